From an optimization exercise on the open Yosys and OpenROAD flow, aimed at small area and a short achievable clock period; shortcuts taken in it are not production practice.
RTL that was checked went through simulation tests only; none was proved equivalent to the original.
Runs are listed by start time; runs that overlapped did not see each other's results, and the first one shown may already differ from the original design.
Some runs may be left out. An edit can pass the tests and still lose a function that they never use.
The RTL of runs 2 to 4, 9, 10 and 22 was laid out without a check of its function.
No activity file was given, so power comes from the tool's default toggle rates.

File: flow/run.sh
#!/bin/bash
# synth_recipe.tcl (not shown) runs the flow's synth.tcl, then flattens the netlist and writes it again
# the make line also repeats each setting of config.mk as NAME=value (left out here)
make -C /OpenROAD-flow-scripts/flow DESIGN_CONFIG=/design/flow/config.mk WORK_HOME=/design/flow/orfs CLKGATE_MAP_FILE= SYNTH_SCRIPT=/design/flow/synth_recipe.tcl finish
File: flow/config.mk
export PLATFORM = sky130hd
export DESIGN_NAME = Microprocessor
export DESIGN_NICKNAME = Microprocessor
export VERILOG_FILES = /design/flow/design.v
export SDC_FILE = /design/flow/constraint.sdc
export NUM_CORES = 4
export LEC_CHECK = 0
export CAP_MARGIN = 20
export CORE_MARGIN = 2
export CORE_UTILIZATION = 40
export SETUP_SLACK_MARGIN = 3.0
export SLEW_MARGIN = 20
File: flow/constraint.sdc
create_clock -name core_clock -period 9.0 [get_ports {clk_in}]
set_input_delay 1.8000 -clock core_clock [delete_from_list [all_inputs] [get_ports {clk_in}]]
set_output_delay 1.8000 -clock core_clock [all_outputs]
set_load 0.01 [all_outputs]
File: flow/design.v
`timescale 1ns / 1ps
module Control(
    input [1:0] instruction,
	 output RegDst,
    output RegWrite,
    output ALUSrc,
    output Branch,
    output MemRead,
    output MemWrite,
    output MemtoReg,
    output ALUOP
    );
	wire op1 = instruction[1];
	wire op0 = instruction[0];
	assign RegDst = ~op1 & ~op0;
	assign RegWrite = ~op1;
	assign ALUSrc = (~op1 & op0)|(op1 & ~op0);
	assign Branch = op1 & op0;
	assign MemRead = ~op1 & op0;
	assign MemWrite =op1 & ~op0;
	assign MemtoReg = op0;
	assign ALUOP = ~op1 & ~op0;
endmodule
`timescale 1ns / 1ps
module ALU(
    input [7:0] Readdata1,
    input [7:0] Readdata2,
	 input ALUOP,
    output [7:0] output_data
    );
	 assign output_data = Readdata1 + Readdata2;
endmodule
`timescale 1ns / 1ps
module PC(
    input branch,
    input [7:0] add,
    input clk,
	 input clr,
	 output reg [7:0] counter 
    );
    always@(posedge clk or posedge clr)
    begin
			if (clr == 1)
				begin
						counter = 8'b00000000;  
				end
				else begin
						if (branch == 1) begin
							counter = counter + add + 8'b00000001;  
						end
						else begin
							counter = counter + 8'b00000001;  
						end
			end
		end
endmodule
`timescale 1ns / 1ps
module registers(
	input clr,
	input clk,
	input RegWrite,
	input [1:0] rs,
	input [1:0] rt,
	input [1:0] writeRegister,
	input [7:0] writeData,
	output [7:0] output_data1,
	output [7:0] output_data2
	);
	reg[7:0] data1;
	reg[7:0] data2;
	reg[7:0] data3;
	reg[7:0] data4;
	assign output_data1 = (rs == 2'b00) ? data1:
				(rs == 2'b01) ? data2:
				(rs == 2'b10) ? data3:
				data4;
	assign output_data2 = (rt == 2'b00) ? data1:
				(rt == 2'b01) ? data2:
				(rt == 2'b10)? data3:
				data4;
	always @(posedge clk or posedge clr) 
		begin
			if (clr)
				begin
					data1 = 8'b00000000;
					data2 = 8'b00000000;
					data3 = 8'b00000000;
					data4 = 8'b00000000;
				end
			else if (RegWrite) begin
				case (writeRegister)
					2'b00: data1 = writeData;
					2'b01: data2 = writeData;
					2'b10: data3 = writeData;
					2'b11: data4 = writeData;
				endcase
			end
		end
	endmodule
`timescale 1ns / 1ps
module data_memory(
    input clk,
    input clr,
    input MemWrite,
    input MemRead,
    input [7:0] Address,
    input [7:0] WriteData,
    output [7:0] ReadData
    );
	 integer i;
	reg [7:0] mem [31:0]; 
	assign ReadData = (MemRead && Address < 32) ? mem[Address[4:0]] : 0;
	always @(posedge clk or posedge clr) begin
		 if (clr) begin
				for(i = 0; i < 16; i= i+ 1)
					begin
						mem[i] = i;
						mem[i + 16] = -i;
					end
		 end
		 else begin
			  if (MemWrite && Address < 32) begin
						mem[Address[4:0]] = WriteData;
					end
			  end
		 end
endmodule
`timescale 1ns / 1ps
module Signextend(
    input [1:0] instruction,
    output [7:0] extended
    );
	assign extended = (instruction == 2'b00) ? 8'b00000000:
							(instruction == 2'b01) ? 8'b00000001:
							(instruction == 2'b10) ? 8'b11111110:
							  8'b11111111;
endmodule
`timescale 1ns / 1ps
module bcd_to_7(
    input [3:0] bcd,
    output reg[6:0] seg
    );
	always@(bcd) begin
		case(bcd)
			4'd0: seg <= 7'b0111111;
			4'd1: seg <= 7'b0000110;
			4'd2: seg <= 7'b1011011;
			4'd3: seg <= 7'b1001111;
			4'd4: seg <= 7'b1100110;
			4'd5: seg <= 7'b1101101;
			4'd6: seg <= 7'b1111101;
			4'd7: seg <= 7'b0000111;
			4'd8: seg <= 7'b1111111;
			4'd9: seg <= 7'b1101111;
			4'd10: seg <= 7'b1110111;
			4'd11: seg <= 7'b1111100;
			4'd12: seg <= 7'b0111001;
			4'd13: seg <= 7'b1011110;
			4'd14: seg <= 7'b1111001;
			4'd15: seg <= 7'b1110001;
		endcase
	end
endmodule
`timescale 1ns / 1ps
module Microprocessor(
    input clk_in,
	 input clr,
	 input [7:0] instruction,
	 output [7:0] counter2,
	 output [6:0] seg1,
	 output [6:0] seg2,
	 output [6:0] seg3,
	 output [6:0] seg4,
	 output [6:0] seg5,
	 output [6:0] seg6
    );
	 wire [7:0] counter;
	 assign counter2 = counter - 1;
	 wire RegDst;
    wire RegWrite;
    wire ALUSrc;
    wire Branch;
    wire MemRead;
    wire MemWrite;
    wire MemtoReg;
    wire ALUOP;
	 wire [1:0] WriteRegister;
	 wire [7:0] writeData;
	 wire clk;
	 wire [7:0] read_data1;
	 wire [7:0] read_data2;
	 wire [7:0] alu_res;
	 wire [7:0] data_out;
	 wire [7:0] value;
	 wire [7:0] display;
	 assign value = MemtoReg ? data_out : alu_res;
	 assign display = MemWrite ? read_data2 : value;
	 wire [7:0] extended;
	 assign clk = clk_in;
	 PC T1(.branch(Branch),.add(extended), .clk(clk), .clr(clr), .counter(counter));
	 Control T3(.instruction(instruction[7:6]), .RegDst(RegDst), .RegWrite(RegWrite), .ALUSrc(ALUSrc), .Branch(Branch),.MemRead(MemRead), .MemWrite(MemWrite), .MemtoReg(MemtoReg), .ALUOP(ALUOP));
	 registers T4(.clr(clr), .clk(clk), .RegWrite(RegWrite), .rs(instruction[5:4]), .rt(instruction[3:2]), .writeRegister(RegDst?instruction[1:0]:instruction[3:2]), .writeData(value), .output_data1(read_data1), .output_data2(read_data2)); 
	 bcd_to_7 T6(.bcd(display[7:4]), .seg(seg1));
	 bcd_to_7 T7(.bcd(display[3:0]), .seg(seg2));
	 bcd_to_7 T00(.bcd(counter[7:4]), .seg(seg3));
	 bcd_to_7 T01(.bcd(counter[3:0]), .seg(seg4));
	 bcd_to_7 T02(.bcd(alu_res[7:4]), .seg(seg5));
	 bcd_to_7 T03(.bcd(alu_res[3:0]), .seg(seg6));
	 Signextend T8(.instruction(instruction[1:0]), .extended(extended));
	 ALU T10(.Readdata1(read_data1), .Readdata2(ALUSrc?extended:read_data2), .ALUOP(ALUOP), .output_data(alu_res));
	 data_memory T11(.clk(clk), .clr(clr), .MemWrite(MemWrite), .MemRead(MemRead), .Address(alu_res), .WriteData(read_data2), .ReadData(data_out));
	 endmodule
==> flow_summary.ini, run 1 <==
[outcome]
outcome = complete, no violations

[critical_path]
start_kind = input port
rr_worst_depth = 21
reg2reg_to = T11.mem[12][4]$_DFFE_PP0P_
worstPathRequired_ns = 7.20
path_buf_inv = 9
cp_top_family = multiplexers
crit_type = in -> out
crit_path_max_fanout = 6
r2r_slack_ns = 3.97
crit_chain = buf_8 > mux4_2 > mux2_4 > ha_4 > inv_4 > fa_2 > ha_4 > buf_12 > buf_4 > and2_4 > buf_8 > buf_6 > nand3_1 > o211ai_1 > a221oi_4 > a31oi_4 > o31ai_4 > buf_4 > ha_4 > mux4_2 > inv_2 > buf_6
reg2reg_from = T4.data4[0]$_DFFE_PP0P_
crit_top_cell = ha_4
arrival_ns = 6.44
critPathCaptureType = output port
cp_slowest_cell = fa_2
max_stage_delay_ns = 0.51

[timing]
skew_ns = 0.0260
setup_violations = 0
fmax_ghz = 0.121
setup_slack_ns = 0.763
worst_slew_pin_slew_ns = 0.883
max_slew_margin = 0.411
slew_violations = 0
fin_crit_ns = 8.24
grt_setup_unrepaired = true
hold_viol = 0
fin_crit_sh = 0.915

[global_route]
grt_overflow = 0
antenna_found_initial = 1
grt_pass1_vias = 15300
grt_max_degree = 158
grt.total_usage = 0.279
grt_pass1_wl_mm = 94.2

[final_layout]
nFillCells = 3508
diodes = 0
layout-drive-gt1-share = 0.510
nets = 2056
syn2layout_area_growth_pct = 37.7
register_area_sq_um = 7560
multi_input_area_sq_um = 10000

[logic_synthesis]
synth-edff-count = 0
async_flop_share = 1.00
yosys_most_used_dff = dfrtp_1
synthSimpleGateAreaFrac = 0.109
synth_top_area_share = 0.251
synth.distinct_cells = 90
syn_area_sq_um = 17100
synth_compound_area_frac = 0.161
synthAdderAreaFrac = 0.0440
synth.area.top_cells = dfrtp_1 25%, dfstp_2 19%, mux2_2 14%
muxShareOfSynthArea = 0.185
synth-xor-area-share = 0.0132
syn_inst = 1660
ys_ff_latch = 296
synth_area_per_cell_sq_um = 10.3
synth_seq_area_share = 0.442
syn-num-nets = 1729
ys_warn_count = 5
synth_top_family_by_area = multiplexers
yosys.area.top_type = dfrtp_1

[drt]
vias = 15000
vias_per_cell = 5.86
routed_wl_mm = 61.9
firstDrtPassIters = 6
antenna_left = 0
wl_per_cell_microns = 24.2
drtIter0Drc = 1397
drc = 0

[die]
die_w_microns = 211
initial_utilization = 0.406
dieHeight_microns = 211
core_sq_um = 42100
io_pins = 60
row_count = 75
dieArea_sq_um = 44500

[placement]
hpwl_mm = 42.1
routabilityCongestion = 0.986
io_buffers = 59
place_ws_ns = -0.622

[hold_path]
min_from = T11.mem[4][6]$_DFFE_PP0P_
min_path_type = reg -> reg
hold_path_end = T11.mem[4][6]$_DFFE_PP0P_
holdPathStages = 2

[clocking]
cts.clk_slew.worst_paths_ns = 0.06
cts_tree = done
htreeDepth = 2
cts_root_buffer = clkbuf_16
ctsLongestPathBuffers = 3
clk_latency_ns = 0.53
hold_buffers = 0
cts_made_buffers = 35
cts_sinks = 296

[flow_run]
drv_cap = 0
## sequential cells by signal, summed over array words and instances (netlist names)
register,count
T4.data3,8
T4.data4,8
T4.data1,8
T4.data2,8
T11.mem,256
T1.counter,8
## cell families after synthesis
family	Yosys count
flops	296
fa+ha+maj	59
buf+inv	185
xor+xnor	22
simple gates	416
mux	266
compound gates	416
## metal layers
layer  part of all wire  vias up  global-route usage
met3              0.072      151              0.0452
met5                  0        -                   0
met1               0.43     7536               0.378
met2               0.47      645               0.451
met4              0.035        0              0.0998
li1                   -     6637                   -
## cell usage in the layout, fill, tap and decap left out, types with 10 or more instances in the layout
cell and instances:
a21oi_1 80, a21oi_2 14, a221oi_2 10, a22oi_1 22
a22oi_2 11, a31oi_1 13, buf_12 25, buf_2 28
buf_4 274, buf_6 62, buf_8 11, clkbuf_16 37
clkdlybuf4s50_1 23, dfrtp_1 172, dfstp_2 124, ha_1 31
ha_4 22, inv_1 27, inv_2 14, mux2_2 210
mux2i_1 29, mux4_2 18, nand2_1 170, nand3_1 45
nor2_1 101, nor3_1 16, o21a_1 11, o21a_2 10
o21ai_0 106, xnor2_1 13
## cell usage after synthesis, drive strengths merged, types with 5 or more instances
master	instances
o22ai	10
a22oi	33
clkbuf	88
nand3	47
a22o	8
a31oi	20
dfstp	124
nor3	23
nor2b	7
o31ai	5
nand2	174
a222oi	6
a311oi	5
nor2	115
a21oi	98
buf	50
xnor2	17
mux2i	36
mux2	212
or3	8
inv	46
ha	57
a221oi	21
a211oi	11
o211ai	5
o21ai	124
mux4	18
dfrtp	172
xor2	5
nand2b	5
o21a	21
and2	7
nor4	6
## worst min-delay path, stage by stage (launching register included)
cell and delay, ns:
dfrtp_1 0.34, nand2_1 0.04, o21ai_0 0.06
## stage by stage
step	std cells	utilization	setup TNS, ns	hold WS [ns]	area (sq um)
finish	2553	0.559	0	0.478	23600
global placement	2363	0.478	-5.16	0.457	20100
global route	2553	0.559	0	0.490	23600
CTS	2520	0.540	0	0.478	22700
detailed placement	2363	0.478	-6.12	0.469	20100
floorplan	1660	-	0	0.444	17700
## repair_timing
action                                  4_1_cts  5_1_grt
endpoints found under the setup margin      240      101
pin swaps                                    61       51
setup buffers                                92       32
gates resized for setup                     298      128
cloned                                        1        1
## worst max-delay path by stage
| stage | slack [ns] | endpoint | startpoint | depth (start not counted) |
|---|---|---|---|---|
| 2_1_floorplan | 0.56 | seg1[3] | instruction[3] | 22 |
| 3_3_place_gp | -0.57 | seg1[3] | instruction[6] | 25 |
| 3_5_place_dp | -0.62 | seg2[3] | instruction[3] | 22 |
| 4_1_cts | 0.86 | seg1[3] | instruction[3] | 23 |
| 5_1_grt | 0.60 | seg2[0] | instruction[3] | 23 |
| 6_report | 0.76 | seg1[3] | instruction[3] | 22 |
## cell type report
type                    count  share of cell area
inverters                  47             0.00813
clock buffers              46              0.0424
flip-flops and latches    296               0.321
clock inverters            18             0.00940
well taps                 539              0.0286
repair buffers            428               0.164
multi-input cells        1179               0.426
Power of run 1 is not shown: default switching activity piles up to over one toggle a cycle in this logic, so the estimate is an artifact.
==> run 2, diff against run 1 <==
==> flow/design.v (replaced) <==
module bcd_to_7(
    input  [3:0] bcd,
    output reg [6:0] seg
    );
  always @(*) begin
    case (bcd)
      4'd0:  seg = 7'b0111111;
      4'd1:  seg = 7'b0000110;
      4'd2:  seg = 7'b1011011;
      4'd3:  seg = 7'b1001111;
      4'd4:  seg = 7'b1100110;
      4'd5:  seg = 7'b1101101;
      4'd6:  seg = 7'b1111101;
      4'd7:  seg = 7'b0000111;
      4'd8:  seg = 7'b1111111;
      4'd9:  seg = 7'b1101111;
      4'd10: seg = 7'b1110111;
      4'd11: seg = 7'b1111100;
      4'd12: seg = 7'b0111001;
      4'd13: seg = 7'b1011110;
      4'd14: seg = 7'b1111001;
      default: seg = 7'b1110001;
    endcase
  end
endmodule
module Microprocessor(
    input        clk_in,
    input        clr,
    input  [7:0] instruction,
    output [7:0] counter2,
    output [6:0] seg1,
    output [6:0] seg2,
    output [6:0] seg3,
    output [6:0] seg4,
    output [6:0] seg5,
    output [6:0] seg6
    );
  wire [1:0] op = instruction[7:6];
  wire [1:0] rs = instruction[5:4];
  wire [1:0] rt = instruction[3:2];
  wire [1:0] fi = instruction[1:0];
  wire [7:0] imm = {{6{fi[1]}}, fi};
  wire op_add  = (op == 2'b00);
  wire op_load = (op == 2'b01);
  wire op_st   = (op == 2'b10);
  wire op_br   = (op == 2'b11);
  reg [7:0] pc;
  reg [7:0] r0, r1, r2, r3;
  reg [255:0] mem;
  reg [7:0] ra, rb;
  always @(*) begin
    case (rs)
      2'd0: ra = r0;
      2'd1: ra = r1;
      2'd2: ra = r2;
      default: ra = r3;
    endcase
    case (rt)
      2'd0: rb = r0;
      2'd1: rb = r1;
      2'd2: rb = r2;
      default: rb = r3;
    endcase
  end
  wire [7:0] alu = ra + ((op_load | op_st) ? imm : rb);
  wire inrange = (alu[7:5] == 3'b000);
  reg [7:0] mrd;
  integer k;
  always @(*) begin
    mrd = 8'd0;
    for (k = 0; k < 32; k = k + 1)
      if (alu[4:0] == k) mrd = mem[k*8 +: 8];
  end
  wire [7:0] ld = (op_load & inrange) ? mrd : 8'd0;
  wire [7:0] value = op[0] ? ld : alu;
  wire [7:0] disp = op_st ? rb : value;
  wire [1:0] wreg = op_add ? fi : rt;
  wire       rwe  = ~op[1];
  always @(posedge clk_in or posedge clr) begin
    if (clr) begin
      pc <= 8'd0;
      r0 <= 8'd0;
      r1 <= 8'd0;
      r2 <= 8'd0;
      r3 <= 8'd0;
    end else begin
      pc <= pc + (op_br ? imm : 8'd0) + 8'd1;
      if (rwe && wreg == 2'd0) r0 <= value;
      if (rwe && wreg == 2'd1) r1 <= value;
      if (rwe && wreg == 2'd2) r2 <= value;
      if (rwe && wreg == 2'd3) r3 <= value;
    end
  end
  genvar gi;
  generate
    for (gi = 0; gi < 32; gi = gi + 1) begin : g_mem
      localparam [7:0] RV = (gi < 16) ? gi : (8'd0 - (gi - 16));
      always @(posedge clk_in or posedge clr) begin
        if (clr)
          mem[gi*8 +: 8] <= RV;
        else if (op_st && inrange && alu[4:0] == gi)
          mem[gi*8 +: 8] <= rb;
      end
    end
  endgenerate
  assign counter2 = pc - 8'd1;
  bcd_to_7 u_seg1(.bcd(disp[7:4]), .seg(seg1));
  bcd_to_7 u_seg2(.bcd(disp[3:0]), .seg(seg2));
  bcd_to_7 u_seg3(.bcd(pc[7:4]),   .seg(seg3));
  bcd_to_7 u_seg4(.bcd(pc[3:0]),   .seg(seg4));
  bcd_to_7 u_seg5(.bcd(alu[7:4]),  .seg(seg5));
  bcd_to_7 u_seg6(.bcd(alu[3:0]),  .seg(seg6));
endmodule
--- a/flow/config.mk
+++ b/flow/config.mk
@@ -10,3 +10,3 @@
 export CORE_UTILIZATION = 40
-export SETUP_SLACK_MARGIN = 3.0
+export SETUP_SLACK_MARGIN = 0
 export SLEW_MARGIN = 20
==> run 2 against run 1 <==
  * Design area fell by 4.2%
  * Worst setup slack got worse by 0.66 ns
  * Global-route usage fell by 0.059 points
  * Highest routed layer unchanged
  * Register-to-register slack got worse by 0.28 ns
  * Die area rose by 2.8%
  * Maximum frequency fell by 7.4%
  * Worst hold slack improved by 0.021 ns
  * First-iteration DRC count fell by 1.0%
  * Wire length rose by 0.96%
  * Synthesized cell count barely moved
  * Final cell count rose by 0.16%
==> flow_summary.ini, run 2 <==
[clocking]
ctsLongestPathBuffers = 3
cts_made_buffers = 36
htreeDepth = 2
cts_root_buffer = clkbuf_16
cts.clk_slew.worst_paths_ns = 0.06
hold_buffers = 0
cts_tree = done
cts_sinks = 296
clk_latency_ns = 0.58

[logic_synthesis]
synth_common_cells = 262 x mux2_2, 172 x dfrtp_1, 124 x dfstp_2
synth.distinct_cells = 88
syn-num-nets = 1730
synthSimpleGateAreaFrac = 0.112
muxShareOfSynthArea = 0.197
ys_ff_latch = 296
yosys.cell_count.top_type = mux2_2
synth_area_per_cell_sq_um = 10.6
synth.area.top_cells = dfrtp_1 24%, dfstp_2 19%, mux2_2 17%
async_flop_share = 1.00
synth_compound_area_frac = 0.167
yosys.area.top_type = dfrtp_1
syn_area_sq_um = 17600
synthAdderAreaFrac = 0.0428
synth_seq_area_share = 0.430
yosys_most_used_dff = dfrtp_1
synth_top_family_by_area = multiplexers
synth_top_area_share = 0.244
synth-xor-area-share = 0.00988
syn_inst = 1661
ys_warn_count = 2
synth-edff-count = 0

[global_route]
grt_max_degree = 188
antenna_found_initial = 0
grt_pass1_wl_mm = 95.3
grt_overflow = 0
grt.total_usage = 0.278
grt_pass1_vias = 15400

[timing]
slew_violations = 0
max_slew_margin = 0.493
setup_violations = 0
skew_ns = 0.0332
worst_slew_pin_slew_ns = 0.761
hold_viol = 0
fmax_ghz = 0.112
fin_crit_sh = 0.989
fin_crit_ns = 8.90

[final_layout]
layout_common_cells = 289 x buf_4, 259 x mux2_2, 172 x dfrtp_1
largest_reg_flops = 256
layout-drive-gt1-share = 0.458
syn2layout_area_growth_pct = 28.2
mostFrequentLayoutCell = buf_4
final_cell_count_no_fill = 2557
nets = 2013
diodes = 0

[die]
dieHeight_microns = 214
die_w_microns = 214
row_count = 76
io_pins = 60
core_sq_um = 43300
dieArea_sq_um = 45700
initial_utilization = 0.407

[critical_path]
worstPathRequired_ns = 7.20
start_kind = input port
arrival_ns = 7.10
crit_type = in -> out
critPathCaptureType = output port
crit_path_max_fanout = 15

[drt]
vias_per_cell = 5.92
antenna_left = 0
vias = 15100
drtIter0Drc = 1383
drc = 0
routed_wl_mm = 62.5
wl_per_cell_microns = 24.4
firstDrtPassIters = 5

[placement]
hpwl_mm = 44.2
dp.cells = 2477
io_buffers = 59
routabilityCongestion = 0.999

[outcome]
outcome = complete, no violations

[flow_run]
drv_cap = 0

[hold_path]
min_path_type = reg -> reg
==> run 2: cell count changes after synthesis, moves of 12 or more <==
cell | previous run | this run
a21oi_1 | 97 | 118
a22oi_1 | 33 | 12
clkbuf_1 | 88 | 73
mux2_2 | 212 | 262
mux2i_1 | 35 | 14
nand2_1 | 172 | 118
nand3_1 | 46 | 20
nor2_1 | 112 | 79
nor2_2 | 1 | 27
nor2b_1 | 7 | 22
o211ai_1 | 5 | 28
o21a_1 | 21 | 9
o21ai_0 | 119 | 75
==> run 2: worst paths after layout <==
| path | slack, ns | startpoint | to | cells past startpoint |
|---|---|---|---|---|
| max | 0.10 | instruction[6] | seg1[2] | 22 |
| min | 0.50 | mem[203]$_DFFE_PP0P_ | mem[203]$_DFFE_PP0P_ | 1 |
| max reg2reg | 3.69 | r3[0]$_DFFE_PP0P_ | r0[7]$_DFFE_PP0P_ | 19 |
| min reg2reg | 0.50 | mem[203]$_DFFE_PP0P_ | mem[203]$_DFFE_PP0P_ | 1 |
| max in group asynchronous | 5.62 | clr | mem[170]$_DFFE_PP0P_ | 5 |
| min in group asynchronous | 1.80 | clr | pc[7]$_DFF_PP0_ | 3 |
==> run 2: metrics by stage <==
step	utilization	hold WS [ns]	area, sq um	worst slack [ns]	setup TNS (ns)
after floorplan	-	0.470	17600	0.163	0
after global placement	0.481	0.483	20800	-0.787	-8.69
after detailed placement	0.481	0.487	20800	-0.863	-9.73
after CTS	0.518	0.501	22400	0.00219	0
after global routing	0.522	0.514	22600	-0.0206	-0.0533
final	0.522	0.499	22600	0.103	0
==> run 2: logic make-up after synthesis <==
| family | count (synthesis) |
|---|---|
| multiplexers | 293 |
| buffers and inverters | 178 |
| XOR/XNOR | 19 |
| AND/OR/NAND/NOR | 384 |
| adder cells (fa/ha/maj) | 59 |
| AO/OA/AOI/OAI | 432 |
| flip-flops | 296 |
==> run 2: routing by layer <==
metal	vias to the layer above	GRT usage	wire length, microns
li1	6716	-	-
met1	7648	0.371	26600
met2	636	0.447	28700
met3	149	0.0543	4580
met4	0	0.105	2600
met5	-	0	0
==> run 2: timing repair <==
action                                  in CTS  in global routing
pin swaps                                   16                 17
endpoints found under the setup margin      14                 14
buffers inserted                            12                  1
resized for setup                           82                 51
==> run 2: final cells by class <==
cell class / instances / area [sq um]
clock buffers: 48 / 996
clock inverters: 18 / 223
fillers: 3850 / 20700
inverters: 57 / 231
multi-input cells: 1187 / 9790
flip-flops and latches: 296 / 7560
well taps: 585 / 732
repair buffers: 366 / 3050
==> run 2: worst max-delay path: stages <==
cell and delay (ns):
clkdlybuf4s50_1 0.50, clkinv_2 0.10, ha_4 0.28, mux2_2 0.33, ha_2 0.20, fa_2 0.61, inv_4 0.07, ha_4 0.21
buf_12 0.16, buf_4 0.14, nand3b_1 0.14, mux2i_1 0.23, o31ai_2 0.16, a41oi_2 0.22, nor3_1 0.09, o211a_1 0.32
o32a_1 0.40, mux2_4 0.33, ha_1 0.25, nor3_2 0.18, a21oi_1 0.06, dlygate4sd2_1 0.29
Power of run 2 is not shown: the default activity estimate is doubtful for this run.
==> run 3, diff against run 2 <==
--- a/flow/config.mk
+++ b/flow/config.mk
@@ -7,6 +7,8 @@
 export LEC_CHECK = 0
-export CAP_MARGIN = 20
+export CAP_MARGIN = 0
 export CORE_MARGIN = 2
-export CORE_UTILIZATION = 40
-export SETUP_SLACK_MARGIN = 0
-export SLEW_MARGIN = 20
+export CORE_UTILIZATION = 60
+export CTS_BUF_LIST = sky130_fd_sc_hd__clkbuf_4 sky130_fd_sc_hd__clkbuf_8
+export GPL_TIMING_DRIVEN = 0
+export SETUP_SLACK_MARGIN = 0.2
+export SLEW_MARGIN = 0
==> run 3 against run 2 <==
  * Now fails the layout checks on setup timing
  * Register-to-register slack lost 0.24 ns
  * Final cell count is 12% lower
  * Worst hold slack gained 0.0015 ns
  * Clock skew grew 0.0088 ns
  * Wire length is 13% higher
  * Utilization up 23 points
  * Synthesized cell count did not move
  * Sequential share of layout area increased by 1.5 points
  * Worst setup slack worse by 0.42 ns
  * Die area shrank 33%
  * Critical path depth grew 2
  * Critical endpoint is now seg1[4]
==> flow_summary.ini, run 3 <==
[placement]
place_ws_ns = -3.82
hpwl_mm = 47.0
io_buffers = 57
routabilityCongestion = 1.03

[timing]
grt_setup_unrepaired = true
setup_slack_ns = -0.314
worst_slew_pin_slew_ns = 1.15
skew_ns = 0.0420
fin_crit_sh = 1.03
max_slew_margin = 0.234
fmax_ghz = 0.107
fin_setup_tns_ns = -1.32
fin_crit_ns = 9.31
slew_violations = 0
hold_viol = 0
setup_violations = 8

[logic_synthesis]
ys_warn_count = 2
synth_compound_area_frac = 0.167
synth.area.top_cells = dfrtp_1 24%, dfstp_2 19%, mux2_2 17%
yosys_most_used_dff = dfrtp_1
synth_top_area_share = 0.244
synthSimpleGateAreaFrac = 0.112
synth-edff-count = 0
syn_inst = 1661
synth_top_family_by_area = multiplexers
syn-num-nets = 1730
ys_ff_latch = 296
yosys.cell_count.top_type = mux2_2
synthAdderAreaFrac = 0.0428
async_flop_share = 1.00
muxShareOfSynthArea = 0.197
synth_common_cells = 262 x mux2_2, 172 x dfrtp_1, 124 x dfstp_2
synth_area_per_cell_sq_um = 10.6
synth_seq_area_share = 0.430
syn_area_sq_um = 17600
yosys.area.top_type = dfrtp_1
synth-xor-area-share = 0.00988
synth.distinct_cells = 88

[drt]
firstDrtPassIters = 6
antenna_left = 0
drtIter0Drc = 2117
wl_per_cell_microns = 31.1
routed_wl_mm = 70.3
drc = 0
vias_per_cell = 7.08
vias = 16000

[critical_path]
arrival_ns = 7.51
crit_type = in -> out
worstPathRequired_ns = 7.20
critPathCaptureType = output port
crit_path_max_fanout = 9
start_kind = input port

[final_layout]
nets = 1903
largest_reg_flops = 256
diodes = 0
syn2layout_area_growth_pct = 22.9
layout-drive-gt1-share = 0.437
mostFrequentLayoutCell = mux2_2
layout_common_cells = 256 x mux2_2, 172 x dfrtp_1, 124 x dfstp_2

[global_route]
grt_pass1_wl_mm = 102
grt_pass1_vias = 15700
grt.total_usage = 0.454
antenna_found_initial = 3
grt_max_degree = 46
grt_overflow = 0

[clocking]
ctsLongestPathBuffers = 3
clk_latency_ns = 0.62
cts_made_buffers = 50
cts.clk_slew.worst_paths_ns = 0.06
htreeDepth = 2
cts_root_buffer = clkbuf_8
hold_buffers = 0
cts_tree = done
cts_sinks = 296

[outcome]
check.faults = setup timing
outcome = finished with violations

[die]
core_sq_um = 28800
io_pins = 60
row_count = 62
initial_utilization = 0.612
dieHeight_microns = 175
die_w_microns = 175
dieArea_sq_um = 30700

[flow_run]
drv_cap = 0

[hold_path]
min_path_type = reg -> reg
## run 3: timing repair
action / CTS / global route
endpoints found under the hold margin: 0 / 0
setup buffers: 34 / 23
gates resized for setup: 321 / 99
setup endpoints to repair: 36 / 14
pin swaps: 31 / 16
## run 3: area by class of cell
type / instances / area [sq um]
multi-input combinational: 1187 / 9990
sequential: 296 / 7560
fill: 1960 / 7140
timing repair buffer: 122 / 1140
buffer: 120 / 1070
clock buffer: 82 / 1010
tap: 384 / 480
inverter: 57 / 239
clock inverter: 11 / 148
## run 3: kinds of logic (layout without fill, tap and decap cells)
group                    Yosys count  after routing
AO/OA/AOI/OAI                    432            432
XOR/XNOR                          19             19
adder cells (fa/ha/maj)           59             59
buffers and inverters            178            392
flip-flops                       296            296
multiplexers                     293            293
AND/OR/NAND/NOR                  384            384
## run 3: path summary, 6_finish.rpt
kind	slack, ns	end	cells after the start	from
hold reg to reg	0.50	mem[55]$_DFFE_PP0P_	1	mem[55]$_DFFE_PP0P_
setup / recovery	-0.31	seg1[4]	24	instruction[3]
min in group asynchronous	1.58	mem[2]$_DFFE_PP0P_	2	clr
setup reg to reg	3.45	r1[7]$_DFFE_PP0P_	18	r3[0]$_DFFE_PP0P_
hold / removal	0.50	mem[55]$_DFFE_PP0P_	1	mem[55]$_DFFE_PP0P_
max in group asynchronous	6.00	mem[232]$_DFFE_PP1P_	6	clr
## run 3: stage by stage
step / cells / util / area (sq um) / hold WS [ns]
3_3_place_gp: 2102 / 0.649 / 18700 / 0.482
5_1_grt: 2259 / 0.752 / 21600 / 0.518
4_1_cts: 2236 / 0.733 / 21100 / 0.501
6_report: 2259 / 0.752 / 21600 / 0.501
3_5_place_dp: 2110 / 0.654 / 18800 / 0.487
2_1_floorplan: 1661 / - / 17600 / 0.470
## run 3: per-layer routing
metal	wire length, microns	GRT usage	part of all wire	up-vias
met5	30	0	0.00043	-
met1	25500	0.573	0.36	7867
met3	9030	0.160	0.13	370
met4	5720	0.296	0.081	4
met2	30000	0.663	0.43	1235
li1	-	-	-	6509
## run 3: critical path, cell delays in order
cell and delay (ns):
buf_8 0.08, buf_6 0.09, mux4_2 0.54, buf_8 0.15, mux2_4 0.27, ha_4 0.17, fa_2 0.53, inv_4 0.13
ha_1 0.23, buf_8 0.17, nor2b_1 0.17, buf_2 0.41, o2111a_1 0.26, a2111oi_1 0.06, nor4_2 0.35, nor3_1 0.12
o211a_1 0.29, o32a_1 0.36, mux2_4 0.35, inv_1 0.19, ha_1 0.18, inv_1 0.04, a221oi_1 0.34, buf_2 0.20
Power of run 3 is not shown: the default activity estimate is doubtful for this run.
==> run 4, diff against run 3 <==
--- a/flow/config.mk
+++ b/flow/config.mk
@@ -11,3 +11,2 @@
 export CTS_BUF_LIST = sky130_fd_sc_hd__clkbuf_4 sky130_fd_sc_hd__clkbuf_8
-export GPL_TIMING_DRIVEN = 0
 export SETUP_SLACK_MARGIN = 0.2
==> run 4 against run 3 <==
  * Flip-flop and latch count stayed put
  * Non-clock buffer count is 106 higher
  * Largest cell class unchanged
  * The run now finishes clean
  * Clock-buffer cell count stayed put
  * Critical endpoint is now seg2[3]
  * Critical path depth is 2 lower
  * Maximum frequency is 7.0% higher
  * Register-to-register slack better by 0.36 ns
  * Worst hold slack worse by 0.00099 ns
  * Critical path type unchanged
  * Die area stayed put
==> flow_summary.ini, run 4 <==
[timing]
worst_slew_pin_slew_ns = 1.23
grt_setup_unrepaired = false
skew_ns = 0.0368
max_slew_margin = 0.181
setup_slack_ns = 0.294
fin_crit_ns = 8.71
fin_crit_sh = 0.967
fmax_ghz = 0.115
setup_violations = 0
slew_violations = 0
hold_viol = 0

[placement]
io_buffers = 59
place_ws_ns = -0.705
dp.cells = 2257
hpwl_mm = 42.3
routabilityCongestion = 1.01

[global_route]
grt_pass1_vias = 15600
grt_overflow = 0
grt_max_degree = 165
grt.total_usage = 0.394
antenna_found_initial = 0
grt_pass1_wl_mm = 92.5

[flow_run]
drv_cap = 0

[clocking]
cts_sinks = 296
cts_tree = done
cts_made_buffers = 49
clk_latency_ns = 0.60
htreeDepth = 2
hold_buffers = 0
cts_root_buffer = clkbuf_8
cts.clk_slew.worst_paths_ns = 0.06
ctsLongestPathBuffers = 3

[logic_synthesis]
synth-edff-count = 0
synth_seq_area_share = 0.430
synth.distinct_cells = 88
synth_common_cells = 262 x mux2_2, 172 x dfrtp_1, 124 x dfstp_2
syn_area_sq_um = 17600
ys_warn_count = 2
syn-num-nets = 1730
synth_area_per_cell_sq_um = 10.6
ys_ff_latch = 296
async_flop_share = 1.00
yosys_most_used_dff = dfrtp_1
yosys.cell_count.top_type = mux2_2
synth.area.top_cells = dfrtp_1 24%, dfstp_2 19%, mux2_2 17%
syn_inst = 1661
yosys.area.top_type = dfrtp_1
synth_top_area_share = 0.244

[drt]
vias = 15600
vias_per_cell = 6.61
drtIter0Drc = 1562
routed_wl_mm = 60.3
firstDrtPassIters = 5
drc = 0
wl_per_cell_microns = 25.5
antenna_left = 0

[hold_path]
min_from = mem[30]$_DFFE_PP0P_
hold_path_end = mem[30]$_DFFE_PP0P_
min_path_type = reg -> reg
holdPathStages = 1

[critical_path]
reg2reg_from = r3[0]$_DFFE_PP0P_
worstPathRequired_ns = 7.20
start_kind = input port
crit_type = in -> out
crit_path_max_fanout = 10
rr_worst_depth = 18
r2r_slack_ns = 3.81
critPathCaptureType = output port
arrival_ns = 6.91
reg2reg_to = r1[7]$_DFFE_PP0P_

[die]
core_sq_um = 28800
die_w_microns = 175
initial_utilization = 0.612
dieArea_sq_um = 30700
row_count = 62
io_pins = 60
dieHeight_microns = 175

[final_layout]
layout_common_cells = 268 x buf_4, 260 x mux2_2, 172 x dfrtp_1
utilization = 0.764
mostFrequentLayoutCell = buf_4
final_cell_count_no_fill = 2362
nets = 2008
diodes = 0
syn2layout_area_growth_pct = 24.9
largest_reg_flops = 256
layout-drive-gt1-share = 0.458

[outcome]
outcome = complete, no violations
-- run 4: worst max path at each step --
stage / from / end / slack [ns]
finish: instruction[3] / seg2[3] / 0.29
global route: instruction[3] / seg2[6] / 0.18
CTS: instruction[7] / seg2[3] / 0.21
detailed placement: instruction[3] / seg1[6] / -0.71
global placement: instruction[3] / seg1[6] / -0.63
floorplan: instruction[3] / seg1[4] / 0.20
-- run 4: cell families (layout without fill, tap and decap cells) --
group / after synthesis / count (layout) / share of synthesized area
and+or+nand+nor: 384 / 384 / 0.112
muxes: 293 / 293 / 0.197
DFF: 296 / 296 / 0.430
adders and majority gates: 59 / 59 / 0.0428
AOI/OAI and AO/OA: 432 / 432 / 0.167
xor gates and xnor gates: 19 / 19 / 0.00988
buffers and inverters: 178 / 495 / 0.0417
-- run 4: cell type report --
class	count	area, sq um
Sequential cell	296	7560
Fill cell	1978	6790
Clock inverter	8	115
Timing Repair Buffer	348	2880
Inverter	57	226
Clock buffer	82	1020
Tap cell	384	480
Multi-Input combinational cell	1187	9700
-- run 4: per-layer routing --
metal / share of wire / GRT usage / wire length, microns / vias to the layer above
met4: 0.057 / 0.196 / 3450 / 0
met1: 0.39 / 0.518 / 23700 / 7758
met3: 0.087 / 0.0727 / 5240 / 248
met5: 0 / 0 / 0 / -
met2: 0.46 / 0.633 / 27900 / 880
li1: - / - / - / 6716
-- run 4: through the flow --
| step | hold slack, ns | TNS (ns) | instance area, sq um |
|---|---|---|---|
| finish | 0.500 | 0 | 22000 |
| global placement | 0.485 | -7.09 | 20300 |
| global route | 0.517 | 0 | 22000 |
| CTS | 0.505 | 0 | 21900 |
| detailed placement | 0.488 | -7.74 | 20300 |
| floorplan | 0.470 | 0 | 17600 |
-- run 4: critical path: stages --
cell and delay, ns:
buf_4 0.10, mux4_2 0.52, mux2_4 0.30, ha_4 0.18
fa_2 0.65, inv_4 0.07, ha_4 0.18, buf_12 0.14
inv_1 0.22, buf_4 0.17, buf_4 0.16, o221ai_1 0.11
and3_1 0.20, nor4_1 0.36, buf_4 0.18, o211ai_1 0.10
buf_4 0.19, a31oi_1 0.27, mux2_2 0.34, inv_1 0.10
mux2_2 0.27, dlygate4sd2_1 0.28
-- run 4: timing repair --
item / 4_1_cts / 5_1_grt
resized for setup: 104 / 36
buffers inserted: 14 / 1
pin swaps: 24 / 17
setup endpoints to repair: 14 / 14
Power of run 4 is not shown: the default activity estimate is doubtful for this run.
==> run 5, diff against run 4 <==
--- a/flow/design.v
+++ b/flow/design.v
@@ -48,3 +48,3 @@
   reg [7:0] r0, r1, r2, r3;
-  reg [255:0] mem;
+  reg [7:0] mem [0:31];
   reg [7:0] ra, rb;
@@ -64,16 +64,54 @@
   end
-  wire [7:0] alu = ra + ((op_load | op_st) ? imm : rb);
-  wire inrange = (alu[7:5] == 3'b000);
-  reg [7:0] mrd;
+  wire [7:0] la  = ra + imm;
+  wire [7:0] sum = ra + rb;
+  wire [7:0] alu = op[0] ^ op[1] ? la : sum;
+  wire [2:0] lo  = {1'b0, ra[1:0]} + {1'b0, fi};
+  wire       c0  = lo[2];
+  wire       cp1 = c0 & ~fi[1];
+  wire       cz  = ~(c0 ^ fi[1]);
+  wire       cm1 = ~c0 & fi[1];
+  wire [9:0] q;
+  assign q[0] = (ra[7:2] == 6'h3f);
+  genvar gi;
+  generate
+    for (gi = 0; gi <= 8; gi = gi + 1) begin : g_q
+      assign q[gi+1] = (ra[7:2] == gi);
+    end
+  endgenerate
+  wire [7:0] p2;    
+  generate
+    for (gi = 0; gi < 8; gi = gi + 1) begin : g_p2
+      assign p2[gi] = (cz & q[gi+1]) | (cp1 & q[gi]) | (cm1 & q[gi+2]);
+    end
+  endgenerate
+  wire [3:0] p1;    
+  generate
+    for (gi = 0; gi < 4; gi = gi + 1) begin : g_p1
+      assign p1[gi] = (lo[1:0] == gi);
+    end
+  endgenerate
+  wire [31:0] sel;
+  generate
+    for (gi = 0; gi < 32; gi = gi + 1) begin : g_sel
+      assign sel[gi] = p1[gi % 4] & p2[gi / 4];
+    end
+  endgenerate
+  reg [7:0] ld;
   integer k;
   always @(*) begin
-    mrd = 8'd0;
+    ld = 8'd0;
     for (k = 0; k < 32; k = k + 1)
-      if (alu[4:0] == k) mrd = mem[k*8 +: 8];
+      ld = ld | ({8{sel[k]}} & mem[k]);
   end
-  wire [7:0] ld = (op_load & inrange) ? mrd : 8'd0;
-  wire [7:0] value = op[0] ? ld : alu;
-  wire [7:0] disp = op_st ? rb : value;
-  wire [1:0] wreg = op_add ? fi : rt;
-  wire       rwe  = ~op[1];
+  reg [7:0] disp;
+  always @(*) begin
+    case (op)
+      2'b00: disp = sum;
+      2'b01: disp = ld;
+      2'b10: disp = rb;
+      default: disp = 8'd0;
+    endcase
+  end
+  wire [7:0] value = op[0] ? ld : sum;
+  wire [1:0] wreg = op[0] ? rt : fi;
   always @(posedge clk_in or posedge clr) begin
@@ -87,9 +125,8 @@
       pc <= pc + (op_br ? imm : 8'd0) + 8'd1;
-      if (rwe && wreg == 2'd0) r0 <= value;
-      if (rwe && wreg == 2'd1) r1 <= value;
-      if (rwe && wreg == 2'd2) r2 <= value;
-      if (rwe && wreg == 2'd3) r3 <= value;
+      if (~op[1] && wreg == 2'd0) r0 <= value;
+      if (~op[1] && wreg == 2'd1) r1 <= value;
+      if (~op[1] && wreg == 2'd2) r2 <= value;
+      if (~op[1] && wreg == 2'd3) r3 <= value;
     end
   end
-  genvar gi;
   generate
@@ -99,5 +136,5 @@
         if (clr)
-          mem[gi*8 +: 8] <= RV;
-        else if (op_st && inrange && alu[4:0] == gi)
-          mem[gi*8 +: 8] <= rb;
+          mem[gi] <= RV;
+        else if (op_st && sel[gi])
+          mem[gi] <= rb;
       end
==> flow/flow/run.sh (new file) <==
#!/bin/bash
# Layout flow: the standard synthesis, then the combinational logic is
# re-mapped by ABC (flip-flops untouched: same instances, names and cells),
# then the standard layout from floorplan to finish.
set -euo pipefail
W=$(pwd)
R=$W/orfs/results/sky130hd/Microprocessor/base
LIB=$FLOW_HOME/platforms/sky130hd/lib/sky130_fd_sc_hd__tt_025C_1v80.lib
EXTRA=()
[[ -f flow/make_args.txt ]] && mapfile -t EXTRA < flow/make_args.txt

bash standard.sh "${EXTRA[@]}" synth > synth_std.log 2>&1

# combinational cell models from the liberty file
python3 flow/gen_cells.py $LIB > comb_cells.v

DU=""
for c in $(sed -n '/DONT_USE_CELLS += /,/^#/p' $FLOW_HOME/platforms/sky130hd/config.mk | grep -o 'sky130_fd_sc_hd__[a-z0-9_]*'); do
  DU="$DU -dont_use $c"
done

cp $R/1_2_yosys.v $R/1_2_yosys_std.v
cat > resynth.ys <<EOY
read_verilog comb_cells.v
read_liberty -lib -ignore_redef $LIB
read_verilog $R/1_2_yosys_std.v
hierarchy -top $FLOW_TOP
flatten
hierarchy -top $FLOW_TOP
read_liberty -lib -ignore_redef $LIB
opt -purge
techmap
opt -fast
abc -script $W/flow/resyn.abc $(cat flow/abc_args.txt 2>/dev/null || true) -liberty $LIB $DU
opt_clean -purge
hilomap -singleton -hicell sky130_fd_sc_hd__conb_1 HI -locell sky130_fd_sc_hd__conb_1 LO
splitnets
opt_clean -purge
insbuf -buf sky130_fd_sc_hd__buf_4 A X
check -assert -mapped
tee -o resynth_stat.txt stat -liberty $LIB
write_verilog -noattr -noexpr -nohex -nodec $W/resynth_out.v
EOY
yosys -s resynth.ys > resynth.log 2>&1
cp $W/resynth_out.v $R/1_2_yosys.v
rm -f $R/1_synth.odb $R/1_synth.sdc

bash standard.sh "${EXTRA[@]}" finish > layout.log 2>&1
==> flow/flow/abc_args.txt (new file) <==
-D 9000
==> flow/flow/gen_cells.py (new file) <==
# Writes a Verilog model of every combinational cell of a liberty file (its
# output functions as assigns), so yosys can re-map the combinational logic.
import re, sys
t = open(sys.argv[1]).read()
def block(s, start):
    d = 1; i = start
    while d:
        c = s[i]
        if c == '{': d += 1
        elif c == '}': d -= 1
        i += 1
    return s[start:i]
def conv(f):
    f = f.replace('!', '~')
    f = re.sub(r'(\w)\s+(?=[\w(~])', r'\1&', f)
    f = re.sub(r'\)\s+(?=[\w(~])', r')&', f)
    return f.replace('*', '&').replace('+', '|')
out = []
for m in re.finditer(r'\n\s*cell\s*\(\s*"?(\w+)"?\s*\)\s*\{', t):
    body = block(t, m.end())
    if re.search(r'\b(ff|latch|statetable)\s*\(', body):
        continue
    pins = []
    for pm in re.finditer(r'\n\s*pin\s*\(\s*"?(\w+)"?\s*\)\s*\{', body):
        pb = block(body, pm.end())
        dm = re.search(r'direction\s*:\s*"?(\w+)', pb)
        fm = re.search(r'\bfunction\s*:\s*"([^"]*)"', pb)
        pins.append((pm.group(1), dm.group(1) if dm else None, fm.group(1) if fm else None))
    outs = [p for p in pins if p[1] == 'output']
    ins = [p for p in pins if p[1] == 'input']
    if not outs or any(o[2] is None for o in outs):
        continue
    decl = ', '.join(['input ' + p[0] for p in ins] + ['output ' + p[0] for p in outs])
    s = 'module %s(%s);\n' % (m.group(1), decl)
    for o in outs:
        s += '  assign %s = %s;\n' % (o[0], conv(o[2]))
    out.append(s + 'endmodule\n')
sys.stdout.write(''.join(out))
==> flow/flow/make_args.txt (new file) <==
ADDER_MAP_FILE=
BUFFER_PORTS_ARGS=-buffer_cell sky130_fd_sc_hd__buf_1
==> flow/flow/resyn.abc (new file) <==
strash
&get -n
&st
&syn2
&dch
&nf
&put
topo
stime -c
buffer -c
upsize -c
dnsize -c
==> flow/standard.sh (new file) <==
#!/bin/bash
# synth_recipe.tcl (not shown) runs the flow's synth.tcl, then flattens the netlist and writes it again
# the make line also repeats each setting of config.mk as NAME=value (left out here)
make -C /OpenROAD-flow-scripts/flow DESIGN_CONFIG=/design/flow/config.mk WORK_HOME=/design/flow/orfs CLKGATE_MAP_FILE= SYNTH_SCRIPT=/design/flow/synth_recipe.tcl "${@:-finish}"
--- a/flow/config.mk
+++ b/flow/config.mk
@@ -10,4 +10,6 @@
 export CORE_UTILIZATION = 60
-export CTS_BUF_LIST = sky130_fd_sc_hd__clkbuf_4 sky130_fd_sc_hd__clkbuf_8
-export SETUP_SLACK_MARGIN = 0.2
+export CTS_BUF_LIST = sky130_fd_sc_hd__clkbuf_16
+export CTS_CLUSTER_DIAMETER = 60
+export CTS_CLUSTER_SIZE = 24
+export SETUP_SLACK_MARGIN = 1.5
 export SLEW_MARGIN = 0
removed: flow/run.sh
==> run 5 against run 4 <==
  * Critical path type unchanged
  * Worst setup slack improved by 1.0 ns
  * Maximum frequency is 14% higher
  * Register-to-register slack better by 0.80 ns
  * Utilization shrank 5.9 points
  * Final cell count down 6.7%
  * Clock skew is 0.0088 ns lower
  * Non-clock buffer count decreased by 175
  * Still clean
  * Design area down 15%
  * Via count decreased by 4.8%
  * Wire length down 7.8%
==> flow_summary.ini, run 5 <==
[power_and_ir_drop]
swShare = 0.455
ir_drop_mv = 0.258
p_per_area_nw_per_um2 = 402
pwr-share-seq = 0.328
p_clk_frac = 0.183
p_sw_mw = 3.43
p_int_mw = 4.11
power.leakage_nw = 7.41
p_comb_frac = 0.489

[timing]
holdWs_ns = 0.485
setup_violations = 0
slew_violations = 0
skew_ns = 0.0280
worst_slew_pin_slew_ns = 1.27
fin_crit_sh = 0.851
setup_slack_ns = 1.34
fmax_ghz = 0.131
grt_setup_unrepaired = true
fin_crit_ns = 7.66
fin_setup_tns_ns = 0
max_slew_margin = 0.149
hold_viol = 0

[drt]
vias = 14900
routed_wl_mm = 55.6
firstDrtPassIters = 6
drc = 0
vias_per_cell = 6.74
antenna_left = 0
wl_per_cell_microns = 25.3
drtIter0Drc = 1762

[critical_path]
critPathCaptureType = output port
crit_type = in -> out
crit_chain = buf_12 > buf_6 > mux4_2 > or4_4 > buf_4 > a21oi_1 > a22oi_1 > nor3_2 > a2111oi_2 > nand4b_1 > o211ai_1 > buf_4 > and2_1 > or3_1 > o211a_1 > buf_1
crit_path_max_fanout = 7
arrival_ns = 5.86
cp_slowest_cell = or4_4
start_kind = input port
worstPathRequired_ns = 7.20
crit_top_cell = buf_4
max_stage_delay_ns = 0.59

[placement]
routabilityCongestion = 1.04
place_ws_ns = 0.535
io_buffers = 59
hpwl_mm = 35.0

[final_layout]
multi_input_area_sq_um = 8350
syn2layout_area_growth_pct = 16.4
largest_reg_flops = 256
layout_common_cells = 269 x nor2_1, 252 x a21oi_1, 181 x nand2_1
diodes = 0
nets = 1850
utilization = 0.705
nFillCells = 2157
register_area_sq_um = 7560
mostFrequentLayoutCell = nor2_1
layout-drive-gt1-share = 0.233

[clocking]
cts_tree = done
clk_latency_ns = 0.58
cts_made_buffers = 28
htreeDepth = 1
ctsLongestPathBuffers = 3
cts.clk_slew.worst_paths_ns = 0.08
cts_root_buffer = clkbuf_16
cts_sinks = 296

[hold_path]
min_path_type = reg -> reg

[die]
initial_utilization = 0.606
dieArea_sq_um = 28200
dieHeight_microns = 168
die_w_microns = 168
core_sq_um = 26700
row_count = 60
io_pins = 60

[global_route]
grt_pass1_wl_mm = 84.9
antenna_found_initial = 0
grt_pass1_vias = 14100
grt.total_usage = 0.394
grt_max_degree = 186
grt_overflow = 0

[flow_run]
drv_cap = 0

[logic_synthesis]
syn_area_sq_um = 16100
synth_area_per_cell_sq_um = 9.01
syn_inst = 1791
syn-num-nets = 1801
ys_warn_count = 3

[outcome]
outcome = complete, no violations
## run 5: per-stage QoR
stage,instances,area (sq um),power (mW)
after global placement,2078,16500,5.47
final,2203,18800,7.54
after detailed placement,2078,16500,5.54
after floorplan,1791,16100,4.79
after CTS,2176,18300,7.22
after global routing,2203,18800,7.94
## run 5: timing repair
action	4_1_cts	5_1_grt
resized for setup	53	70
buffers inserted	40	26
hold buffers	0	0
cloned	6	1
endpoints found under the setup margin	21	21
pin swaps	21	27
## run 5: metal layers
| metal | wire [microns] | vias up | track usage |
|---|---|---|---|
| met5 | 0 | - | 0 |
| met4 | 3660 | 0 | 0.212 |
| met1 | 22000 | 7162 | 0.534 |
| li1 | - | 6576 | - |
| met2 | 24500 | 878 | 0.596 |
| met3 | 5390 | 239 | 0.0837 |
## run 5: final timing paths
kind                                           to  slack [ns]                    from  depth (start not counted)
min in group asynchronous  mem[24][2]$_DFFE_PP0P_        1.35                     clr                          2
max                                       seg2[0]        1.34          instruction[4]                         16
max reg2reg                     r0[2]$_DFFE_PP0P_        4.61       r0[0]$_DFFE_PP0P_                         11
min                        mem[17][7]$_DFFE_PP1P_        0.48  mem[17][7]$_DFFE_PP1P_                          2
max in group asynchronous         pc[0]$_DFF_PP0_        6.16                     clr                          3
min reg2reg                mem[17][7]$_DFFE_PP1P_        0.48  mem[17][7]$_DFFE_PP1P_                          2
## run 5: worst max-delay path: cells and delay by family
kind                   cells  cell delay, ns
AND/OR/NAND/NOR            5            1.77
buffers and inverters      5            0.71
multiplexers               1            0.57
AO/OA/AOI/OAI              5            1.00
## run 5: cell type report
type                    instances  area share
clock buffers                  29      0.0386
clock inverters                23      0.0209
inverters                      17     0.00360
multi-input cells            1324       0.444
flip-flops and latches        296       0.403
well taps                     341      0.0227
repair buffers                173      0.0673
## run 5: power groups by stage
stage	sequential [mW]	clock [mW]	combinational [mW]
floorplan	2.29	0	2.50
global placement	2.44	0	3.03
detailed placement	2.45	0	3.09
CTS	2.45	1.39	3.38
global route	2.53	1.44	3.97
finish	2.47	1.38	3.69
==> run 6, diff against run 5 <==
==> flow/flow/make_args.txt (replaced) <==
ADDER_MAP_FILE=
--- a/flow/config.mk
+++ b/flow/config.mk
@@ -13,3 +13,3 @@
 export CTS_CLUSTER_SIZE = 24
-export SETUP_SLACK_MARGIN = 1.5
+export SETUP_SLACK_MARGIN = 0.2
 export SLEW_MARGIN = 0
==> run 6 against run 5 <==
  * Still clean
  * Non-clock buffer count decreased by 29
  * Worst setup slack got worse by 1.0 ns
  * Design area decreased by 3.1%
  * Final cell count decreased by 1.6%
  * Sequential power about the same
  * Combinational power decreased by 3%
  * Register-to-register slack got worse by 0.31 ns
  * Worst hold slack got worse by 0.0044 ns
  * Via count decreased by 2.1%
==> flow_summary.ini, run 6 <==
[die]
row_count = 60
dieArea_sq_um = 28200
core_sq_um = 26700
initial_utilization = 0.606
die_w_microns = 168
io_pins = 60
dieHeight_microns = 168

[timing]
setup_violations = 0
skew_ns = 0.0301
worst_slew_pin_slew_ns = 1.31
fin_crit_sh = 0.967
slew_violations = 0
hold_viol = 0
fin_crit_ns = 8.70
fin_setup_tns_ns = 0
max_slew_margin = 0.122
fmax_ghz = 0.115
setup_slack_ns = 0.300
grt_setup_unrepaired = true

[global_route]
grt_overflow = 0
grt.total_usage = 0.385
grt_pass1_vias = 14000
grt_max_degree = 157
grt_pass1_wl_mm = 83.4
antenna_found_initial = 0

[placement]
hpwl_mm = 37.4
routabilityCongestion = 1.01
io_buffers = 59
place_ws_ns = 0.0664

[logic_synthesis]
synth_area_per_cell_sq_um = 9.01
ys_warn_count = 3
syn_inst = 1791
syn_area_sq_um = 16100
syn-num-nets = 1801

[final_layout]
layout-drive-gt1-share = 0.185
largest_reg_flops = 256
nets = 1815
diodes = 0
nFillCells = 2145
syn2layout_area_growth_pct = 12.7
layout_common_cells = 272 x nor2_1, 255 x a21oi_1, 187 x nand2_1
register_area_sq_um = 7560
utilization = 0.683
multi_input_area_sq_um = 7850
mostFrequentLayoutCell = nor2_1

[critical_path]
reg2reg_to = r2[7]$_DFFE_PP0P_
start_kind = input port
r2r_slack_ns = 4.30
critPathCapture = seg1[3]
worstPathRequired_ns = 7.20
critPathCaptureType = output port
crit_type = in -> out
rr_worst_depth = 11
crit_path_max_fanout = 54
startpoint = instruction[5]
arrival_ns = 6.90
reg2reg_from = r2[0]$_DFFE_PP0P_

[clocking]
cts.clk_slew.worst_paths_ns = 0.07
cts_sinks = 296
cts_setup_buffers = 0
cts_tree = done
htreeDepth = 1
clk_latency_ns = 0.60
cts_root_buffer = clkbuf_16
cts_made_buffers = 27
hold_buffers = 0
ctsLongestPathBuffers = 3

[hold_path]
min_path_type = reg -> reg

[drt]
drc = 0
firstDrtPassIters = 6
antenna_left = 0
drtIter0Drc = 1571
routed_wl_mm = 53.7
vias_per_cell = 6.71
vias = 14600
wl_per_cell_microns = 24.8

[power_and_ir_drop]
ir_drop_mv = 0.230
power.leakage_nw = 7.18
p_per_area_nw_per_um2 = 403
power.total_mw = 7.33

[outcome]
outcome = complete, no violations

[flow_run]
drv_cap = 0
## run 6: changes by cell type in the layout (fill, tap and decap cells not counted), moves of 5 or more
cell / previous run / this run
buf_1: 49 / 0
buf_4: 99 / 81
buf_6: 5 / 0
clkdlybuf4s50_1: 0 / 58
inv_8: 2 / 7
nand2_1: 181 / 187
nor3_1: 21 / 27
nor3_2: 6 / 1
o21ai_0: 127 / 135
## run 6: area by class of cell
class	count	share of cell area
clock inverter	22	0.0171
clock buffer	28	0.0385
tap	341	0.0234
multi-input combinational	1319	0.431
timing repair buffer	144	0.0702
inverter	17	0.00371
sequential	296	0.416
## run 6: worst min-delay path by stage
stage | cells after the start | slack, ns | to | start
after floorplan | 2 | 0.45 | mem[0][3]$_DFFE_PP0P_ | mem[0][3]$_DFFE_PP0P_
after global placement | 2 | 0.46 | mem[27][3]$_DFFE_PP0P_ | mem[27][3]$_DFFE_PP0P_
after detailed placement | 2 | 0.47 | mem[24][0]$_DFFE_PP0P_ | mem[24][0]$_DFFE_PP0P_
after CTS | 2 | 0.48 | mem[27][4]$_DFFE_PP1P_ | mem[27][4]$_DFFE_PP1P_
after global routing | 2 | 0.51 | mem[27][5]$_DFFE_PP1P_ | mem[27][5]$_DFFE_PP1P_
final | 2 | 0.48 | mem[27][4]$_DFFE_PP1P_ | mem[27][4]$_DFFE_PP1P_
## run 6: where the power goes
| part | total (mW) | switching [mW] | internal, mW |
|---|---|---|---|
| combinational | 3.59 | 2.12 | 1.47 |
| clock | 1.29 | 0.656 | 0.634 |
| sequential | 2.45 | 0.440 | 2.01 |
## run 6: repair_timing
item,CTS,global route
resized for setup,4,5
endpoints found under the setup margin,6,13
pin swaps,0,0
## run 6: stage by stage
| step | cells | hold WS [ns] | cell area, sq um |
|---|---|---|---|
| after global routing | 2167 | 0.509 | 18200 |
| after CTS | 2167 | 0.483 | 18200 |
| after detailed placement | 2117 | 0.471 | 17100 |
| final | 2167 | 0.480 | 18200 |
| after global placement | 2117 | 0.463 | 17100 |
| after floorplan | 1791 | 0.449 | 16100 |
## run 6: layer usage
metal | GRT usage | share of wire
met4 | 0.183 | 0.052
met2 | 0.608 | 0.46
met5 | 0 | 0
met3 | 0.0684 | 0.089
met1 | 0.520 | 0.40
## run 6: worst max-delay path, cell delays in order
cell	delay (ns)
clkdlybuf4s50_1	0.50
buf_4	0.20
mux4_2	0.44
buf_4	0.26
xnor2_4	0.20
mux2i_4	0.23
buf_12	0.21
a222oi_1	0.39
a21oi_1	0.19
a2111o_1	0.51
nor3_1	0.59
o22ai_4	0.24
o2111a_1	0.28
o21ai_0	0.21
clkdlybuf4s50_1	0.58
==> run 7, diff against run 6 <==
==> flow/flow/make_args.txt (replaced) <==
ADDER_MAP_FILE=
BUFFER_PORTS_ARGS=-buffer_cell sky130_fd_sc_hd__buf_1
CTS_ARGS=-sink_clustering_enable -repair_clock_nets -dont_use_dummy_load -buf_list sky130_fd_sc_hd__clkbuf_16 -sink_clustering_size 30 -sink_clustering_max_diameter 80
--- a/flow/config.mk
+++ b/flow/config.mk
@@ -10,6 +10,3 @@
 export CORE_UTILIZATION = 60
-export CTS_BUF_LIST = sky130_fd_sc_hd__clkbuf_16
-export CTS_CLUSTER_DIAMETER = 60
-export CTS_CLUSTER_SIZE = 24
-export SETUP_SLACK_MARGIN = 0.2
+export SETUP_SLACK_MARGIN = 2.5
 export SLEW_MARGIN = 0
==> run 7 against run 6 <==
  * Still clean
  * Highest routed layer is now met5
  * Non-clock buffer count is 88 higher
  * Combinational power is 18% higher
  * Wire length is 6.0% higher
  * Via count is 4.8% higher
  * Critical path depth is 3 higher
  * Register-to-register slack better by 0.35 ns
  * Largest cell class unchanged
  * Flip-flop and latch count stayed put
==> flow_summary.ini, run 7 <==
[final_layout]
multi_input_area_sq_um = 8820
diodes = 0
syn2layout_area_growth_pct = 18.0
nFillCells = 2020
register_area_sq_um = 7560
layout-drive-gt1-share = 0.282
largest_reg_flops = 256
layout_common_cells = 267 x nor2_1, 245 x a21oi_1, 180 x nand2_1
nets = 1895
mostFrequentLayoutCell = nor2_1

[power_and_ir_drop]
pwr-share-seq = 0.333
swShare = 0.459
p_per_area_nw_per_um2 = 390
power.total_mw = 7.42
p_clk_frac = 0.099
ir_drop_mv = 0.224
p_sw_mw = 3.40
power.leakage_nw = 7.55
p_int_mw = 4.02
p_comb_frac = 0.569

[drt]
vias_per_cell = 6.86
routed_wl_mm = 57.0
vias = 15300
wl_per_cell_microns = 25.6
drtIter0Drc = 2037
antenna_left = 0
firstDrtPassIters = 7
drc = 0

[global_route]
grt_pass1_vias = 14600
grt_overflow = 0
antenna_found_initial = 0
grt_max_degree = 145
grt.total_usage = 0.403
grt_pass1_wl_mm = 87.5

[critical_path]
critPathCaptureType = output port
rr_worst_depth = 13
max_stage_delay_ns = 0.56
reg2reg_from = r0[1]$_DFFE_PP0P_
crit_path_max_fanout = 10
cp_slowest_cell = or4_4
crit_chain = buf_12 > buf_12 > mux4_2 > buf_4 > buf_4 > buf_4 > inv_1 > or4_4 > o21ai_2 > buf_6 > a32oi_1 > a31o_2 > o2111ai_4 > o22ai_4 > or3_1 > or3_1 > o211a_1 > buf_2
r2r_slack_ns = 4.65
crit_top_cell = buf_4
crit_type = in -> out
start_kind = input port
reg2reg_to = r0[2]$_DFFE_PP0P_
worstPathRequired_ns = 7.20
arrival_ns = 5.72

[hold_path]
holdPathStages = 2
min_from = mem[17][3]$_DFFE_PP1P_
hold_path_end = mem[17][3]$_DFFE_PP1P_
min_path_type = reg -> reg

[die]
dieHeight_microns = 168
io_pins = 60
core_sq_um = 26700
initial_utilization = 0.606
dieArea_sq_um = 28200
die_w_microns = 168
row_count = 60

[timing]
fmax_ghz = 0.133
hold_viol = 0
skew_ns = 0.0922
slew_violations = 0
fin_crit_sh = 0.835
fin_setup_tns_ns = 0
max_slew_margin = 0.127
setup_violations = 0
grt_setup_unrepaired = true
worst_slew_pin_slew_ns = 1.31
fin_crit_ns = 7.52

[clocking]
cts_sinks = 296
cts_made_buffers = 15
cts_root_buffer = clkbuf_16
htreeDepth = 1
clk_latency_ns = 0.55
cts_tree = done
ctsLongestPathBuffers = 3
cts.clk_slew.worst_paths_ns = 0.05
hold_buffers = 0

[placement]
io_buffers = 59
hpwl_mm = 35.4
routabilityCongestion = 1.04

[outcome]
outcome = complete, no violations

[logic_synthesis]
synth_area_per_cell_sq_um = 9.01
syn-num-nets = 1801
syn_inst = 1791
ys_warn_count = 3
syn_area_sq_um = 16100

[flow_run]
drv_cap = 0
[run 7: layer usage]
layer	share of wire	vias to the layer above	GRT usage	wire length (microns)
met2	0.43	988	0.599	24700
met4	0.073	2	0.233	4170
met1	0.39	7378	0.552	22100
met5	0.0011	-	0.0209	60
met3	0.11	274	0.0818	6040
li1	-	6612	-	-
[run 7: area by class of cell]
class	instances	share of cell area
repair buffers	232	0.0940
inverters	17	0.00361
flip-flops and latches	296	0.397
multi-input cells	1323	0.463
clock buffers	15	0.0197
well taps	341	0.0224
[run 7: worst max-delay path by stage]
stage | startpoint | to | slack [ns]
after floorplan | instruction[4] | seg2[0] | 2.14
after global placement | instruction[4] | seg2[0] | 0.83
after detailed placement | instruction[4] | seg2[0] | 0.83
after CTS | instruction[5] | seg2[0] | 1.64
after global routing | instruction[4] | seg2[0] | 1.40
final | instruction[4] | seg2[0] | 1.48
[run 7: power groups by stage]
| stage | Sequential [mW] | Combinational [mW] | Clock [mW] |
|---|---|---|---|
| global placement | 2.45 | 3.07 | 0 |
| finish | 2.47 | 4.22 | 0.732 |
| floorplan | 2.29 | 2.59 | 0 |
| global route | 2.53 | 4.47 | 0.779 |
| detailed placement | 2.46 | 3.13 | 0 |
| CTS | 2.45 | 3.77 | 0.730 |
[run 7: critical path: cells and delay by family]
kind	cells	cell delay (ns)
multiplexers	1	0.40
AO/OA/AOI/OAI	6	1.10
buffers and inverters	8	1.10
AND/OR/NAND/NOR	3	1.31
[run 7: timing repair]
item / in CTS / in global routing
gates cloned: 5 / 0
endpoints found under the setup margin: 28 / 27
gates resized for setup: 161 / 60
buffers inserted: 107 / 22
pin swaps: 66 / 19
[run 7: stage by stage]
stage                     hold slack [ns]  instances   util  cell area (sq um)  setup slack [ns]
final                               0.489       2224  0.714              19000              1.48
after global routing                0.507       2224  0.714              19000              1.40
after CTS                           0.488       2202  0.698              18600              1.64
after detailed placement            0.472       2075  0.622              16600             0.829
after global placement              0.464       2075  0.622              16600             0.832
after floorplan                     0.449       1791      -              16400              2.14
==> run 8, diff against run 7 <==
==> flow/flow/abc_args.txt (replaced) <==
==> flow/flow/make_args.txt (replaced) <==
ADDER_MAP_FILE=
BUFFER_PORTS_ARGS=-buffer_cell sky130_fd_sc_hd__buf_1
CTS_ARGS=-sink_clustering_enable -repair_clock_nets -dont_use_dummy_load -buf_list sky130_fd_sc_hd__clkbuf_16 -sink_clustering_size 26 -sink_clustering_max_diameter 70
==> flow/flow/resyn.abc (replaced) <==
strash
&get -n
&st
&syn2
&dch
&put
dch
map -D 2000
topo
stime -c
buffer -c
upsize -c
dnsize -c
==> run 8 against run 7 <==
  * Now fails the layout checks on capacitance limit, slew limit
  * Die area increased by 1.3%
  * Combinational power down 39%
  * Sequential share of layout area shrank 2.5 points
  * Power down 25%
  * Flip-flop and latch count stayed put
  * Wire length rose by 7.0%
  * Clock skew down 0.028 ns
  * Final cell count up 14%
  * First-iteration DRC count is 5.4% higher
  * Design area increased by 6.8%
  * Critical path depth rose by 4
  * Critical path type unchanged
  * Highest routed layer unchanged
==> flow_summary.ini, run 8 <==
[timing]
worst_slew_pin_slew_ns = 1.50
fmax_ghz = 0.146
max_slew_margin = -0.00259
fin_setup_tns_ns = 0
skew_ns = 0.0646
grt_setup_unrepaired = true
setup_violations = 0
hold_viol = 0
slew_violations = 1
holdWs_ns = 0.487
fin_crit_sh = 0.763
fin_crit_ns = 6.87

[placement]
place_area_sq_um = 16400
io_buffers = 59
routabilityCongestion = 1.00
hpwl_mm = 36.7

[power_and_ir_drop]
power.total_mw = 5.56
p_per_area_nw_per_um2 = 273
p_int_mw = 3.17
power.leakage_nw = 8.82
swShare = 0.430
p_clk_frac = 0.157
ir_drop_mv = 0.171
pwr-share-seq = 0.376
p_sw_mw = 2.39
p_comb_frac = 0.466

[critical_path]
worstPathRequired_ns = 7.20
critPathCaptureType = output port
arrival_ns = 5.07
cp_top_family = compound AO/OA/AOI/OAI gates
path_buf_inv = 5
cp_slowest_cell = a211oi_2
start_kind = input port
crit_path_max_fanout = 8
crit_chain = buf_12 > buf_12 > a21oi_4 > o21ai_4 > and2_4 > nand2_8 > nand3_4 > nor2_4 > nor3_4 > o21ai_4 > nor2_4 > buf_6 > a22oi_2 > o21ai_2 > a211oi_2 > nand3_2 > nand3_4 > inv_6 > nand2_4 > nand2_2 > a32oi_1 > buf_2
crit_type = in -> out
max_stage_delay_ns = 0.36

[clocking]
ctsLongestPathBuffers = 3
htreeDepth = 1
clk_latency_ns = 0.56
hold_buffers = 0
cts_sinks = 296
cts_made_buffers = 21
cts.clk_slew.worst_paths_ns = 0.06
cts_root_buffer = clkbuf_16
cts_tree = done

[die]
core_sq_um = 26900
die_w_microns = 169
io_pins = 60
dieArea_sq_um = 28600
dieHeight_microns = 169
row_count = 60
initial_utilization = 0.608

[flow_run]
drv_cap = 1

[drt]
vias = 16600
firstDrtPassIters = 9
drc = 0
drtIter0Drc = 2147
antenna_left = 0
vias_per_cell = 6.52
wl_per_cell_microns = 23.9
routed_wl_mm = 61.0

[global_route]
grt_pass1_wl_mm = 90.8
antenna_found_initial = 0
grt.total_usage = 0.417
grt_overflow = 0
grt_max_degree = 171
grt_pass1_vias = 15400

[logic_synthesis]
syn_inst = 2050
syn-num-nets = 2060
syn_area_sq_um = 16300
ys_warn_count = 3
synth_area_per_cell_sq_um = 7.98

[final_layout]
postLayoutCellArea_sq_um = 20300
layout-drive-gt1-share = 0.309
mostFrequentLayoutCell = nand2_1
syn2layout_area_growth_pct = 24.4
largest_reg_flops = 256
nFillCells = 1913
layout_common_cells = 385 x nand2_1, 255 x o21ai_0, 186 x nor2_1
nets = 2216
diodes = 0

[hold_path]
min_path_type = reg -> reg

[outcome]
outcome = finished with violations
check.faults = capacitance limit, slew limit
-- run 8: per-layer routing --
layer	GRT usage	share of wire	vias up
met4	0.276	0.085	2
met5	0.00348	0.00031	-
met2	0.634	0.44	1188
li1	-	-	7198
met3	0.103	0.12	361
met1	0.533	0.36	7854
-- run 8: power groups by stage --
stage          combinational [mW]  sequential (mW)  clock, mW
4_1_cts                      2.26             2.08      0.870
5_1_grt                      2.79             2.14      0.914
3_3_place_gp                 1.86             2.08          0
3_5_place_dp                 1.89             2.08          0
2_1_floorplan                1.53             1.99          0
6_report                     2.59             2.09      0.874
-- run 8: final cells by class --
cell class,count,area (sq um),share of cell area
Inverter,162,718,0.0353
Timing Repair Buffer,275,2340,0.115
Multi-Input combinational cell,1449,8760,0.431
Tap cell,341,427,0.0210
Timing Repair inverter,1,5.00,0.000246
Clock buffer,21,526,0.0258
Sequential cell,296,7560,0.372
-- run 8: worst reg2reg max path: cells and delay by family, from the launching register on --
kind | cells | cell delay, ns
simple gates | 9 | 1.04
buf+inv | 28 | 3.61
flops | 1 | 0.47
compound gates | 4 | 0.64
-- run 8: per-stage QoR --
stage               utilization  worst slack [ns]  std cells
finish                    0.757              2.13       2545
global route              0.757              2.06       2545
CTS                       0.712              2.38       2488
detailed placement        0.611             0.888       2333
global placement          0.611             0.967       2333
floorplan                     -              3.01       2050
-- run 8: repair_timing --
| item | 4_1_cts | 5_1_grt |
|---|---|---|
| pin swaps | 83 | 104 |
| buffers inserted | 128 | 56 |
| hold endpoints to repair | 0 | 0 |
| cloned | 6 | 1 |
| setup endpoints to repair | 28 | 36 |
| gates resized for setup | 235 | 190 |
-- run 8: path summary, 6_finish.rpt --
| path | startpoint | endpoint | slack, ns | cells past startpoint |
|---|---|---|---|---|
| min | r2[5]$_DFFE_PP0P_ | r2[5]$_DFFE_PP0P_ | 0.49 | 2 |
| min reg2reg | r2[5]$_DFFE_PP0P_ | r2[5]$_DFFE_PP0P_ | 0.49 | 2 |
| max | instruction[4] | seg2[3] | 2.13 | 22 |
| max reg2reg | r3[0]$_DFFE_PP0P_ | mem[10][5]$_DFFE_PP0P_ | 3.19 | 41 |
| min in group asynchronous | clr | mem[0][7]$_DFFE_PP0P_ | 1.51 | 3 |
| max in group asynchronous | clr | pc[6]$_DFF_PP0_ | 5.98 | 4 |
==> run 9, diff against run 8 <==
--- a/flow/design.v
+++ b/flow/design.v
@@ -134,8 +134,10 @@
       localparam [7:0] RV = (gi < 16) ? gi : (8'd0 - (gi - 16));
+      reg [7:0] mx;
       always @(posedge clk_in or posedge clr) begin
         if (clr)
-          mem[gi] <= RV;
+          mx <= 8'd0;
         else if (op_st && sel[gi])
-          mem[gi] <= rb;
+          mx <= rb ^ RV;
       end
+      always @(*) mem[gi] = mx ^ RV;
     end
==> flow/flow/resyn.abc (replaced) <==
strash
&get -n
&st
&syn2
&dch
&nf -R 1000
&put
==> run 9 against run 8 <==
  * The run now finishes clean
  * Clock-buffer cell count down 2
  * Critical endpoint is now seg1[6]
  * Critical path depth unchanged
  * Worst setup slack got worse by 0.86 ns
  * Flip-flop and latch count is the same
  * Worst hold slack got worse by 0.0035 ns
  * First-iteration DRC count is 10% higher
  * Area after synthesis fell by 8.1%
  * Global-route usage is 1.7 points higher
  * Critical path type unchanged
  * Register-to-register slack improved by 1.6 ns
  * Power rose by 31%
  * Design area shrank 9.4%
  * Clock skew down 0.011 ns
==> flow_summary.ini, run 9 <==
[drt]
firstDrtPassIters = 7
routed_wl_mm = 58.5
drtIter0Drc = 2363
vias_per_cell = 6.84
vias = 15300
wl_per_cell_microns = 26.1
antenna_left = 0
drc = 0

[final_layout]
final_cell_count_no_fill = 2242
nets = 1930
layout-drive-gt1-share = 0.215
diodes = 0
mostFrequentLayoutCell = dfrtp_1
layout_common_cells = 296 x dfrtp_1, 261 x nor2_1, 223 x nand2_1
postLayoutCellArea_sq_um = 18400
largest_reg_flops = 256
utilization = 0.754
syn2layout_area_growth_pct = 22.6

[power_and_ir_drop]
ir_drop_mv = 0.314
power.leakage_nw = 7.95
p_per_area_nw_per_um2 = 395
power.total_mw = 7.27

[critical_path]
crit_type = in -> out
worstPathRequired_ns = 7.20
start_kind = input port
cp_top_family = adder cells
path_buf_inv = 6
arrival_ns = 5.93
crit_top_cell = buf_6
max_stage_delay_ns = 0.55
cp_slowest_cell = mux4_2
critPathCaptureType = output port
crit_chain = buf_8 > mux4_2 > buf_6 > buf_6 > and2_4 > nor2_4 > a21oi_2 > maj3_2 > maj3_2 > maj3_2 > a21o_1 > o21ai_4 > xor2_1 > nor2_1 > xnor2_1 > o22ai_2 > buf_6 > buf_6 > a21oi_4 > nor2_4 > a221oi_2 > buf_2
crit_path_max_fanout = 4

[logic_synthesis]
synth_area_per_cell_sq_um = 8.82
syn_area_sq_um = 15000
syn-num-nets = 1714
syn_inst = 1704
ys_warn_count = 3

[hold_path]
min_path_type = reg -> reg

[placement]
dp.cells = 2087
hpwl_mm = 36.3
io_buffers = 59
routabilityCongestion = 1.05
place_area_sq_um = 16100
place_ws_ns = 0.688

[global_route]
grt_pass1_wl_mm = 86.0
grt_overflow = 0
grt_pass1_vias = 14200
grt.total_usage = 0.434
antenna_found_initial = 0
grt_max_degree = 154

[timing]
slew_violations = 0
setup_slack_ns = 1.27
skew_ns = 0.0535
worst_slew_pin_slew_ns = 1.24
holdWs_ns = 0.484
fin_crit_ns = 7.73
fin_crit_sh = 0.859
fmax_ghz = 0.129
grt_setup_unrepaired = true
setup_violations = 0
fin_setup_tns_ns = 0
max_slew_margin = 0.176
hold_viol = 0

[clocking]
htreeDepth = 1
cts_sinks = 296
ctsLongestPathBuffers = 3
clk_latency_ns = 0.53
cts.clk_slew.worst_paths_ns = 0.06
cts_made_buffers = 19
cts_root_buffer = clkbuf_16
hold_buffers = 0
cts_tree = done

[flow_run]
drv_cap = 0

[die]
core_sq_um = 24500
io_pins = 60
row_count = 57
die_w_microns = 162
initial_utilization = 0.614
dieArea_sq_um = 26300
dieHeight_microns = 162

[outcome]
outcome = complete, no violations
[run 9: worst min-delay path, delay by kind of cell (launching register included)]
family / cells / cell delay [ns]
flops: 1 / 0.34
simple gates: 1 / 0.05
compound gates: 1 / 0.06
[run 9: cell type report]
type	instances	area [sq um]
clock buffer	19	475
sequential	296	7410
multi-input combinational	1352	8300
timing repair buffer	242	1790
fill	1762	6030
inverter	9	51.3
tap	324	405
[run 9: per-layer routing]
layer	routed length [microns]	vias up	track usage
met2	24800	1151	0.630
li1	-	6576	-
met4	3780	0	0.204
met3	7820	300	0.128
met5	0	-	0
met1	22100	7310	0.602
[run 9: power breakdown]
part           switching (mW)  internal (mW)  total [mW]
clock                   0.436          0.376       0.812
sequential              0.427           1.83        2.25
combinational            2.53           1.68        4.21
total                    3.39           3.88        7.27
[run 9: path summary, 6_finish.rpt]
kind | from | endpoint | slack [ns] | cells after the start
max in group asynchronous | clr | r3[4]$_DFFE_PP0P_ | 6.21 | 3
min reg2reg | g_mem[19].mx[1]$_DFFE_PP0P_ | g_mem[19].mx[1]$_DFFE_PP0P_ | 0.48 | 2
max reg2reg | r2[0]$_DFFE_PP0P_ | r3[5]$_DFFE_PP0P_ | 4.77 | 19
min in group asynchronous | clr | g_mem[22].mx[2]$_DFFE_PP0P_ | 1.41 | 2
max | instruction[4] | seg1[6] | 1.27 | 22
min | g_mem[19].mx[1]$_DFFE_PP0P_ | g_mem[19].mx[1]$_DFFE_PP0P_ | 0.48 | 2
[run 9: timing repair]
item | CTS | global route
resized for setup | 148 | 73
pin swaps | 67 | 36
endpoints found under the setup margin | 28 | 28
gates cloned | 3 | 0
buffers inserted | 100 | 33
==> run 10, diff against run 9 <==
--- a/flow/design.v
+++ b/flow/design.v
@@ -72,10 +72,24 @@
   wire       cm1 = ~c0 & fi[1];
-  wire [9:0] q;
-  assign q[0] = (ra[7:2] == 6'h3f);
+  function [9:0] qdec(input [7:0] r);
+    integer j;
+    begin
+      qdec[0] = (r[7:2] == 6'h3f);
+      for (j = 0; j <= 8; j = j + 1)
+        qdec[j+1] = (r[7:2] == j);
+    end
+  endfunction
+  wire [9:0] q0 = qdec(r0);
+  wire [9:0] q1 = qdec(r1);
+  wire [9:0] q2 = qdec(r2);
+  wire [9:0] q3 = qdec(r3);
+  reg  [9:0] q;
+  always @(*) begin
+    case (rs)
+      2'd0: q = q0;
+      2'd1: q = q1;
+      2'd2: q = q2;
+      default: q = q3;
+    endcase
+  end
   genvar gi;
-  generate
-    for (gi = 0; gi <= 8; gi = gi + 1) begin : g_q
-      assign q[gi+1] = (ra[7:2] == gi);
-    end
-  endgenerate
   wire [7:0] p2;    
@@ -134,10 +148,8 @@
       localparam [7:0] RV = (gi < 16) ? gi : (8'd0 - (gi - 16));
-      reg [7:0] mx;
       always @(posedge clk_in or posedge clr) begin
         if (clr)
-          mx <= 8'd0;
+          mem[gi] <= RV;
         else if (op_st && sel[gi])
-          mx <= rb ^ RV;
+          mem[gi] <= rb;
       end
-      always @(*) mem[gi] = mx ^ RV;
     end
==> run 10 against run 9 <==
  * Sequential share of layout area is 1.7 points higher
  * First-iteration DRC count shrank 35%
  * Worst setup slack got worse by 0.017 ns
  * Largest power group unchanged
==> flow_summary.ini, run 10 <==
[outcome]
outcome = complete, no violations

[power_and_ir_drop]
p_int_mw = 3.79
ir_drop_mv = 0.226
swShare = 0.439
power.leakage_nw = 7.17
p_sw_mw = 2.96
p_clk_frac = 0.121
pwr-share-seq = 0.344
power.total_mw = 6.74
p_per_area_nw_per_um2 = 374
p_comb_frac = 0.536

[clocking]
cts_root_buffer = clkbuf_16
cts_sinks = 296
ctsLongestPathBuffers = 3
cts_made_buffers = 19
cts_tree = done
htreeDepth = 1
cts.clk_slew.worst_paths_ns = 0.06
clk_latency_ns = 0.54

[critical_path]
r2r_slack_ns = 4.49
crit_type = in -> out
rr_worst_depth = 15
arrival_ns = 5.95
start_kind = input port
worstPathRequired_ns = 7.20
reg2reg_from = r0[1]$_DFFE_PP0P_
crit_chain = buf_8 > mux4_2 > xnor2_4 > buf_4 > buf_6 > nor2_4 > buf_4 > buf_4 > a222oi_1 > a21oi_2 > or4_1 > a221oi_2 > nand3_1 > a21oi_2 > o32a_4 > buf_4 > o22ai_1 > a211oi_2 > buf_2
cp_top_family = compound AO/OA/AOI/OAI gates
crit_path_max_fanout = 10
crit_top_cell = buf_4
cp_slowest_cell = mux4_2
max_stage_delay_ns = 0.61
path_buf_inv = 7
reg2reg_to = r3[7]$_DFFE_PP0P_
critPathCaptureType = output port

[logic_synthesis]
syn-num-nets = 1685
syn_area_sq_um = 15100
synth_area_per_cell_sq_um = 9.00
syn_inst = 1675
ys_warn_count = 3

[timing]
hold_viol = 0
fmax_ghz = 0.129
worst_slew_pin_slew_ns = 1.37
setup_violations = 0
skew_ns = 0.0711
slew_violations = 0
max_slew_margin = 0.0856
fin_setup_tns_ns = 0
fin_crit_ns = 7.75
fin_crit_sh = 0.861
grt_setup_unrepaired = true

[final_layout]
layout-drive-gt1-share = 0.261
nets = 1875
diodes = 0
syn2layout_area_growth_pct = 19.7
nFillCells = 1917
layout_common_cells = 298 x nand2_1, 221 x o21ai_0, 180 x nor2_1
mostFrequentLayoutCell = nand2_1
largest_reg_flops = 256
multi_input_area_sq_um = 7930
register_area_sq_um = 7560

[die]
row_count = 58
io_pins = 60
dieArea_sq_um = 26400
dieHeight_microns = 163
core_sq_um = 25000
initial_utilization = 0.604
die_w_microns = 163

[drt]
firstDrtPassIters = 7
drc = 0
routed_wl_mm = 48.8
wl_per_cell_microns = 22.3
vias = 14100
antenna_left = 0
drtIter0Drc = 1533
vias_per_cell = 6.43

[global_route]
antenna_found_initial = 0
grt_overflow = 0
met1_usage = 0.500
grt_pass1_wl_mm = 75.6
grt_max_degree = 177
grt.total_usage = 0.367
met3_usage = 0.0660
met2_usage = 0.580
busiest_layer = met2
grt_pass1_vias = 13300

[placement]
routabilityCongestion = 1.01
hpwl_mm = 31.2
io_buffers = 59

[hold_path]
min_path_type = reg -> reg
hold_path_end = mem[20][5]$_DFFE_PP1P_
holdPathStages = 2
min_from = mem[20][5]$_DFFE_PP1P_

[flow_run]
drv_cap = 0
## run 10: how the worst max path moves through the flow
stage | startpoint | to | slack (ns) | depth (start not counted)
after floorplan | instruction[3] | seg1[2] | 1.12 | 22
after global placement | instruction[5] | seg2[6] | 0.45 | 19
after detailed placement | instruction[5] | seg2[6] | 0.47 | 20
after CTS | instruction[5] | seg1[5] | 1.39 | 22
after global routing | instruction[5] | seg2[3] | 1.16 | 22
final | instruction[5] | seg1[3] | 1.25 | 19
## run 10: per-stage QoR
stage | hold slack, ns | instances | cell area, sq um | worst slack, ns | util
3_5_place_dp | 0.471 | 2070 | 16000 | 0.475 | 0.641
4_1_cts | 0.484 | 2160 | 17500 | 1.39 | 0.701
5_1_grt | 0.500 | 2193 | 18100 | 1.16 | 0.723
6_report | 0.483 | 2193 | 18100 | 1.25 | 0.723
3_3_place_gp | 0.460 | 2070 | 16000 | 0.451 | 0.641
2_1_floorplan | 0.442 | 1675 | 15300 | 1.12 | -
## run 10: worst register-to-register path: stages, from the launching register on
cell and delay (ns):
dfrtp_1 0.43, mux4_2 0.60, xnor2_4 0.27, buf_4 0.16, buf_6 0.12, nor2_4 0.10, buf_4 0.16, buf_4 0.18
a222oi_1 0.36, a21oi_2 0.16, or4_1 0.51, a221oi_2 0.22, nand3_1 0.16, a21oi_2 0.25, o21ai_0 0.31, mux2_1 0.39
## run 10: cell type report
type,instances,area share
Multi-Input combinational cell,1304,0.439
Sequential cell,296,0.419
Timing Repair Buffer,218,0.0862
Clock buffer,19,0.0263
Tap cell,330,0.0229
Inverter,26,0.00645
## run 10: power groups by stage
stage / clock [mW] / combinational [mW] / sequential, mW
global route: 0.863 / 3.88 / 2.38
CTS: 0.821 / 3.16 / 2.31
floorplan: 0 / 2.16 / 2.19
finish: 0.814 / 3.61 / 2.32
detailed placement: 0 / 2.75 / 2.32
global placement: 0 / 2.70 / 2.32
## run 10: layer usage
metal,vias up,share of wire
li1,6404,-
met1,6766,0.40
met2,755,0.46
met3,182,0.088
met4,0,0.052
met5,-,0
## run 10: timing repair
| item | CTS | global route |
|---|---|---|
| setup buffers | 70 | 33 |
| pin swaps | 61 | 54 |
| hold buffers | 0 | 0 |
| setup endpoints to repair | 28 | 28 |
| gates resized for setup | 143 | 84 |
| cloned | 1 | 0 |
==> run 11, diff against run 10 <==
--- a/flow/design.v
+++ b/flow/design.v
@@ -72,24 +72,10 @@
   wire       cm1 = ~c0 & fi[1];
-  function [9:0] qdec(input [7:0] r);
-    integer j;
-    begin
-      qdec[0] = (r[7:2] == 6'h3f);
-      for (j = 0; j <= 8; j = j + 1)
-        qdec[j+1] = (r[7:2] == j);
+  wire [9:0] q;
+  assign q[0] = (ra[7:2] == 6'h3f);
+  genvar gi;
+  generate
+    for (gi = 0; gi <= 8; gi = gi + 1) begin : g_q
+      assign q[gi+1] = (ra[7:2] == gi);
     end
-  endfunction
-  wire [9:0] q0 = qdec(r0);
-  wire [9:0] q1 = qdec(r1);
-  wire [9:0] q2 = qdec(r2);
-  wire [9:0] q3 = qdec(r3);
-  reg  [9:0] q;
-  always @(*) begin
-    case (rs)
-      2'd0: q = q0;
-      2'd1: q = q1;
-      2'd2: q = q2;
-      default: q = q3;
-    endcase
-  end
-  genvar gi;
+  endgenerate
   wire [7:0] p2;    
==> flow/flow/abc_args.txt (replaced) <==
-D 9000
==> flow/flow/make_args.txt (replaced) <==
ADDER_MAP_FILE=
BUFFER_PORTS_ARGS=-buffer_cell sky130_fd_sc_hd__buf_1
CTS_ARGS=-sink_clustering_enable -repair_clock_nets -dont_use_dummy_load -buf_list sky130_fd_sc_hd__clkbuf_16 -sink_clustering_size 30 -sink_clustering_max_diameter 80
==> run 11 against run 10 <==
  * Still clean on timing, DRC and antenna
  * First-iteration DRC count grew 25%
  * Final cell count shrank 2.1%
  * Wire length grew 4.6%
  * Utilization grew 1.9 points
  * Clock skew shrank 0.021 ns
  * Clock power shrank 12%
  * Worst setup slack gained 0.057 ns
  * Largest cell class unchanged
==> flow_summary.ini, run 11 <==
[outcome]
outcome = complete, no violations

[power_and_ir_drop]
p_per_area_nw_per_um2 = 383
power.leakage_nw = 7.22
swShare = 0.447
p_comb_frac = 0.550
p_int_mw = 3.83
p_clk_frac = 0.104
pwr-share-seq = 0.346
ir_drop_mv = 0.236
p_sw_mw = 3.10

[drt]
drtIter0Drc = 1916
vias = 14400
wl_per_cell_microns = 23.8
firstDrtPassIters = 8
routed_wl_mm = 51.1
antenna_left = 0
vias_per_cell = 6.69
drc = 0

[timing]
fin_setup_tns_ns = 0
grt_setup_unrepaired = true
fmax_ghz = 0.130
max_slew_margin = 0.154
setup_slack_ns = 1.31
worst_slew_pin_slew_ns = 1.26
hold_viol = 0
slew_violations = 0
skew_ns = 0.0503
fin_crit_sh = 0.855
fin_crit_ns = 7.69
setup_violations = 0

[die]
dieHeight_microns = 162
dieArea_sq_um = 26200
die_w_microns = 162
row_count = 57
initial_utilization = 0.613
core_sq_um = 24400
io_pins = 60

[clocking]
ctsLongestPathBuffers = 3
cts_root_buffer = clkbuf_16
cts_tree = done
htreeDepth = 1
cts.clk_slew.worst_paths_ns = 0.10
cts_made_buffers = 15
clk_latency_ns = 0.52
cts_sinks = 296

[hold_path]
min_path_type = reg -> reg

[final_layout]
nets = 1834
final_cell_count_no_fill = 2147
nFillCells = 1842
syn2layout_area_growth_pct = 21.0
layout_common_cells = 272 x nor2_1, 238 x a21oi_1, 173 x nand2_1
largest_reg_flops = 256
layout-drive-gt1-share = 0.267
postLayoutCellArea_sq_um = 18100
mostFrequentLayoutCell = nor2_1

[global_route]
met3_usage = 0.0615
grt_pass1_vias = 13700
met1_usage = 0.529
antenna_found_initial = 0
busiest_layer = met2
grt.total_usage = 0.381
grt_overflow = 0
grt_pass1_wl_mm = 78.0
grt_max_degree = 158
met2_usage = 0.598

[critical_path]
cp_top_family = compound AO/OA/AOI/OAI gates
reg2reg_from = r0[0]$_DFFE_PP0P_
critPathCaptureType = output port
critPathCapture = seg1[3]
cp_num_cells = 21
crit_type = in -> out
worstPathRequired_ns = 7.20
rr_worst_depth = 17
crit_top_cell = nor2_4
max_stage_delay_ns = 0.58
start_kind = input port
crit_path_max_fanout = 8
crit_chain = buf_12 > mux4_2 > and2_4 > nor2_4 > nor2_4 > a21o_4 > buf_12 > buf_8 > buf_16 > a222oi_1 > o32ai_1 > a21oi_1 > nand3_1 > nor3_2 > buf_4 > buf_6 > nor2_4 > buf_4 > o21ai_0 > a21o_1 > buf_2
arrival_ns = 5.89
r2r_slack_ns = 4.80
startpoint = instruction[4]
path_buf_inv = 8
cp_slowest_cell = mux4_2
reg2reg_to = r3[0]$_DFFE_PP0P_

[placement]
dp.cells = 2013
place_area_sq_um = 15900
hpwl_mm = 32.3
io_buffers = 59
routabilityCongestion = 1.01
place_ws_ns = 0.374

[logic_synthesis]
syn_inst = 1635
syn_area_sq_um = 15000
syn-num-nets = 1645
ys_warn_count = 3
synth_area_per_cell_sq_um = 9.15

[flow_run]
drv_cap = 0
==> run 11: metal layers <==
metal	part of all wire	up-vias
met5	0	-
met1	0.39	6943
li1	-	6316
met2	0.45	884
met4	0.058	0
met3	0.097	215
==> run 11: cell type report <==
class / count / area (sq um) / area share
Antenna cell: 1 / 2.50 / 0.000138
Clock buffer: 15 / 375 / 0.0207
Tap cell: 324 / 405 / 0.0224
Inverter: 18 / 90.1 / 0.00498
Timing Repair Buffer: 219 / 1700 / 0.0939
Sequential cell: 296 / 7560 / 0.418
Multi-Input combinational cell: 1274 / 7970 / 0.440
==> run 11: power by group through the flow <==
| stage | logic [mW] | clock network [mW] | registers [mW] |
|---|---|---|---|
| floorplan | 2.31 | 0 | 2.24 |
| global placement | 2.83 | 0 | 2.38 |
| detailed placement | 2.91 | 0 | 2.39 |
| CTS | 3.38 | 0.722 | 2.38 |
| global route | 4.08 | 0.763 | 2.45 |
| finish | 3.82 | 0.720 | 2.40 |
==> run 11: through the flow <==
stage	total power, mW	hold WS, ns	util
floorplan	4.55	0.449	-
global placement	5.22	0.464	0.652
detailed placement	5.30	0.474	0.652
CTS	6.48	0.487	0.716
global route	7.29	0.503	0.742
finish	6.93	0.486	0.742
==> run 11: worst register-to-register path: cells and delay by family, from the launching register on <==
family / cells / cell delay (ns)
AOI/OAI and AO/OA: 7 / 1.46
and+or+nand+nor: 5 / 1.01
muxes: 2 / 0.68
buffers and inverters: 3 / 0.48
DFF: 1 / 0.44
==> run 11: worst min path at each step <==
stage | endpoint | depth (start not counted) | slack (ns) | startpoint
finish | mem[17][6]$_DFFE_PP1P_ | 2 | 0.49 | mem[17][6]$_DFFE_PP1P_
detailed placement | mem[24][5]$_DFFE_PP1P_ | 2 | 0.47 | mem[24][5]$_DFFE_PP1P_
CTS | mem[24][5]$_DFFE_PP1P_ | 2 | 0.49 | mem[24][5]$_DFFE_PP1P_
global route | mem[24][4]$_DFFE_PP1P_ | 2 | 0.50 | mem[24][4]$_DFFE_PP1P_
global placement | mem[25][3]$_DFFE_PP0P_ | 2 | 0.46 | mem[25][3]$_DFFE_PP0P_
floorplan | mem[0][3]$_DFFE_PP0P_ | 2 | 0.45 | mem[0][3]$_DFFE_PP0P_
==> run 11: repair_timing <==
item / CTS / global route
hold buffers: 0 / 0
gates cloned: 5 / 2
setup endpoints to repair: 28 / 28
setup buffers: 76 / 35
pin swaps: 58 / 40
gates resized for setup: 137 / 91
==> run 12, diff against run 11 <==
--- a/flow/design.v
+++ b/flow/design.v
@@ -72,10 +72,24 @@
   wire       cm1 = ~c0 & fi[1];
-  wire [9:0] q;
-  assign q[0] = (ra[7:2] == 6'h3f);
+  function [9:0] qdec(input [7:0] r);
+    integer j;
+    begin
+      qdec[0] = (r[7:2] == 6'h3f);
+      for (j = 0; j <= 8; j = j + 1)
+        qdec[j+1] = (r[7:2] == j);
+    end
+  endfunction
+  wire [9:0] q0 = qdec(r0);
+  wire [9:0] q1 = qdec(r1);
+  wire [9:0] q2 = qdec(r2);
+  wire [9:0] q3 = qdec(r3);
+  reg  [9:0] q;
+  always @(*) begin
+    case (rs)
+      2'd0: q = q0;
+      2'd1: q = q1;
+      2'd2: q = q2;
+      default: q = q3;
+    endcase
+  end
   genvar gi;
-  generate
-    for (gi = 0; gi <= 8; gi = gi + 1) begin : g_q
-      assign q[gi+1] = (ra[7:2] == gi);
-    end
-  endgenerate
   wire [7:0] p2;    
@@ -92,15 +106,16 @@
   endgenerate
-  wire [31:0] sel;
-  generate
-    for (gi = 0; gi < 32; gi = gi + 1) begin : g_sel
-      assign sel[gi] = p1[gi % 4] & p2[gi / 4];
+  reg [7:0] grp [0:7];
+  reg [7:0] ld;
+  integer g, j;
+  always @(*) begin
+    for (g = 0; g < 8; g = g + 1) begin
+      grp[g] = 8'd0;
+      for (j = 0; j < 4; j = j + 1)
+        grp[g] = grp[g] | ({8{p1[j]}} & mem[4*g+j]);
     end
-  endgenerate
-  reg [7:0] ld;
-  integer k;
-  always @(*) begin
     ld = 8'd0;
-    for (k = 0; k < 32; k = k + 1)
-      ld = ld | ({8{sel[k]}} & mem[k]);
+    for (g = 0; g < 8; g = g + 1)
+      ld = ld | ({8{p2[g]}} & grp[g]);
   end
+  wire st_ok = op_st & (la[7:5] == 3'b000);
   reg [7:0] disp;
@@ -137,3 +152,3 @@
           mem[gi] <= RV;
-        else if (op_st && sel[gi])
+        else if (st_ok && la[4:0] == gi)
           mem[gi] <= rb;
==> flow/flow/abc_args.txt (replaced) <==
==> flow/flow/make_args.txt (replaced) <==
ADDER_MAP_FILE=
BUFFER_PORTS_ARGS=-buffer_cell sky130_fd_sc_hd__buf_1
CTS_ARGS=-sink_clustering_enable -repair_clock_nets -dont_use_dummy_load -buf_list sky130_fd_sc_hd__clkbuf_16 -sink_clustering_size 26 -sink_clustering_max_diameter 70
==> run 12 against run 11 <==
  * Still clean
  * Combinational power up 3%
  * Flip-flop and latch count unchanged
  * Critical path depth up 1
  * Clock skew down 0.0013 ns
  * Sequential power about the same
  * Worst hold slack worse by 0.0035 ns
  * Area after synthesis up 1.1%
  * Non-clock buffer count up 20
  * Register-to-register slack better by 0.03 ns
  * Power up 2.5%
  * Largest cell class unchanged
  * Highest routed layer unchanged
==> flow_summary.ini, run 12 <==
[drt]
wl_per_cell_microns = 23.3
drc = 0
routed_wl_mm = 52.6
drtIter0Drc = 1935
vias_per_cell = 6.61
firstDrtPassIters = 6
antenna_left = 0
vias = 14900

[die]
dieHeight_microns = 163
core_sq_um = 25000
dieArea_sq_um = 26500
io_pins = 60
die_w_microns = 163
initial_utilization = 0.606
row_count = 58

[timing]
hold_viol = 0
setup_violations = 0
fin_crit_ns = 7.48
max_slew_margin = 0.129
worst_slew_pin_slew_ns = 1.31
fmax_ghz = 0.134
fin_crit_sh = 0.831
grt_setup_unrepaired = true
slew_violations = 0
skew_ns = 0.0490
fin_setup_tns_ns = 0

[critical_path]
arrival_ns = 5.68
cp_top_family = simple AND/OR/NAND/NOR gates
crit_chain = buf_8 > buf_8 > mux4_2 > and2_4 > and2_4 > nand2_4 > nor2_4 > nand3_2 > clkinv_1 > nand3_1 > nand2_1 > a21oi_2 > buf_6 > buf_4 > buf_6 > o21ai_0 > nor4_4 > o21bai_4 > or2_1 > nand2b_1 > a32oi_2 > buf_2
worstPathRequired_ns = 7.20
critPathCapture = seg1[5]
cp_slowest_cell = mux4_2
r2r_slack_ns = 4.83
max_stage_delay_ns = 0.58
cp_num_cells = 22
reg2reg_to = r2[6]$_DFFE_PP0P_
path_buf_inv = 7
critPathCaptureType = output port
rr_worst_depth = 13
start_kind = input port
reg2reg_from = r2[1]$_DFFE_PP0P_
startpoint = instruction[4]
crit_type = in -> out
crit_path_max_fanout = 8

[final_layout]
diodes = 0
mostFrequentLayoutCell = nand2_1
postLayoutCellArea_sq_um = 18700
syn2layout_area_growth_pct = 23.3
nets = 1940
largest_reg_flops = 256
layout_common_cells = 410 x nand2_1, 287 x o21ai_0, 172 x dfrtp_1
nFillCells = 1796
layout-drive-gt1-share = 0.277

[outcome]
outcome = complete, no violations

[logic_synthesis]
syn_area_sq_um = 15100
synth_area_per_cell_sq_um = 8.84
syn_inst = 1711
ys_warn_count = 4
syn-num-nets = 1721

[clocking]
cts_tree = done
cts_made_buffers = 18
ctsLongestPathBuffers = 3
htreeDepth = 1
cts_root_buffer = clkbuf_16
cts.clk_slew.worst_paths_ns = 0.06
cts_sinks = 296
clk_latency_ns = 0.53

[flow_run]
drv_cap = 0

[power_and_ir_drop]
p_int_mw = 3.85
p_per_area_nw_per_um2 = 381
ir_drop_mv = 0.335
p_comb_frac = 0.553
power.leakage_nw = 7.43
p_clk_frac = 0.112
p_sw_mw = 3.25
swShare = 0.458
pwr-share-seq = 0.335

[placement]
io_buffers = 59
routabilityCongestion = 0.938
place_area_sq_um = 16100
hpwl_mm = 30.3

[global_route]
grt_pass1_wl_mm = 78.2
grt.total_usage = 0.382
antenna_found_initial = 0
grt_max_degree = 180
grt_overflow = 0
grt_pass1_vias = 13500

[hold_path]
min_path_type = reg -> reg
-- run 12: metal layers --
layer / global-route usage / routed length (microns) / part of all wire / vias to the layer above
li1: - / - / - / 6581
met3: 0.0794 / 5850 / 0.11 / 210
met2: 0.587 / 23400 / 0.45 / 936
met4: 0.138 / 2550 / 0.048 / 0
met1: 0.539 / 20800 / 0.40 / 7192
met5: 0 / 0 / 0 / -
-- run 12: layout make-up --
class                      instances  area (sq um)  area share
multi-input combinational       1356          8320       0.446
sequential                       296          7560       0.405
timing repair buffer             239          1830      0.0978
clock buffer                      18           450      0.0241
tap                              330           413      0.0221
inverter                          19          92.6     0.00496
-- run 12: per-stage QoR --
stage	power, mW	setup slack (ns)	cells	util	hold slack (ns)
after detailed placement	5.26	0.537	2090	0.644	0.466
after global placement	5.20	0.574	2090	0.644	0.458
after global routing	7.46	1.44	2258	0.748	0.500
after CTS	6.56	1.61	2201	0.715	0.485
after floorplan	4.51	1.81	1711	-	0.445
final	7.10	1.52	2258	0.748	0.482
-- run 12: power groups by stage --
stage | Sequential [mW] | Combinational [mW] | Clock, mW
2_1_floorplan | 2.24 | 2.27 | 0
3_3_place_gp | 2.37 | 2.84 | 0
3_5_place_dp | 2.37 | 2.89 | 0
4_1_cts | 2.36 | 3.41 | 0.790
5_1_grt | 2.44 | 4.18 | 0.838
6_report | 2.38 | 3.93 | 0.794
-- run 12: worst min-delay path by stage --
stage               slack [ns]  cells past startpoint                      to              startpoint
floorplan                 0.44                      2  mem[11][2]$_DFFE_PP0P_  mem[11][2]$_DFFE_PP0P_
global placement          0.46                      2   mem[3][7]$_DFFE_PP0P_   mem[3][7]$_DFFE_PP0P_
detailed placement        0.47                      2   mem[1][5]$_DFFE_PP0P_   mem[1][5]$_DFFE_PP0P_
CTS                       0.48                      2  mem[18][4]$_DFFE_PP1P_  mem[18][4]$_DFFE_PP1P_
global route              0.50                      2  mem[23][6]$_DFFE_PP1P_  mem[23][6]$_DFFE_PP1P_
finish                    0.48                      2  mem[18][4]$_DFFE_PP1P_  mem[18][4]$_DFFE_PP1P_
-- run 12: worst register-to-register path, stage by stage, from the launching register on --
cell	delay [ns]
dfrtp_1	0.43
mux4_2	0.55
and2_4	0.19
nor2_4	0.22
nor2_4	0.13
a21o_4	0.24
buf_4	0.15
a222oi_1	0.58
a21oi_1	0.22
nor4_1	0.22
nand2_1	0.16
a21oi_2	0.20
o21ai_0	0.32
mux2_1	0.41
-- run 12: repair_timing --
action / 4_1_cts / 5_1_grt
setup buffers: 82 / 57
resized for setup: 162 / 100
endpoints found under the setup margin: 28 / 28
pin swaps: 67 / 64
cloned: 11 / 0
hold buffers: 0 / 0
==> run 13, diff against run 12 <==
--- a/flow/design.v
+++ b/flow/design.v
@@ -72,24 +72,10 @@
   wire       cm1 = ~c0 & fi[1];
-  function [9:0] qdec(input [7:0] r);
-    integer j;
-    begin
-      qdec[0] = (r[7:2] == 6'h3f);
-      for (j = 0; j <= 8; j = j + 1)
-        qdec[j+1] = (r[7:2] == j);
+  wire [9:0] q;
+  assign q[0] = (ra[7:2] == 6'h3f);
+  genvar gi;
+  generate
+    for (gi = 0; gi <= 8; gi = gi + 1) begin : g_q
+      assign q[gi+1] = (ra[7:2] == gi);
     end
-  endfunction
-  wire [9:0] q0 = qdec(r0);
-  wire [9:0] q1 = qdec(r1);
-  wire [9:0] q2 = qdec(r2);
-  wire [9:0] q3 = qdec(r3);
-  reg  [9:0] q;
-  always @(*) begin
-    case (rs)
-      2'd0: q = q0;
-      2'd1: q = q1;
-      2'd2: q = q2;
-      default: q = q3;
-    endcase
-  end
-  genvar gi;
+  endgenerate
   wire [7:0] p2;    
@@ -106,16 +92,15 @@
   endgenerate
-  reg [7:0] grp [0:7];
+  wire [31:0] sel;
+  generate
+    for (gi = 0; gi < 32; gi = gi + 1) begin : g_sel
+      assign sel[gi] = p1[gi % 4] & p2[gi / 4];
+    end
+  endgenerate
   reg [7:0] ld;
-  integer g, j;
+  integer k;
   always @(*) begin
-    for (g = 0; g < 8; g = g + 1) begin
-      grp[g] = 8'd0;
-      for (j = 0; j < 4; j = j + 1)
-        grp[g] = grp[g] | ({8{p1[j]}} & mem[4*g+j]);
-    end
     ld = 8'd0;
-    for (g = 0; g < 8; g = g + 1)
-      ld = ld | ({8{p2[g]}} & grp[g]);
+    for (k = 0; k < 32; k = k + 1)
+      ld = ld | ({8{sel[k]}} & mem[k]);
   end
-  wire st_ok = op_st & (la[7:5] == 3'b000);
   reg [7:0] disp;
@@ -152,3 +137,3 @@
           mem[gi] <= RV;
-        else if (st_ok && la[4:0] == gi)
+        else if (op_st && sel[gi])
           mem[gi] <= rb;
--- a/flow/config.mk
+++ b/flow/config.mk
@@ -12 +12,2 @@
 export SLEW_MARGIN = 0
+export TNS_END_PERCENT = 10
==> run 13 against run 12 <==
  * Still clean
  * First-iteration DRC count shrank 4.9%
  * Area after synthesis shrank 1.1%
  * Non-clock buffer count shrank 71
  * Combinational power shrank 13%
  * Synthesized cell count shrank 4.4%
  * Design area shrank 6.8%
==> flow_summary.ini, run 13 <==
[outcome]
outcome = complete, no violations

[critical_path]
cp_top_family = simple AND/OR/NAND/NOR gates
arrival_ns = 6.08
critPathCaptureType = output port
cp_slowest_cell = mux4_2
worstPathRequired_ns = 7.20
start_kind = input port
path_buf_inv = 4
crit_chain = buf_12 > mux4_2 > or3_1 > nand2b_2 > or4_1 > nand2_1 > a22oi_1 > nor2_2 > nor4_4 > o211ai_1 > o21ai_1 > nand2b_4 > buf_6 > buf_4 > nor4_1 > a211oi_2 > buf_2
crit_type = in -> out
cp_num_cells = 17
rr_worst_depth = 18
max_stage_delay_ns = 0.63
crit_path_max_fanout = 8

[power_and_ir_drop]
power.leakage_nw = 6.86
pwr-share-seq = 0.363
p_sw_mw = 2.97
ir_drop_mv = 0.245
swShare = 0.450
p_clk_frac = 0.120
p_comb_frac = 0.517
p_int_mw = 3.64
p_per_area_nw_per_um2 = 380

[timing]
setup_violations = 0
worst_slew_pin_slew_ns = 1.27
max_slew_margin = 0.147
fin_crit_ns = 7.88
hold_viol = 0
fmax_ghz = 0.127
fin_setup_tns_ns = 0
skew_ns = 0.0705
grt_setup_unrepaired = true
fin_crit_sh = 0.876
slew_violations = 0

[logic_synthesis]
synth_area_per_cell_sq_um = 9.15
syn-num-nets = 1645
ys_warn_count = 3
syn_area_sq_um = 15000
syn_inst = 1635

[die]
initial_utilization = 0.613
dieArea_sq_um = 26200
core_sq_um = 24400
io_pins = 60
row_count = 57
dieHeight_microns = 162
die_w_microns = 162

[final_layout]
nFillCells = 1919
register_area_sq_um = 7560
layout_common_cells = 278 x nor2_1, 245 x a21oi_1, 177 x nand2_1
diodes = 0
multi_input_area_sq_um = 7680
largest_reg_flops = 256
nets = 1786
syn2layout_area_growth_pct = 16.3
layout-drive-gt1-share = 0.214
utilization = 0.713
mostFrequentLayoutCell = nor2_1

[global_route]
antenna_found_initial = 1
grt_pass1_vias = 13400
grt_overflow = 0
grt_pass1_wl_mm = 78.5
grt.total_usage = 0.389
grt_max_degree = 185

[placement]
routabilityCongestion = 1.03
io_buffers = 59
hpwl_mm = 32.9

[drt]
drc = 0
vias_per_cell = 6.62
routed_wl_mm = 50.9
vias = 13900
drtIter0Drc = 1841
antenna_left = 0
firstDrtPassIters = 8
wl_per_cell_microns = 24.2

[clocking]
cts_made_buffers = 18
cts_sinks = 296
cts.clk_slew.worst_paths_ns = 0.07
ctsLongestPathBuffers = 3
htreeDepth = 1
clk_latency_ns = 0.54
cts_root_buffer = clkbuf_16
cts_tree = done

[hold_path]
min_path_type = reg -> reg
holdPathStages = 2

[flow_run]
drv_cap = 0
==> run 13: worst paths after layout <==
path / start / to / slack (ns)
min reg2reg: mem[24][3]$_DFFE_PP1P_ / mem[24][3]$_DFFE_PP1P_ / 0.48
min: mem[24][3]$_DFFE_PP1P_ / mem[24][3]$_DFFE_PP1P_ / 0.48
min in group asynchronous: clr / r0[6]$_DFFE_PP0P_ / 1.44
max: instruction[4] / seg2[0] / 1.12
max reg2reg: r0[1]$_DFFE_PP0P_ / r3[6]$_DFFE_PP0P_ / 4.58
max in group asynchronous: clr / mem[14][0]$_DFFE_PP0P_ / 6.09
==> run 13: what timing repair did <==
item                       4_1_cts  5_1_grt
hold buffers                     0        0
resized for setup               82       41
setup buffers                   49       18
pin swaps                       37       35
gates cloned                     5        0
setup endpoints to repair       28       28
==> run 13: through the flow <==
stage	power, mW	setup slack [ns]	hold slack (ns)	std cells	cell area (sq um)
floorplan	4.55	1.76	0.449	1635	15200
global placement	5.20	0.393	0.463	2008	15900
detailed placement	5.29	0.417	0.472	2008	15900
CTS	6.40	1.47	0.485	2080	17100
global route	6.97	1.03	0.507	2098	17400
finish	6.61	1.12	0.481	2098	17400
==> run 13: layer usage <==
layer,global-route usage,wire [microns],share of wire,up-vias
met5,0,11,0.00022,-
met4,0.176,2780,0.055,2
met3,0.0807,4840,0.095,179
met2,0.609,23200,0.46,778
met1,0.529,20000,0.39,6711
li1,-,-,-,6224
==> run 13: layout make-up <==
class | count | area share
multi-input combinational | 1274 | 0.441
sequential | 296 | 0.435
timing repair buffer | 168 | 0.0707
clock buffer | 18 | 0.0259
tap | 324 | 0.0233
inverter | 18 | 0.00439
==> run 13: power groups by stage <==
stage	Clock (mW)	Sequential (mW)	Combinational, mW
2_1_floorplan	0	2.25	2.31
3_3_place_gp	0	2.38	2.82
3_5_place_dp	0	2.39	2.90
4_1_cts	0.796	2.38	3.23
5_1_grt	0.839	2.46	3.68
6_report	0.795	2.40	3.41
==> run 13: tightest hold or removal path: stages (launching register included) <==
cell	delay (ns)
dfstp_2	0.37
nand2_1	0.04
o21ai_0	0.06
==> run 14, diff against run 13 <==
==> flow/flow/resyn.abc (replaced) <==
strash
&get -n
&st
&syn2
&dch
&put
dch
map -D 2000
--- a/flow/config.mk
+++ b/flow/config.mk
@@ -12,2 +12 @@
 export SLEW_MARGIN = 0
-export TNS_END_PERCENT = 10
==> run 14 against run 13 <==
  * Still clean
  * Sequential power decreased by 13%
  * Flip-flop and latch count stayed put
  * Clock-buffer cell count increased by 1
  * Critical path depth shrank 6
  * Synthesized cell count up 20%
  * Area after synthesis rose by 3.8%
  * First-iteration DRC count grew 31%
  * Power shrank 15%
  * Via count grew 21%
  * Sequential share of layout area decreased by 5.5 points
  * Maximum frequency up 8.0%
  * Clock power increased by 4.3%
  * Critical path type unchanged
  * Largest cell class unchanged
  * Highest routed layer unchanged
==> flow_summary.ini, run 14 <==
[clocking]
cts.clk_slew.worst_paths_ns = 0.09
cts_tree = done
cts_root_buffer = clkbuf_16
ctsLongestPathBuffers = 3
cts_made_buffers = 19
htreeDepth = 1
cts_sinks = 296
hold_buffers = 0
clk_latency_ns = 0.55

[critical_path]
crit_type = in -> out
critPathCaptureType = output port
reg2reg_from = r1[0]$_DFFE_PP0P_
arrival_ns = 5.50
cp_slowest_cell = clkinv_1
crit_chain = buf_1 > buf_4 > clkinv_1 > buf_4 > nor2_1 > clkinv_1 > nand3_4 > clkinv_4 > buf_4 > a21oi_1 > buf_2
crit_path_max_fanout = 20
worstPathRequired_ns = 7.20
rr_worst_depth = 14
max_stage_delay_ns = 1.01
start_kind = input port
crit_top_cell = buf_4
startpoint = instruction[6]

[die]
io_pins = 60
dieArea_sq_um = 27200
initial_utilization = 0.613
dieHeight_microns = 165
die_w_microns = 165
row_count = 58
core_sq_um = 25300

[flow_run]
drv_cap = 0

[global_route]
grt.total_usage = 0.433
grt_max_degree = 180
grt_pass1_vias = 15200
grt_overflow = 0
grt_pass1_wl_mm = 88.2
antenna_found_initial = 4

[power_and_ir_drop]
power.total_mw = 5.63
p_per_area_nw_per_um2 = 282
ir_drop_mv = 0.245
power.leakage_nw = 7.99

[final_layout]
final_cell_count_no_fill = 2498
mostFrequentLayoutCell = nand2_1
utilization = 0.787
syn2layout_area_growth_pct = 28.4
postLayoutCellArea_sq_um = 19900
nets = 2178
largest_reg_flops = 256
layout_common_cells = 389 x nand2_1, 252 x o21ai_0, 188 x nor2_1
layout-drive-gt1-share = 0.298
nFillCells = 1682

[placement]
dp.cells = 2339
place_area_sq_um = 16300
routabilityCongestion = 1.09
hpwl_mm = 37.1
io_buffers = 59

[timing]
hold_viol = 0
fin_setup_tns_ns = 0
skew_ns = 0.0620
slew_violations = 0
max_slew_margin = 0.0211
grt_setup_unrepaired = true
fin_crit_ns = 7.30
fmax_ghz = 0.137
worst_slew_pin_slew_ns = 1.46
fin_crit_sh = 0.811
setup_violations = 0

[drt]
vias_per_cell = 6.73
antenna_left = 0
drtIter0Drc = 2418
vias = 16800
top_layer_used = met5
routed_wl_mm = 63.4
drc = 0
firstDrtPassIters = 9
wl_per_cell_microns = 25.4
wl_met1_mm = 21.9
routed-wl-met2_mm = 26.9
dr_wl_met3_mm = 8.97

[logic_synthesis]
syn-num-nets = 1965
ys_warn_count = 3
syn_area_sq_um = 15500
syn_inst = 1955
synth_area_per_cell_sq_um = 7.94

[hold_path]
min_from = mem[30][4]$_DFFE_PP1P_
holdPathStages = 2
min_path_type = reg -> reg

[outcome]
outcome = complete, no violations
==> run 14: cell types whose count changed in the layout (fill, tap and decap cells not counted), sizes merged, moves of 48 or more <==
| cell | previous run | this run |
|---|---|---|
| a21oi | 257 | 156 |
| buf | 166 | 235 |
| clkinv | 15 | 156 |
| nand2 | 181 | 463 |
| nand3 | 22 | 70 |
| nor2 | 300 | 215 |
| o21ai | 138 | 287 |
==> run 14: critical path, delay by kind of cell <==
| kind | cells | cell delay (ns) |
|---|---|---|
| AO/OA/AOI/OAI | 1 | 0.16 |
| buffers and inverters | 8 | 2.26 |
| AND/OR/NAND/NOR | 2 | 1.24 |
==> run 14: what timing repair did <==
item / 4_1_cts / 5_1_grt
setup buffers: 91 / 41
cloned: 3 / 3
setup endpoints to repair: 28 / 28
gates resized for setup: 379 / 132
pin swaps: 94 / 76
==> run 14: metal layers <==
metal | track usage | vias up
met1 | 0.549 | 7902
met4 | 0.260 | 9
met3 | 0.129 | 415
met2 | 0.656 | 1344
li1 | - | 7146
met5 | 0 | -
==> run 14: stage by stage <==
| step | hold WS [ns] | setup slack (ns) |
|---|---|---|
| floorplan | 0.453 | 2.51 |
| global placement | 0.467 | 0.920 |
| detailed placement | 0.473 | 0.783 |
| CTS | 0.491 | 2.35 |
| global route | 0.507 | 1.57 |
| finish | 0.489 | 1.70 |
==> run 14: cell type report <==
| cell class | instances | area [sq um] | share of cell area |
|---|---|---|---|
| Sequential cell | 296 | 7560 | 0.379 |
| Multi-Input combinational cell | 1450 | 8760 | 0.440 |
| Timing Repair inverter | 1 | 11.3 | 0.000565 |
| Clock buffer | 19 | 475 | 0.0238 |
| Tap cell | 330 | 413 | 0.0207 |
| Inverter | 162 | 782 | 0.0392 |
| Timing Repair Buffer | 238 | 1930 | 0.0967 |
| Antenna cell | 2 | 5.00 | 0.000251 |
==> run 14: report_power, final <==
group          leakage [nW]  internal, mW  switching [mW]
Clock                 0.234         0.377           0.452
Combinational          4.32         0.950            1.77
Sequential             3.44          1.81           0.271
Total                  7.99          3.14            2.49
==> run 14: path summary, 6_finish.rpt <==
| kind | slack (ns) | end |
|---|---|---|
| worst min-delay path | 0.49 | mem[30][4]$_DFFE_PP1P_ |
| worst max-delay path | 1.70 | seg2[5] |
| worst max register to register | 4.80 | mem[13][5]$_DFFE_PP0P_ |
| worst min register to register | 0.49 | mem[30][4]$_DFFE_PP1P_ |
| min in group asynchronous | 1.41 | r3[0]$_DFFE_PP0P_ |
| max in group asynchronous | 6.31 | pc[4]$_DFF_PP0_ |
==> run 15, diff against run 14 <==
==> flow/flow/resyn.abc (replaced) <==
strash
&get -n
&st
&syn2
&dch
&nf -R 1000
&put
--- a/flow/config.mk
+++ b/flow/config.mk
@@ -10,3 +10,4 @@
 export CORE_UTILIZATION = 60
-export SETUP_SLACK_MARGIN = 2.5
+export SETUP_SLACK_MARGIN = 3.5
 export SLEW_MARGIN = 0
+export TNS_END_PERCENT = 10
==> run 15 against run 14 <==
  * Still clean
  * Combinational power increased by 29%
  * Power up 19%
  * Design area down 11%
  * Synthesized cell count is 16% lower
  * Worst hold slack got worse by 0.0037 ns
  * Critical path depth up 10
  * Sequential power is 15% higher
  * Die area is 3.6% lower
  * Clock power is 2% lower
  * Utilization decreased by 6.0 points
  * Flip-flop and latch count stayed put
  * First-iteration DRC count shrank 25%
==> flow_summary.ini, run 15 <==
[placement]
hpwl_mm = 32.8
routabilityCongestion = 1.03
io_buffers = 59
place_area_sq_um = 16000
place_ws_ns = 0.536
dp.cells = 2022

[clocking]
cts_tree = done
ctsLongestPathBuffers = 3
cts_root_buffer = clkbuf_16
cts.clk_slew.worst_paths_ns = 0.08
clk_latency_ns = 0.54
cts_sinks = 296
htreeDepth = 1
hold_buffers = 0
cts_made_buffers = 19

[hold_path]
min_path_type = reg -> reg

[critical_path]
crit_path_max_fanout = 8
max_stage_delay_ns = 0.58
crit_type = in -> out
path_buf_inv = 8
cp_slowest_cell = mux4_2
crit_top_cell = nor2_4
critPathCaptureType = output port
crit_chain = buf_8 > buf_8 > mux4_2 > and2_4 > nor2_4 > buf_4 > nor2_4 > buf_6 > a222oi_1 > o22ai_1 > a2111oi_2 > buf_4 > nand3_2 > nor3_4 > buf_6 > nor2_4 > nand2_2 > clkinv_1 > o22ai_1 > a211o_1 > buf_2
cp_top_family = compound AO/OA/AOI/OAI gates
start_kind = input port
worstPathRequired_ns = 7.20
arrival_ns = 5.84

[die]
dieArea_sq_um = 26200
initial_utilization = 0.613
core_sq_um = 24400
io_pins = 60
die_w_microns = 162
dieHeight_microns = 162
row_count = 57

[logic_synthesis]
syn-num-nets = 1645
synth_area_per_cell_sq_um = 9.15
syn_inst = 1635
syn_area_sq_um = 15000
ys_warn_count = 3

[timing]
setup_slack_ns = 1.36
grt_setup_unrepaired = true
skew_ns = 0.0650
worst_slew_pin_slew_ns = 1.21
fin_crit_ns = 7.64
slew_violations = 0
fin_setup_tns_ns = 0
fmax_ghz = 0.131
max_slew_margin = 0.188
fin_crit_sh = 0.849
setup_violations = 0
hold_viol = 0

[drt]
wl_per_cell_microns = 23.8
routed_wl_mm = 50.6
vias = 14000
firstDrtPassIters = 8
antenna_left = 0
drtIter0Drc = 1811
vias_per_cell = 6.58
drc = 0

[power_and_ir_drop]
ir_drop_mv = 0.231
p_comb_frac = 0.522
p_int_mw = 3.73
power.leakage_nw = 7.03
pwr-share-seq = 0.357
p_per_area_nw_per_um2 = 378
swShare = 0.445
p_sw_mw = 2.99
p_clk_frac = 0.121

[global_route]
grt.total_usage = 0.391
grt_overflow = 0
grt_pass1_wl_mm = 78.6
antenna_found_initial = 0
grt_pass1_vias = 13200
grt_max_degree = 135

[final_layout]
layout_common_cells = 280 x nor2_1, 241 x a21oi_1, 175 x nand2_1
postLayoutCellArea_sq_um = 17700
mostFrequentLayoutCell = nor2_1
layout-drive-gt1-share = 0.237
syn2layout_area_growth_pct = 18.6
largest_reg_flops = 256
final_cell_count_no_fill = 2124
nets = 1812
diodes = 0

[outcome]
outcome = complete, no violations

[flow_run]
drv_cap = 0
run 15: final timing paths:
kind	start	endpoint	slack, ns	depth (start not counted)
max	instruction[4]	seg1[0]	1.36	21
max reg2reg	r2[1]$_DFFE_PP0P_	r1[6]$_DFFE_PP0P_	4.77	16
min reg2reg	mem[25][4]$_DFFE_PP1P_	mem[25][4]$_DFFE_PP1P_	0.49	2
min in group asynchronous	clr	r2[6]$_DFFE_PP0P_	1.43	2
max in group asynchronous	clr	mem[14][6]$_DFFE_PP0P_	5.99	3
min	mem[25][4]$_DFFE_PP1P_	mem[25][4]$_DFFE_PP1P_	0.49	2
run 15: tightest hold or removal path, stage by stage (launching register included):
cell	delay (ns)
dfstp_2	0.37
nand2_1	0.04
o21ai_0	0.07
run 15: metal layers:
layer / GRT usage / vias up / wire [microns]
li1: - / 6263 / -
met1: 0.542 / 6766 / 20200
met2: 0.606 / 780 / 22900
met3: 0.0641 / 170 / 4790
met4: 0.186 / 0 / 2680
met5: 0 / - / 0
run 15: final cells by class:
cell class	count	area, sq um
fill	1811	6650
tap	324	405
inverter	18	87.6
timing repair buffer	195	1420
clock buffer	19	475
sequential	296	7560
multi-input combinational	1272	7790
run 15: per-stage QoR:
step | util | hold slack (ns) | power, mW
after global placement | 0.655 | 0.464 | 5.25
after CTS | 0.715 | 0.488 | 6.51
after detailed placement | 0.655 | 0.473 | 5.32
final | 0.728 | 0.486 | 6.72
after floorplan | - | 0.449 | 4.56
after global routing | 0.728 | 0.501 | 7.09
run 15: what timing repair did:
| item | CTS | global route |
|---|---|---|
| buffers inserted | 59 | 20 |
| pin swaps | 50 | 23 |
| cloned | 4 | 0 |
| setup endpoints to repair | 93 | 32 |
| gates resized for setup | 112 | 33 |
run 15: power by group through the flow:
stage / Clock (mW) / Sequential, mW / Combinational [mW]
6_report: 0.810 / 2.40 / 3.50
5_1_grt: 0.858 / 2.46 / 3.77
4_1_cts: 0.815 / 2.38 / 3.31
3_5_place_dp: 0 / 2.39 / 2.93
3_3_place_gp: 0 / 2.38 / 2.87
2_1_floorplan: 0 / 2.24 / 2.32
==> run 16, diff against run 15 <==
--- a/flow/design.v
+++ b/flow/design.v
@@ -72,10 +72,24 @@
   wire       cm1 = ~c0 & fi[1];
-  wire [9:0] q;
-  assign q[0] = (ra[7:2] == 6'h3f);
+  function [9:0] qdec(input [7:0] r);
+    integer j;
+    begin
+      qdec[0] = (r[7:2] == 6'h3f);
+      for (j = 0; j <= 8; j = j + 1)
+        qdec[j+1] = (r[7:2] == j);
+    end
+  endfunction
+  wire [9:0] q0 = qdec(r0);
+  wire [9:0] q1 = qdec(r1);
+  wire [9:0] q2 = qdec(r2);
+  wire [9:0] q3 = qdec(r3);
+  reg  [9:0] q;
+  always @(*) begin
+    case (rs)
+      2'd0: q = q0;
+      2'd1: q = q1;
+      2'd2: q = q2;
+      default: q = q3;
+    endcase
+  end
   genvar gi;
-  generate
-    for (gi = 0; gi <= 8; gi = gi + 1) begin : g_q
-      assign q[gi+1] = (ra[7:2] == gi);
-    end
-  endgenerate
   wire [7:0] p2;    
@@ -92,15 +106,16 @@
   endgenerate
-  wire [31:0] sel;
-  generate
-    for (gi = 0; gi < 32; gi = gi + 1) begin : g_sel
-      assign sel[gi] = p1[gi % 4] & p2[gi / 4];
+  reg [7:0] grp [0:7];
+  reg [7:0] ld;
+  integer g, j;
+  always @(*) begin
+    for (g = 0; g < 8; g = g + 1) begin
+      grp[g] = 8'd0;
+      for (j = 0; j < 4; j = j + 1)
+        grp[g] = grp[g] | ({8{p1[j]}} & mem[4*g+j]);
     end
-  endgenerate
-  reg [7:0] ld;
-  integer k;
-  always @(*) begin
     ld = 8'd0;
-    for (k = 0; k < 32; k = k + 1)
-      ld = ld | ({8{sel[k]}} & mem[k]);
+    for (g = 0; g < 8; g = g + 1)
+      ld = ld | ({8{p2[g]}} & grp[g]);
   end
+  wire st_ok = op_st & (la[7:5] == 3'b000);
   reg [7:0] disp;
@@ -137,3 +152,3 @@
           mem[gi] <= RV;
-        else if (op_st && sel[gi])
+        else if (st_ok && la[4:0] == gi)
           mem[gi] <= rb;
==> run 16 against run 15 <==
  * Still clean on timing, DRC and antenna
  * Sequential share of layout area rose by 0.19 points
  * Synthesized cell count rose by 4.6%
  * Clock-buffer cell count is 1 higher
  * Non-clock buffer count is 19 lower
  * Critical endpoint is now seg1[6]
  * Largest cell class unchanged
  * Largest power group unchanged
  * Highest routed layer unchanged
==> flow_summary.ini, run 16 <==
[timing]
hold_viol = 0
worst_slew_pin_slew_ns = 1.18
setup_violations = 0
setup_slack_ns = 1.44
fmax_ghz = 0.132
fin_crit_ns = 7.56
skew_ns = 0.0472
slew_violations = 0
max_slew_margin = 0.212
fin_crit_sh = 0.840
fin_setup_tns_ns = 0
holdWs_ns = 0.481
grt_setup_unrepaired = true

[hold_path]
min_path_type = reg -> reg

[critical_path]
reg2reg_to = r2[6]$_DFFE_PP0P_
rr_worst_depth = 14
start_kind = input port
crit_path_max_fanout = 7
reg2reg_from = r0[1]$_DFFE_PP0P_
worstPathRequired_ns = 7.20
critPathCapture = seg1[6]
r2r_slack_ns = 4.78
crit_type = in -> out
critPathCaptureType = output port
startpoint = instruction[4]
arrival_ns = 5.76

[final_layout]
mostFrequentLayoutCell = nand2_1
largest_reg_flops = 256
layout_common_cells = 420 x nand2_1, 293 x o21ai_0, 172 x dfrtp_1
postLayoutCellArea_sq_um = 17700
layout-drive-gt1-share = 0.208
syn2layout_area_growth_pct = 16.8
diodes = 0
nets = 1878
final_cell_count_no_fill = 2196
utilization = 0.708

[die]
row_count = 58
initial_utilization = 0.606
die_w_microns = 163
dieHeight_microns = 163
dieArea_sq_um = 26500
io_pins = 60
core_sq_um = 25000

[global_route]
busiest_layer = met2
grt.total_usage = 0.372
met3_usage = 0.0731
grt_max_degree = 179
grt_pass1_vias = 13100
grt_overflow = 0
grt_pass1_wl_mm = 76.0
met1_usage = 0.532
met2_usage = 0.569
antenna_found_initial = 0

[clocking]
hold_buffers = 0
cts_root_buffer = clkbuf_16
cts_made_buffers = 20
ctsLongestPathBuffers = 3
cts_sinks = 296
cts_tree = done
cts.clk_slew.worst_paths_ns = 0.05
htreeDepth = 1
clk_latency_ns = 0.53

[drt]
firstDrtPassIters = 7
drc = 0
drtIter0Drc = 1692
antenna_left = 0
vias = 14200
wl_per_cell_microns = 22.6
routed_wl_mm = 49.7
vias_per_cell = 6.46

[logic_synthesis]
syn_area_sq_um = 15100
ys_warn_count = 4
syn-num-nets = 1721
synth_area_per_cell_sq_um = 8.84
syn_inst = 1711

[outcome]
outcome = complete, no violations

[placement]
routabilityCongestion = 0.936
dp.cells = 2085
io_buffers = 59
place_ws_ns = 0.350
place_area_sq_um = 16100
hpwl_mm = 30.4

[power_and_ir_drop]
power.total_mw = 6.67
power.leakage_nw = 6.95
p_per_area_nw_per_um2 = 378
ir_drop_mv = 0.258

[flow_run]
drv_cap = 0
==> run 16: worst min path at each step <==
stage,endpoint,startpoint,slack (ns),depth (start not counted)
finish,mem[3][3]$_DFFE_PP0P_,mem[3][3]$_DFFE_PP0P_,0.48,2
floorplan,mem[11][2]$_DFFE_PP0P_,mem[11][2]$_DFFE_PP0P_,0.44,2
detailed placement,mem[3][7]$_DFFE_PP0P_,mem[3][7]$_DFFE_PP0P_,0.47,2
global placement,mem[11][2]$_DFFE_PP0P_,mem[11][2]$_DFFE_PP0P_,0.46,2
global route,mem[20][2]$_DFFE_PP1P_,mem[20][2]$_DFFE_PP1P_,0.49,2
CTS,mem[3][3]$_DFFE_PP0P_,mem[3][3]$_DFFE_PP0P_,0.48,2
==> run 16: repair_timing <==
| action | 4_1_cts | 5_1_grt |
|---|---|---|
| buffers inserted | 62 | 20 |
| endpoints found under the setup margin | 79 | 28 |
| cloned | 8 | 1 |
| pin swaps | 40 | 34 |
| gates resized for setup | 83 | 28 |
==> run 16: per-layer routing <==
layer,vias up,routed length [microns]
met2,736,22200
met4,0,1990
li1,6472,-
met5,-,0
met3,149,5220
met1,6823,20200
==> run 16: worst max-delay path: stages <==
cell and delay [ns]:
buf_12 0.08, mux4_2 0.53, buf_6 0.14, nor2_4 0.12, nor2_4 0.09, buf_6 0.13
buf_6 0.12, a21o_4 0.24, buf_4 0.14, a222oi_1 0.43, a21o_1 0.24, o221ai_1 0.23
or4_4 0.60, o21ai_4 0.15, buf_4 0.18, nor2_2 0.05, nor3_1 0.22, a31oi_1 0.09
buf_2 0.15
==> run 16: layout make-up <==
type                       instances  area [sq um]
inverter                          19          90.1
fill                            1975          7300
clock buffer                      20           500
multi-input combinational       1355          7870
sequential                       296          7560
tap                              330           413
timing repair buffer             176          1240
==> run 16: report_power, final <==
| group | switching (mW) | internal, mW | total (mW) |
|---|---|---|---|
| Sequential | 0.401 | 1.96 | 2.36 |
| Clock | 0.443 | 0.395 | 0.837 |
| Combinational | 2.19 | 1.29 | 3.48 |
| Total | 3.03 | 3.65 | 6.67 |
==> run 17, diff against run 16 <==
==> flow/flow/abc_args.txt (replaced) <==
 -dont_use sky130_fd_sc_hd__or3_1 -dont_use sky130_fd_sc_hd__or3_2 -dont_use sky130_fd_sc_hd__or3_4 -dont_use sky130_fd_sc_hd__or4_1 -dont_use sky130_fd_sc_hd__or4_2 -dont_use sky130_fd_sc_hd__or4_4 -dont_use sky130_fd_sc_hd__nor4_1 -dont_use sky130_fd_sc_hd__nor4_2 -dont_use sky130_fd_sc_hd__nor4_4 -dont_use sky130_fd_sc_hd__mux4_1 -dont_use sky130_fd_sc_hd__mux4_2 -dont_use sky130_fd_sc_hd__mux4_4 -dont_use sky130_fd_sc_hd__or2_0 -dont_use sky130_fd_sc_hd__or3b_1 -dont_use sky130_fd_sc_hd__or3b_2 -dont_use sky130_fd_sc_hd__or3b_4 -dont_use sky130_fd_sc_hd__or4b_1 -dont_use sky130_fd_sc_hd__or4b_2 -dont_use sky130_fd_sc_hd__or4b_4 -dont_use sky130_fd_sc_hd__or4bb_1 -dont_use sky130_fd_sc_hd__or4bb_2 -dont_use sky130_fd_sc_hd__or4bb_4
--- a/flow/config.mk
+++ b/flow/config.mk
@@ -10,3 +10,3 @@
 export CORE_UTILIZATION = 60
-export SETUP_SLACK_MARGIN = 3.5
+export SETUP_SLACK_MARGIN = 2.5
 export SLEW_MARGIN = 0
==> run 17 against run 16 <==
  * Combinational power fell by 15%
  * Utilization rose by 2.4 points
  * Flip-flop and latch count did not move
  * Wire length rose by 2.0%
  * Design area rose by 3.7%
  * Die area rose by 0.44%
  * Via count rose by 3.3%
  * Critical path depth rose by 2
  * Critical endpoint is now seg2[0]
  * Largest power group unchanged
==> flow_summary.ini, run 17 <==
[outcome]
outcome = complete, no violations

[drt]
drtIter0Drc = 1811
firstDrtPassIters = 8
vias_per_cell = 6.51
drc = 0
antenna_left = 0
wl_per_cell_microns = 22.5
vias = 14600
routed_wl_mm = 50.6

[hold_path]
holdPathStages = 2
min_path_type = reg -> reg
hold_path_end = mem[29][1]$_DFFE_PP1P_
min_from = mem[29][1]$_DFFE_PP1P_

[die]
initial_utilization = 0.607
dieHeight_microns = 163
die_w_microns = 163
core_sq_um = 25000
io_pins = 60
row_count = 58
dieArea_sq_um = 26600

[power_and_ir_drop]
power.leakage_nw = 7.33
p_clk_frac = 0.134
p_comb_frac = 0.488
p_sw_mw = 2.61
p_per_area_nw_per_um2 = 332
swShare = 0.428
ir_drop_mv = 0.246
p_int_mw = 3.48
pwr-share-seq = 0.378

[timing]
skew_ns = 0.0684
fin_crit_sh = 0.810
setup_slack_ns = 1.71
max_slew_margin = 0.175
fin_setup_tns_ns = 0
fin_crit_ns = 7.29
slew_violations = 0
worst_slew_pin_slew_ns = 1.24
setup_violations = 0
hold_viol = 0
grt_setup_unrepaired = true
fmax_ghz = 0.137

[clocking]
cts_tree = done
cts_made_buffers = 19
clk_latency_ns = 0.54
cts_sinks = 296
htreeDepth = 1
hold_buffers = 0
cts_root_buffer = clkbuf_16
cts.clk_slew.worst_paths_ns = 0.07
ctsLongestPathBuffers = 3

[critical_path]
arrival_ns = 5.49
reg2reg_from = r2[0]$_DFFE_PP0P_
reg2reg_to = r3[7]$_DFFE_PP0P_
worstPathRequired_ns = 7.20
rr_worst_depth = 21
crit_type = in -> out
crit_path_max_fanout = 8
critPathCaptureType = output port
r2r_slack_ns = 4.91
start_kind = input port

[logic_synthesis]
syn_inst = 1741
synth_area_per_cell_sq_um = 8.73
syn-num-nets = 1751
syn_area_sq_um = 15200
ys_warn_count = 4

[placement]
hpwl_mm = 30.9
place_ws_ns = 0.534
routabilityCongestion = 0.925
io_buffers = 59

[final_layout]
multi_input_area_sq_um = 8210
register_area_sq_um = 7560
layout_common_cells = 349 x nor2_1, 264 x a21oi_1, 207 x nand2_1
nFillCells = 1894
syn2layout_area_growth_pct = 20.5
layout-drive-gt1-share = 0.229
mostFrequentLayoutCell = nor2_1
nets = 1932
diodes = 0
largest_reg_flops = 256

[global_route]
grt_pass1_vias = 13500
grt.total_usage = 0.381
grt_overflow = 0
grt_pass1_wl_mm = 78.0
antenna_found_initial = 0
grt_max_degree = 166

[flow_run]
drv_cap = 0
[run 17: changes by cell type in the layout (fill, tap and decap cells not counted), moves of 6 or more]
cell and delta:
buf_12 +8, buf_4 +19, a21oi_1 +191, nor4_1 -11
nand2b_1 -7, nand2_1 -213, o21ai_0 -190, mux4_2 -6
clkinv_1 -6, nor2_1 +219, nand2b_4 +6
[run 17: how the worst max path moves through the flow]
stage	from	to	slack (ns)	cells past startpoint
final	instruction[4]	seg2[0]	1.71	21
after global routing	instruction[2]	seg5[1]	1.58	21
after CTS	instruction[2]	seg1[6]	1.82	19
after detailed placement	instruction[4]	seg1[6]	0.53	20
after global placement	instruction[4]	seg2[0]	0.60	19
after floorplan	instruction[3]	seg5[0]	1.53	19
[run 17: routing by layer]
metal,routed length (microns),part of all wire,GRT usage
met2,22400,0.44,0.571
met3,4910,0.097,0.0838
met4,2820,0.056,0.186
met1,20500,0.41,0.526
met5,0,0,0
[run 17: power by group through the flow]
stage / clock (mW) / combinational (mW) / sequential (mW)
finish: 0.816 / 2.97 / 2.31
global route: 0.867 / 3.20 / 2.37
CTS: 0.825 / 2.78 / 2.29
detailed placement: 0 / 2.43 / 2.31
global placement: 0 / 2.36 / 2.30
floorplan: 0 / 1.94 / 2.20
[run 17: area by class of cell]
cell class,count,area share
clock buffers,19,0.0259
inverters,13,0.00498
multi-input cells,1390,0.448
flip-flops and latches,296,0.413
well taps,330,0.0225
repair buffers,202,0.0858
[run 17: repair_timing]
item	CTS	global route
resized for setup	115	45
gates cloned	8	1
setup buffers	74	25
setup endpoints to repair	28	28
pin swaps	59	39
[run 17: worst max-delay path: stages]
cell and delay [ns]:
buf_12 0.13, buf_8 0.12, nor2_4 0.09, nor2_4 0.04
o21ai_4 0.06, o21ai_4 0.09, or2_4 0.26, and2_4 0.23
o21a_4 0.27, buf_12 0.14, buf_12 0.12, a222oi_1 0.52
a21oi_2 0.15, a211oi_2 0.41, nand2_1 0.18, o21ai_4 0.15
nand2b_4 0.19, nand2b_1 0.12, nor2_1 0.04, a211oi_1 0.21
clkbuf_2 0.17
[run 17: metrics by stage]
stage	instance area (sq um)	hold slack, ns	total power, mW	instances	util
floorplan	15500	0.445	4.13	1741	-
global placement	16200	0.460	4.67	2123	0.649
detailed placement	16200	0.470	4.74	2123	0.649
CTS	17900	0.485	5.91	2224	0.715
global route	18300	0.505	6.44	2250	0.732
finish	18300	0.481	6.09	2250	0.732
==> run 18, diff against run 17 <==
==> flow/flow/abc_args.txt (replaced) <==
==> run 18 against run 17 <==
  * Via count is 3.9% lower
  * Critical path depth decreased by 2
  * Worst setup slack got worse by 0.094 ns
  * Sequential share of layout area is 2.2 points higher
  * Power grew 6.9%
  * First-iteration DRC count down 12%
  * Wire length is 5.0% lower
  * Utilization is 3.6 points lower
  * Final cell count fell by 3.6%
  * Clock-buffer cell count unchanged
  * Clock power is essentially flat
  * Register-to-register slack got worse by 0.02 ns
==> flow_summary.ini, run 18 <==
[outcome]
outcome = complete, no violations

[critical_path]
worstPathRequired_ns = 7.20
reg2reg_from = r2[1]$_DFFE_PP0P_
start_kind = input port
rr_worst_depth = 14
critPathCapture = seg2[0]
crit_path_max_fanout = 14
critPathCaptureType = output port
crit_type = in -> out
startpoint = instruction[4]
r2r_slack_ns = 4.89
reg2reg_to = r3[6]$_DFFE_PP0P_
arrival_ns = 5.59

[global_route]
grt_overflow = 0
grt_pass1_wl_mm = 75.0
grt_max_degree = 171
grt_pass1_vias = 13100
grt.total_usage = 0.365
antenna_found_initial = 0

[final_layout]
nets = 1851
diodes = 0
layout-drive-gt1-share = 0.188
mostFrequentLayoutCell = nand2_1
layout_common_cells = 419 x nand2_1, 299 x o21ai_0, 172 x dfrtp_1
largest_reg_flops = 256
syn2layout_area_growth_pct = 14.8

[clocking]
cts_root_buffer = clkbuf_16
cts.clk_slew.worst_paths_ns = 0.06
cts_made_buffers = 19
cts_tree = done
clk_latency_ns = 0.55
cts_sinks = 296
htreeDepth = 1
hold_buffers = 0
ctsLongestPathBuffers = 3

[power_and_ir_drop]
p_per_area_nw_per_um2 = 375
ir_drop_mv = 0.249
power.total_mw = 6.51
power.leakage_nw = 6.81

[drt]
vias = 14100
routed_wl_mm = 48.1
firstDrtPassIters = 6
drtIter0Drc = 1589
wl_per_cell_microns = 22.2
drc = 0
vias_per_cell = 6.49
antenna_left = 0

[timing]
grt_setup_unrepaired = true
skew_ns = 0.0785
slew_violations = 0
setup_violations = 0
fin_crit_ns = 7.39
fmax_ghz = 0.135
setup_slack_ns = 1.61
fin_setup_tns_ns = 0
max_slew_margin = 0.143
hold_viol = 0
worst_slew_pin_slew_ns = 1.28
fin_crit_sh = 0.821

[logic_synthesis]
ys_warn_count = 4
syn_area_sq_um = 15100
syn-num-nets = 1721
synth_area_per_cell_sq_um = 8.84
syn_inst = 1711

[placement]
routabilityCongestion = 0.981
place_ws_ns = 0.665
io_buffers = 59
hpwl_mm = 30.7

[die]
row_count = 58
initial_utilization = 0.606
dieArea_sq_um = 26500
die_w_microns = 163
io_pins = 60
dieHeight_microns = 163
core_sq_um = 25000

[flow_run]
drv_cap = 0

[hold_path]
min_path_type = reg -> reg
[run 18: layer usage]
layer / global-route usage / wire (microns) / vias up
met5: 0 / 0 / -
met4: 0.106 / 1470 / 0
met3: 0.0830 / 5130 / 109
met2: 0.564 / 21900 / 696
met1: 0.519 / 19600 / 6860
li1: - / - / 6408
[run 18: worst min path at each step]
stage	startpoint	endpoint	cells after the start
floorplan	mem[11][2]$_DFFE_PP0P_	mem[11][2]$_DFFE_PP0P_	2
global placement	mem[9][7]$_DFFE_PP0P_	mem[9][7]$_DFFE_PP0P_	2
detailed placement	mem[9][4]$_DFFE_PP0P_	mem[9][4]$_DFFE_PP0P_	2
CTS	mem[24][3]$_DFFE_PP1P_	mem[24][3]$_DFFE_PP1P_	2
global route	mem[18][4]$_DFFE_PP1P_	mem[18][4]$_DFFE_PP1P_	2
finish	mem[31][4]$_DFFE_PP1P_	mem[31][4]$_DFFE_PP1P_	2
[run 18: report_power, final]
group	switching (mW)	internal [mW]	total, mW	leakage (nW)
logic	2.11	1.23	3.33	2.99
registers	0.413	1.96	2.37	3.58
clock network	0.437	0.376	0.814	0.234
[run 18: area by class of cell]
class / count / area [sq um]
Timing Repair Buffer: 153 / 1070
Clock buffer: 19 / 475
Sequential cell: 296 / 7560
Multi-Input combinational cell: 1352 / 7770
Tap cell: 330 / 413
Inverter: 19 / 83.8
Fill cell: 2023 / 7590
[run 18: critical path: stages]
cell      delay [ns]
buf_8           0.09
mux4_2          0.56
nor2_4          0.19
nor2_4          0.07
buf_12          0.14
buf_4           0.14
o21ai_4         0.44
buf_4           0.27
o221ai_1        0.22
o22ai_1         0.26
nor4_1          0.09
nand2_1         0.14
a21boi_4        0.29
clkinv_2        0.16
and2_0          0.20
nand3b_1        0.08
o21ai_0         0.10
a21oi_1         0.16
clkbuf_2        0.16
[run 18: repair_timing]
action | in CTS | in global routing
setup buffers | 38 | 16
gates cloned | 6 | 0
gates resized for setup | 58 | 21
endpoints found under the setup margin | 28 | 28
pin swaps | 17 | 20
[run 18: metrics by stage]
stage | hold slack, ns | instance area (sq um) | utilization | std cells
after global routing | 0.498 | 17400 | 0.696 | 2169
after floorplan | 0.445 | 15400 | - | 1711
after CTS | 0.483 | 17200 | 0.688 | 2153
final | 0.481 | 17400 | 0.696 | 2169
after detailed placement | 0.470 | 16100 | 0.644 | 2090
after global placement | 0.461 | 16100 | 0.644 | 2090
==> run 19, diff against run 18 <==
--- a/flow/config.mk
+++ b/flow/config.mk
@@ -10,3 +10,3 @@
 export CORE_UTILIZATION = 60
-export SETUP_SLACK_MARGIN = 2.5
+export SETUP_SLACK_MARGIN = 2.0
 export SLEW_MARGIN = 0
==> run 19 against run 18 <==
  * Clock-buffer cell count unchanged
  * Critical path depth stayed put
  * Non-clock buffer count up 4
  * Combinational power about the same
  * Critical path type unchanged
  * Highest routed layer unchanged
==> flow_summary.ini, run 19 <==
[timing]
hold_viol = 0
fin_crit_sh = 0.848
fin_setup_tns_ns = 0
worst_slew_pin_slew_ns = 1.20
setup_violations = 0
fin_crit_ns = 7.63
grt_setup_unrepaired = true
skew_ns = 0.0982
max_slew_margin = 0.197
slew_violations = 0
holdWs_ns = 0.481
fmax_ghz = 0.131

[final_layout]
diodes = 0
largest_reg_flops = 256
syn2layout_area_growth_pct = 14.6
postLayoutCellArea_sq_um = 17300
mostFrequentLayoutCell = nand2_1
layout-drive-gt1-share = 0.186
layout_common_cells = 421 x nand2_1, 298 x o21ai_0, 172 x dfrtp_1
nets = 1856
utilization = 0.695
nFillCells = 2026

[die]
io_pins = 60
dieHeight_microns = 163
initial_utilization = 0.606
dieArea_sq_um = 26500
row_count = 58
core_sq_um = 25000
die_w_microns = 163

[clocking]
cts_tree = done
ctsLongestPathBuffers = 3
cts_sinks = 296
cts_made_buffers = 19
cts_root_buffer = clkbuf_16
htreeDepth = 1
clk_latency_ns = 0.56
cts.clk_slew.worst_paths_ns = 0.06

[global_route]
grt.total_usage = 0.364
grt_pass1_vias = 12800
grt_max_degree = 177
antenna_found_initial = 0
grt_overflow = 0
grt_pass1_wl_mm = 74.8

[drt]
antenna_left = 0
routed_wl_mm = 48.5
firstDrtPassIters = 6
wl_per_cell_microns = 22.3
drc = 0
vias = 14000
vias_per_cell = 6.43
drtIter0Drc = 1810

[logic_synthesis]
syn-num-nets = 1721
ys_warn_count = 4
synth_area_per_cell_sq_um = 8.84
syn_area_sq_um = 15100
syn_inst = 1711

[placement]
io_buffers = 59
place_area_sq_um = 16000
hpwl_mm = 29.9
routabilityCongestion = 0.933

[critical_path]
worstPathRequired_ns = 7.20
reg2reg_from = r2[1]$_DFFE_PP0P_
arrival_ns = 5.83
start_kind = input port
critPathCaptureType = output port
crit_path_max_fanout = 14
crit_type = in -> out
startpoint = instruction[4]

[power_and_ir_drop]
power.leakage_nw = 6.78
p_per_area_nw_per_um2 = 375
ir_drop_mv = 0.233

[hold_path]
min_from = mem[27][4]$_DFFE_PP1P_
min_path_type = reg -> reg

[flow_run]
drv_cap = 0

[outcome]
outcome = complete, no violations
run 19: what timing repair did:
item / CTS / global route
hold buffers: 0 / 0
cloned: 6 / 1
gates resized for setup: 51 / 28
pin swaps: 27 / 26
setup buffers: 31 / 31
endpoints found under the setup margin: 22 / 27
hold endpoints to repair: 0 / 0
run 19: critical path, cell delays in order:
cell and delay, ns:
buf_8 0.08, mux4_2 0.57, and2_4 0.19, nor2_4 0.22, buf_4 0.23, buf_4 0.17, buf_4 0.25, nand2_2 0.22
o22ai_1 0.21, nor3_1 0.08, or4_4 0.52, nor4_4 0.23, o21bai_4 0.20, buf_4 0.15, buf_6 0.10, a21oi_1 0.09
a21oi_1 0.20, a211o_1 0.13, buf_1 0.15
run 19: path summary, 6_finish.rpt:
path                                     endpoint  slack [ns]  depth (start not counted)
setup reg to reg                r2[4]$_DFFE_PP0P_        4.78                         17
hold / removal             mem[27][4]$_DFFE_PP1P_        0.48                          2
hold reg to reg            mem[27][4]$_DFFE_PP1P_        0.48                          2
max in group asynchronous       r1[3]$_DFFE_PP0P_        6.02                          3
setup / recovery                          seg1[0]        1.37                         19
min in group asynchronous   mem[4][7]$_DFFE_PP0P_        1.39                          2
run 19: power by group:
group | internal [mW] | switching [mW]
clock network | 0.375 | 0.441
registers | 1.96 | 0.393
logic | 1.20 | 2.14
run 19: final cells by class:
class,count,area (sq um),share of cell area
Sequential cell,296,7560,0.436
Multi-Input combinational cell,1353,7750,0.447
Timing Repair Buffer,157,1060,0.0612
Clock buffer,19,475,0.0274
Tap cell,330,413,0.0238
Inverter,19,83.8,0.00483
run 19: layer usage:
layer / vias up / wire length (microns) / global-route usage / part of all wire
met2: 651 / 21400 / 0.550 / 0.44
li1: 6421 / - / - / -
met4: 0 / 1750 / 0.103 / 0.036
met5: - / 0 / 0 / 0
met1: 6789 / 20800 / 0.545 / 0.43
met3: 118 / 4610 / 0.0593 / 0.095
run 19: stage by stage:
step / cells / total power, mW / setup slack, ns
after detailed placement: 2086 / 5.25 / 0.713
after global routing: 2174 / 6.89 / 1.31
final: 2174 / 6.51 / 1.37
after global placement: 2086 / 5.19 / 0.764
after CTS: 2142 / 6.28 / 1.49
after floorplan: 1711 / 4.50 / 1.81
==> run 20, diff against run 19 <==
--- a/flow/config.mk
+++ b/flow/config.mk
@@ -10,4 +10,4 @@
 export CORE_UTILIZATION = 60
-export SETUP_SLACK_MARGIN = 2.0
+export SETUP_SLACK_MARGIN = 2.5
 export SLEW_MARGIN = 0
-export TNS_END_PERCENT = 10
+export TNS_END_PERCENT = 0
==> run 20 against run 19 <==
  * Wire length rose by 1.2%
  * Die area did not move
  * Clock-buffer cell count fell by 2
  * Worst hold slack barely moved
  * Highest routed layer unchanged
  * Register-to-register slack improved by 0.05 ns
  * Power rose by 0.50%
  * Design area rose by 1.5%
  * Global-route usage rose by 0.98 points
  * Utilization rose by 1.0 points
  * Clock power fell by 5.8%
==> flow_summary.ini, run 20 <==
[die]
row_count = 58
core_sq_um = 25000
initial_utilization = 0.606
dieArea_sq_um = 26500
io_pins = 60
die_w_microns = 163
dieHeight_microns = 163

[final_layout]
layout_common_cells = 420 x nand2_1, 300 x o21ai_0, 172 x dfrtp_1
syn2layout_area_growth_pct = 16.3
nets = 1880
utilization = 0.705
final_cell_count_no_fill = 2198
postLayoutCellArea_sq_um = 17600
diodes = 0
layout-drive-gt1-share = 0.202
mostFrequentLayoutCell = nand2_1
largest_reg_flops = 256

[timing]
fmax_ghz = 0.134
hold_viol = 0
slew_violations = 0
grt_setup_unrepaired = true
fin_crit_ns = 7.46
max_slew_margin = 0.195
worst_slew_pin_slew_ns = 1.21
holdWs_ns = 0.480
skew_ns = 0.0416
setup_violations = 0
fin_setup_tns_ns = 0
fin_crit_sh = 0.829

[global_route]
grt_pass1_vias = 13400
grt_max_degree = 159
grt_overflow = 0
grt.total_usage = 0.374
antenna_found_initial = 0
grt_pass1_wl_mm = 77.1

[critical_path]
arrival_ns = 5.66
worstPathRequired_ns = 7.20
critPathCaptureType = output port
crit_path_max_fanout = 11
crit_type = in -> out
start_kind = input port

[clocking]
cts_root_buffer = clkbuf_16
cts.clk_slew.worst_paths_ns = 0.07
cts_made_buffers = 17
clk_latency_ns = 0.53
cts_sinks = 296
hold_buffers = 0
htreeDepth = 1
cts_tree = done
ctsLongestPathBuffers = 3

[outcome]
outcome = complete, no violations

[power_and_ir_drop]
power.leakage_nw = 6.93
p_per_area_nw_per_um2 = 371
ir_drop_mv = 0.259

[placement]
routabilityCongestion = 0.965
place_area_sq_um = 16100
hpwl_mm = 30.3
dp.cells = 2093
io_buffers = 59

[logic_synthesis]
syn-num-nets = 1721
syn_area_sq_um = 15100
synth_area_per_cell_sq_um = 8.84
syn_inst = 1711
ys_warn_count = 4

[hold_path]
min_path_type = reg -> reg

[drt]
antenna_left = 0
vias = 14100
drc = 0
drtIter0Drc = 1707
wl_per_cell_microns = 22.3
vias_per_cell = 6.43
firstDrtPassIters = 6
routed_wl_mm = 49.1

[flow_run]
drv_cap = 0
[run 20: metrics by stage]
stage | power, mW | setup WS, ns
after global placement | 5.18 | 0.685
after CTS | 6.38 | 1.62
after global routing | 6.92 | 1.43
after detailed placement | 5.25 | 0.579
after floorplan | 4.49 | 1.81
final | 6.54 | 1.54
[run 20: worst max-delay path, stage by stage]
cell and delay (ns):
buf_12 0.10, mux4_2 0.58, nor2_4 0.17, nor2_4 0.07, buf_12 0.14, buf_4 0.17, o21a_4 0.28, buf_4 0.19
a222oi_1 0.40, a21oi_1 0.20, nor4_2 0.36, nand2_1 0.19, a21oi_2 0.20, o32a_4 0.26, a21oi_1 0.10, a211o_1 0.29
buf_2 0.14
[run 20: worst paths after layout]
path                                             start                     end  slack, ns  cells past startpoint
worst max-delay path                    instruction[4]                 seg1[0]       1.54                     17
worst min-delay path            mem[27][7]$_DFFE_PP1P_  mem[27][7]$_DFFE_PP1P_       0.48                      2
worst max register to register       r0[1]$_DFFE_PP0P_       r3[6]$_DFFE_PP0P_       4.83                     14
worst min register to register  mem[27][7]$_DFFE_PP1P_  mem[27][7]$_DFFE_PP1P_       0.48                      2
max in group asynchronous                          clr       r0[2]$_DFFE_PP0P_       6.02                      3
min in group asynchronous                          clr   mem[4][1]$_DFFE_PP0P_       1.53                      2
[run 20: power breakdown]
part / internal (mW) / leakage [nW] / switching (mW) / total [mW]
registers: 1.96 / 3.58 / 0.411 / 2.37
logic: 1.27 / 3.14 / 2.13 / 3.40
clock network: 0.339 / 0.209 / 0.431 / 0.770
total: 3.57 / 6.93 / 2.97 / 6.54
[run 20: cell type report]
cell class | count | area (sq um)
multi-input cells | 1355 | 7840
flip-flops and latches | 296 | 7560
fillers | 2016 | 7360
repair buffers | 181 | 1280
clock buffers | 17 | 425
well taps | 330 | 413
inverters | 19 | 85.1
[run 20: per-layer routing]
metal	up-vias	share of wire	wire, microns	track usage
met1	6769	0.41	20000	0.519
met4	0	0.053	2620	0.155
met2	689	0.45	21900	0.578
met5	-	0	0	0
met3	200	0.093	4590	0.0731
li1	6468	-	-	-
[run 20: timing repair]
action,in CTS,in global routing
setup endpoints to repair,28,28
resized for setup,75,29
gates cloned,9,0
pin swaps,41,17
buffers inserted,67,12
==> run 21, diff against run 20 <==
--- a/flow/config.mk
+++ b/flow/config.mk
@@ -9,5 +9,5 @@
 export CORE_MARGIN = 2
-export CORE_UTILIZATION = 60
+export CORE_UTILIZATION = 50
 export SETUP_SLACK_MARGIN = 2.5
 export SLEW_MARGIN = 0
-export TNS_END_PERCENT = 0
+export TNS_END_PERCENT = 10
==> run 21 against run 20 <==
  * First-iteration DRC count fell by 20%
  * Maximum frequency is 0.26% lower
  * Utilization fell by 11 points
  * Sequential share of layout area is essentially flat
  * Final cell count grew 1.9%
==> flow_summary.ini, run 21 <==
[placement]
dp.cells = 2152
io_buffers = 59
routabilityCongestion = 0.954
hpwl_mm = 31.2
place_ws_ns = 0.818

[die]
initial_utilization = 0.509
core_sq_um = 29700
io_pins = 60
dieHeight_microns = 178
die_w_microns = 178
dieArea_sq_um = 31700
row_count = 63

[power_and_ir_drop]
ir_drop_mv = 0.210
power.leakage_nw = 6.89
p_per_area_nw_per_um2 = 373
power.total_mw = 6.57

[final_layout]
syn2layout_area_growth_pct = 16.4
layout-drive-gt1-share = 0.196
register_area_sq_um = 7560
nets = 1861
multi_input_area_sq_um = 7820
mostFrequentLayoutCell = nand2_1
final_cell_count_no_fill = 2239
layout_common_cells = 417 x nand2_1, 298 x o21ai_0, 172 x dfrtp_1
diodes = 0
largest_reg_flops = 256
nFillCells = 2681

[drt]
vias_per_cell = 6.14
drtIter0Drc = 1369
antenna_left = 0
routed_wl_mm = 48.4
wl_per_cell_microns = 21.6
firstDrtPassIters = 6
vias = 13700
drc = 0

[timing]
setup_slack_ns = 1.52
worst_slew_pin_slew_ns = 1.28
fin_crit_ns = 7.48
max_slew_margin = 0.142
holdWs_ns = 0.480
grt_setup_unrepaired = true
fin_crit_sh = 0.831
setup_violations = 0
slew_violations = 0
fmax_ghz = 0.134
fin_setup_tns_ns = 0
skew_ns = 0.0452
hold_viol = 0

[logic_synthesis]
syn_area_sq_um = 15100
ys_warn_count = 4
syn_inst = 1711
synth_area_per_cell_sq_um = 8.84
syn-num-nets = 1721

[flow_run]
drv_cap = 0

[global_route]
grt_overflow = 0
antenna_found_initial = 0
grt_pass1_vias = 12700
grt_max_degree = 104
grt_pass1_wl_mm = 74.9
grt.total_usage = 0.306

[clocking]
cts.clk_slew.worst_paths_ns = 0.06
cts_sinks = 296
htreeDepth = 1
cts_root_buffer = clkbuf_16
cts_made_buffers = 22
hold_buffers = 0
clk_latency_ns = 0.54
ctsLongestPathBuffers = 3
cts_tree = done

[critical_path]
crit_type = in -> out
arrival_ns = 5.68
critPathCaptureType = output port
start_kind = input port
worstPathRequired_ns = 7.20
crit_path_max_fanout = 8

[hold_path]
min_path_type = reg -> reg

[outcome]
outcome = complete, no violations
## run 21: metrics by stage
stage,instance area [sq um],util
finish,17600,0.593
global route,17600,0.593
CTS,17200,0.578
detailed placement,16200,0.544
global placement,16200,0.544
floorplan,15400,-
## run 21: final timing paths
path,startpoint,end,slack (ns),cells after the start
worst min register to register,mem[13][6]$_DFFE_PP0P_,mem[13][6]$_DFFE_PP0P_,0.48,2
worst max-delay path,instruction[4],seg1[3],1.52,17
worst max register to register,r1[1]$_DFFE_PP0P_,r3[6]$_DFFE_PP0P_,4.90,12
worst min-delay path,mem[13][6]$_DFFE_PP0P_,mem[13][6]$_DFFE_PP0P_,0.48,2
min in group asynchronous,clr,mem[6][3]$_DFFE_PP0P_,1.42,2
max in group asynchronous,clr,mem[16][6]$_DFFE_PP0P_,6.13,3
## run 21: report_power, final
group          internal [mW]  leakage, nW  switching, mW  total [mW]
clock network          0.432        0.271          0.451       0.883
registers               1.96         3.58          0.399        2.36
logic                   1.25         3.04           2.08        3.33
total                   3.64         6.89           2.93        6.57
## run 21: final cells by class
cell class | count | share of cell area
Timing Repair Buffer | 159 | 0.0628
Clock buffer | 22 | 0.0313
Tap cell | 390 | 0.0277
Multi-Input combinational cell | 1353 | 0.444
Inverter | 19 | 0.00497
Sequential cell | 296 | 0.429
## run 21: timing repair
action,CTS,global route
gates cloned,5,2
resized for setup,51,52
setup endpoints to repair,28,28
buffers inserted,31,27
pin swaps,18,25
## run 21: critical path, cell delays in order
cell and delay, ns:
buf_8 0.09, mux4_2 0.60, and2_4 0.21, nor2_4 0.20
nor2_4 0.09, a21o_4 0.25, buf_12 0.14, a222oi_1 0.37
a21oi_2 0.14, or4_4 0.59, nor4_4 0.27, o21bai_4 0.24
nand2b_4 0.20, nand2b_4 0.14, o221ai_2 0.08, o21ai_1 0.09
buf_2 0.15
## run 21: routing by layer
layer | vias to the layer above | global-route usage | wire, microns
met5 | - | 0 | 0
met4 | 0 | 0.0840 | 1580
met3 | 89 | 0.0413 | 3520
met2 | 534 | 0.476 | 21600
met1 | 6691 | 0.450 | 21700
li1 | 6426 | - | -
==> run 22, diff against run 21 <==
--- a/flow/design.v
+++ b/flow/design.v
@@ -149,8 +149,10 @@
       localparam [7:0] RV = (gi < 16) ? gi : (8'd0 - (gi - 16));
+      reg [7:0] mx;
       always @(posedge clk_in or posedge clr) begin
         if (clr)
-          mem[gi] <= RV;
+          mx <= 8'd0;
         else if (st_ok && la[4:0] == gi)
-          mem[gi] <= rb;
+          mx <= rb ^ RV;
       end
+      always @(*) mem[gi] = mx ^ RV;
     end
--- a/flow/config.mk
+++ b/flow/config.mk
@@ -9,3 +9,3 @@
 export CORE_MARGIN = 2
-export CORE_UTILIZATION = 50
+export CORE_UTILIZATION = 60
 export SETUP_SLACK_MARGIN = 2.5
==> run 22 against run 21 <==
  * Critical path depth rose by 1
  * Non-clock buffer count rose by 4
  * Via count rose by 2.3%
  * Flip-flop and latch count did not move
  * First-iteration DRC count rose by 24%
  * Clock skew rose by 0.014 ns
  * Worst hold slack improved by 0.0037 ns
  * Largest cell class unchanged
  * Largest power group unchanged
==> flow_summary.ini, run 22 <==
[placement]
io_buffers = 59
dp.cells = 2098
place_ws_ns = 0.530
routabilityCongestion = 1.02
hpwl_mm = 32.2
place_area_sq_um = 15900

[die]
row_count = 58
core_sq_um = 24900
dieHeight_microns = 163
io_pins = 60
initial_utilization = 0.606
die_w_microns = 163
dieArea_sq_um = 26400

[clocking]
hold_buffers = 0
cts_tree = done
ctsLongestPathBuffers = 3
cts_sinks = 296
clk_latency_ns = 0.53
cts.clk_slew.worst_paths_ns = 0.09
htreeDepth = 1
cts_root_buffer = clkbuf_16
cts_made_buffers = 18

[critical_path]
crit_top_cell = a21oi_1
reg2reg_from = r2[1]$_DFFE_PP0P_
start_kind = input port
crit_chain = buf_8 > buf_6 > mux4_2 > xnor2_4 > buf_12 > a21o_4 > buf_4 > bufbuf_16 > a222oi_1 > a21oi_1 > nor4_4 > nor2_1 > a21oi_2 > nand2b_4 > nand3_2 > a21oi_1 > a21oi_1 > clkbuf_2
critPathCaptureType = output port
rr_worst_depth = 10
cp_slowest_cell = mux4_2
r2r_slack_ns = 4.65
arrival_ns = 5.71
critPathCapture = seg1[1]
reg2reg_to = g_mem[12].mx[2]$_DFFE_PP0P_
max_stage_delay_ns = 0.62
worstPathRequired_ns = 7.20
startpoint = instruction[4]
crit_type = in -> out
crit_path_max_fanout = 15

[timing]
grt_setup_unrepaired = true
holdWs_ns = 0.484
fin_crit_sh = 0.834
setup_slack_ns = 1.49
max_slew_margin = 0.268
fin_setup_tns_ns = 0
slew_violations = 0
skew_ns = 0.0593
fmax_ghz = 0.133
fin_crit_ns = 7.51
setup_violations = 0
hold_viol = 0
worst_slew_pin_slew_ns = 1.10

[drt]
vias = 14100
drtIter0Drc = 1697
drc = 0
wl_per_cell_microns = 22.7
routed_wl_mm = 49.3
firstDrtPassIters = 6
vias_per_cell = 6.47
antenna_left = 0

[power_and_ir_drop]
power.total_mw = 6.78
ir_drop_mv = 0.265
p_per_area_nw_per_um2 = 390
power.leakage_nw = 7.31

[final_layout]
utilization = 0.698
nFillCells = 1945
syn2layout_area_growth_pct = 15.3
nets = 1854
diodes = 0
multi_input_area_sq_um = 7890
layout-drive-gt1-share = 0.131
final_cell_count_no_fill = 2172
largest_reg_flops = 256
layout_common_cells = 406 x nand2_1, 302 x o21ai_0, 296 x dfrtp_1
register_area_sq_um = 7410
postLayoutCellArea_sq_um = 17400
mostFrequentLayoutCell = nand2_1

[outcome]
outcome = complete, no violations

[global_route]
grt_pass1_wl_mm = 75.4
grt.total_usage = 0.369
grt_overflow = 0
grt_pass1_vias = 13100
grt_max_degree = 189
antenna_found_initial = 1

[hold_path]
min_path_type = reg -> reg

[logic_synthesis]
syn-num-nets = 1720
syn_area_sq_um = 15100
syn_inst = 1710
ys_warn_count = 4
synth_area_per_cell_sq_um = 8.82

[flow_run]
drv_cap = 0
run 22: how the worst min path moves through the flow:
stage | start | end | cells past startpoint
floorplan | g_mem[18].mx[2]$_DFFE_PP0P_ | g_mem[18].mx[2]$_DFFE_PP0P_ | 2
finish | g_mem[18].mx[6]$_DFFE_PP0P_ | g_mem[18].mx[6]$_DFFE_PP0P_ | 2
detailed placement | g_mem[18].mx[6]$_DFFE_PP0P_ | g_mem[18].mx[6]$_DFFE_PP0P_ | 2
global route | g_mem[10].mx[3]$_DFFE_PP0P_ | g_mem[10].mx[3]$_DFFE_PP0P_ | 2
CTS | g_mem[18].mx[6]$_DFFE_PP0P_ | g_mem[18].mx[6]$_DFFE_PP0P_ | 2
global placement | g_mem[28].mx[2]$_DFFE_PP0P_ | g_mem[28].mx[2]$_DFFE_PP0P_ | 2
run 22: what timing repair did:
| action | 4_1_cts | 5_1_grt |
|---|---|---|
| gates cloned | 2 | 1 |
| endpoints found under the setup margin | 28 | 28 |
| gates resized for setup | 65 | 98 |
| pin swaps | 18 | 29 |
| buffers inserted | 26 | 27 |
run 22: metal layers:
layer,track usage,vias up,part of all wire
met4,0.138,0,0.044
met1,0.511,6723,0.40
li1,-,6377,-
met5,0,-,0
met3,0.0851,179,0.11
met2,0.572,779,0.45
run 22: power breakdown:
part | internal, mW | total [mW] | switching [mW]
logic | 1.43 | 3.81 | 2.38
clock network | 0.357 | 0.785 | 0.428
registers | 1.80 | 2.19 | 0.388
run 22: cell type report:
| type | count | share of cell area |
|---|---|---|
| inverters | 15 | 0.00367 |
| well taps | 330 | 0.0238 |
| clock buffers | 18 | 0.0259 |
| repair buffers | 163 | 0.0667 |
| flip-flops and latches | 296 | 0.426 |
| multi-input cells | 1350 | 0.454 |
run 22: critical path, delay by kind of cell:
family,cells,cell delay [ns]
muxes,1,0.62
AOI/OAI and AO/OA,6,1.39
and+or+nand+nor,4,0.78
buffers and inverters,6,0.89
xor gates and xnor gates,1,0.22
==> run 23, diff against run 22 <==
--- a/flow/design.v
+++ b/flow/design.v
@@ -149,10 +149,8 @@
       localparam [7:0] RV = (gi < 16) ? gi : (8'd0 - (gi - 16));
-      reg [7:0] mx;
       always @(posedge clk_in or posedge clr) begin
         if (clr)
-          mx <= 8'd0;
+          mem[gi] <= RV;
         else if (st_ok && la[4:0] == gi)
-          mx <= rb ^ RV;
+          mem[gi] <= rb;
       end
-      always @(*) mem[gi] = mx ^ RV;
     end
==> flow/flow/make_args.txt (replaced) <==
ADDER_MAP_FILE=
BUFFER_PORTS_ARGS=-buffer_cell sky130_fd_sc_hd__buf_1
CTS_ARGS=-sink_clustering_enable -repair_clock_nets -dont_use_dummy_load -buf_list sky130_fd_sc_hd__clkbuf_16 -sink_clustering_size 26 -sink_clustering_max_diameter 70
RECOVER_POWER=100
==> run 23 against run 22 <==
  * Now fails the layout checks on capacitance limit, slew limit
  * Non-clock buffer count is 10 lower
  * Via count is 0.37% lower
  * Global-route usage is 0.40 points lower
  * Utilization is 0.82 points lower
  * Design area is 0.89% lower
  * Clock-buffer cell count is 1 higher
  * Maximum frequency is 7.4% lower
  * Critical path depth is 1 higher
  * First-iteration DRC count is 5.8% lower
  * Flip-flop and latch count stayed put
  * Highest routed layer unchanged
==> flow_summary.ini, run 23 <==
[outcome]
outcome = finished with violations
check.faults = capacitance limit, slew limit

[logic_synthesis]
syn-num-nets = 1721
syn_inst = 1711
ys_warn_count = 4
syn_area_sq_um = 15100
synth_area_per_cell_sq_um = 8.84

[hold_path]
hold_path_end = mem[31][4]$_DFFE_PP1P_
min_from = mem[31][4]$_DFFE_PP1P_
min_path_type = reg -> reg
holdPathStages = 2

[timing]
fin_setup_tns_ns = 0
setup_violations = 0
fmax_ghz = 0.123
slew_violations = 128
worst_slew_pin_slew_ns = 5.48
fin_crit_sh = 0.902
fin_crit_ns = 8.11
grt_setup_unrepaired = true
hold_viol = 0
skew_ns = 0.0722
max_slew_margin = -2.67

[critical_path]
cp_slowest_cell = mux4_2
reg2reg_from = r0[1]$_DFFE_PP0P_
rr_worst_depth = 15
reg2reg_to = r3[4]$_DFFE_PP0P_
crit_type = in -> out
crit_top_cell = a21oi_1
cp_num_cells = 19
crit_path_max_fanout = 11
start_kind = input port
cp_top_family = compound AO/OA/AOI/OAI gates
max_stage_delay_ns = 0.60
critPathCaptureType = output port
path_buf_inv = 5
crit_chain = clkbuf_1 > mux4_2 > and2_4 > nor2_1 > buf_12 > nor2_4 > a21o_1 > a222oi_1 > a21oi_1 > a211oi_1 > o211ai_1 > nor3_1 > o21bai_1 > clkinv_2 > a21oi_4 > clkbuf_4 > a21oi_1 > a21oi_1 > clkbuf_2
r2r_slack_ns = 4.52
arrival_ns = 6.31
worstPathRequired_ns = 7.20

[die]
core_sq_um = 25000
initial_utilization = 0.606
dieHeight_microns = 163
io_pins = 60
dieArea_sq_um = 26500
die_w_microns = 163
row_count = 58

[global_route]
grt_overflow = 0
grt_pass1_vias = 13100
grt_max_degree = 171
grt_pass1_wl_mm = 75.0
grt.total_usage = 0.365
antenna_found_initial = 0

[clocking]
clk_latency_ns = 0.54
cts.clk_slew.worst_paths_ns = 0.06
cts_sinks = 296
ctsLongestPathBuffers = 3
htreeDepth = 1
hold_buffers = 0
cts_made_buffers = 19
cts_tree = done
cts_root_buffer = clkbuf_16

[placement]
hpwl_mm = 30.7
routabilityCongestion = 0.981
io_buffers = 59

[final_layout]
mostFrequentLayoutCell = nand2_1
nets = 1851
layout_common_cells = 419 x nand2_1, 304 x o21ai_0, 172 x dfrtp_1
layout-drive-gt1-share = 0.175
syn2layout_area_growth_pct = 13.9
diodes = 0
largest_reg_flops = 256

[drt]
drc = 0
routed_wl_mm = 48.0
vias_per_cell = 6.46
firstDrtPassIters = 6
wl_per_cell_microns = 22.1
antenna_left = 0
drtIter0Drc = 1598
vias = 14000

[flow_run]
drv_cap = 1

[power_and_ir_drop]
p_per_area_nw_per_um2 = 374
ir_drop_mv = 0.250
power.total_mw = 6.45
power.leakage_nw = 6.74
[run 23: layout make-up]
type / instances / area, sq um
sequential: 296 / 7560
tap: 330 / 413
clock buffer: 19 / 475
fill: 2052 / 7730
inverter: 19 / 77.6
multi-input combinational: 1352 / 7670
timing repair buffer: 153 / 1030
[run 23: layer usage]
| metal | up-vias | share of wire | global-route usage |
|---|---|---|---|
| met5 | - | 0 | 0 |
| met4 | 0 | 0.029 | 0.106 |
| met3 | 102 | 0.11 | 0.0830 |
| met2 | 695 | 0.46 | 0.564 |
| met1 | 6806 | 0.41 | 0.519 |
| li1 | 6403 | - | - |
[run 23: how the worst max path moves through the flow]
stage | start | endpoint | slack (ns)
after CTS | instruction[4] | seg2[2] | 1.63
after detailed placement | instruction[4] | seg2[6] | 0.66
final | instruction[4] | seg2[0] | 0.89
after global routing | instruction[4] | seg2[0] | 0.73
after global placement | instruction[4] | seg2[6] | 0.66
after floorplan | instruction[4] | seg1[3] | 1.81
[run 23: worst min-delay path, cell delays in order, from the launching register on]
cell     delay [ns]
dfstp_2        0.37
nand2_1        0.04
o21ai_0        0.06
[run 23: report_power, final]
part	internal (mW)	total (mW)	switching (mW)
combinational	1.19	3.27	2.08
sequential	1.96	2.37	0.413
clock	0.376	0.810	0.434
[run 23: what timing repair did]
item,4_1_cts,5_1_grt
buffers inserted,38,16
cloned,6,0
gates resized for setup,58,21
pin swaps,17,20
setup endpoints to repair,28,28
[run 23: metrics by stage]
step / setup WS (ns) / hold WS, ns / instances / instance area, sq um / utilization
floorplan: 1.81 / 0.445 / 1711 / 15400 / -
global placement: 0.660 / 0.461 / 2090 / 16100 / 0.644
detailed placement: 0.665 / 0.470 / 2090 / 16100 / 0.644
CTS: 1.63 / 0.483 / 2153 / 17200 / 0.688
global route: 0.735 / 0.498 / 2169 / 17200 / 0.690
finish: 0.886 / 0.481 / 2169 / 17200 / 0.690
==> run 24, diff against run 23 <==
==> flow/flow/make_args.txt (replaced) <==
ADDER_MAP_FILE=
BUFFER_PORTS_ARGS=-buffer_cell sky130_fd_sc_hd__buf_1
CTS_ARGS=-sink_clustering_enable -repair_clock_nets -dont_use_dummy_load -buf_list sky130_fd_sc_hd__clkbuf_16 -sink_clustering_size 26 -sink_clustering_max_diameter 70
--- a/flow/config.mk
+++ b/flow/config.mk
@@ -10,3 +10,3 @@
 export CORE_UTILIZATION = 60
-export SETUP_SLACK_MARGIN = 2.5
+export SETUP_SLACK_MARGIN = 3.0
 export SLEW_MARGIN = 0
==> run 24 against run 23 <==
  * Now clean on timing, DRC and antenna
  * Power is essentially flat
  * Via count is essentially flat
  * Critical path depth shrank 1
  * Maximum frequency grew 8.1%
  * Clock power is essentially flat
  * Global-route usage shrank 0.35 points
  * Utilization grew 0.28 points
  * Die area is the same
  * Flip-flop and latch count is the same
  * Worst setup slack gained 0.61 ns
  * Sequential share of layout area shrank 0.17 points
==> flow_summary.ini, run 24 <==
[critical_path]
arrival_ns = 5.71
start_kind = input port
path_buf_inv = 4
cp_top_family = compound AO/OA/AOI/OAI gates
r2r_slack_ns = 4.76
crit_type = in -> out
cp_slowest_cell = mux4_2
max_stage_delay_ns = 0.56
critPathCaptureType = output port
reg2reg_from = r2[1]$_DFFE_PP0P_
worstPathRequired_ns = 7.20
crit_chain = buf_12 > mux4_2 > nor2_2 > nor2_4 > buf_4 > a21o_4 > a222oi_1 > a21oi_2 > a211oi_2 > o21ai_1 > nor4_2 > nand2_1 > a21oi_4 > buf_6 > or2_1 > nand2b_1 > a32oi_1 > buf_2
crit_path_max_fanout = 6
rr_worst_depth = 15
reg2reg_to = r3[4]$_DFFE_PP0P_

[logic_synthesis]
syn_inst = 1711
ys_warn_count = 4
syn-num-nets = 1721
syn_area_sq_um = 15100
synth_area_per_cell_sq_um = 8.84

[drt]
drtIter0Drc = 1804
firstDrtPassIters = 9
drc = 0
top_layer_used = met4
vias = 14000
wl_per_cell_microns = 22.1
vias_per_cell = 6.45
routed_wl_mm = 47.9
wl_met1_mm = 20.0
dr_wl_met3_mm = 4.58
antenna_left = 0
routed-wl-met2_mm = 21.5

[clocking]
cts_sinks = 296
clk_latency_ns = 0.54
cts_made_buffers = 19
cts.clk_slew.worst_paths_ns = 0.09
hold_buffers = 0
ctsLongestPathBuffers = 3
cts_tree = done
htreeDepth = 1
cts_root_buffer = clkbuf_16

[timing]
setup_violations = 0
max_slew_margin = 0.195
fin_setup_tns_ns = 0
worst_slew_pin_slew_ns = 1.21
grt_setup_unrepaired = true
fin_crit_ns = 7.51
holdWs_ns = 0.482
slew_violations = 0
hold_viol = 0
fin_crit_sh = 0.834
fmax_ghz = 0.133
skew_ns = 0.0827

[flow_run]
drv_cap = 0

[hold_path]
min_from = mem[31][6]$_DFFE_PP1P_
holdPathStages = 2
hold_path_end = mem[31][6]$_DFFE_PP1P_
min_path_type = reg -> reg

[final_layout]
nFillCells = 2047
nets = 1851
layout-drive-gt1-share = 0.184
utilization = 0.693
mostFrequentLayoutCell = nand2_1
layout_common_cells = 419 x nand2_1, 294 x o21ai_0, 172 x dfrtp_1
largest_reg_flops = 256
syn2layout_area_growth_pct = 14.3

[placement]
io_buffers = 59
hpwl_mm = 30.0
routabilityCongestion = 0.931

[global_route]
grt.total_usage = 0.361
grt_overflow = 0
grt_pass1_vias = 13000
grt_pass1_wl_mm = 74.5
antenna_found_initial = 1
grt_max_degree = 175

[outcome]
outcome = complete, no violations

[die]
initial_utilization = 0.606
dieHeight_microns = 163
die_w_microns = 163
core_sq_um = 25000
row_count = 58
io_pins = 60
dieArea_sq_um = 26500

[power_and_ir_drop]
power.leakage_nw = 6.76
ir_drop_mv = 0.219
power.total_mw = 6.45
p_per_area_nw_per_um2 = 373
-- run 24: cell types whose count changed in the layout (fill, tap and decap cells not counted), moves of 3 or more --
cell / delta
a21boi_1: +3
buf_1: +4
buf_12: -4
buf_4: +12
clkbuf_1: -11
clkbuf_4: -4
o21ai_0: -10
o21ai_1: +9
-- run 24: how the worst max path moves through the flow --
stage                         from      end  slack [ns]  depth (start not counted)
finish              instruction[4]  seg1[5]        1.49                         18
global route        instruction[4]  seg1[6]        1.39                         18
CTS                 instruction[4]  seg1[5]        1.56                         18
detailed placement  instruction[5]  seg1[6]        0.55                         23
global placement    instruction[5]  seg1[6]        0.61                         23
floorplan           instruction[4]  seg1[3]        1.81                         16
-- run 24: area by class of cell --
cell class | count | area (sq um) | share of cell area
Multi-Input combinational cell | 1354 | 7760 | 0.449
Sequential cell | 296 | 7560 | 0.437
Timing Repair Buffer | 151 | 998 | 0.0577
Clock buffer | 19 | 475 | 0.0275
Tap cell | 330 | 413 | 0.0239
Inverter | 19 | 83.8 | 0.00485
Antenna cell | 1 | 2.50 | 0.000145
-- run 24: what timing repair did --
action                                  in CTS  in global routing
buffers inserted                            39                 15
endpoints found under the setup margin      28                 28
hold endpoints to repair                     0                  0
pin swaps                                   23                 15
gates cloned                                 7                  1
gates resized for setup                     52                 25
-- run 24: power breakdown --
group          leakage [nW]  internal, mW  switching, mW
sequential             3.58          1.96          0.405
combinational          2.94          1.17           2.10
clock                 0.234         0.376          0.433
-- run 24: stage by stage --
stage | setup slack [ns] | area, sq um | std cells
2_1_floorplan | 1.81 | 15400 | 1711
3_3_place_gp | 0.610 | 16100 | 2088
3_5_place_dp | 0.546 | 16100 | 2088
4_1_cts | 1.56 | 17100 | 2153
5_1_grt | 1.39 | 17300 | 2169
6_report | 1.49 | 17300 | 2170
-- run 24: tightest hold or removal path, delay by kind of cell (launching register included) --
family           cells  cell delay [ns]
flip-flops           1             0.38
AND/OR/NAND/NOR      1             0.04
AO/OA/AOI/OAI        1             0.06
-- run 24: layer usage --
layer  global-route usage  vias up
met1                0.520     6785
met2                0.550      663
met4                0.121        0
met3               0.0746      139
met5                    0        -
li1                     -     6417
==> run 25, diff against run 24 <==
--- a/flow/config.mk
+++ b/flow/config.mk
@@ -7,7 +7,7 @@
 export LEC_CHECK = 0
-export CAP_MARGIN = 0
+export CAP_MARGIN = 10
 export CORE_MARGIN = 2
 export CORE_UTILIZATION = 60
-export SETUP_SLACK_MARGIN = 3.0
-export SLEW_MARGIN = 0
+export SETUP_SLACK_MARGIN = 2.5
+export SLEW_MARGIN = 10
 export TNS_END_PERCENT = 10
==> run 25 against run 24 <==
  * Highest routed layer unchanged
  * Combinational power grew 2%
  * Critical endpoint is now seg2[0]
  * Maximum frequency grew 1.4%
  * Clock power grew 0.6%
  * Area after synthesis is the same
  * Worst hold slack lost 0.0024 ns
==> flow_summary.ini, run 25 <==
[power_and_ir_drop]
power.leakage_nw = 6.81
p_per_area_nw_per_um2 = 375
p_int_mw = 3.56
ir_drop_mv = 0.249
p_clk_frac = 0.125
pwr-share-seq = 0.364
p_sw_mw = 2.96
swShare = 0.454
p_comb_frac = 0.512

[timing]
setup_slack_ns = 1.60
fin_crit_sh = 0.823
hold_viol = 0
fin_setup_tns_ns = 0
max_slew_margin = 0.173
worst_slew_pin_slew_ns = 1.24
fmax_ghz = 0.135
holdWs_ns = 0.479
setup_violations = 0
grt_setup_unrepaired = true
fin_crit_ns = 7.40
skew_ns = 0.0745
slew_violations = 0

[die]
core_sq_um = 25000
initial_utilization = 0.606
dieArea_sq_um = 26500
dieHeight_microns = 163
row_count = 58
io_pins = 60
die_w_microns = 163

[critical_path]
critPathCaptureType = output port
reg2reg_from = r0[1]$_DFFE_PP0P_
max_stage_delay_ns = 0.56
crit_path_max_fanout = 14
crit_type = in -> out
crit_chain = buf_8 > mux4_2 > nor2_4 > nor2_4 > buf_12 > buf_4 > o21ai_4 > buf_4 > o221ai_1 > o22ai_1 > nor4_1 > nand2_1 > a21boi_4 > clkinv_2 > and2_0 > nand3b_1 > o21ai_0 > a21oi_1 > clkbuf_2
start_kind = input port
rr_worst_depth = 14
r2r_slack_ns = 4.85
arrival_ns = 5.60
worstPathRequired_ns = 7.20
cp_slowest_cell = mux4_2
reg2reg_to = r3[6]$_DFFE_PP0P_

[logic_synthesis]
ys_warn_count = 4
synth_area_per_cell_sq_um = 8.84
syn-num-nets = 1721
syn_area_sq_um = 15100
syn_inst = 1711

[final_layout]
postLayoutCellArea_sq_um = 17400
diodes = 0
syn2layout_area_growth_pct = 14.9
utilization = 0.696
layout_common_cells = 419 x nand2_1, 299 x o21ai_0, 172 x dfrtp_1
layout-drive-gt1-share = 0.188
nets = 1852
mostFrequentLayoutCell = nand2_1
largest_reg_flops = 256

[global_route]
grt_pass1_wl_mm = 75.0
grt.total_usage = 0.365
grt_pass1_vias = 13100
antenna_found_initial = 0
grt_overflow = 0
grt_max_degree = 171

[placement]
routabilityCongestion = 0.981
hpwl_mm = 30.7
io_buffers = 59
place_area_sq_um = 16100
place_ws_ns = 0.665

[hold_path]
min_path_type = reg -> reg
hold_path_end = mem[27][4]$_DFFE_PP1P_
min_from = mem[27][4]$_DFFE_PP1P_
holdPathStages = 2

[clocking]
cts_tree = done
clk_latency_ns = 0.55
cts_made_buffers = 19
hold_buffers = 0
cts.clk_slew.worst_paths_ns = 0.06
htreeDepth = 1
ctsLongestPathBuffers = 3
cts_sinks = 296
cts_root_buffer = clkbuf_16

[drt]
vias = 14100
routed_wl_mm = 48.1
drtIter0Drc = 1673
vias_per_cell = 6.48
wl_per_cell_microns = 22.2
antenna_left = 0
firstDrtPassIters = 8
drc = 0

[outcome]
outcome = complete, no violations

[flow_run]
drv_cap = 0
## run 25: power by group through the flow
stage	registers [mW]	clock network, mW	logic [mW]
finish	2.37	0.813	3.33
global route	2.43	0.867	3.63
CTS	2.36	0.816	3.16
detailed placement	2.37	0	2.90
global placement	2.37	0	2.84
floorplan	2.24	0	2.27
## run 25: stage by stage
stage	instances	power [mW]
2_1_floorplan	1711	4.52
3_3_place_gp	2090	5.21
3_5_place_dp	2090	5.28
4_1_cts	2153	6.33
5_1_grt	2170	6.93
6_report	2170	6.51
## run 25: per-layer routing
layer | share of wire | global-route usage | wire (microns)
met4 | 0.031 | 0.106 | 1470
met3 | 0.10 | 0.0830 | 4950
met2 | 0.45 | 0.564 | 21800
met1 | 0.41 | 0.519 | 19900
met5 | 0 | 0 | 0
## run 25: final cells by class
cell class	instances	area, sq um
Tap cell	330	413
Multi-Input combinational cell	1352	7770
Inverter	19	83.8
Clock buffer	19	475
Sequential cell	296	7560
Timing Repair Buffer	154	1080
Fill cell	2023	7580
## run 25: repair_timing
action | 4_1_cts | 5_1_grt
resized for setup | 58 | 21
setup endpoints to repair | 28 | 28
pin swaps | 17 | 20
buffers inserted | 38 | 16
cloned | 6 | 0
## run 25: worst max-delay path by stage
stage | to | from | depth (start not counted) | slack [ns]
global placement | seg2[6] | instruction[4] | 16 | 0.66
detailed placement | seg2[6] | instruction[4] | 15 | 0.66
finish | seg2[0] | instruction[4] | 19 | 1.60
global route | seg2[0] | instruction[4] | 18 | 1.45
CTS | seg2[2] | instruction[4] | 20 | 1.63
floorplan | seg1[3] | instruction[4] | 16 | 1.81
## run 25: worst max-delay path: cells and delay by family
family | cells | cell delay [ns]
buffers and inverters | 6 | 0.96
AND/OR/NAND/NOR | 6 | 0.77
multiplexers | 1 | 0.56
AO/OA/AOI/OAI | 6 | 1.49
==> run 26, diff against run 25 <==
==> flow/flow/make_args.txt (replaced) <==
ADDER_MAP_FILE=
BUFFER_PORTS_ARGS=-buffer_cell sky130_fd_sc_hd__buf_1
CTS_ARGS=-sink_clustering_enable -repair_clock_nets -dont_use_dummy_load -buf_list sky130_fd_sc_hd__clkbuf_16 -sink_clustering_size 20 -sink_clustering_max_diameter 60
--- a/flow/config.mk
+++ b/flow/config.mk
@@ -7,3 +7,3 @@
 export LEC_CHECK = 0
-export CAP_MARGIN = 10
+export CAP_MARGIN = 0
 export CORE_MARGIN = 2
@@ -11,3 +11,3 @@
 export SETUP_SLACK_MARGIN = 2.5
-export SLEW_MARGIN = 10
+export SLEW_MARGIN = 0
 export TNS_END_PERCENT = 10
==> run 26 against run 25 <==
  * Maximum frequency down 1.2%
  * Clock-buffer cell count up 7
  * Still clean on timing, DRC and antenna
  * Area after synthesis unchanged
==> flow_summary.ini, run 26 <==
[drt]
wl_per_cell_microns = 22.4
wl_met1_mm = 19.8
vias = 14100
dr_wl_met3_mm = 4.98
antenna_left = 0
drc = 0
vias_per_cell = 6.52
firstDrtPassIters = 7
top_layer_used = met4
routed_wl_mm = 48.5
drtIter0Drc = 1859
routed-wl-met2_mm = 21.9

[die]
core_sq_um = 25000
initial_utilization = 0.606
row_count = 58
die_w_microns = 163
io_pins = 60
dieArea_sq_um = 26500
dieHeight_microns = 163

[logic_synthesis]
syn-num-nets = 1721
syn_area_sq_um = 15100
syn_inst = 1711
ys_warn_count = 4
synth_area_per_cell_sq_um = 8.84

[timing]
setup_violations = 0
skew_ns = 0.0575
worst_slew_pin_slew_ns = 1.26
fin_crit_sh = 0.833
fmax_ghz = 0.133
hold_viol = 0
grt_setup_unrepaired = true
max_slew_margin = 0.157
fin_crit_ns = 7.50
fin_setup_tns_ns = 0
setup_slack_ns = 1.50
slew_violations = 0

[critical_path]
cp_slowest_cell = mux4_2
arrival_ns = 5.70
crit_type = in -> out
crit_chain = buf_8 > mux4_2 > and2_4 > buf_4 > or2_1 > buf_4 > nand2_1 > a21oi_1 > a221oi_1 > nor2_1 > nor3_1 > nand2_1 > a21boi_4 > nand2b_1 > nand2b_1 > o21ai_0 > a21oi_1 > clkbuf_2
max_stage_delay_ns = 0.56
rr_worst_depth = 14
reg2reg_to = r3[6]$_DFFE_PP0P_
crit_path_max_fanout = 13
start_kind = input port
path_buf_inv = 4
cp_top_family = simple AND/OR/NAND/NOR gates
worstPathRequired_ns = 7.20
r2r_slack_ns = 4.77
reg2reg_from = r2[1]$_DFFE_PP0P_
critPathCaptureType = output port

[final_layout]
diodes = 0
layout_common_cells = 419 x nand2_1, 298 x o21ai_0, 172 x dfrtp_1
largest_reg_flops = 256
nets = 1848
nFillCells = 1992
mostFrequentLayoutCell = nand2_1
syn2layout_area_growth_pct = 15.9
layout-drive-gt1-share = 0.188

[power_and_ir_drop]
power.total_mw = 6.71
p_comb_frac = 0.502
p_clk_frac = 0.144
swShare = 0.449
pwr-share-seq = 0.354
power.leakage_nw = 6.85
p_sw_mw = 3.01
p_int_mw = 3.70
p_per_area_nw_per_um2 = 383
ir_drop_mv = 0.254

[global_route]
antenna_found_initial = 0
grt.total_usage = 0.367
grt_overflow = 0
grt_max_degree = 171
grt_pass1_vias = 13100
grt_pass1_wl_mm = 75.6

[placement]
routabilityCongestion = 0.981
io_buffers = 59
place_ws_ns = 0.665
hpwl_mm = 30.7

[clocking]
cts_root_buffer = clkbuf_16
ctsLongestPathBuffers = 3
cts.clk_slew.worst_paths_ns = 0.04
cts_tree = done
hold_buffers = 0
cts_sinks = 296
clk_latency_ns = 0.56
htreeDepth = 1
cts_made_buffers = 26

[flow_run]
drv_cap = 0

[hold_path]
holdPathStages = 2
hold_path_end = mem[13][7]$_DFFE_PP0P_
min_from = mem[13][7]$_DFFE_PP0P_
min_path_type = reg -> reg

[outcome]
outcome = complete, no violations
==> run 26: worst register-to-register path, delay by kind of cell (launching register included) <==
family,cells,cell delay [ns]
multiplexers,2,0.99
AO/OA/AOI/OAI,5,1.57
flip-flops,1,0.43
AND/OR/NAND/NOR,4,0.73
buffers and inverters,3,0.37
==> run 26: cell type report <==
type | instances | area [sq um] | share of cell area
sequential | 296 | 7560 | 0.431
multi-input combinational | 1353 | 7820 | 0.446
inverter | 19 | 86.3 | 0.00492
tap | 330 | 413 | 0.0236
clock buffer | 26 | 651 | 0.0371
timing repair buffer | 142 | 1000 | 0.0572
==> run 26: worst max path at each step <==
stage              startpoint  cells after the start  endpoint  slack, ns
3_5_place_dp   instruction[4]                     15   seg2[6]       0.66
2_1_floorplan  instruction[4]                     16   seg1[3]       1.81
6_report       instruction[4]                     18   seg2[0]       1.50
5_1_grt        instruction[4]                     19   seg2[0]       1.42
4_1_cts        instruction[4]                     20   seg1[3]       1.63
3_3_place_gp   instruction[4]                     16   seg2[6]       0.66
==> run 26: power groups by stage <==
stage / Combinational, mW / Sequential (mW) / Clock (mW)
final: 3.37 / 2.37 / 0.968
after global routing: 3.65 / 2.44 / 1.02
after CTS: 3.19 / 2.36 / 0.975
after detailed placement: 2.90 / 2.37 / 0
after global placement: 2.84 / 2.37 / 0
after floorplan: 2.27 / 2.24 / 0
==> run 26: what timing repair did <==
item | 4_1_cts | 5_1_grt
resized for setup | 55 | 35
pin swaps | 22 | 21
setup endpoints to repair | 28 | 28
cloned | 7 | 0
buffers inserted | 34 | 9
==> run 26: per-stage QoR <==
step | std cells | area, sq um | util | hold WS (ns)
2_1_floorplan | 1711 | 15400 | - | 0.445
3_3_place_gp | 2090 | 16100 | 0.644 | 0.461
3_5_place_dp | 2090 | 16100 | 0.644 | 0.470
4_1_cts | 2157 | 17300 | 0.693 | 0.480
5_1_grt | 2166 | 17500 | 0.702 | 0.495
6_report | 2166 | 17500 | 0.702 | 0.478
==> run 26: metal layers <==
metal / global-route usage / vias to the layer above
met5: 0 / -
met4: 0.109 / 0
met3: 0.0769 / 127
met2: 0.571 / 697
met1: 0.523 / 6905
li1: - / 6395
==> run 27, diff against run 26 <==
==> flow/flow/make_args.txt (replaced) <==
ADDER_MAP_FILE=
BUFFER_PORTS_ARGS=-buffer_cell sky130_fd_sc_hd__buf_1
CTS_ARGS=-sink_clustering_enable -repair_clock_nets -dont_use_dummy_load -buf_list sky130_fd_sc_hd__clkbuf_16 -sink_clustering_size 26 -sink_clustering_max_diameter 70
--- a/flow/config.mk
+++ b/flow/config.mk
@@ -10,2 +10,3 @@
 export CORE_UTILIZATION = 60
+export PLACE_DENSITY = 0.8
 export SETUP_SLACK_MARGIN = 2.5
==> run 27 against run 26 <==
  * Still clean on timing, DRC and antenna
  * Worst setup slack better by 0.040 ns
  * Worst hold slack better by 0.00097 ns
  * Critical path depth is 2 higher
  * Design area is 1.9% higher
  * Via count is 3.3% higher
  * Clock power is 17% lower
  * Global-route usage hardly changed
  * Power is 0.19% lower
  * Synthesized cell count stayed put
  * Die area stayed put
  * Sequential power hardly changed
  * Critical path type unchanged
  * Critical endpoint is now seg1[5]
  * Largest power group unchanged
  * Highest routed layer unchanged
==> flow_summary.ini, run 27 <==
[outcome]
outcome = complete, no violations

[global_route]
grt.total_usage = 0.367
grt_max_degree = 174
grt_pass1_vias = 13300
antenna_found_initial = 0
grt_pass1_wl_mm = 75.6
grt_overflow = 0

[critical_path]
crit_path_max_fanout = 13
critPathCapture = seg1[5]
arrival_ns = 5.66
rr_worst_depth = 16
worstPathRequired_ns = 7.20
start_kind = input port
crit_chain = buf_8 > buf_6 > mux4_2 > buf_6 > nor2_4 > buf_6 > buf_12 > buf_4 > o21a_4 > a222oi_1 > a21oi_2 > a211oi_2 > o21ai_1 > nor4_2 > nand2_1 > a21oi_4 > or2_1 > nand2b_1 > a32oi_1 > buf_2
startpoint = instruction[4]
cp_slowest_cell = mux4_2
max_stage_delay_ns = 0.44
reg2reg_from = r2[1]$_DFFE_PP0P_
crit_type = in -> out
cp_top_family = compound AO/OA/AOI/OAI gates
critPathCaptureType = output port
r2r_slack_ns = 4.85
path_buf_inv = 7
reg2reg_to = r3[4]$_DFFE_PP0P_
crit_top_cell = buf_6
cp_num_cells = 20

[timing]
worst_slew_pin_slew_ns = 1.27
fin_crit_sh = 0.828
setup_slack_ns = 1.54
grt_setup_unrepaired = true
hold_viol = 0
skew_ns = 0.0555
setup_violations = 0
max_slew_margin = 0.152
slew_violations = 0
fin_crit_ns = 7.46
fin_setup_tns_ns = 0
fmax_ghz = 0.134

[drt]
antenna_left = 0
vias = 14600
vias_per_cell = 6.60
drc = 0
firstDrtPassIters = 6
drtIter0Drc = 2013
routed_wl_mm = 49.7
wl_per_cell_microns = 22.5

[clocking]
htreeDepth = 1
cts_root_buffer = clkbuf_16
cts_sinks = 296
hold_buffers = 0
cts_made_buffers = 19
cts.clk_slew.worst_paths_ns = 0.06
cts_tree = done
ctsLongestPathBuffers = 3
clk_latency_ns = 0.53

[logic_synthesis]
syn-num-nets = 1721
synth_area_per_cell_sq_um = 8.84
syn_inst = 1711
ys_warn_count = 4
syn_area_sq_um = 15100

[flow_run]
drv_cap = 0

[power_and_ir_drop]
swShare = 0.457
pwr-share-seq = 0.353
p_per_area_nw_per_um2 = 375
ir_drop_mv = 0.199
p_int_mw = 3.64
p_comb_frac = 0.526
power.leakage_nw = 7.04
p_sw_mw = 3.06
p_clk_frac = 0.121

[die]
io_pins = 60
dieArea_sq_um = 26500
initial_utilization = 0.606
dieHeight_microns = 163
core_sq_um = 25000
die_w_microns = 163
row_count = 58

[placement]
dp.cells = 2087
io_buffers = 59
place_area_sq_um = 16000
routabilityCongestion = 0.980
place_ws_ns = 0.413
hpwl_mm = 29.9

[final_layout]
mostFrequentLayoutCell = nand2_1
largest_reg_flops = 256
diodes = 0
nets = 1894
layout_common_cells = 418 x nand2_1, 299 x o21ai_0, 172 x dfrtp_1
layout-drive-gt1-share = 0.217
syn2layout_area_growth_pct = 18.0
postLayoutCellArea_sq_um = 17900
multi_input_area_sq_um = 7920
nFillCells = 1904
utilization = 0.715
register_area_sq_um = 7560
final_cell_count_no_fill = 2212

[hold_path]
min_from = mem[22][7]$_DFFE_PP1P_
min_path_type = reg -> reg
-- run 27: worst min path at each step --
stage	endpoint	cells past startpoint
final	mem[22][7]$_DFFE_PP1P_	2
after global routing	mem[20][6]$_DFFE_PP1P_	2
after CTS	mem[19][1]$_DFFE_PP0P_	2
after detailed placement	mem[3][7]$_DFFE_PP0P_	2
after global placement	mem[3][7]$_DFFE_PP0P_	2
after floorplan	mem[11][2]$_DFFE_PP0P_	2
-- run 27: layout make-up --
class | instances | share of cell area
multi-input cells | 1355 | 0.443
well taps | 330 | 0.0231
flip-flops and latches | 296 | 0.423
clock buffers | 19 | 0.0266
repair buffers | 193 | 0.0788
inverters | 19 | 0.00490
-- run 27: timing repair --
| item | 4_1_cts | 5_1_grt |
|---|---|---|
| endpoints found under the setup margin | 28 | 28 |
| pin swaps | 34 | 32 |
| setup buffers | 42 | 54 |
| resized for setup | 71 | 52 |
| gates cloned | 9 | 1 |
-- run 27: routing by layer --
layer,global-route usage,part of all wire,up-vias
li1,-,-,6501
met1,0.510,0.39,7008
met2,0.556,0.44,890
met3,0.0950,0.11,198
met4,0.144,0.053,0
met5,0,0,-
-- run 27: through the flow --
stage,hold slack [ns],total power [mW]
floorplan,0.445,4.52
global placement,0.458,5.15
detailed placement,0.466,5.25
CTS,0.481,6.32
global route,0.502,7.06
finish,0.479,6.69
-- run 27: power by group through the flow --
| stage | registers [mW] | clock network [mW] | logic, mW |
|---|---|---|---|
| 3_3_place_gp | 2.35 | 0 | 2.80 |
| 4_1_cts | 2.35 | 0.808 | 3.17 |
| 6_report | 2.37 | 0.808 | 3.52 |
| 2_1_floorplan | 2.24 | 0 | 2.27 |
| 5_1_grt | 2.43 | 0.852 | 3.78 |
| 3_5_place_dp | 2.37 | 0 | 2.88 |
-- run 27: worst register-to-register path, cell delays in order, from the launching register on --
cell and delay [ns]:
dfrtp_1 0.45, mux4_2 0.55, nor2_4 0.18, nor2_4 0.05, buf_12 0.15, buf_6 0.17, a21o_4 0.30, a222oi_1 0.45
a21oi_2 0.12, a211oi_2 0.30, o21ai_1 0.13, nor4_2 0.23, nand2_1 0.17, buf_4 0.18, buf_4 0.12, o21a_1 0.18
mux2_1 0.32
==> run 28, diff against run 27 <==
--- a/flow/config.mk
+++ b/flow/config.mk
@@ -10,3 +10,3 @@
 export CORE_UTILIZATION = 60
-export PLACE_DENSITY = 0.8
+export GPL_ROUTABILITY_DRIVEN = 0
 export SETUP_SLACK_MARGIN = 2.5
==> run 28 against run 27 <==
  * Sequential power is essentially flat
  * Clock-buffer cell count shrank 1
  * Highest routed layer unchanged
  * Wire length shrank 4.2%
  * Still clean on timing, DRC and antenna
  * Final cell count shrank 1.8%
  * Critical path depth shrank 2
  * Die area is the same
==> flow_summary.ini, run 28 <==
[outcome]
outcome = complete, no violations

[clocking]
ctsLongestPathBuffers = 3
cts_root_buffer = clkbuf_16
hold_buffers = 0
cts_sinks = 296
htreeDepth = 1
cts_made_buffers = 18
clk_latency_ns = 0.55
cts_tree = done
cts.clk_slew.worst_paths_ns = 0.08

[final_layout]
syn2layout_area_growth_pct = 14.6
postLayoutCellArea_sq_um = 17300
final_cell_count_no_fill = 2173
register_area_sq_um = 7560
layout-drive-gt1-share = 0.186
layout_common_cells = 420 x nand2_1, 299 x o21ai_0, 172 x dfrtp_1
diodes = 0
nFillCells = 2019
largest_reg_flops = 256
utilization = 0.695
multi_input_area_sq_um = 7740
mostFrequentLayoutCell = nand2_1
nets = 1855

[logic_synthesis]
syn_inst = 1711
syn-num-nets = 1721
synth_area_per_cell_sq_um = 8.84
ys_warn_count = 4
syn_area_sq_um = 15100

[placement]
place_area_sq_um = 16000
place_ws_ns = 0.703
hpwl_mm = 30.5
io_buffers = 59
dp.cells = 2088

[critical_path]
crit_type = in -> out
start_kind = input port
crit_chain = buf_8 > mux4_2 > nor2_4 > nor2_4 > buf_4 > buf_6 > a21o_4 > buf_4 > a222oi_1 > a21oi_1 > nor4_1 > nand2_1 > o21ai_4 > o22ai_2 > or2_4 > o31ai_2 > a21oi_1 > clkbuf_2
rr_worst_depth = 12
startpoint = instruction[4]
r2r_slack_ns = 4.88
reg2reg_to = r3[6]$_DFFE_PP0P_
max_stage_delay_ns = 0.56
crit_path_max_fanout = 9
arrival_ns = 5.68
cp_slowest_cell = mux4_2
worstPathRequired_ns = 7.20
reg2reg_from = r0[1]$_DFFE_PP0P_
critPathCaptureType = output port
critPathCapture = seg2[2]

[power_and_ir_drop]
p_clk_frac = 0.122
p_int_mw = 3.55
pwr-share-seq = 0.365
ir_drop_mv = 0.191
p_comb_frac = 0.514
p_per_area_nw_per_um2 = 375
p_sw_mw = 2.96
power.leakage_nw = 6.80
swShare = 0.455
power.total_mw = 6.51

[timing]
hold_viol = 0
setup_violations = 0
skew_ns = 0.0932
slew_violations = 0
fmax_ghz = 0.134
worst_slew_pin_slew_ns = 1.25
fin_crit_sh = 0.831
max_slew_margin = 0.163
grt_setup_unrepaired = true
setup_slack_ns = 1.52
fin_crit_ns = 7.48
holdWs_ns = 0.484
fin_setup_tns_ns = 0

[global_route]
grt_pass1_wl_mm = 74.8
grt.total_usage = 0.361
antenna_found_initial = 0
grt_max_degree = 154
grt_overflow = 0
grt_pass1_vias = 13100

[die]
initial_utilization = 0.606
dieArea_sq_um = 26500
core_sq_um = 25000
io_pins = 60
die_w_microns = 163
dieHeight_microns = 163
row_count = 58

[drt]
firstDrtPassIters = 6
vias = 14000
routed_wl_mm = 47.6
top_layer_used = met4
antenna_left = 0
drtIter0Drc = 1633
dr_wl_met3_mm = 4.79
vias_per_cell = 6.46
drc = 0
routed-wl-met2_mm = 20.9
wl_met1_mm = 20.0
wl_per_cell_microns = 21.9

[hold_path]
min_from = mem[27][7]$_DFFE_PP1P_
min_path_type = reg -> reg

[flow_run]
drv_cap = 0
## run 28: timing repair
action	CTS	global route
endpoints found under the setup margin	28	28
cloned	7	0
setup buffers	34	26
pin swaps	26	22
resized for setup	49	32
## run 28: metal layers
| layer | GRT usage | vias to the layer above |
|---|---|---|
| met5 | 0 | - |
| met2 | 0.540 | 736 |
| met4 | 0.143 | 0 |
| li1 | - | 6421 |
| met3 | 0.0688 | 140 |
| met1 | 0.523 | 6730 |
## run 28: cell type report
class                   count  area share
clock buffers              18      0.0260
inverters                  19     0.00498
multi-input cells        1353       0.446
flip-flops and latches    296       0.436
well taps                 330      0.0238
repair buffers            157      0.0630
## run 28: how the worst min path moves through the flow
stage / endpoint / slack (ns) / cells past startpoint
6_report: mem[27][7]$_DFFE_PP1P_ / 0.48 / 2
5_1_grt: mem[24][3]$_DFFE_PP1P_ / 0.50 / 2
4_1_cts: mem[25][5]$_DFFE_PP1P_ / 0.48 / 2
3_5_place_dp: mem[27][1]$_DFFE_PP0P_ / 0.47 / 2
3_3_place_gp: mem[3][7]$_DFFE_PP0P_ / 0.46 / 2
2_1_floorplan: mem[11][2]$_DFFE_PP0P_ / 0.44 / 2
## run 28: power by group through the flow
stage,registers [mW],clock network (mW),logic [mW]
2_1_floorplan,2.24,0,2.27
3_3_place_gp,2.38,0,2.84
3_5_place_dp,2.38,0,2.89
4_1_cts,2.36,0.792,3.13
5_1_grt,2.44,0.834,3.63
6_report,2.37,0.791,3.34
## run 28: critical path, delay by kind of cell
kind / cells / cell delay [ns]
and+or+nand+nor: 5 / 1.21
buffers and inverters: 5 / 0.69
AOI/OAI and AO/OA: 7 / 1.42
muxes: 1 / 0.56

## what the ideal ports hide
The flow's constraints put no driver on any port. The routed layouts listed below were extracted and timed again, unchanged, in two steps.
Step 1 (the two cells are an assumption about what drives the block):
set clk [get_ports {clk_in}]
set_driving_cell -lib_cell sky130_fd_sc_hd__clkbuf_16 $clk
set_driving_cell -lib_cell sky130_fd_sc_hd__buf_2 [delete_from_list [all_inputs] $clk]
Step 2 adds t to the input delays and takes it off the output delays; t is the mean of the earliest and latest rising clock arrival at the registers after step 1. Input paths then give back, and output paths get back, about the clock's delay inside the block.
Three values: no drivers, after step 1, after step 2; two values: the first two.
| run | shift t [ns] | setup slack, ns | worst setup path at the end | cell pins on the clock port's net |
|---|---|---|---|---|
| run 1 | 0.584 | 0.763 / 0.710 / 0.710 | input to output | 1 |
| run 2 | 0.609 | 0.103 / 0.068 / 0.068 | input to output | 1 |
| run 3 | 0.643 | -0.314 / -0.371 / -0.371 | input to output | 1 |
| run 4 | 0.633 | 0.294 / 0.264 / 0.264 | input to output | 1 |
| run 5 | 0.619 | 1.343 / 1.276 / 1.276 | input to output | 1 |
| run 6 | 0.634 | 0.300 / 0.265 / 0.265 | input to output | 1 |
| run 7 | 0.556 | 1.482 / 1.421 / 1.421 | input to output | 1 |
| run 8 | 0.578 | 2.130 / 2.067 / 1.603 | input to register | 1 |
| run 9 | 0.555 | 1.266 / 1.216 / 1.216 | input to output | 1 |
| run 10 | 0.549 | 1.250 / 1.198 / 1.198 | input to output | 1 |
| run 11 | 0.547 | 1.307 / 1.237 / 1.237 | input to output | 1 |
| run 12 | 0.557 | 1.518 / 1.466 / 1.466 | input to output | 1 |
| run 13 | 0.553 | 1.119 / 1.054 / 1.054 | input to output | 1 |
| run 14 | 0.577 | 1.703 / 1.671 / 1.671 | input to output | 1 |
| run 15 | 0.561 | 1.356 / 1.286 / 1.286 | input to output | 1 |
| run 16 | 0.564 | 1.441 / 1.363 / 1.363 | input to output | 1 |
| run 17 | 0.561 | 1.707 / 1.627 / 1.627 | input to output | 1 |
| run 18 | 0.558 | 1.613 / 1.564 / 1.564 | input to output | 1 |
| run 19 | 0.556 | 1.368 / 1.313 / 1.313 | input to output | 1 |
| run 20 | 0.557 | 1.539 / 1.478 / 1.478 | input to output | 1 |
| run 21 | 0.574 | 1.520 / 1.465 / 1.465 | input to output | 1 |
| run 22 | 0.552 | 1.490 / 1.440 / 1.440 | input to output | 1 |
| run 23 | 0.557 | 0.886 / 0.863 / 0.863 | input to output | 1 |
| run 24 | 0.550 | 1.492 / 1.431 / 1.431 | input to output | 1 |
| run 25 | 0.562 | 1.596 / 1.547 / 1.547 | input to output | 1 |
| run 26 | 0.582 | 1.503 / 1.454 / 1.454 | input to output | 1 |
| run 27 | 0.554 | 1.544 / 1.493 / 1.493 | input to output | 1 |
| run 28 | 0.556 | 1.523 / 1.464 / 1.464 | input to output | 1 |
The setup slack of run 8, which loses most, moves by -0.063 ns with the drivers and by -0.527 ns with both steps.
